This is an optimization exercise on Yosys and OpenROAD, whose aim is small area, not a production implementation. Where RTL was checked, it was by simulation tests only, not by an equivalence proof against the original. The runs stand in the order in which they began. Some may have run side by side, so a run need not build on the results above it, and the first need not be the original design. Not every run is shown, and edits may drop behaviour that the tests do not exercise. Only the layout flow was run in runs 4 to 7, 23 and 24; the RTL was not checked for function there. Power and IR drop assume default switching activity.

--- flow/design.v ---
module DPA (clk,reset,IM_A, IM_Q,IM_D,IM_WEN,CR_A,CR_Q);
input clk;
input reset;
output [19:0] IM_A;
input [23:0] IM_Q;
output [23:0] IM_D;
output IM_WEN;
output [8:0] CR_A;
input [12:0] CR_Q;
wire clk_200ms,clk_odd,clk_even,clk_19;
reg [19:0]IM_A;
reg [23:0]IM_D;
reg IM_WEN;
wire [19:0]IM_A_pic,IM_A_CR;
wire [23:0]init_time;
wire [19:0]FB_addr;
wire [2:0]pic_size;
wire [23:0]IM_D_CR,IM_D_256,IM_D_Scaling;
wire IM_WEN_PIC,IM_WEN_CR;
wire CR_Done,Pixel_Done;
wire [1:0]control_cs;
wire [1:0]control_ns;
wire [2:0]i_mode_start;
wire process_mode;
reg transition_mode,transition_mode_ns;
Control_v3 Control_v3(
    .clk(clk),
    .reset(reset),
    .PIC_Write_Done(Pixel_Done),
    .clk_200ms(clk_200ms),
    .clk_even(clk_even),
    .PIC_size(pic_size),
    .Control_CS(control_cs),
    .i_mode_start(i_mode_start)
);
fdiv fdiv(
    .clk(clk),  
    .reset_p(reset),
    .clk_odd_sec(clk_odd),
    .clk_even_sec(clk_even),
    .clk_even_02sec(clk_200ms),
    .clk_19(clk_19) 
    );
IM_A_module IM_A_module(
	.clk(clk),
	.Reset(reset),
	.Clk_Even02(clk_200ms),
	.Clk_Even(clk_even),
	.Clk_19(clk_19),
	.Transition_Mode(transition_mode),
	.IM_Q(IM_Q),	
	.IM_WEN(IM_WEN_PIC),
	.IM_A(IM_A_pic),
	.Init_Time(init_time),
	.FB_Addr(FB_addr),
	.pic_size(pic_size),
	.Pixel_Done(Pixel_Done)
);
assign IM_D_256=IM_Q;
Clock CR(
	.clk(clk),
	.reset(reset),
	.Pixel_Done(Pixel_Done),
	.clk_odd(clk_odd),
	.clk_even(clk_even),
	.Init_time(init_time),
	.FB_Addr(FB_addr),
	.CR_Q(CR_Q),
	.CR_A(CR_A),
	.IM_A(IM_A_CR),
	.IM_WEN(IM_WEN_CR),
	.IM_D(IM_D_CR)
);
assign process_mode=(i_mode_start[0])?1'b0:
                    (i_mode_start[2])?1'b1:1'b0;
always @(posedge clk or posedge reset) begin
    if(reset)begin
        transition_mode<=1'b0;
    end
    else begin
        transition_mode<=transition_mode_ns;
    end
end
always @(*) begin
    if(clk_200ms)begin
            transition_mode_ns=1'b1;
        end
    else if(clk_even) begin
            transition_mode_ns=1'b0;
        end
    else begin
            transition_mode_ns=transition_mode;
        end
end
scaling scaling(
    .pixel_in(IM_Q),
    .clk(clk), 
    .trantion_mode(transition_mode),  
    .process_mode(process_mode),   
    .enable(|i_mode_start),         
    .pixel_out(IM_D_Scaling),
    .clk_200ms(clk_200ms)
);
always @(*) begin
    case (control_cs)
        2'd1:IM_WEN=IM_WEN_PIC;
        2'd2:IM_WEN=IM_WEN_CR; 
        default: IM_WEN=1'd1;
    endcase
end
always @(*) begin
    case (control_cs)
        2'd1:IM_A=IM_A_pic;
        2'd2:IM_A=IM_A_CR; 
        default: IM_A=20'd0;
    endcase    
end
always @(*) begin
    case (control_cs)
        2'd1:IM_D=(pic_size==3'd2)?IM_D_256:IM_D_Scaling;
        2'd2:IM_D=IM_D_CR;
        default: IM_D=24'd0;
    endcase
end
endmodule
module Control_v3(
    clk,
    reset,
    PIC_Write_Done,
    clk_200ms,
    clk_even,
    PIC_size,
    Control_CS,
    i_mode_start
);
input clk;
input reset;
input PIC_Write_Done;
input clk_200ms;
input clk_even;
input [2:0]PIC_size;
output [2-1:0]Control_CS;
output [2:0]i_mode_start;
localparam INITIAL = 2'd0;
localparam PIC_DRAW = 2'd1;
localparam CR_DRAW = 2'd2;
reg [2-1:0]Control_CS,Control_NS;
reg [2:0]i_mode_start;
always @(posedge clk or posedge reset) begin
    if(reset)begin
        Control_CS<=INITIAL;
    end
    else begin
        Control_CS<=Control_NS;
    end
end
always @(*) begin
    case(Control_CS)
    INITIAL:begin
        Control_NS=PIC_DRAW;
    end
    PIC_DRAW:begin
        Control_NS=(PIC_Write_Done)?CR_DRAW:Control_CS;
    end
    CR_DRAW:begin
        Control_NS=(clk_even|clk_200ms)?PIC_DRAW:Control_CS;
    end
    default:begin
        Control_NS=INITIAL;
    end
    endcase
end
always @(posedge clk or posedge reset) begin
    if(reset)begin
        i_mode_start<=3'd0;
    end
    else begin
        if(Control_CS==PIC_DRAW && |PIC_size==1)begin
            i_mode_start<=PIC_size;
        end
        else begin
            i_mode_start<=3'd0;
        end
    end
end
endmodule
module IM_A_module(
	clk,
	Reset,
	Clk_Even02,
	Clk_Even,
	Clk_19,
	Transition_Mode,
	IM_Q,	
	IM_WEN,
	IM_A,
	Init_Time,
	FB_Addr,
	pic_size,
	Pixel_Done
);
parameter DATASIZE = 24;
parameter ADDRSIZE = 20;
parameter STATE = 5;
parameter COORDINATE = 10;
input clk;
input Reset;
input [DATASIZE - 1 : 0] IM_Q;
input Clk_Even02;
input Clk_Even;
input Clk_19;
input Transition_Mode;
output [ADDRSIZE - 1 : 0] IM_A;
output [DATASIZE - 1 : 0] Init_Time;
output [ADDRSIZE - 1 : 0] FB_Addr;
output [2:0] pic_size;
output IM_WEN;
output Pixel_Done;
wire [DATASIZE - 1 : 0] _Init_Time;
wire [ADDRSIZE - 1 : 0] _FB_Addr;
wire [2:0] _Photo_Num;
wire [2:0] _pic_size;
wire [ADDRSIZE - 1 : 0] _pic_addr;
wire [1:0] _Photo_Num_Cnt;
reg [ADDRSIZE - 1 : 0] FB_Addr;
reg [DATASIZE - 1 : 0] Init_Time;
reg [2:0] Photo_Num;
reg [2:0] pic_size;
reg [ADDRSIZE - 1 : 0] pic_addr;
reg [1:0] Photo_Num_Cnt;
reg IM_WEN;
reg [ADDRSIZE - 1 : 0] IM_A, _IM_A;
reg [STATE - 1 : 0] cs, ns;
reg Read_En;
reg [ADDRSIZE - 1 : 0] IM_A_Base;
wire [COORDINATE - 1 : 0] pixel_PosX, pixel_PosY;
wire Pixel_Done;					 
reg Loop_Rst;
reg _Loop_Rst;
reg [ADDRSIZE - 1 : 0] pixel_IM_A;
reg [2:0] loopi_add;
reg [2:0] loopj_add;
reg [COORDINATE - 1 : 0] pixel_UB;
reg [1:0] LBj;
reg [1:0] _LBj;
reg [9:0] UBi;
reg [9:0] UBj;
reg Write_En;
reg _Write_En;
reg Write_Set;
reg [1:0] Write_LBj;
reg [1:0] _Write_LBj;
reg [2:0] Readi_add;
wire [ADDRSIZE - 1 : 0] Write_IM_A;
wire [ADDRSIZE - 1 : 0] Read_Base;
wire [COORDINATE - 1 : 0] write_PosX, write_PosY;
assign Pixel_Done = (pic_size == 3'b001)? ((Loop_Rst == 1'd1 && cs == 5'd15)? 1'd1 : 1'd0) :
					(pic_size == 3'b010)? ((Loop_Rst == 1'd1 && cs == 5'd14)? 1'd1 : 1'd0) : 
					(pic_size == 3'b100)? ((Loop_Rst == 1'd1 && cs == 5'd14)? 1'd1 : 1'd0) : 
					1'd0;										  
assign _Photo_Num = (cs == 5'd2)? IM_Q : Photo_Num;
assign _Init_Time = (cs == 5'd4)? IM_Q : Init_Time;
assign _FB_Addr = (cs == 5'd5 && Loop_Rst == 1'd0)? IM_Q : FB_Addr;
assign _pic_size = (cs == 5'd6)? IM_Q[9:7] : ((Clk_19 == 1'd1)? 3'd0 : pic_size);
assign _pic_addr = (cs == 5'd7 && Transition_Mode == 1'd0)? IM_Q : pic_addr;
assign _Photo_Num_Cnt = (cs == 5'd3)? Photo_Num - 3'd1 : 
						((cs == 5'd6)? ((Photo_Num_Cnt == 2'd0)? Photo_Num - 3'd1 : Photo_Num_Cnt - 2'd1) : 
						Photo_Num_Cnt);
always @(posedge clk or posedge Reset)
	if(Reset == 1'd1) begin
		IM_A      <= 20'd2;
		cs        <= 5'd0;
		Init_Time <= 24'd0;
		FB_Addr   <= 20'd0;
		Photo_Num <= 3'd0;
		pic_addr  <= 20'd0;
		pic_size  <= 3'd0;
		Photo_Num_Cnt <= 2'd0;
		LBj       <= 2'd0;
		Loop_Rst  <= 1'd0;
		Write_LBj <= 2'd1;
	end
	else begin
		IM_A      <= _IM_A;
		cs        <= ns;
		Init_Time <= _Init_Time;
		FB_Addr   <= _FB_Addr;
		Photo_Num <= _Photo_Num;
		pic_addr  <= _pic_addr;
		pic_size  <= _pic_size;
		Photo_Num_Cnt <= _Photo_Num_Cnt;
		LBj       <= _LBj;
		Loop_Rst  <= _Loop_Rst;
		Write_LBj <= _Write_LBj;		
	end	
always @(*)
	case(cs)
		5'd0   : ns = 5'd1;
		5'd1    : ns =   5'd2;
		5'd2   : ns =   5'd3;
		5'd3     : ns =   5'd4;
		5'd4   : ns =   5'd5;
		5'd5    : ns =   5'd6;
		5'd6    : ns =   5'd7;
		5'd7   : ns =   5'd8;
		5'd8   : ns =   5'd9;
		5'd9  : ns =   (pic_size == 3'b010)? 5'd14 : 5'd10;
		5'd10  : ns =   5'd11;
		5'd11  : ns =   5'd12;
		5'd12  : ns =   5'd13;
		5'd13  : ns =   5'd14;
		5'd14 : ns =   (Pixel_Done == 1'd1)? 5'd16 : ((pic_size == 3'b001)?  5'd15 : 5'd9);
		5'd15 : ns =   (Pixel_Done == 1'd1)? 5'd16 : 5'd9;
		5'd16   : ns =   (Clk_Even == 1'd1)? 5'd5 : ((Clk_Even02 == 1'd1)? 5'd7 : 5'd16);
		default :ns = 5'd1;
	endcase
always @(*)
	case(cs)
		5'd1    : IM_WEN = 1'd1;
		5'd8   : IM_WEN = 1'd1;
		5'd9  : IM_WEN = 1'd1;
		5'd10  : IM_WEN = 1'd1;
		5'd11  : IM_WEN = 1'd1;
		5'd12  : IM_WEN = 1'd1;
		5'd13  : IM_WEN = 1'd1;
		5'd14 : IM_WEN = 1'd0;  
		5'd15 : IM_WEN = 1'd0;  
		default     : IM_WEN = 1'd1;
	endcase
always @(*)
	case(cs)
		5'd0	: _IM_A = IM_A;
		5'd1    : _IM_A = 20'd2;
		5'd2   : _IM_A = IM_A - 20'd2;
		5'd3   : _IM_A = IM_A + 20'd1;
		5'd4   	: _IM_A = ((Photo_Num - Photo_Num_Cnt) << 1) + 20'd2;
		5'd5    : _IM_A = IM_A - 20'd1;
		5'd6    : _IM_A = 20'd0;
		5'd8   : _IM_A = pixel_IM_A;
		5'd9  : _IM_A = (pic_size == 3'b010)? Write_IM_A : pixel_IM_A;
		5'd10  : _IM_A = pixel_IM_A;
		5'd11  : _IM_A = pixel_IM_A;
		5'd12  : _IM_A = pixel_IM_A;
		5'd13  : _IM_A = (pic_size == 3'b100 || pic_size == 3'b001)? Write_IM_A : pixel_IM_A; 
		5'd14 : _IM_A = (pic_size == 3'b001)? ((Transition_Mode == 1'd0)? Write_IM_A + 20'd255 : Write_IM_A + 20'd257) : pixel_IM_A;			 
		5'd15 : _IM_A = pixel_IM_A;
		5'd16 	: _IM_A = (Clk_Even == 1'd1)? ((Photo_Num - Photo_Num_Cnt) << 1) + 20'd2 : 20'd0;
		default     : _IM_A = IM_A;
	endcase
always @(*)
	case(pic_size)
		3'b001 : IM_A_Base = {6'b000000, pixel_PosY[6:0], pixel_PosX[6:0]};
		3'b010 : IM_A_Base = {4'b0000, pixel_PosY[7:0], pixel_PosX[7:0]};
		3'b100 : IM_A_Base = {2'b00, pixel_PosY[8:0], pixel_PosX[8:0]};
		default : IM_A_Base = 20'd0;
	endcase
always @(*)
	case(cs)
		5'd8   : pixel_IM_A = IM_A_Base + pic_addr;
		5'd9  : pixel_IM_A = (pic_size == 3'b001)? (pixel_PosY == 10'd127)?
														 IM_A_Base + pic_addr :
														 IM_A_Base + pic_addr + 20'd128 :
								   (pic_size == 3'b010)? IM_A_Base + pic_addr :
								   (pic_size == 3'b100)? IM_A_Base + pic_addr + 20'd1 :
								   20'd0;	
		5'd10  : pixel_IM_A = (pic_size == 3'b001)? (pixel_PosX == 10'd127)?
														 IM_A_Base + pic_addr:
														 IM_A_Base + pic_addr + 20'd1:
								   (pic_size == 3'b100)? IM_A_Base + pic_addr + 20'd512 : 
								   20'd0;
		5'd11  : pixel_IM_A = (pic_size == 3'b001)? (pixel_PosY == 10'd127)?
														 IM_A_Base + pic_addr + 20'd1 :
														 (pixel_PosX == 10'd127)?
														 IM_A_Base + pic_addr + 20'd128 :
														 IM_A_Base + pic_addr + 20'd129 : 
								   (pic_size == 3'b100)? IM_A_Base + pic_addr + 20'd513 : 
								   20'd0;	
		5'd14 : pixel_IM_A = (pic_size != 3'b001)? IM_A_Base + pic_addr : 20'd0;
		5'd15 : pixel_IM_A = IM_A_Base + pic_addr;		
		default     : pixel_IM_A = 20'd0;
	endcase
always @(*)
	case(pic_size)
		3'b001 : Read_En = (cs == 5'd14)? 1'd1 : 1'd0;
		3'b010 : Read_En = (cs == 5'd9)? 1'd1 : 1'd0;
		3'b100 : Read_En = (cs == 5'd13)? 1'd1 : 1'd0;
		default  : Read_En = 1'd0;
	endcase
always @(*)
	case(cs)
		5'd7   : _Loop_Rst = 1'd1;    
		5'd9  : _Loop_Rst = (pic_size == 3'b010)? (((pixel_PosX == 10'd254 && pixel_PosY == 10'd255) || (pixel_PosX == 10'd255 && pixel_PosY == 10'd255))? 1'd1 : 1'd0) : 1'd0;		
		5'd13  : _Loop_Rst = (pic_size == 3'b100)? (((pixel_PosX == 10'd510 && pixel_PosY == 10'd510) || (pixel_PosX == 10'd508 && pixel_PosY == 10'd510))? 1'd1 : 1'd0) : 1'd0;							 				 
		5'd14 : _Loop_Rst = (pic_size == 3'b001)? ((pixel_PosX == 10'd127 && pixel_PosY == 10'd127)? 1'd1 : 1'd0) : 1'd0;		
		5'd16   : _Loop_Rst = 1'd1;
		default     : _Loop_Rst = 1'd0;
	endcase
always @(*)
	case(pic_size)
		3'b001 : loopi_add = 3'd1;
		3'b010 : loopi_add = 3'd1;
		3'b100 : loopi_add = 3'd2;
		default : loopi_add = 3'd2;
	endcase
always @(*)
	case(pic_size)
		3'b001 : loopj_add = 3'd1;
		3'b010 : loopj_add = 3'd2;
		3'b100 : loopj_add = 3'd4;
		default : loopj_add = 3'd1;
	endcase		
always @(*)
	case(cs)
		5'd7   : _LBj = (Transition_Mode == 1'd0)? 
							 (pic_size == 3'b001)? 2'd0 : 
							 (pic_size == 3'b010)? 2'd1 :
							 (pic_size == 3'b100)? 2'd2 : LBj : 2'd0;						
		5'd14 : _LBj = (pic_size == 3'b010)? ((pixel_PosX[0])? 2'd0 : 2'd1) : LBj;		
		5'd13  : _LBj = (pic_size == 3'b100)? ((pixel_PosX[0] ^ pixel_PosX[1])? 2'd0 : 2'd2) : 2'd0;		
		5'd16   : _LBj = (pic_size == 3'b100)? ((Clk_Even02)? 2'd0 : LBj) : LBj;
		default     :  _LBj = LBj;
	endcase
always @(*)
	case(pic_size)
		3'b001 : UBi = 10'd127;
		3'b010 : UBi = 10'd255;
		3'b100 : UBi = 10'd510;
		default : UBi = 10'd0;
	endcase
always @(*)
	case(pic_size)
		3'b001 : UBj = 10'd127;
		3'b010 : UBj = 10'd254;
		3'b100 : UBj = 10'd508;
		default : UBj = 10'd0;
	endcase
Loop_ij Pixel(
	.clk(clk),
	.rst(Reset),
	.Reset(_Loop_Rst),
	.En(Read_En),
	.Loopi_Add(loopi_add),
	.Loopj_Add(loopj_add),
	.LBi(1'd0),
	.LBj(_LBj),
	.UBi(UBi),
	.UBj(UBj),
	.i(pixel_PosY),
	.j(pixel_PosX)
);
assign Read_Base = {4'b0000, write_PosY[7:0], write_PosX[7:0]};
assign Write_IM_A = Read_Base + FB_Addr;
always @(*)
	case(pic_size)
		3'b001 : Write_En = (cs == 5'd14)? 1'd1 : 1'd0;
		3'b010 : Write_En = (cs == 5'd14)? 1'd1 : 1'd0;
		3'b100 : Write_En = (cs == 5'd14)? 1'd1 : 1'd0;
		default  : Write_En = 1'd0;
	endcase
always @(*)
	case(cs)
		5'd7   : Write_Set = 1'd1;    
		5'd9  : Write_Set = (pic_size == 3'b010)? (((pixel_PosX == 10'd254 && pixel_PosY == 10'd255) || (pixel_PosX == 10'd255 && pixel_PosY == 10'd255))? 1'd1 : 1'd0) : 1'd0;		
		5'd13  : Write_Set = (pic_size == 3'b100)? (((pixel_PosX == 10'd510 && pixel_PosY == 10'd510) || (pixel_PosX == 10'd508 && pixel_PosY == 10'd510))? 1'd1 : 1'd0) : 1'd0;							 				 
		5'd14 : Write_Set = (pic_size == 3'b001)? ((pixel_PosX == 10'd127 && pixel_PosY == 10'd127)? 1'd1 : 1'd0) : 1'd0;		
		5'd16   : Write_Set = 1'd1;
		default     : Write_Set = 1'd0;
	endcase
always @(*)
	case(pic_size)
		3'b001 : Readi_add = 3'd2;
		default : Readi_add = 3'd1;
	endcase	
always @(*)
	case(cs)		
		5'd14 : _Write_LBj = (write_PosX[0])? 2'd0 : 2'd1;
		5'd13  : _Write_LBj = (pic_size == 3'b001)? ((Transition_Mode == 1'd0)? 2'd1 : 2'd0) : ((pic_size == 3'b100)? ((write_PosX[0])? 2'd0 : 2'd1) : Write_LBj); 
		default     :  _Write_LBj = Write_LBj;
	endcase
Loop_ij Write(
	.clk(clk),
	.rst(Reset), 
	.Reset(Write_Set),
	.En(Write_En),
	.Loopi_Add(Readi_add),
	.Loopj_Add(3'd2),
	.LBi(1'd0),
	.LBj(Write_LBj),
	.UBi(10'd255),
	.UBj(10'd254),
	.i(write_PosY),
	.j(write_PosX)
);
endmodule
module Loop_ij(
	clk, 
	rst,
	Reset,
	En,
	Loopi_Add,
	Loopj_Add,
	LBi, 
	LBj, 
	UBi, 
	UBj,
	i, 
	j 
);
input clk; 
input rst;
input Reset;
input En;
input LBi;
input [1:0] LBj;
input [9:0] UBi;
input [9:0] UBj;
input [2:0] Loopi_Add;
input [2:0] Loopj_Add;
output reg [9:0] i, j;
wire [9:0] ni, nj;
always@(posedge clk or posedge rst )
	begin
		if(rst)begin
			i <= 'd0;
			j <= 'd0;
		end
		else begin
			i <= ni;
			j <= nj;
		end
	end
assign ni = (Reset)?{9'b000000000, LBi}:(En == 1'd0)? i : ((i >= UBi)? i : (j >= UBj)? i + {7'b0000000, Loopi_Add} : i);
assign nj = (Reset)?{8'b00000000, LBj}:(En == 1'd0)? j : ((j >= UBj)? ((i >= UBi)? j : {8'b00000000, LBj}) : j + {7'b0000000, Loopj_Add});
endmodule
module Clock(
	clk,
	reset,
	Pixel_Done,
	clk_odd,
	clk_even,
	Init_time,
	FB_Addr,
	CR_Q,
	CR_A,
	IM_A,
	IM_WEN,
	IM_D
);
parameter DATASIZE = 24;
parameter ADDRSIZE = 20;
parameter CR_ADDRSIZE = 9;
parameter CR_DATASIZE = 13;
parameter TIMESIZE = 8;
parameter BCDSIZE = 4;
parameter STATE = 3;
parameter COUNT = 6;
input clk;
input reset;
input [CR_DATASIZE - 1:0] CR_Q;
input Pixel_Done;
input clk_odd;
input clk_even;
input [DATASIZE - 1 : 0] Init_time;
input [ADDRSIZE - 1 : 0] FB_Addr;
output [ADDRSIZE - 1:0] IM_A;
output IM_WEN;
output [CR_ADDRSIZE - 1:0] CR_A;
output [DATASIZE - 1:0] IM_D;
reg Complete;
reg [ADDRSIZE - 1:0] IM_A;
reg IM_WEN;
reg [CR_ADDRSIZE - 1:0] CR_A, nx_CR_A;
reg [DATASIZE - 1:0] IM_D, nx_CR_Q_Out;
reg [COUNT - 1:0] CR_Q_count, nx_IM_D;									
reg [TIMESIZE - 1:0] hours, nx_hours;				  
reg [TIMESIZE - 1:0] minutes, nx_minutes;			
reg [TIMESIZE - 1:0] seconds, nx_seconds;													
reg [COUNT - 1:0] count_num, nx_count_num;       	
reg [COUNT - 1:0] count_data, nx_count_data;    		
reg [STATE - 1:0] cs, ns;
reg [BCDSIZE - 1:0] write_num;							
reg [CR_ADDRSIZE - 1:0] Init_CR_A;	
reg [ADDRSIZE - 1:0] _IM_A;
wire [BCDSIZE - 1:0] BCD_Sec[0:1], BCD_Min[0:1], BCD_Hor[0:1]; 	  	
wire nx_Complete;
wire start;
wire CR_Done;
reg Loop_En;
wire [4:0] Row;
wire [4:0] Column;
wire [4:0] Number; 
wire [6:0] Shift;
wire [ADDRSIZE - 1 : 0] FB_Base;
wire [ADDRSIZE - 1 : 0] FB_Base_test;
wire enj;
wire eni;
always @(posedge clk or posedge reset)
	if(reset == 1'd1) begin
		CR_A <= 8'b0;
		cs <= 3'd0;
		IM_D <= 24'b0;
		hours <= 8'b0;
		minutes <= 8'b0;
		seconds <= 8'b0;
		IM_A <= 20'd0;
	end
	else begin 
		CR_A <= nx_CR_A;
		cs <= ns;
		IM_D <= nx_CR_Q_Out;
		hours <= nx_hours;
		minutes <= nx_minutes;
		seconds <= nx_seconds;
		IM_A <= _IM_A;
	end
assign CR_Done = (Number == 5'd7 && Column == 5'd23 && Row == 5'd13)? 1'd1 : 1'd0;
assign start = Pixel_Done | clk_odd;
always @(*)												
	case(cs)				
		3'd0 : ns = (start)? 3'd2 : cs;			 
		3'd1 : ns = (start)? 3'd2 : cs;		 
		3'd2 : ns = 3'd3;
		3'd3 : ns = 3'd4;
		3'd4 : ns = 3'd5;
		3'd5 : ns = (CR_Done == 1'd1)? 3'd1 : 	
						((Row == 5'd13)?  
						3'd3 : 
						cs);								
		default ns = cs;
	endcase
assign Shift = {Number,3'd0}+{Number,2'd0}+Number;   
assign FB_Base = 20'd59544 + {7'b0, Column, 3'b0, Row} + Shift;
always @(*)
	case(Row)
		5'd13 : _IM_A = IM_A;
		default : _IM_A = FB_Base + FB_Addr;
	endcase
always @(*)
	case(cs)
		3'd5 : IM_WEN = 1'd0;
		default : IM_WEN = 1'd1;
	endcase
always @(*)									
	case(cs)
		3'd2 : nx_CR_A = Init_CR_A;
		3'd3 : nx_CR_A = (Row == 5'd0 && Column == 5'd0)? Init_CR_A : CR_A + 9'd1; 
		default nx_CR_A = CR_A;
	endcase
always @(*)
	case(cs)
		3'd4 : nx_CR_Q_Out = (CR_Q[5'd12 - Row] == 1'd1)?  24'hffffff : 24'h000000; 
		3'd5 : nx_CR_Q_Out = (CR_Q[5'd12 - Row] == 1'd1)? 24'hffffff : 24'h000000; 
		default nx_CR_Q_Out = IM_D;
	endcase
always @(*)
	case(cs)
		3'd3 : Loop_En = 1'd0;
		3'd0 : Loop_En = 1'd0;
		3'd1 : Loop_En = 1'd0;
		3'd2 : Loop_En = 1'd0;
		default : Loop_En = 1'd1;
	endcase
Loop_1 loopRow(
	.clk(clk),
	.rst(reset),
	.UB(5'd13),
	.LB(5'd0),
	.en(Loop_En),
	.en_n(enj),
	.loop_out(Row)
);
Loop_1 loopCol(
	.clk(clk),
	.rst(reset),
	.UB(5'd23),
	.LB(5'd0),
	.en(enj),
	.en_n(eni),
	.loop_out(Column)
);
Loop_1 loopNum(
	.clk(clk),
	.rst(reset),
	.UB(5'd7),
	.LB(5'd0),
	.en(eni),
	.en_n(),
	.loop_out(Number)
);
always @(*)								
	case(Number)
		5'd0 : write_num = BCD_Hor[1];
		5'd1 : write_num = BCD_Hor[0];
		5'd2 : write_num = 4'd10;		 
		5'd3 : write_num = BCD_Min[1];
		5'd4 : write_num = BCD_Min[0];
		5'd5 : write_num = 4'd10;		 
		5'd6 : write_num = BCD_Sec[1];
		5'd7 : write_num = BCD_Sec[0];
		default write_num = 4'd0;
	endcase
always @(*)
	case(write_num)						
		4'd0 : Init_CR_A = 13'd0;
		4'd1 : Init_CR_A = 13'd24;
		4'd2 : Init_CR_A = 13'd48;
		4'd3 : Init_CR_A = 13'd72;
		4'd4 : Init_CR_A = 13'd96;
		4'd5 : Init_CR_A = 13'd120;
		4'd6 : Init_CR_A = 13'd144;
		4'd7 : Init_CR_A = 13'd168;
		4'd8 : Init_CR_A = 13'd192;
		4'd9 : Init_CR_A = 13'd216;
		4'd10 : Init_CR_A = 13'd240;
		default Init_CR_A = 13'd0;
	endcase	
always @(*)
	case(cs)
		3'd0 : nx_hours = Init_time[23:16];
		3'd1 : nx_hours = (clk_even || clk_odd)? ((seconds == 8'd59)? 
								((minutes == 8'd59)? 
								((hours == 8'd23)? 8'd0 
								: hours + 8'd1) : 
								hours) : hours) : 
								hours;
		default nx_hours = hours;
	endcase
always @(*)
	case(cs)
		3'd0 : nx_minutes = Init_time[15:8];
		3'd1 : nx_minutes = (clk_even || clk_odd)? ((seconds == 8'd59)? 
									((minutes == 8'd59)? 8'd0 : 
									minutes + 8'd1) : 
									minutes) : 
									minutes;
		default nx_minutes = minutes;
	endcase
always @(*)
	case(cs)
		3'd0 : nx_seconds = Init_time[7:0];
		3'd1 : nx_seconds = (clk_even || clk_odd)? ((seconds == 8'd59)? 
									8'd0 : 
									seconds + 8'd1) : 
									seconds;
		default nx_seconds = seconds;
	endcase
BtoBCD_6bit BCD1(
    .raw_num(seconds),
    .bcd_ten(BCD_Sec[1]),
    .bcd_one(BCD_Sec[0])
);
BtoBCD_6bit BCD2(
    .raw_num(minutes),
    .bcd_ten(BCD_Min[1]),
    .bcd_one(BCD_Min[0])
);
BtoBCD_6bit_hour BCD3(
    .raw_num(hours),
    .bcd_ten(BCD_Hor[1]),
    .bcd_one(BCD_Hor[0])
);
endmodule
module BtoBCD_6bit (
    input [7:0] raw_num,
    output [3:0] bcd_ten,
    output [3:0] bcd_one
);
    assign bcd_ten = (raw_num < 8'd10) ? 4'd0 :
                     (raw_num < 8'd20) ? 4'd1 :
                     (raw_num < 8'd30) ? 4'd2 :
                     (raw_num < 8'd40) ? 4'd3 :
                     (raw_num < 8'd50) ? 4'd4 :
                     (raw_num < 8'd60) ? 4'd5 : 4'd0;
    assign  bcd_one = raw_num - bcd_ten * 10 ;
endmodule
module BtoBCD_6bit_hour (
    input [7:0] raw_num,
    output [3:0] bcd_ten,
    output [3:0] bcd_one
);
    assign bcd_ten = (raw_num < 8'd10) ? 4'd0 :
                     (raw_num < 8'd20) ? 4'd1 :
                     (raw_num < 8'd30) ? 4'd2 : 4'd0;
    assign  bcd_one = raw_num - bcd_ten * 10 ;
endmodule
module Loop_1(
	clk,
	rst,
	UB,
	LB,
	en,
	en_n,
	loop_out
);
input clk, rst, en;
input [4:0] UB, LB;
output reg [4:0] loop_out;
output en_n;
reg [4:0] _loop_out;
wire cmpUB;
always @(posedge clk or posedge rst)
	if(rst)
		loop_out <= 5'd0;
	else
		loop_out <= _loop_out; 
always @(*)
	if(en_n)
		_loop_out <= LB;
	else if(en)
		_loop_out <= loop_out + 5'd1;
	else	
		_loop_out <= loop_out;
assign cmpUB = (loop_out >= UB)? 1'b1 : 1'b0;
assign en_n = cmpUB & en;
endmodule
module scaling 
(
    input [23:0] pixel_in,
    input clk, 
    input trantion_mode,  
    input process_mode,   
    input enable,
    input clk_200ms,
    output reg [23:0] pixel_out
);
    localparam INIT = 4'd0;
    localparam RECEIVE_A = 4'd1;
    localparam RECEIVE_B = 4'd2;
    localparam RECEIVE_C = 4'd3;
    localparam RECEIVE_D = 4'd4;
    localparam WB1 = 4'd5;
    localparam WB2 = 4'd6;
    localparam NOP = 4'd7;
    localparam BEFORE02SEC = 1'b0;
    localparam AFTER02SEC = 1'b1;
    localparam EXPAND = 1'b0;
    localparam COMPRESS = 1'b1;
    reg [3:0] scaling_cs, scaling_ns;
    reg  [8:0] next_pixel_sum_r, next_pixel_sum_g, next_pixel_sum_b;
    reg  [9:0] next_pixel_sum_r1, next_pixel_sum_g1, next_pixel_sum_b1;
    reg  [8:0] pixel_sum_r, pixel_sum_g, pixel_sum_b;
    reg  [9:0] pixel_sum_r1, pixel_sum_g1, pixel_sum_b1;
    reg  [9:0] pixel_addition_r, pixel_addition_g, pixel_addition_b;
    wire [9:0] pixel_addition_sum_r, pixel_addition_sum_g, pixel_addition_sum_b;
    always @(posedge clk ) begin
        if (enable == 0) begin 
            scaling_cs <= NOP;
        end
        else if(clk_200ms)begin
            scaling_cs <= WB1;
        end
        else begin 
            scaling_cs <= scaling_ns;
        end
    end
    always @(*) begin
        case (scaling_cs)
            NOP:begin
                scaling_ns = INIT;
            end
            INIT : begin 
                scaling_ns = RECEIVE_A ;
            end
            RECEIVE_A: begin 
                scaling_ns = RECEIVE_B ;
            end
            RECEIVE_B: begin 
                scaling_ns = RECEIVE_C ;
            end
            RECEIVE_C : begin 
                scaling_ns = RECEIVE_D ; 
            end
            RECEIVE_D :begin 
                scaling_ns = (process_mode == COMPRESS)?  WB2 : WB1 ;
            end
            WB1 :begin  
                scaling_ns =  WB2 ; 
            end
            WB2 : begin 
                scaling_ns = INIT ;  
            end
            default : begin 
                scaling_ns = INIT;
            end
        endcase 
    end
    always @(posedge clk) begin
        case (scaling_cs)
            INIT, NOP : begin 
                pixel_sum_r <= 9'd0;
                pixel_sum_g <= 9'd0;
                pixel_sum_b <= 9'd0;
                pixel_sum_r1 <= 10'd0;
                pixel_sum_g1 <= 10'd0;
                pixel_sum_b1 <= 10'd0;
            end
            RECEIVE_A, RECEIVE_B, RECEIVE_C, RECEIVE_D : begin  
                pixel_sum_r <= next_pixel_sum_r;
                pixel_sum_g <= next_pixel_sum_g;
                pixel_sum_b <= next_pixel_sum_b;
                pixel_sum_r1 <= next_pixel_sum_r1;
                pixel_sum_g1 <= next_pixel_sum_g1;
                pixel_sum_b1 <= next_pixel_sum_b1;
            end 
        endcase
    end
    assign pixel_addition_sum_r = pixel_addition_r + pixel_in[23:16];
    assign pixel_addition_sum_g = pixel_addition_g + pixel_in[15:8];
    assign pixel_addition_sum_b = pixel_addition_b + pixel_in[7:0];
    always @(*) begin 
        case (scaling_cs)
            RECEIVE_B : begin  
                pixel_addition_r = pixel_sum_r1;
                pixel_addition_g = pixel_sum_g1;
                pixel_addition_b = pixel_sum_b1;
            end
            RECEIVE_C : begin  
                if (process_mode == EXPAND && trantion_mode == BEFORE02SEC) begin 
                    pixel_addition_r = {1'b0,pixel_sum_r};
                    pixel_addition_g = {1'b0,pixel_sum_g};
                    pixel_addition_b = {1'b0,pixel_sum_b};
                end else begin 
                    pixel_addition_r = pixel_sum_r1;
                    pixel_addition_g = pixel_sum_g1;
                    pixel_addition_b = pixel_sum_b1;
                end
            end
            RECEIVE_D : begin 
                    pixel_addition_r = pixel_sum_r1;
                    pixel_addition_g = pixel_sum_g1;
                    pixel_addition_b = pixel_sum_b1;
            end 
            default : begin 
                pixel_addition_r = 10'd0;
                pixel_addition_g = 10'd0;
                pixel_addition_b = 10'd0;
            end
        endcase
    end
    always @(*) begin
        case(scaling_cs)
            RECEIVE_A : begin    
                    next_pixel_sum_r = pixel_in[23:16];
                    next_pixel_sum_g = pixel_in[15:8]; 
                    next_pixel_sum_b = pixel_in[7:0];
                    next_pixel_sum_r1 = pixel_in[23:16];
                    next_pixel_sum_g1 = pixel_in[15:8];
                    next_pixel_sum_b1 = pixel_in[7:0];
            end
            RECEIVE_B : begin
                        next_pixel_sum_r = pixel_sum_r;
                        next_pixel_sum_g = pixel_sum_g; 
                        next_pixel_sum_b = pixel_sum_b;
                        next_pixel_sum_r1 = pixel_addition_sum_r;
                        next_pixel_sum_g1 = pixel_addition_sum_g;
                        next_pixel_sum_b1 = pixel_addition_sum_b;
            end
            RECEIVE_C : begin
                    if (trantion_mode == BEFORE02SEC && process_mode == EXPAND)begin 
                        next_pixel_sum_r = pixel_addition_sum_r [8:0];
                        next_pixel_sum_g = pixel_addition_sum_g [8:0];
                        next_pixel_sum_b = pixel_addition_sum_b [8:0];
                        next_pixel_sum_r1 = pixel_sum_r1;
                        next_pixel_sum_g1 = pixel_sum_g1;
                        next_pixel_sum_b1 = pixel_sum_b1;
                    end else begin 
                        next_pixel_sum_r = pixel_sum_r;
                        next_pixel_sum_g = pixel_sum_g; 
                        next_pixel_sum_b = pixel_sum_b;
                        next_pixel_sum_r1 =  pixel_addition_sum_r;
                        next_pixel_sum_g1 =  pixel_addition_sum_g;
                        next_pixel_sum_b1 =  pixel_addition_sum_b;
                    end
            end
            RECEIVE_D : begin                    
                    if (trantion_mode == BEFORE02SEC && process_mode == EXPAND)begin 
                        next_pixel_sum_r = pixel_sum_r;
                        next_pixel_sum_g = pixel_sum_g; 
                        next_pixel_sum_b = pixel_sum_b;
                        next_pixel_sum_r1 = pixel_sum_r1;
                        next_pixel_sum_g1 = pixel_sum_g1;
                        next_pixel_sum_b1 = pixel_sum_b1;
                    end else begin 
                        next_pixel_sum_r = pixel_sum_r;
                        next_pixel_sum_g = pixel_sum_g; 
                        next_pixel_sum_b = pixel_sum_b;
                        next_pixel_sum_r1 =  pixel_addition_sum_r;
                        next_pixel_sum_g1 =  pixel_addition_sum_g;
                        next_pixel_sum_b1 =  pixel_addition_sum_b;
                    end
            end
            default : begin 
                next_pixel_sum_r1 = 10'd0;
                next_pixel_sum_g1 = 10'd0;
                next_pixel_sum_b1 = 10'd0;
                next_pixel_sum_r = 9'd0;
                next_pixel_sum_g = 9'd0;
                next_pixel_sum_b = 9'd0;
            end 
        endcase
    end
always @ (*) begin 
    case (scaling_cs) 
        WB1 : begin
            if(trantion_mode == BEFORE02SEC) begin  
                pixel_out = {pixel_sum_r[8:1], pixel_sum_g[8:1], pixel_sum_b[8:1]};  
            end else begin 
                pixel_out = {pixel_sum_r[7:0], pixel_sum_g[7:0], pixel_sum_b[7:0]};  
            end
        end
        WB2 : begin 
            if (trantion_mode == BEFORE02SEC && process_mode == EXPAND) begin 
                pixel_out = {pixel_sum_r1[8:1], pixel_sum_g1[8:1], pixel_sum_b1[8:1]};  
            end else begin 
                pixel_out = {pixel_sum_r1[9:2], pixel_sum_g1[9:2], pixel_sum_b1[9:2]};  
            end
        end
        default: begin 
            pixel_out = 24'd0;
        end
    endcase
end
endmodule
module fdiv (
    input clk,  
    input reset_p,
    output reg clk_odd_sec,
    output reg clk_even_sec,
    output reg clk_even_02sec,
    output reg clk_19
     );
    reg [21:0] cs; 
    wire [21:0] ns;
    always @(posedge clk or posedge reset_p ) begin
        if(reset_p == 1) begin
            cs <= 22'd0;
        end
        else begin
            cs <= ns ;
        end
    end
    assign ns = (cs >= 22'd2_200_000) ? 200_001 : cs + 1; 
    always @(posedge clk) begin
        case (cs)
            22'd 200_000 : begin  
                clk_odd_sec <= 1'b0;
                clk_even_sec <= 1'b0;
                clk_even_02sec <= 1'b1;
                clk_19 <= 1'b0;
            end
            22'd 1_000_000 :begin  
                clk_odd_sec <= 1'b1;
                clk_even_sec <= 1'b0;
                clk_even_02sec <= 1'b0;
                clk_19 <= 1'b0;
            end 
            22'd 1_999_999 : begin  
                clk_odd_sec <= 1'b0;
                clk_even_sec <= 1'b1;
                clk_even_02sec <= 1'b0;
                clk_19 <= 1'b0;
            end
            22'd 1_900_000 : begin  
                clk_odd_sec <= 1'b0;
                clk_even_sec <= 1'b0;
                clk_even_02sec <= 1'b0;
                clk_19 <= 1'b1;
            end
            22'd 2_200_000 : begin  
                clk_odd_sec <= 1'b0;
                clk_even_sec <= 1'b0;
                clk_even_02sec <= 1'b1;
                clk_19 <= 1'b0;
            end
            default : begin 
                clk_odd_sec <= 1'b0;
                clk_even_sec <= 1'b0;
                clk_even_02sec <= 1'b0;
                clk_19 <= 1'b0;
            end
        endcase    
    end
endmodule
--- flow/constraint.sdc ---
create_clock -name core_clock -period 10.0 [get_ports {clk}]
set_input_delay 2.0000 -clock core_clock [delete_from_list [all_inputs] [get_ports {clk}]]
set_output_delay 2.0000 -clock core_clock [all_outputs]
set_load 0.01 [all_outputs]
--- flow/config.mk ---
export PLATFORM = sky130hd
export DESIGN_NAME = DPA
export DESIGN_NICKNAME = DPA
export VERILOG_FILES = /design/flow/design.v
export SDC_FILE = /design/flow/constraint.sdc
export NUM_CORES = 4
export LEC_CHECK = 0
export CAP_MARGIN = 20
export CORE_MARGIN = 2
export CORE_UTILIZATION = 40
export SLEW_MARGIN = 20
--- flow/run.sh ---
#!/bin/bash
# synth_recipe.tcl (not shown) runs the flow's synth.tcl, then flattens the netlist and writes it again
# the make line also repeats each setting of config.mk as NAME=value (left out here)
make -C /OpenROAD-flow-scripts/flow DESIGN_CONFIG=/design/flow/config.mk WORK_HOME=/design/flow/orfs CLKGATE_MAP_FILE= SYNTH_SCRIPT=/design/flow/synth_recipe.tcl finish
==> flow_summary.ini, run 1 <==
[run_status]
status = finished clean

[timing]
rsz0062_at_grt = false
fin_crit_sh_pct = 63.9
slew_viol_final = 0
fmax_mhz = 156
setup_violations = 0
setup_tns_ns = 0
relSlewSlack_pct = 21.8
skew_ns = 0.0198
hold_viol = 0
tightest_slew_ns = 1.17
fin_crit_ns = 6.39
setup_slack_ns = 3.61

[job]
max_cap_violations = 0

[pwr]
leakage_uw = 0.0122
power.total_uw = 5640
peakVddDrop_uv = 140
power.density_mw_per_mm2 = 192

[clocking]
clock_latency_ns = 0.57
cts.repair.resized = 0
cts_buffers = 38
hold_buffers = 0
clk_pin_slew_ns = 0.06
cts_setup_buffers = 0
cts_sinks = 305
cts.htree.levels = 2
cts_root_buf = clkbuf_16
clockBufferDepth = 3
cts_tree = done

[global_route]
grt_overflow = 0
first_global_vias = 23300
grt_pass1_wl_mm = 136
antenna_found_initial = 2
grt_usage_pct = 25.4
grt_max_degree = 85

[routing]
num_vias = 24600
vias_per_cell = 6.20
initialDrtViolationCount = 2321
drt_wl_total_mm = 88.0
antenna_left = 0
drc = 0
wl_per_cell_um = 22.2
drtPass1Iterations = 6

[synthesis]
synth_edf_count = 57
async_flop_share_pct = 79.0
syn_area_mm2 = 0.0263
syn_nets = 3311
netlist_top_cells_count = nand2_1, dfrtp_1, nor2_1, o21ai_0, a21oi_1
synth_top_cell_area_share_pct = 22.7
yosysSeqAreaShare_pct = 30.0
yosysMostFrequentCell = nand2_1
syn_avg_cell_area_um2 = 8.63
yosysUniqueCellTypes = 104
synth.area.top_cells = dfrtp_1, ha_1, edfxtp_1
ys_seq_elements = 305
yosys_most_used_dff = dfrtp_1
yosys_warnings = 8
synth_top_cell_by_area = dfrtp_1
syn_inst = 3052

[setup_path]
end_kind = flip-flop
critical_path_arrival_ns = 6.83
startpoint = IM_A_module.pic_size[2]
critical_path_class = flip-flop to flip-flop
critPathRequiredTime_ns = 10.43
path_max_fanout = 17
worstReg2RegStart = IM_A_module.pic_size[2]
start_kind = flip-flop

[layout]
syn2layout_area_growth_pct = 11.4
diodes = 0
fin_area_mm2 = 0.0293
instances_no_fill = 3959
final_layout_size_suffix_gt1_share_pct = 7.63
nets = 3325

[placement]
gp_routability_congestion = 0.948
post_dp_cell_area_mm2 = 0.0281
placed_cells = 3890
place_hpwl_mm = 64.5
dp_slack_ns = 3.50
io_buffers = 92

[floorplanning]
dieArea_mm2 = 0.0679
num_io_pins = 93
design.core.area_mm2 = 0.0655
die_x_um = 261
rows = 94
start_util_pct = 40.2
die_h_um = 261

[worst_hold_path]
hp-start = fdiv.cs[0]
min_path_type = flip-flop to flip-flop
-- final cells by class --
cell class | instances | area (um2)
Clock inverter | 12 | 125
Clock buffer | 57 | 1120
Inverter | 114 | 435
Fill cell | 6298 | 36200
Timing Repair Buffer | 128 | 1210
Tap cell | 864 | 1080
Sequential cell | 305 | 7890
Multi-Input combinational cell | 2479 | 17500
-- power by group --
| part | switching (uW) | internal [uW] |
|---|---|---|
| Clock | 587 | 811 |
| Combinational | 1400 | 959 |
| Sequential | 309 | 1570 |
| Total | 2300 | 3340 |
-- cell usage in the layout (no fill, tap or decap), drive strengths merged, types with 37 or more instances in the layout --
cell type,netlist,routed
nand2,246,246
dfrtp,239,239
o21ai,239,239
nor2,235,235
a21oi,228,228
ha,196,196
inv,113,115
xnor2,99,99
nand3,98,98
clkdlybuf4s50,0,92
a22o,75,75
xor2,72,72
mux2i,70,70
mux2,68,68
nor3,67,67
nor2b,66,66
edfxtp,57,57
clkbuf,131,57
a21o,49,49
a22oi,42,42
a21boi,40,40
o211ai,38,38
o221ai,37,37
-- state kept, by name (all words and copies together) (netlist names), 10 cells and up --
register / count
IM_A_module.Write.j: 10
IM_A_module.Init_Time: 24
IM_A_module.Write.i: 10
IM_A_module.Pixel.j: 10
IM_A_module.FB_Addr: 20
CR.IM_A: 20
scaling.pixel_sum_b1: 10
scaling.pixel_sum_g1: 10
IM_A_module.IM_A: 20
IM_A_module.pic_addr: 20
IM_A_module.Pixel.i: 10
fdiv.cs: 22
scaling.pixel_sum_r1: 10
-- critical path, cell delays in order, from the launching register on --
cell and delay (ns):
dfrtp_1 0.42, nor2b_1 0.24, nor2b_1 0.16, buf_4 0.22, clkinv_1 0.15, buf_4 0.28
nand2_1 0.33, nand2_1 0.17, nand2_1 0.11, fa_1 0.49, a211oi_4 0.33, o21ai_2 0.14
a2111oi_4 0.51, nor2_1 0.14, xor2_2 0.58, ha_1 0.67, nand3_1 0.36, a2111oi_2 0.43
a21oi_1 0.11, a211oi_1 0.28, nand3_1 0.13
-- path summary, 6_finish.rpt --
path                       slack (ns)                   endpoint  cells after the start
setup / recovery                 3.61       IM_A_module.IM_A[15]                     20
hold / removal                   0.48                 fdiv.cs[0]                      1
setup reg to reg                 3.61       IM_A_module.IM_A[15]                     20
hold reg to reg                  0.48                 fdiv.cs[0]                      1
max in group asynchronous        6.82                CR.IM_A[18]                      3
min in group asynchronous        1.94  IM_A_module.Init_Time[20]                      2
-- cells by family (layout without fill, tap and decap cells) --
family	Yosys count	count (layout)	synth area share, %
mux	141	141	5.83
compound gates	1006	1006	25.6
flops	305	305	30.0
simple gates	941	941	17.8
buf+inv	268	311	3.90
xor+xnor	171	171	5.75
fa+ha+maj	220	220	11.1
-- routing by layer --
metal	track usage [%]	share of wire (%)	vias up
met5	0	0.015	-
met4	9.27	3.5	2
met3	3.53	7.2	163
met2	40.0	45	999
met1	35.3	44	12000
li1	-	-	11400
-- metrics by stage --
step | util [%] | hold WS (ns)
after floorplan | - | 0.455
after global placement | 42.8 | 0.480
after detailed placement | 42.8 | 0.479
after CTS | 44.7 | 0.487
after global routing | 44.8 | 0.510
final | 44.8 | 0.478
==> run 2, diff against run 1 <==
==> flow/design.v (replaced) <==
module DPA (clk,reset,IM_A, IM_Q,IM_D,IM_WEN,CR_A,CR_Q);
input clk;
input reset;
output [19:0] IM_A;
input [23:0] IM_Q;
output [23:0] IM_D;
output IM_WEN;
output [8:0] CR_A;
input [12:0] CR_Q;
reg [2:0] ph;
reg [18:0] hi;
reg [1:0] pno;
reg [19:0] fb, pa;
reg sz128, sz256;
reg [5:0] sec, min;
reg [4:0] hour;
reg [9:0] acc_r, acc_g, acc_b;
reg pb;
wire ph4 = (ph == 3'd4);
wire [19:0] hi_inc = {1'b0, hi} + 20'd1;
wire wrap = hi_inc[19];
wire init = (hi[18:16] == 3'd0);
wire hdr  = (hi[18:12] == 7'd30);
wire clk1 = (hi[18:12] == 7'd31);
wire clk2 = (hi[18:12] == 7'd80);
wire clkd = clk1 | clk2;
wire pass = (hi[18:15] == 4'd4) | (hi[18:15] == 4'd6);
wire first = ~hi[16];
always @(posedge clk or posedge reset)
	if (reset) begin
		ph <= 3'd0;
		hi <= 19'd0;
	end else begin
		ph <= ph4 ? 3'd0 : ph + 3'd1;
		if (ph4) hi <= (wrap | init) ? 19'd124288 : hi_inc[18:0];
	end
wire [2:0] pnext = {1'b0, pno} + 3'd1;
always @(posedge clk or posedge reset)
	if (reset) pno <= 2'd0;
	else if (wrap & ph4) pno <= (pnext == IM_Q[2:0]) ? 2'd0 : pnext[1:0];
always @(posedge clk) begin
	if (init & (ph == 3'd3)) fb <= IM_Q[19:0];
	if (hdr & (ph == 3'd2)) pa <= IM_Q[19:0];
	if (hdr & (ph == 3'd3)) begin
		sz128 <= IM_Q[7];
		sz256 <= IM_Q[8];
	end
end
wire tinc = (wrap & ph4) | (clk2 & (hi[11:0] == 12'd0) & (ph == 3'd0));
wire s59 = (sec == 6'd59);
wire m59 = (min == 6'd59);
wire h23 = (hour == 5'd23);
always @(posedge clk) begin
	if (init & (ph == 3'd2)) begin
		sec <= IM_Q[5:0];
		min <= IM_Q[13:8];
		hour <= IM_Q[20:16];
	end else if (tinc) begin
		sec <= s59 ? 6'd0 : sec + 6'd1;
		if (s59) begin
			min <= m59 ? 6'd0 : min + 6'd1;
			if (m59) hour <= h23 ? 5'd0 : hour + 5'd1;
		end
	end
end
wire [2:0] ci = hi[11:9];
wire [4:0] cr = hi[8:4];
wire [3:0] cc = hi[3:0];
reg [5:0] dv;
always @(*)
	case (ci)
		3'd0, 3'd1: dv = {1'b0, hour};
		3'd3, 3'd4: dv = min;
		default: dv = sec;
	endcase
wire [2:0] tens = (dv >= 6'd50) ? 3'd5 : (dv >= 6'd40) ? 3'd4 : (dv >= 6'd30) ? 3'd3 :
                  (dv >= 6'd20) ? 3'd2 : (dv >= 6'd10) ? 3'd1 : 3'd0;
wire [3:0] ones = dv - tens * 4'd10;
wire colon = (ci == 3'd2) | (ci == 3'd5);
wire tsel = (ci == 3'd0) | (ci == 3'd3) | (ci == 3'd6);
wire [3:0] dig = colon ? 4'd10 : tsel ? {1'b0, tens} : ones;
assign CR_A = dig * 9'd24 + cr;
wire cvalid = ~(cc[3] & cc[2] & (cc[1] | cc[0])) & ~(cr[4] & cr[3]);
wire bit12 = ((ci == 3'd0) & (cr == 5'd0)) ? CR_Q[12] : pb;
wire cbit = (cc == 4'd0) ? bit12 : CR_Q[4'd12 - cc];
always @(posedge clk)
	if (clkd & cvalid & (cc != 4'd0)) pb <= CR_Q[12];
reg [7:0] kx;
always @(*)
	case (ci)
		3'd0: kx = 8'd152;
		3'd1: kx = 8'd165;
		3'd2: kx = 8'd178;
		3'd3: kx = 8'd191;
		3'd4: kx = 8'd204;
		3'd5: kx = 8'd217;
		3'd6: kx = 8'd230;
		default: kx = 8'd243;
	endcase
wire [7:0] py = hi[14:7];
wire [6:0] pxh = hi[6:0];
wire px0 = py[0] ^ first;
wire dx = ph[0];
wire dy = ph[1];
wire inclk = (py[7] & py[6] & py[5] & (py[4] | py[3])) & (pxh[6] & (pxh[5] | pxh[4] | (pxh[3] & pxh[2])));
wire dx1 = dx & px0 & ~(pxh == 7'd127);
wire dy1 = dy & py[0] & ~(py[7:1] == 7'd127);
reg [19:0] base, off;
always @(*) begin
	base = 20'd0;
	off = 20'd0;
	if (clkd) begin
		base = fb;
		off = {4'd0, 3'b111, cr + 5'd8, kx} + cc;
	end else if (pass) begin
		if (ph4) begin
			base = fb;
			off = {4'd0, py, pxh, px0};
		end else begin
			base = pa;
			if (sz256) off = {4'd0, py, pxh, px0};
			else if (sz128) off = {6'd0, py[7:1] + dy1, pxh + dx1};
			else off = {2'd0, py, dy, pxh, px0, dx};
		end
	end else if (hdr) begin
		off = {17'd0, pno, 1'b0} + {17'd0, ph} + 20'd2;
	end else begin
		off = {17'd0, ph} - 20'd1;
	end
end
assign IM_A = base + off;
wire clr = (ph == 3'd1);
wire [9:0] s_r = (clr ? 10'd0 : acc_r) + IM_Q[23:16];
wire [9:0] s_g = (clr ? 10'd0 : acc_g) + IM_Q[15:8];
wire [9:0] s_b = (clr ? 10'd0 : acc_b) + IM_Q[7:0];
always @(posedge clk) begin
	acc_r <= s_r;
	acc_g <= s_g;
	acc_b <= s_b;
end
wire we = ph4 & ((pass & ~inclk) | (clkd & cvalid));
assign IM_WEN = ~we;
assign IM_D = clkd ? {24{cbit}} : {s_r[9:2], s_g[9:2], s_b[9:2]};
endmodule
--- a/flow/config.mk
+++ b/flow/config.mk
@@ -5,6 +5,7 @@
 export SDC_FILE = /design/flow/constraint.sdc
 export NUM_CORES = 4
 export LEC_CHECK = 0
+export ABC_AREA = 1
 export CAP_MARGIN = 20
 export CORE_MARGIN = 2
 export CORE_UTILIZATION = 40
==> run 2 against run 1 <==
Still clean. Sequential power fell by about 70%. Worst setup slack got worse by 1.0 ns. Critical path depth rose by 4. Power fell by 67%. Die area fell by 65%. Register-to-register slack improved by 2.4 ns.
==> flow_summary.ini, run 2 <==
[setup_path]
crit_slowest_cell = dfrtp_1
crit_chain = inv_2 > nor2_1 > a21oi_1 > ha_1 > inv_1 > nor2_1 > o21ai_0 > nand2_1 > o21ai_0 > o21ai_0 > nand2_1 > o21ai_0 > ha_1 > nand2_1 > nor2_1 > and3_1 > nor2_1 > o21ai_0 > nand3_1 > nand2_1 > nand3_1 > nand2_1 > xor2_1 > clkdlybuf4s50_1
worstReg2RegStart = ph[1]
critPathRequiredTime_ns = 8.00
critical_path_arrival_ns = 5.42
critical_path_class = flip-flop to primary output
end_kind = primary output
start_kind = flip-flop
cp_slowest_stage_delay_ns = 0.73
path_max_fanout = 15
startpoint = hi[9]

[timing]
skew_ns = 0.0102
fin_crit_ns = 7.42
setup_violations = 0
hold_viol = 0
setup_tns_ns = 0
tightest_slew_ns = 0.938
relSlewSlack_pct = 37.3
fmax_mhz = 135
setup_slack_ns = 2.58
hold_ws_ns = 0.505
rsz0062_at_grt = false
slew_viol_final = 0
fin_crit_sh_pct = 74.2

[placement]
io_buffers = 92
gp_routability_congestion = 0.928
post_dp_cell_area_mm2 = 0.0103
place_hpwl_mm = 20.6
dp_slack_ns = 2.72

[clocking]
cts_tree = done
cts_setup_buffers = 0
cts_sinks = 114
clockBufferDepth = 2
clock_latency_ns = 0.42
cts_root_buf = clkbuf_16
hold_buffers = 0
cts_buffers = 17
cts.repair.resized = 0
clk_pin_slew_ns = 0.06
cts.htree.levels = 4

[synthesis]
yosysSeqAreaShare_pct = 32.9
syn_inst = 1233
syn_area_mm2 = 0.00914
synth_top_cell_area_share_pct = 19.7
syn_avg_cell_area_um2 = 7.41
synth_edf_count = 60
yosysMostFrequentCell = nand2_1
yosysUniqueCellTypes = 51
syn_nets = 1357
yosys_warnings = 1
netlist_top_cells_count = nand2_1, inv_1, nor2_1, o21ai_0, ha_1
synth.area.top_cells = edfxtp_1, ha_1, nand2_1
async_flop_share_pct = 21.1
synth_top_cell_by_area = edfxtp_1
ys_seq_elements = 114
yosys_most_used_dff = edfxtp_1

[pwr]
sequentialPowerShare_pct = 30.2
p_comb_share_pct = 38.3
leakage_uw = 0.00503
p_sw_uw = 619
switching_share_pct = 33.3
power.density_mw_per_mm2 = 171
peakVddDrop_uv = 200
p_clk_share_pct = 31.5
p_int_uw = 1240

[routing]
drtPass1Iterations = 8
wl_met2_mm = 12.1
initialDrtViolationCount = 645
maxUsedRoutingLayer = met4
drt_wl_total_mm = 26.6
vias_per_cell = 5.28
wl_per_cell_um = 16.5
num_vias = 8518
drc = 0
wl_met3_mm = 1.44
antenna_left = 0
wl_met1_mm = 12.4

[floorplanning]
num_io_pins = 93
design.core.area_mm2 = 0.0225
die_x_um = 155
rows = 55
start_util_pct = 40.6
die_h_um = 155
dieArea_mm2 = 0.0241

[global_route]
antenna_found_initial = 0
grt_pass1_wl_mm = 42.4
grt_max_degree = 26
grt_usage_pct = 22.3
first_global_vias = 8281
grt_overflow = 0

[layout]
post-route-util_pct = 48.3
nets = 1439
final_layout_size_suffix_gt1_share_pct = 5.35
diodes = 0
final_cell_mix = nand2_1, inv_1, nor2_1
top_regs = fb: 20 flops, pa: 20 flops, hi: 19 flops
fin_area_mm2 = 0.0109
syn2layout_area_growth_pct = 18.8
final_common_cell = nand2_1

[run_status]
status = finished clean

[worst_hold_path]
min_path_type = flip-flop to flip-flop
hp-start = acc_b[9]

[job]
max_cap_violations = 0
==> run 2: changes by cell type after synthesis, sizes merged, moves of 79 or more <==
cell,before,now
a21oi,228,70
ha,196,76
xnor2,99,20
clkbuf,131,18
dfrtp,239,24
o21ai,239,101
==> run 2: cells by family after synthesis <==
logic type	share of synthesized area, %
adder cells (fa/ha/maj)	12.4
buffers and inverters	9.04
flip-flops	32.9
AO/OA/AOI/OAI	14.5
multiplexers	0.110
XOR/XNOR	6.71
AND/OR/NAND/NOR	24.4
==> run 2: worst max-delay path, delay by kind of cell, from the launching register on <==
| kind | cells | cell delay, ns |
|---|---|---|
| AOI/OAI and AO/OA | 6 | 1.01 |
| buffers and inverters | 3 | 0.93 |
| DFF | 1 | 0.73 |
| and+or+nand+nor | 12 | 1.47 |
| adders and majority gates | 2 | 0.71 |
| xor gates and xnor gates | 1 | 0.14 |
==> run 2: power groups by stage <==
| stage | Combinational, uW | Sequential (uW) | Clock (uW) |
|---|---|---|---|
| finish | 713 | 562 | 585 |
| global route | 798 | 567 | 612 |
| CTS | 716 | 562 | 590 |
| detailed placement | 705 | 571 | 0 |
| global placement | 707 | 570 | 0 |
| floorplan | 426 | 568 | 0 |
==> run 2: layout make-up <==
type                    instances  area, um2
fillers                      2224      11600
clock buffers                  18        429
multi-input cells             911       5320
flip-flops and latches        114       3000
well taps                     285        357
repair buffers                 99        981
inverters                     172        646
clock inverters                14        130
==> run 2: worst paths after layout <==
| kind | cells past startpoint | slack [ns] | endpoint |
|---|---|---|---|
| max | 24 | 2.58 | IM_A[16] |
| min | 2 | 0.51 | acc_b[9] |
| max reg2reg | 15 | 6.00 | acc_r[8] |
| min reg2reg | 2 | 0.51 | acc_b[9] |
| max in group asynchronous | 3 | 7.80 | pno[1] |
| min in group asynchronous | 2 | 1.79 | hi[6] |
==> run 2: stage by stage <==
step	instances	power (uW)
6_report	1613	1860
4_1_cts	1612	1870
2_1_floorplan	1233	993
3_3_place_gp	1580	1280
5_1_grt	1613	1980
3_5_place_dp	1580	1280
==> run 2: metal layers <==
layer	GRT usage, %	vias to the layer above
met5	0	-
li1	-	4247
met2	37.0	292
met1	29.7	3944
met3	3.79	35
met4	7.32	0
==> run 3, diff against run 2 <==
--- a/flow/config.mk
+++ b/flow/config.mk
@@ -5,7 +5,6 @@
 export SDC_FILE = /design/flow/constraint.sdc
 export NUM_CORES = 4
 export LEC_CHECK = 0
-export ABC_AREA = 1
 export CAP_MARGIN = 20
 export CORE_MARGIN = 2
 export CORE_UTILIZATION = 40
==> run 3 against run 2 <==
Still clean. Power shrank 3.0%. Synthesized area decreased by 1.1%. Critical path depth decreased by 5. Synthesized cell count fell by 14%. Cell area down 1.9%. Core utilization is 0.11 points higher. Combinational power fell by 4.2%. Count of clock-buffer cells in the layout did not move. Sequential power is essentially flat. Cell count fell by 12%. Critical endpoint is now CR_A[8]. Largest power group unchanged. Highest routed layer unchanged.
==> flow_summary.ini, run 3 <==
[run_status]
status = finished clean

[routing]
vias_per_cell = 5.59
antenna_left = 0
initialDrtViolationCount = 562
drt_wl_total_mm = 25.5
drtPass1Iterations = 5
drc = 0
num_vias = 7905
wl_per_cell_um = 18.0

[synthesis]
async_flop_share_pct = 21.1
yosysSeqAreaShare_pct = 33.2
yosysUniqueCellTypes = 75
syn_avg_cell_area_um2 = 8.49
synth.area.top_cells = edfxtp_1, ha_1, nand2_1
syn_inst = 1064
syn_nets = 1188
synth_edf_count = 60
synth_top_cell_area_share_pct = 19.9
netlist_top_cells_count = nand2_1, a21oi_1, ha_1, nor2_1, o21ai_0
yosysMostFrequentCell = nand2_1
yosys_warnings = 1
ys_seq_elements = 114
syn_area_mm2 = 0.00903
synth_top_cell_by_area = edfxtp_1
yosys_most_used_dff = edfxtp_1

[setup_path]
crit_cells = 19
critical_path_arrival_ns = 6.37
r2r_setup_slack_ns = 6.53
start_kind = flip-flop
critPathRequiredTime_ns = 8.00
critical_path_class = flip-flop to primary output
critPathTopFamily = compound AO/OA/AOI/OAI gates
end_kind = primary output
crit_chain = clkinv_1 > a211oi_1 > a211oi_4 > inv_2 > o21ai_0 > a221oi_1 > nor2_1 > ha_1 > fa_1 > or3_1 > a31oi_1 > and2_1 > inv_2 > ha_1 > nor4b_1 > nand2b_1 > a21oi_1 > a221o_1 > clkdlybuf4s50_1
worst-path-buf-inv = 4
crit_slowest_cell = dfrtp_1
worstReg2RegStart = hi[1]
path_max_fanout = 24
rr_worst_depth = 7
cp_slowest_stage_delay_ns = 0.84
startpoint = hi[11]

[timing]
hold_ws_ns = 0.508
hold_viol = 0
relSlewSlack_pct = 30.6
skew_ns = 0.0112
slew_viol_final = 0
rsz0062_at_grt = false
setup_tns_ns = 0
fin_crit_sh_pct = 83.7
fin_crit_ns = 8.37
tightest_slew_ns = 1.04
fmax_mhz = 120
setup_violations = 0

[worst_hold_path]
hold-path-cell-count = 2
min_path_type = flip-flop to flip-flop
hp-start = acc_g[8]

[pwr]
p_clk_share_pct = 31.0
sequentialPowerShare_pct = 31.1
switching_share_pct = 29.8
p_comb_share_pct = 37.9
p_int_uw = 1270
p_sw_uw = 538
peakVddDrop_uv = 187
power.density_mw_per_mm2 = 169
leakage_uw = 0.00442

[global_route]
first_global_vias = 7478
grt_max_degree = 50
grt_overflow = 0
grt_pass1_wl_mm = 40.8
grt_usage_pct = 21.6
antenna_found_initial = 0

[floorplanning]
die_h_um = 154
dieArea_mm2 = 0.0238
num_io_pins = 93
start_util_pct = 41.0
die_x_um = 154
rows = 54
design.core.area_mm2 = 0.0220

[clocking]
hold_buffers = 0
cts_tree = done
cts.repair.resized = 0
cts_setup_buffers = 0
cts.htree.levels = 4
clock_latency_ns = 0.42
clockBufferDepth = 2
cts_buffers = 17
cts_root_buf = clkbuf_16
clk_pin_slew_ns = 0.05
cts_sinks = 114

[layout]
fillers = 2112
top_regs = fb: 20 flops, pa: 20 flops, hi: 19 flops
final_common_cell = nand2_1
diodes = 0
instances_no_fill = 1414
nets = 1245
syn2layout_area_growth_pct = 17.9
final_cell_mix = nand2_1, clkdlybuf4s50_1, a21oi_1
final_layout_size_suffix_gt1_share_pct = 5.38

[placement]
place_hpwl_mm = 18.9
io_buffers = 92
placed_cells = 1382
gp_routability_congestion = 0.912

[job]
max_cap_violations = 0
run 3: worst min-delay path, delay by kind of cell (launching register included):
kind | cells | cell delay (ns)
DFF | 1 | 0.30
xor gates and xnor gates | 1 | 0.08
and+or+nand+nor | 1 | 0.06
run 3: path summary, 6_finish.rpt:
kind / to
max reg2reg: min[2]
min: acc_g[8]
max in group asynchronous: hi[10]
max: CR_A[8]
min reg2reg: acc_g[8]
min in group asynchronous: hi[6]
run 3: cells by family after synthesis:
family / Yosys count / synth area share (%)
XOR/XNOR: 85 / 8.24
multiplexers: 9 / 1.55
buffers and inverters: 111 / 4.97
flip-flops: 114 / 33.2
AO/OA/AOI/OAI: 290 / 20.6
adder cells (fa/ha/maj): 87 / 12.7
AND/OR/NAND/NOR: 368 / 18.7
run 3: metrics by stage:
stage                     instance area, um2  total power (uW)  worst slack (ns)  utilization [%]
after global routing                   10700              1900              1.14             48.4
after global placement                 10100              1250              2.24             45.9
after detailed placement               10100              1250              2.05             45.9
final                                  10700              1800              1.63             48.4
after CTS                              10600              1820              1.63             48.3
after floorplan                         9030               984              3.63                -
run 3: layout make-up:
class                   count  area [um2]  area share, %
well taps                 280         350           3.29
multi-input cells         839        5600           52.5
repair buffers             99         973           9.14
clock buffers              18         429           4.03
inverters                  50         188           1.76
clock inverters            14         115           1.08
flip-flops and latches    114        3000           28.2
run 3: layer usage:
| metal | part of all wire, % | global-route usage [%] |
|---|---|---|
| met1 | 48 | 31.7 |
| met2 | 44 | 33.0 |
| met3 | 6.2 | 3.73 |
| met4 | 1.8 | 5.82 |
| met5 | 0 | 0 |
run 3: power by group through the flow:
stage               registers (uW)  logic [uW]  clock network (uW)
CTS                            561         689                 567
global placement               569         679                   0
floorplan                      565         418                   0
detailed placement             570         679                   0
global route                   567         750                 587
finish                         561         683                 560
==> run 4, diff against run 3 <==
==> flow/design.v (replaced) <==
module DPA (clk,reset,IM_A, IM_Q,IM_D,IM_WEN,CR_A,CR_Q);
input clk;
input reset;
output [19:0] IM_A;
input [23:0] IM_Q;
output [23:0] IM_D;
output IM_WEN;
output [8:0] CR_A;
input [12:0] CR_Q;
genvar k;
reg [2:0] ph;
reg [18:0] hi;
reg [1:0] pno;
reg [19:0] fb, pa;
reg sz128, sz256;
reg [5:0] sec, min;
reg [4:0] hour;
reg [29:0] acc;
reg pb;
wire ph0 = (ph == 3'd0);
wire ph1 = (ph == 3'd1);
wire ph2 = (ph == 3'd2);
wire ph3 = (ph == 3'd3);
wire ph4 = ph[2];
wire [19:0] hc;
wire [18:0] hn;
assign hc[0] = 1'b1;
generate for (k = 0; k < 19; k = k + 1) begin : hinc
	assign hn[k] = hi[k] ^ hc[k];
	assign hc[k+1] = hi[k] & hc[k];
end endgenerate
wire wrap = hc[19];
wire init = ~(hi[18] | hi[17] | hi[16]);
wire hdr  = (hi[18:12] == 7'd30);
wire clk1 = (hi[18:12] == 7'd31);
wire clk2 = (hi[18:12] == 7'd80);
wire clkd = clk1 | clk2;
wire pass = ~hi[18] & hi[17] & ~hi[15];
wire first = ~hi[16];
wire rl = wrap | init;
wire [18:0] hload = {hn[18:17], hn[16:13] | {4{rl}}, hn[12:11], hn[10] | rl, hn[9], hn[8:7] | {2{rl}}, hn[6:0]};
always @(posedge clk or posedge reset)
	if (reset) begin
		ph <= 3'd0;
		hi <= 19'd0;
	end else begin
		ph <= {ph3, ph2 | (ph1), ph0 | ph2};
		if (ph4) hi <= hload;
	end
wire [1:0] pnext = {pno[1] ^ pno[0], ~pno[0]};
wire plast = ({pno == 2'd3, pnext} == IM_Q[2:0]);
always @(posedge clk or posedge reset)
	if (reset) pno <= 2'd0;
	else if (wrap & ph4) pno <= plast ? 2'd0 : pnext;
always @(posedge clk) begin
	if (init & ph3) fb <= IM_Q[19:0];
	if (hdr & ph2) pa <= IM_Q[19:0];
	if (hdr & ph3) begin
		sz128 <= IM_Q[7];
		sz256 <= IM_Q[8];
	end
end
wire tinc = (wrap & ph4) | (clk2 & (hi[11:0] == 12'd0) & ph0);
wire [6:0] sc, mc;
wire [5:0] sn, mn;
wire [5:0] hrc;
wire [4:0] hn5;
assign sc[0] = 1'b1;
assign mc[0] = 1'b1;
assign hrc[0] = 1'b1;
generate for (k = 0; k < 6; k = k + 1) begin : tinc6
	assign sn[k] = sec[k] ^ sc[k];
	assign sc[k+1] = sec[k] & sc[k];
	assign mn[k] = min[k] ^ mc[k];
	assign mc[k+1] = min[k] & mc[k];
end endgenerate
generate for (k = 0; k < 5; k = k + 1) begin : tinc5
	assign hn5[k] = hour[k] ^ hrc[k];
	assign hrc[k+1] = hour[k] & hrc[k];
end endgenerate
wire s59 = sec[5] & sec[4] & sec[3] & sec[1] & sec[0];
wire m59 = min[5] & min[4] & min[3] & min[1] & min[0];
wire h23 = hour[4] & hour[2] & hour[1] & hour[0];
always @(posedge clk) begin
	if (init & ph2) begin
		sec <= IM_Q[5:0];
		min <= IM_Q[13:8];
		hour <= IM_Q[20:16];
	end else if (tinc) begin
		sec <= s59 ? 6'd0 : sn;
		if (s59) begin
			min <= m59 ? 6'd0 : mn;
			if (m59) hour <= h23 ? 5'd0 : hn5;
		end
	end
end
wire [2:0] ci = hi[11:9];
wire [4:0] cr = hi[8:4];
wire [3:0] cc = hi[3:0];
reg [5:0] dv;
always @(*)
	case (ci)
		3'd0, 3'd1: dv = {1'b0, hour};
		3'd3, 3'd4: dv = min;
		default: dv = sec;
	endcase
wire [2:0] tens = (dv >= 6'd50) ? 3'd5 : (dv >= 6'd40) ? 3'd4 : (dv >= 6'd30) ? 3'd3 :
                  (dv >= 6'd20) ? 3'd2 : (dv >= 6'd10) ? 3'd1 : 3'd0;
wire [5:0] ones6 = dv - tens * 4'd10;
wire [3:0] ones = ones6[3:0];
wire colon = (ci == 3'd2) | (ci == 3'd5);
wire tsel = (ci == 3'd0) | (ci == 3'd3) | (ci == 3'd6);
wire [3:0] dig = colon ? 4'd10 : tsel ? {1'b0, tens} : ones;
wire [1:0] rh = cr[4:3] - 2'd1;
assign CR_A = {{1'b0, dig, 1'b0} + {2'b0, dig} + {4'b0, rh}, cr[2:0]};
wire cvalid = ~(cc[3] & cc[2] & (cc[1] | cc[0])) & (cr[4] | cr[3]);
wire bit12 = ((ci == 3'd0) & (cr == 5'd8)) ? CR_Q[12] : pb;
wire cbit = (cc == 4'd0) ? bit12 : CR_Q[4'd12 - cc];
always @(posedge clk)
	if (clkd & cvalid & (cc != 4'd0)) pb <= CR_Q[12];
reg [7:0] kx;
always @(*)
	case (ci)
		3'd0: kx = 8'd152;
		3'd1: kx = 8'd165;
		3'd2: kx = 8'd178;
		3'd3: kx = 8'd191;
		3'd4: kx = 8'd204;
		3'd5: kx = 8'd217;
		3'd6: kx = 8'd230;
		default: kx = 8'd243;
	endcase
wire [8:0] xc;
wire [7:0] cx;
wire [7:0] cc8 = {4'd0, cc};
assign xc[0] = 1'b0;
generate for (k = 0; k < 8; k = k + 1) begin : cxadd
	wire b = cc8[k];
	assign cx[k] = kx[k] ^ b ^ xc[k];
	assign xc[k+1] = (kx[k] & b) | (xc[k] & (kx[k] ^ b));
end endgenerate
wire [7:0] py = hi[14:7];
wire [6:0] pxh = hi[6:0];
wire px0 = py[0] ^ first;
wire dx = ph[0];
wire dy = ph[1];
wire inclk = (py[7] & py[6] & py[5] & (py[4] | py[3])) & (pxh[6] & (pxh[5] | pxh[4] | (pxh[3] & pxh[2])));
wire dx1 = dx & px0 & ~(&pxh);
wire dy1 = dy & py[0] & ~(&py[7:1]);
wire [7:0] yc;
wire [6:0] Y1;
assign yc[0] = dy1;
generate for (k = 0; k < 7; k = k + 1) begin : yinc
	assign Y1[k] = py[k+1] ^ yc[k];
	assign yc[k+1] = py[k+1] & yc[k];
end endgenerate
wire sW = clkd | (pass & ph4);
wire sP = pass & ~ph4;
wire sA = pass & (ph4 | sz256);
wire sE = pass & ~ph4 & ~sz256 & sz128;
wire sF = pass & ~ph4 & ~sz256 & ~sz128;
wire sH = ~clkd & ~pass;
reg [3:0] hs;
always @(*)
	if (hdr) hs = {1'b0, pno, 1'b1} + 4'd2 + {3'd0, ph[1]};
	else hs = {1'b0, ph} - 4'd1;
wire [19:0] base = ({20{sW}} & fb) | ({20{sP}} & pa);
wire [19:0] off = ({20{clkd}} & {4'd0, 3'b111, cr, cx}) |
                  ({20{sA}} & {4'd0, py, pxh, px0}) |
                  ({20{sE}} & {6'd0, Y1, pxh}) |
                  ({20{sF}} & {2'd0, py, dy, pxh, px0, dx}) |
                  ({20{sH}} & {16'd0, hs});
wire [20:0] ac;
assign ac[0] = sE & dx1;
generate for (k = 0; k < 20; k = k + 1) begin : aadd
	assign IM_A[k] = base[k] ^ off[k] ^ ac[k];
	assign ac[k+1] = (base[k] & off[k]) | (ac[k] & (base[k] ^ off[k]));
end endgenerate
wire [29:0] s;
generate for (k = 0; k < 3; k = k + 1) begin : ch
	wire [10:0] c;
	wire [9:0] q10 = {2'b00, IM_Q[k*8+7:k*8]};
	assign c[0] = 1'b0;
	genvar j;
	for (j = 0; j < 10; j = j + 1) begin : b
		wire a = acc[k*10+j] & ~ph1;
		wire q = q10[j];
		assign s[k*10+j] = a ^ q ^ c[j];
		assign c[j+1] = (a & q) | (c[j] & (a ^ q));
	end
	assign IM_D[k*8+7:k*8] = clkd ? {8{cbit}} : s[k*10+9:k*10+2];
end endgenerate
always @(posedge clk) acc <= s;
wire we = ph4 & ((pass & ~inclk) | (clkd & cvalid));
assign IM_WEN = ~we;
endmodule
--- a/flow/config.mk
+++ b/flow/config.mk
@@ -8,4 +8,6 @@
 export CAP_MARGIN = 20
 export CORE_MARGIN = 2
 export CORE_UTILIZATION = 40
+export CTS_BUF_LIST = sky130_fd_sc_hd__clkbuf_4
+export CTS_CLUSTER_SIZE = 20
 export SLEW_MARGIN = 20
==> run 4 against run 3 <==
Now fails the layout checks on setup timing. Largest power group is now sequential cells. Sequential power shrank 2%. Cell area is 12% lower. Critical path depth rose by 11. Clock power is 34% lower. Synthesized cell count down 37%. Core utilization up 2.1 points. Cell count shrank 27%. Die area down 16%. Non-clock buffer count is 46 higher. Register-to-register slack worse by 1.8 ns. Worst hold slack lost 0.014 ns. Sequential cell count unchanged.
==> flow_summary.ini, run 4 <==
[run_status]
status = failed layout checks
failed_layout_checks = setup timing

[floorplanning]
rows = 50
num_io_pins = 93
die_h_um = 141
start_util_pct = 40.6
design.core.area_mm2 = 0.0186
die_x_um = 141
dieArea_mm2 = 0.0200

[layout]
top_register = acc
top_regs = acc: 30 flops, fb: 20 flops, pa: 20 flops
final_layout_size_suffix_gt1_share_pct = 19.2
syn2layout_area_growth_pct = 24.3
largest_reg_flops = 30
final_common_cell = clkdlybuf4s50_1
final_cell_mix = clkdlybuf4s50_1, ha_1, edfxtp_1
nets = 940

[setup_path]
worst-path-buf-inv = 4
start_kind = flip-flop
path_max_fanout = 4
critical_path_arrival_ns = 8.38
critical_path_class = flip-flop to primary output
end_kind = primary output
worst_path_most_repeated_cell = fa_2
cp_slowest_stage_delay_ns = 0.45
critPathTopFamily = adder cells
crit_slowest_cell = dfrtp_1
critPathRequiredTime_ns = 8.00

[global_route]
antenna_found_initial = 1
grt_max_degree = 36
grt_overflow = 0
first_global_vias = 5784
grt_usage_pct = 20.0
grt_pass1_wl_mm = 30.6

[timing]
skew_ns = 0.0232
slew_viol_final = 0
fmax_mhz = 96.3
hold_viol = 0
fin_crit_sh_pct = 104
rsz0062_at_grt = true
setup_slack_ns = -0.383
setup_tns_ns = -1.14
setup_violations = 4
fin_crit_ns = 10.38
relSlewSlack_pct = 32.6
tightest_slew_ns = 1.01
hold_ws_ns = 0.495

[routing]
drtPass1Iterations = 6
num_vias = 5620
wl_per_cell_um = 18.8
drc = 0
initialDrtViolationCount = 383
vias_per_cell = 5.41
drt_wl_total_mm = 19.5
antenna_left = 0

[synthesis]
netlist_top_cells_count = ha_1, edfxtp_1, nand2_1, fa_1, inv_1
syn_inst = 668
synth_edf_count = 60
yosysUniqueCellTypes = 72
synth_top_cell_area_share_pct = 23.9
yosys_warnings = 1
synth_top_cell_by_area = edfxtp_1
syn_area_mm2 = 0.00754
async_flop_share_pct = 21.1
syn_nets = 818
yosys_most_used_dff = edfxtp_1
yosysSeqAreaShare_pct = 39.8
synth.area.top_cells = edfxtp_1, fa_1, ha_1
syn_avg_cell_area_um2 = 11.3
yosysMostFrequentCell = ha_1
ys_seq_elements = 114

[job]
max_cap_violations = 0

[clocking]
clk_pin_slew_ns = 0.12
cts_setup_buffers = 0
cts_root_buf = clkbuf_4
cts.htree.levels = 4
clockBufferDepth = 2
hold_buffers = 0
cts_buffers = 17
clock_latency_ns = 0.53
cts_tree = done
cts_sinks = 114

[pwr]
p_clk_share_pct = 25.9
leakage_uw = 0.00386
power.density_mw_per_mm2 = 152
sequentialPowerShare_pct = 38.7
p_sw_uw = 405
switching_share_pct = 28.4
p_int_uw = 1020
p_comb_share_pct = 35.4
peakVddDrop_uv = 159

[placement]
io_buffers = 92
gp_routability_congestion = 0.880
place_hpwl_mm = 14.8

[worst_hold_path]
min_path_type = flip-flop to flip-flop
-- run 4: metal layers --
| layer | GRT usage (%) | share of wire (%) | routed length (um) | vias up |
|---|---|---|---|---|
| li1 | - | - | - | 2667 |
| met4 | 4.47 | 1.0 | 195 | 0 |
| met1 | 26.6 | 44 | 8650 | 2785 |
| met5 | 0 | 0 | 0 | - |
| met3 | 4.59 | 5.3 | 1030 | 14 |
| met2 | 33.7 | 49 | 9650 | 154 |
-- run 4: path summary, 6_finish.rpt --
check / startpoint / to / slack [ns] / cells after the start
worst max-delay path: hi[18] / IM_A[19] / -0.38 / 30
worst min-delay path: acc[19] / acc[19] / 0.49 / 2
worst max register to register: hi[1] / hour[1] / 4.70 / 24
worst min register to register: acc[19] / acc[19] / 0.49 / 2
max in group asynchronous: reset / hi[14] / 7.77 / 2
min in group asynchronous: reset / hi[5] / 1.84 / 2
-- run 4: layout make-up --
cell class,instances,area [um2]
inverters,44,165
well taps,234,293
repair buffers,145,1330
multi-input cells,468,4280
clock buffers,19,143
clock inverters,13,159
fillers,1653,9210
flip-flops and latches,114,3000
diodes,1,2.50
-- run 4: power groups by stage --
stage	Clock (uW)	Sequential [uW]	Combinational [uW]
global placement	0	562	498
detailed placement	0	563	503
finish	370	552	504
global route	399	557	555
CTS	381	552	513
floorplan	0	560	266
-- run 4: cells by family (layout without fill, tap and decap cells) --
| group | after synthesis | in the layout | synth area share, % |
|---|---|---|---|
| simple gates | 156 | 156 | 10.4 |
| flops | 114 | 114 | 39.8 |
| mux | 18 | 18 | 2.76 |
| other cells | 0 | 1 | 0 |
| buf+inv | 86 | 221 | 4.76 |
| compound gates | 161 | 161 | 16.7 |
| fa+ha+maj | 112 | 112 | 23.1 |
| xor+xnor | 21 | 21 | 2.44 |
-- run 4: timing repair --
item / 4_1_cts / 5_1_grt
resized for setup: 41 / 7
setup endpoints to repair: 6 / 6
pin swaps: 3 / 1
-- run 4: through the flow --
stage | total power [uW] | std cells | area [um2] | util [%] | worst slack, ns
after global routing | 1510 | 1038 | 9370 | 50.4 | -0.707
after CTS | 1450 | 1036 | 9340 | 50.3 | -0.379
after global placement | 1060 | 1004 | 8990 | 48.4 | -0.527
final | 1430 | 1038 | 9370 | 50.4 | -0.383
after floorplan | 826 | 668 | 7580 | - | 0.0227
after detailed placement | 1070 | 1004 | 8990 | 48.4 | -0.612
-- run 4: worst register-to-register path, delay by kind of cell (launching register included) --
family / cells / cell delay (ns)
compound gates: 2 / 0.26
fa+ha+maj: 18 / 3.47
buf+inv: 2 / 0.31
flops: 1 / 0.47
simple gates: 2 / 0.52
==> run 5, diff against run 4 <==
--- a/flow/design.v
+++ b/flow/design.v
@@ -170,12 +170,24 @@
                   ({20{sE}} & {6'd0, Y1, pxh}) |
                   ({20{sF}} & {2'd0, py, dy, pxh, px0, dx}) |
                   ({20{sH}} & {16'd0, hs});
-wire [20:0] ac;
+wire [16:0] ac;
 assign ac[0] = sE & dx1;
-generate for (k = 0; k < 20; k = k + 1) begin : aadd
+generate for (k = 0; k < 16; k = k + 1) begin : aadd
 	assign IM_A[k] = base[k] ^ off[k] ^ ac[k];
 	assign ac[k+1] = (base[k] & off[k]) | (ac[k] & (base[k] ^ off[k]));
 end endgenerate
+wire [4:0] c0, c1;
+wire [3:0] t0, t1;
+wire [3:0] ot = {2'b00, off[17:16]};
+assign c0[0] = 1'b0;
+assign c1[0] = 1'b1;
+generate for (k = 0; k < 4; k = k + 1) begin : asel
+	assign t0[k] = base[16+k] ^ ot[k] ^ c0[k];
+	assign c0[k+1] = (base[16+k] & ot[k]) | (c0[k] & (base[16+k] ^ ot[k]));
+	assign t1[k] = base[16+k] ^ ot[k] ^ c1[k];
+	assign c1[k+1] = (base[16+k] & ot[k]) | (c1[k] & (base[16+k] ^ ot[k]));
+end endgenerate
+assign IM_A[19:16] = ac[16] ? t1 : t0;
 wire [29:0] s;
 generate for (k = 0; k < 3; k = k + 1) begin : ch
 	wire [10:0] c;
==> run 5 against run 4 <==
Still fails the layout checks on setup timing. Synthesized area rose by 0.17%. Register-to-register slack got worse by 0.04 ns. Via count increased by 1.6%. Worst hold slack worse by 0.013 ns. Global-route usage increased by 0.23 points. Largest cell class unchanged. Power is 1.0% lower. Critical path type unchanged. Cell area down 0.65%.
==> flow_summary.ini, run 5 <==
[placement]
dp_slack_ns = -0.670
gp_routability_congestion = 0.844
post_dp_cell_area_mm2 = 0.00894
place_hpwl_mm = 14.8
io_buffers = 92

[clocking]
clk_pin_slew_ns = 0.11
clock_latency_ns = 0.53
cts_root_buf = clkbuf_4
cts_setup_buffers = 0
cts_sinks = 114
cts_tree = done
hold_buffers = 0
cts.htree.levels = 4
cts_buffers = 17
clockBufferDepth = 2

[setup_path]
start_kind = flip-flop
cp_slowest_stage_delay_ns = 0.44
critical_path_arrival_ns = 8.17
end_kind = primary output
critPathRequiredTime_ns = 8.00
critical_path_class = flip-flop to primary output
worst_path_most_repeated_cell = fa_2
path_max_fanout = 4
crit_slowest_cell = dfrtp_1

[routing]
wl_per_cell_um = 18.4
initialDrtViolationCount = 414
drtPass1Iterations = 6
drt_wl_total_mm = 19.3
antenna_left = 0
vias_per_cell = 5.44
drc = 0
num_vias = 5710

[pwr]
leakage_uw = 0.00402
power.density_mw_per_mm2 = 152
peakVddDrop_uv = 181

[synthesis]
synth_top_cell_by_area = edfxtp_1
syn_area_mm2 = 0.00755
synth.area.top_cells = edfxtp_1, fa_1, ha_1
async_flop_share_pct = 21.1
ys_seq_elements = 114
synth_top_cell_area_share_pct = 23.9
netlist_top_cells_count = ha_1, nand2_1, edfxtp_1, inv_1, fa_1
yosys_warnings = 1
syn_inst = 687
yosysUniqueCellTypes = 61
syn_nets = 837
yosysMostFrequentCell = ha_1
yosysSeqAreaShare_pct = 39.8
yosys_most_used_dff = edfxtp_1
synth_edf_count = 60
syn_avg_cell_area_um2 = 11.0

[floorplanning]
die_x_um = 141
dieArea_mm2 = 0.0200
num_io_pins = 93
rows = 50
die_h_um = 141
design.core.area_mm2 = 0.0186
start_util_pct = 40.5

[layout]
top_register = acc
final_common_cell = clkdlybuf4s50_1
fin_area_mm2 = 0.00931
final_cell_mix = clkdlybuf4s50_1, ha_1, nand2_1
nets = 952
largest_reg_flops = 30
final_layout_size_suffix_gt1_share_pct = 15.5
syn2layout_area_growth_pct = 23.3
top_regs = acc: 30 flops, fb: 20 flops, pa: 20 flops
fillers = 1707

[timing]
rsz0062_at_grt = true
setup_violations = 3
fin_crit_sh_pct = 102
hold_viol = 0
relSlewSlack_pct = 35.0
fin_crit_ns = 10.17
setup_tns_ns = -0.366
tightest_slew_ns = 0.960
fmax_mhz = 98.4
setup_slack_ns = -0.168
hold_ws_ns = 0.481
skew_ns = 0.0243
slew_viol_final = 0

[global_route]
grt_pass1_wl_mm = 31.3
grt_max_degree = 35
first_global_vias = 5878
antenna_found_initial = 1
grt_overflow = 0
grt_usage_pct = 20.3

[run_status]
failed_layout_checks = setup timing
status = failed layout checks

[worst_hold_path]
min_path_type = flip-flop to flip-flop

[job]
max_cap_violations = 0
[run 5: cell type report]
class,count,area [um2],area share (%)
Multi-Input combinational cell,482,4270,45.9
Sequential cell,114,3000,32.3
Timing Repair Buffer,139,1270,13.6
Tap cell,234,293,3.15
Inverter,48,180,1.94
Clock buffer,20,150,1.61
Clock inverter,12,141,1.52
Antenna cell,1,2.50,0.0269
[run 5: cell families after synthesis]
logic type	Yosys count	synth area share (%)
AO/OA/AOI/OAI	151	15.2
XOR/XNOR	23	2.77
adder cells (fa/ha/maj)	111	22.8
buffers and inverters	91	5.19
flip-flops	114	39.8
multiplexers	15	2.62
AND/OR/NAND/NOR	182	11.7
[run 5: power breakdown]
| group | leakage (uW) | switching (uW) | internal (uW) |
|---|---|---|---|
| clock network | 0.000158 | 182 | 179 |
| logic | 0.00279 | 207 | 291 |
| registers | 0.00107 | 8.88 | 544 |
[run 5: final timing paths]
kind,start,endpoint,slack (ns),depth (start not counted)
worst max-delay path,hi[17],IM_A[19],-0.17,30
worst min-delay path,acc[9],acc[9],0.48,2
worst max register to register,hi[0],hour[0],4.66,23
worst min register to register,acc[9],acc[9],0.48,2
max in group asynchronous,reset,pno[0],7.70,2
min in group asynchronous,reset,hi[2],1.87,2
[run 5: timing repair]
item,CTS,global route
setup endpoints to repair,6,6
pin swaps,6,5
resized for setup,37,10
[run 5: critical path: cells and delay by family (launching register included)]
kind	cells	cell delay, ns
buffers and inverters	5	0.36
AO/OA/AOI/OAI	1	0.34
adder cells (fa/ha/maj)	18	5.56
AND/OR/NAND/NOR	4	0.60
multiplexers	1	0.22
XOR/XNOR	1	0.11
flip-flops	1	0.44
[run 5: routing by layer]
| metal | track usage [%] | wire, um | up-vias |
|---|---|---|---|
| li1 | - | - | 2693 |
| met1 | 27.5 | 8560 | 2806 |
| met2 | 32.7 | 9180 | 192 |
| met3 | 4.69 | 1200 | 19 |
| met4 | 6.00 | 346 | 0 |
| met5 | 0 | 0 | - |
[run 5: stage by stage]
| step | utilization [%] | instances | total power (uW) |
|---|---|---|---|
| after floorplan | - | 687 | 821 |
| after global placement | 48.0 | 1017 | 1050 |
| after detailed placement | 48.0 | 1017 | 1060 |
| after CTS | 49.8 | 1049 | 1430 |
| after global routing | 49.9 | 1050 | 1500 |
| final | 49.9 | 1050 | 1410 |
==> run 6, diff against run 5 <==
==> flow/flow/run.sh (new file) <==
#!/bin/bash
set -euo pipefail
export BUFFER_PORTS_ARGS="-buffer_cell sky130_fd_sc_hd__buf_1"
export CTS_ARGS="-sink_clustering_enable -repair_clock_nets -buf_list sky130_fd_sc_hd__clkbuf_4 -sink_clustering_size 20 -dont_use_dummy_load"
bash standard.sh > standard_flow.log 2>&1
==> flow/standard.sh (new file) <==
#!/bin/bash
# synth_recipe.tcl (not shown) runs the flow's synth.tcl, then flattens the netlist and writes it again
# the make line also repeats each setting of config.mk as NAME=value (left out here)
make -C /OpenROAD-flow-scripts/flow DESIGN_CONFIG=/design/flow/config.mk WORK_HOME=/design/flow/orfs CLKGATE_MAP_FILE= SYNTH_SCRIPT=/design/flow/synth_recipe.tcl "${@:-finish}"
removed: flow/run.sh
==> run 6 against run 5 <==
Still fails the layout checks on setup timing. Fmax up 0.69%. Count of clock-buffer cells in the layout down 3. Global-route usage is 0.22 points lower. Sequential share of layout area increased by 2.7 points. Largest cell class unchanged. Critical path type unchanged.
==> flow_summary.ini, run 6 <==
[run_status]
status = failed layout checks
failed_layout_checks = setup timing

[clocking]
hold_buffers = 0
cts_setup_buffers = 0
cts_buffers = 17
clock_latency_ns = 0.50
clockBufferDepth = 2
cts_tree = done
clk_pin_slew_ns = 0.09
cts.htree.levels = 4
cts_sinks = 114
cts_root_buf = clkbuf_4

[setup_path]
worst_path_most_repeated_cell = fa_2
crit_cells = 32
cp_slowest_stage_delay_ns = 0.40
worst-path-buf-inv = 5
end_kind = primary output
critPathTopFamily = adder cells
rr_worst_depth = 23
critPathRequiredTime_ns = 8.00
r2r-end = hour[3]
crit_slowest_cell = dfrtp_1
worstReg2RegStart = hi[0]
critical_path_class = flip-flop to primary output
crit_path_end = IM_A[19]
start_kind = flip-flop
startpoint = hi[17]
path_max_fanout = 3
critical_path_arrival_ns = 8.10
r2r_setup_slack_ns = 4.56

[pwr]
power.total_uw = 1160
sequentialPowerShare_pct = 47.7
power.density_mw_per_mm2 = 135
p_clk_share_pct = 19.4
p_sw_uw = 364
peakVddDrop_uv = 145
p_comb_share_pct = 32.9
leakage_uw = 0.00367
switching_share_pct = 31.3
p_int_uw = 798

[layout]
largest_reg_flops = 30
top_regs = acc: 30 flops, fb: 20 flops, pa: 20 flops
final_common_cell = buf_1
final_layout_size_suffix_gt1_share_pct = 14.4
final_cell_mix = buf_1, ha_1, nand2_1
fillers = 1797
syn2layout_area_growth_pct = 13.9
top_register = acc
nets = 949

[global_route]
grt_usage_pct = 20.1
grt_pass1_wl_mm = 30.8
antenna_found_initial = 1
grt_overflow = 0
first_global_vias = 5754
grt_max_degree = 35

[synthesis]
synth_top_cell_by_area = edfxtp_1
syn_inst = 687
syn_area_mm2 = 0.00755
synth_top_cell_area_share_pct = 23.9
synth_edf_count = 60
syn_nets = 837
yosysUniqueCellTypes = 61
yosys_warnings = 1
syn_avg_cell_area_um2 = 11.0
yosysSeqAreaShare_pct = 39.8
yosys_most_used_dff = edfxtp_1
netlist_top_cells_count = ha_1, nand2_1, edfxtp_1, inv_1, fa_1
ys_seq_elements = 114
yosysMostFrequentCell = ha_1
synth.area.top_cells = edfxtp_1, fa_1, ha_1
async_flop_share_pct = 21.1

[floorplanning]
num_io_pins = 93
start_util_pct = 40.5
die_x_um = 141
design.core.area_mm2 = 0.0186
rows = 50
dieArea_mm2 = 0.0200
die_h_um = 141

[routing]
drt_wl_total_mm = 19.1
vias_per_cell = 5.48
wl_per_cell_um = 18.5
drc = 0
antenna_left = 0
drtPass1Iterations = 5
num_vias = 5654
initialDrtViolationCount = 413

[job]
max_cap_violations = 0

[timing]
fin_crit_sh_pct = 101
fmax_mhz = 99.0
rsz0062_at_grt = true
relSlewSlack_pct = 34.1
slew_viol_final = 0
setup_tns_ns = -0.171
setup_slack_ns = -0.0978
setup_violations = 3
hold_viol = 0
fin_crit_ns = 10.10
hold_ws_ns = 0.485
skew_ns = 0.0232
tightest_slew_ns = 0.982

[placement]
dp_slack_ns = -0.246
gp_routability_congestion = 0.891
io_buffers = 92
place_hpwl_mm = 14.9

[worst_hold_path]
min_path_type = flip-flop to flip-flop
## run 6: per-layer routing
| layer | global-route usage, % | vias to the layer above | share of wire, % |
|---|---|---|---|
| met5 | 0 | - | 0 |
| met4 | 6.11 | 0 | 1.7 |
| met3 | 4.29 | 19 | 5.4 |
| met2 | 31.9 | 182 | 47 |
| met1 | 27.7 | 2766 | 46 |
| li1 | - | 2687 | - |
## run 6: cell type report
class | count | area, um2 | area share (%)
Multi-Input combinational cell | 482 | 4290 | 49.9
Inverter | 48 | 180 | 2.10
Antenna cell | 1 | 2.50 | 0.0291
Sequential cell | 114 | 3010 | 35.0
Tap cell | 234 | 293 | 3.41
Timing Repair Buffer | 136 | 696 | 8.09
Clock buffer | 17 | 128 | 1.48
## run 6: per-stage QoR
stage               area [um2]  util [%]  instances
floorplan                 7580         -        687
global placement          8350      44.8       1014
detailed placement        8350      44.8       1014
CTS                       8550      45.9       1031
global route              8600      46.1       1032
finish                    8600      46.1       1032
## run 6: worst reg2reg max path, cell delays in order, from the launching register on
cell	delay (ns)
dfrtp_1	0.43
ha_1	0.24
ha_1	0.19
ha_1	0.18
ha_1	0.18
ha_1	0.18
ha_1	0.20
ha_1	0.19
ha_1	0.18
ha_1	0.18
ha_1	0.18
ha_1	0.20
ha_1	0.19
ha_1	0.19
ha_1	0.18
ha_1	0.19
ha_1	0.19
ha_1	0.19
ha_1	0.19
nand2_1	0.20
o311ai_0	0.29
buf_4	0.29
nor2b_1	0.23
nor2b_1	0.27
## run 6: worst min path at each step
stage | from | endpoint | cells after the start
final | acc[19] | acc[19] | 2
after floorplan | acc[19] | acc[19] | 2
after global placement | acc[19] | acc[19] | 2
after global routing | acc[19] | acc[19] | 2
after CTS | acc[19] | acc[19] | 2
after detailed placement | acc[19] | acc[19] | 2
## run 6: power by group through the flow
stage	Combinational, uW	Sequential [uW]	Clock, uW
4_1_cts	389	555	237
5_1_grt	432	558	255
2_1_floorplan	261	560	0
3_5_place_dp	380	565	0
3_3_place_gp	366	562	0
6_report	383	554	225
## run 6: logic make-up (layout without fill, tap and decap cells)
kind of cell	after synthesis	after routing	synth area share, %
fa+ha+maj	111	111	22.8
flops	114	114	39.8
compound gates	151	151	15.2
simple gates	182	182	11.7
other cells	0	1	0
xor+xnor	23	23	2.77
mux	15	15	2.62
buf+inv	91	201	5.19
## run 6: timing repair
action,in CTS,in global routing
pin swaps,8,8
endpoints found under the setup margin,5,3
resized for setup,28,8
==> run 7, diff against run 6 <==
--- a/flow/design.v
+++ b/flow/design.v
@@ -170,24 +170,15 @@
                   ({20{sE}} & {6'd0, Y1, pxh}) |
                   ({20{sF}} & {2'd0, py, dy, pxh, px0, dx}) |
                   ({20{sH}} & {16'd0, hs});
-wire [16:0] ac;
+wire [20:0] ac;
+wire [7:0] sp = (base[15:8] | off[15:8]) & ~(base[15:8] & off[15:8]);
+wire skip = &sp;
 assign ac[0] = sE & dx1;
-generate for (k = 0; k < 16; k = k + 1) begin : aadd
-	assign IM_A[k] = base[k] ^ off[k] ^ ac[k];
-	assign ac[k+1] = (base[k] & off[k]) | (ac[k] & (base[k] ^ off[k]));
+generate for (k = 0; k < 20; k = k + 1) begin : aadd
+	wire ci = (k == 16) ? (skip ? ac[8] : ac[16]) : ac[k];
+	assign IM_A[k] = base[k] ^ off[k] ^ ci;
+	assign ac[k+1] = (base[k] & off[k]) | (ci & (base[k] ^ off[k]));
 end endgenerate
-wire [4:0] c0, c1;
-wire [3:0] t0, t1;
-wire [3:0] ot = {2'b00, off[17:16]};
-assign c0[0] = 1'b0;
-assign c1[0] = 1'b1;
-generate for (k = 0; k < 4; k = k + 1) begin : asel
-	assign t0[k] = base[16+k] ^ ot[k] ^ c0[k];
-	assign c0[k+1] = (base[16+k] & ot[k]) | (c0[k] & (base[16+k] ^ ot[k]));
-	assign t1[k] = base[16+k] ^ ot[k] ^ c1[k];
-	assign c1[k+1] = (base[16+k] & ot[k]) | (c1[k] & (base[16+k] ^ ot[k]));
-end endgenerate
-assign IM_A[19:16] = ac[16] ? t1 : t0;
 wire [29:0] s;
 generate for (k = 0; k < 3; k = k + 1) begin : ch
 	wire [10:0] c;
==> run 7 against run 6 <==
The layout still fails its checks (setup timing). Routed wire length fell by 2.8%. Global-route usage fell by 0.82 points. Clock skew rose by 0.0049 ns. Cell count fell by 0.39%. Sequential power barely moved. Synthesized cell count fell by 1.2%. Fmax fell by 4.4%. Synthesized area rose by 1.6%.
==> flow_summary.ini, run 7 <==
[routing]
initialDrtViolationCount = 420
num_vias = 5577
drt_wl_total_mm = 18.6
vias_per_cell = 5.43
drtPass1Iterations = 5
drc = 0
antenna_left = 0
wl_per_cell_um = 18.1

[synthesis]
synth_edf_count = 60
synth_top_cell_by_area = edfxtp_1
syn_nets = 837
syn_avg_cell_area_um2 = 11.3
syn_inst = 679
yosys_most_used_dff = edfxtp_1
netlist_top_cells_count = ha_1, edfxtp_1, nand2_1, fa_1, inv_1
synth.area.top_cells = edfxtp_1, ha_1, fa_1
ys_seq_elements = 114
yosysUniqueCellTypes = 69
yosys_warnings = 1
async_flop_share_pct = 21.1
yosysSeqAreaShare_pct = 39.1
synth_top_cell_area_share_pct = 23.5
yosysMostFrequentCell = ha_1
syn_area_mm2 = 0.00767

[layout]
final_cell_mix = buf_1, ha_1, nand2_1, edfxtp_1, buf_4
final_layout_size_suffix_gt1_share_pct = 15.7
syn2layout_area_growth_pct = 13.5
diodes = 0
top_regs = acc: 30 flops, fb: 20 flops, pa: 20 flops
fin_area_mm2 = 0.00871
top_register = acc
final_common_cell = buf_1
largest_reg_flops = 30
nets = 954

[setup_path]
path_max_fanout = 3
crit_slowest_cell = dfrtp_1
cp_slowest_stage_delay_ns = 0.37
critical_path_class = flip-flop to primary output
end_kind = primary output
start_kind = flip-flop
r2r_setup_slack_ns = 4.84
critical_path_arrival_ns = 8.57
critPathRequiredTime_ns = 8.00
worst_path_most_repeated_cell = fa_2

[global_route]
grt_overflow = 0
antenna_found_initial = 0
grt_pass1_wl_mm = 30.1
grt_usage_pct = 19.2
grt_max_degree = 31
first_global_vias = 5680

[pwr]
power.density_mw_per_mm2 = 133
peakVddDrop_uv = 171
leakage_uw = 0.00371

[timing]
rsz0062_at_grt = true
fin_crit_sh_pct = 106
tightest_slew_ns = 1.02
setup_slack_ns = -0.567
setup_tns_ns = -1.90
setup_violations = 4
fin_crit_ns = 10.57
skew_ns = 0.0280
fmax_mhz = 94.6
slew_viol_final = 0
relSlewSlack_pct = 32.1
hold_viol = 0

[clocking]
cts.htree.levels = 4
cts_tree = done
clock_latency_ns = 0.52
cts_sinks = 114
cts_root_buf = clkbuf_4
clockBufferDepth = 2
clk_pin_slew_ns = 0.10
cts_buffers = 17

[floorplanning]
num_io_pins = 93
die_x_um = 142
dieArea_mm2 = 0.0203
start_util_pct = 40.9
design.core.area_mm2 = 0.0188
rows = 50
die_h_um = 142

[run_status]
failed_layout_checks = setup timing
status = failed layout checks

[placement]
io_buffers = 92
gp_routability_congestion = 0.910
post_dp_cell_area_mm2 = 0.00851
place_hpwl_mm = 14.7

[worst_hold_path]
min_path_type = flip-flop to flip-flop

[job]
max_cap_violations = 0
-- run 7: changes by cell type after synthesis, sizes merged, moves of 4 or more --
cell	previous run	this run
ha	67	74
nand3	16	7
o21ai	20	24
nand3b	5	1
clkbuf	23	29
a21oi	16	12
nand2	64	60
buf	20	12
inv	47	42
-- run 7: final timing paths --
path                            cells past startpoint       end    start
worst max-delay path                               32  IM_A[19]   hi[18]
worst min-delay path                                2   acc[29]  acc[29]
worst max register to register                     23   hour[3]    hi[1]
worst min register to register                      2   acc[29]  acc[29]
max in group asynchronous                           2    hi[11]    reset
min in group asynchronous                           2     hi[2]    reset
-- run 7: layer usage --
| metal | vias to the layer above | share of wire [%] | global-route usage (%) |
|---|---|---|---|
| li1 | 2674 | - | - |
| met4 | 0 | 1.5 | 5.42 |
| met1 | 2726 | 46 | 26.2 |
| met3 | 23 | 5.7 | 4.44 |
| met5 | - | 0 | 0 |
| met2 | 154 | 47 | 30.9 |
-- run 7: logic make-up (layout without fill, tap and decap cells) --
family	Yosys count	in the layout	share of synthesized area, %
mux	19	19	3.15
flops	114	114	39.1
xor+xnor	21	21	2.50
simple gates	169	169	10.9
compound gates	153	153	15.8
fa+ha+maj	120	120	24.0
buf+inv	83	198	4.52
-- run 7: repair_timing --
item	in CTS	in global routing
gates resized for setup	8	13
buffers inserted	0	1
pin swaps	1	3
endpoints found under the setup margin	5	5
hold buffers	0	0
-- run 7: power breakdown --
part | switching, uW | leakage [uW] | total [uW] | internal (uW)
sequential | 10.1 | 0.00107 | 554 | 544
clock | 148 | 0.0000782 | 226 | 77.5
combinational | 203 | 0.00257 | 378 | 175
-- run 7: worst max-delay path: cells and delay by family (launching register included) --
kind	cells	cell delay (ns)
AOI/OAI and AO/OA	2	0.49
xor gates and xnor gates	1	0.11
adders and majority gates	19	5.97
buffers and inverters	5	0.49
DFF	1	0.37
muxes	1	0.13
and+or+nand+nor	4	0.47
-- run 7: final cells by class --
class	count	area [um2]
clock buffers	17	128
flip-flops and latches	114	3000
multi-input cells	482	4400
repair buffers	139	729
well taps	234	293
inverters	42	158
fillers	1779	10100
-- run 7: per-stage QoR --
stage / std cells / utilization (%) / worst slack, ns / hold WS [ns] / power [uW]
after global placement: 1010 / 45.4 / -0.128 / 0.466 / 928
final: 1028 / 46.4 / -0.567 / 0.489 / 1160
after CTS: 1027 / 46.1 / -0.623 / 0.489 / 1170
after detailed placement: 1010 / 45.4 / -0.232 / 0.473 / 941
after global routing: 1028 / 46.4 / -0.933 / 0.500 / 1240
after floorplan: 679 / - / 0.0288 / 0.455 / 822
==> run 8, diff against run 7 <==
--- a/flow/design.v
+++ b/flow/design.v
@@ -170,15 +170,13 @@
                   ({20{sE}} & {6'd0, Y1, pxh}) |
                   ({20{sF}} & {2'd0, py, dy, pxh, px0, dx}) |
                   ({20{sH}} & {16'd0, hs});
-wire [20:0] ac;
-wire [7:0] sp = (base[15:8] | off[15:8]) & ~(base[15:8] & off[15:8]);
-wire skip = &sp;
+wire [12:0] ac;
 assign ac[0] = sE & dx1;
-generate for (k = 0; k < 20; k = k + 1) begin : aadd
-	wire ci = (k == 16) ? (skip ? ac[8] : ac[16]) : ac[k];
-	assign IM_A[k] = base[k] ^ off[k] ^ ci;
-	assign ac[k+1] = (base[k] & off[k]) | (ci & (base[k] ^ off[k]));
+generate for (k = 0; k < 12; k = k + 1) begin : aadd
+	assign IM_A[k] = base[k] ^ off[k] ^ ac[k];
+	assign ac[k+1] = (base[k] & off[k]) | (ac[k] & (base[k] ^ off[k]));
 end endgenerate
+assign IM_A[19:12] = base[19:12] + {2'b00, off[17:12]} + {7'd0, ac[12]};
 wire [29:0] s;
 generate for (k = 0; k < 3; k = k + 1) begin : ch
 	wire [10:0] c;
==> flow/run.sh (new file) <==
#!/bin/bash
# synth_recipe.tcl (not shown) runs the flow's synth.tcl, then flattens the netlist and writes it again
# the make line also repeats each setting of config.mk as NAME=value (left out here)
make -C /OpenROAD-flow-scripts/flow DESIGN_CONFIG=/design/flow/config.mk WORK_HOME=/design/flow/orfs CLKGATE_MAP_FILE= SYNTH_SCRIPT=/design/flow/synth_recipe.tcl finish
--- a/flow/config.mk
+++ b/flow/config.mk
@@ -9,5 +9,5 @@
 export CORE_MARGIN = 2
 export CORE_UTILIZATION = 40
 export CTS_BUF_LIST = sky130_fd_sc_hd__clkbuf_4
-export CTS_CLUSTER_SIZE = 20
+export CTS_CLUSTER_SIZE = 14
 export SLEW_MARGIN = 20
removed: flow/flow/run.sh
removed: flow/standard.sh
==> run 8 against run 7 <==
Now clean on timing, DRC and antenna. Register-to-register slack lost 0.10 ns. Synthesized cell count is 5.4% higher. Power rose by 22%. Cell area grew 7.4%. Non-clock buffer count decreased by 8. Sequential share of layout area is 2.4 points lower.
==> flow_summary.ini, run 8 <==
[timing]
slew_viol_final = 0
rsz0062_at_grt = true
setup_tns_ns = 0
fmax_mhz = 103
fin_crit_ns = 9.73
fin_crit_sh_pct = 97.3
relSlewSlack_pct = 37.1
setup_violations = 0
skew_ns = 0.0198
hold_viol = 0
tightest_slew_ns = 0.938

[synthesis]
synth_edf_count = 60
syn_avg_cell_area_um2 = 10.7
yosysUniqueCellTypes = 76
synth_top_cell_area_share_pct = 23.4
synth.area.top_cells = edfxtp_1, ha_1, fa_1
synth_top_cell_by_area = edfxtp_1
yosysMostFrequentCell = nand2_1
yosysSeqAreaShare_pct = 39.0
yosys_most_used_dff = edfxtp_1
yosys_warnings = 1
syn_area_mm2 = 0.00770
ys_seq_elements = 114
syn_nets = 866
syn_inst = 716
async_flop_share_pct = 21.1
netlist_top_cells_count = nand2_1, ha_1, edfxtp_1, inv_1, fa_1

[clocking]
clock_latency_ns = 0.55
cts.htree.levels = 4
clockBufferDepth = 2
cts_root_buf = clkbuf_4
cts_buffers = 17
cts_sinks = 114
cts_tree = done
clk_pin_slew_ns = 0.12

[routing]
num_vias = 5832
drtPass1Iterations = 6
initialDrtViolationCount = 462
drc = 0
drt_wl_total_mm = 19.7
antenna_left = 0
wl_per_cell_um = 18.3
vias_per_cell = 5.43

[pwr]
p_clk_share_pct = 25.0
leakage_uw = 0.00402
p_sw_uw = 439
p_comb_share_pct = 35.8
p_int_uw = 972
switching_share_pct = 31.1
power.total_uw = 1410
sequentialPowerShare_pct = 39.2
power.density_mw_per_mm2 = 151
peakVddDrop_uv = 210

[layout]
regArea_mm2 = 0.00300
nets = 977
top_register = acc
instances_no_fill = 1074
syn2layout_area_growth_pct = 21.5
fillers = 1697
final_common_cell = nand2_1
multi_input_area_mm2 = 0.00438
diodes = 0
final_cell_mix = nand2_1, clkdlybuf4s50_1, ha_1
largest_reg_flops = 30
final_layout_size_suffix_gt1_share_pct = 15.7
top_regs = acc: 30 flops, fb: 20 flops, pa: 20 flops
post-route-util_pct = 49.8

[floorplanning]
num_io_pins = 93
die_h_um = 143
design.core.area_mm2 = 0.0188
rows = 50
start_util_pct = 41.0
die_x_um = 143
dieArea_mm2 = 0.0204

[setup_path]
start_kind = flip-flop
path_max_fanout = 3
critical_path_class = flip-flop to primary output
worst_path_most_repeated_cell = fa_2
critical_path_arrival_ns = 7.73
worst-path-buf-inv = 5
end_kind = primary output
crit_slowest_cell = or3b_4
critPathTopFamily = adder cells
critPathRequiredTime_ns = 8.00
cp_slowest_stage_delay_ns = 0.43

[worst_hold_path]
min_path_type = flip-flop to flip-flop

[job]
max_cap_violations = 0

[global_route]
antenna_found_initial = 0
grt_max_degree = 28
grt_pass1_wl_mm = 31.5
grt_usage_pct = 20.2
grt_overflow = 0
first_global_vias = 6019

[placement]
placed_cells = 1040
io_buffers = 92
place_hpwl_mm = 15.3
gp_routability_congestion = 0.884

[run_status]
status = finished clean
[run 8: cell types whose count changed in the layout (fill, tap and decap cells not counted), moves of 6 or more]
cell             previous run  this run
clkdlybuf4s50_1             0        88
buf_1                      87         0
nand2_1                    60        99
a21o_1                     26         5
buf_4                      47        39
fa_2                       18        11
inv_1                      36        43
o21a_1                      3         9
[run 8: per-stage QoR]
| step | hold WS, ns | instance area (um2) | setup WS (ns) |
|---|---|---|---|
| 3_5_place_dp | 0.489 | 8980 | -0.188 |
| 2_1_floorplan | 0.456 | 7700 | 0.413 |
| 6_report | 0.508 | 9350 | 0.274 |
| 5_1_grt | 0.516 | 9350 | -0.0559 |
| 3_3_place_gp | 0.468 | 8980 | 0.0317 |
| 4_1_cts | 0.506 | 9320 | 0.00667 |
[run 8: per-layer routing]
layer	vias up	wire length (um)	track usage, %
li1	2782	-	-
met1	2836	8750	27.4
met2	200	9290	33.2
met3	14	1450	4.63
met5	-	0	0
met4	0	177	4.38
[run 8: logic make-up after synthesis]
logic type | after synthesis | synth area share (%)
flops | 114 | 39.0
simple gates | 213 | 13.1
compound gates | 147 | 15.0
buf+inv | 87 | 5.10
fa+ha+maj | 111 | 22.0
xor+xnor | 25 | 2.85
mux | 19 | 2.89
[run 8: worst reg2reg max path: cells and delay by family, from the launching register on]
| family | cells | cell delay (ns) |
|---|---|---|
| and+or+nand+nor | 2 | 0.53 |
| DFF | 1 | 0.49 |
| adders and majority gates | 18 | 3.50 |
| buffers and inverters | 1 | 0.18 |
| AOI/OAI and AO/OA | 2 | 0.29 |
[run 8: timing repair]
action | in CTS | in global routing
hold buffers | 0 | 0
hold endpoints to repair | 0 | 0
gates resized for setup | 17 | 14
endpoints found under the setup margin | 7 | 5
setup buffers | 2 | 0
pin swaps | 6 | 3
[run 8: path summary, 6_finish.rpt]
path                            cells after the start  slack (ns)       end     from
worst max-delay path                               31        0.27  IM_A[19]   hi[17]
worst min-delay path                                2        0.51   acc[19]  acc[19]
worst max register to register                     23        4.74   hour[4]    hi[0]
worst min register to register                      2        0.51   acc[19]  acc[19]
max in group asynchronous                           2        7.70    hi[12]    reset
min in group asynchronous                           2        1.85     ph[0]    reset
[run 8: layout make-up]
| class | count | area share (%) |
|---|---|---|
| Clock inverter | 14 | 1.62 |
| Sequential cell | 114 | 32.1 |
| Multi-Input combinational cell | 515 | 46.9 |
| Timing Repair Buffer | 131 | 12.9 |
| Inverter | 48 | 1.93 |
| Tap cell | 234 | 3.13 |
| Clock buffer | 18 | 1.45 |
[run 8: power by group through the flow]
stage               combinational, uW  clock (uW)  sequential [uW]
finish                            505         353              553
global route                      566         381              558
floorplan                         255           0              560
CTS                               516         359              553
global placement                  501           0              562
detailed placement                505           0              564
==> run 9, diff against run 8 <==
==> flow/flow/run.sh (new file) <==
#!/bin/bash
set -euo pipefail
export BUFFER_PORTS_ARGS="-buffer_cell sky130_fd_sc_hd__buf_1"
export CTS_ARGS="-sink_clustering_enable -repair_clock_nets -buf_list sky130_fd_sc_hd__clkbuf_4 -sink_clustering_size 20 -dont_use_dummy_load"
bash standard.sh > standard_flow.log 2>&1
==> flow/standard.sh (new file) <==
#!/bin/bash
# synth_recipe.tcl (not shown) runs the flow's synth.tcl, then flattens the netlist and writes it again
# the make line also repeats each setting of config.mk as NAME=value (left out here)
make -C /OpenROAD-flow-scripts/flow DESIGN_CONFIG=/design/flow/config.mk WORK_HOME=/design/flow/orfs CLKGATE_MAP_FILE= SYNTH_SCRIPT=/design/flow/synth_recipe.tcl "${@:-finish}"
--- a/flow/config.mk
+++ b/flow/config.mk
@@ -9,5 +9,5 @@
 export CORE_MARGIN = 2
 export CORE_UTILIZATION = 40
 export CTS_BUF_LIST = sky130_fd_sc_hd__clkbuf_4
-export CTS_CLUSTER_SIZE = 14
+export CTS_CLUSTER_SIZE = 20
 export SLEW_MARGIN = 20
removed: flow/run.sh
==> run 9 against run 8 <==
Global-route usage shrank 0.74 points. Critical path type unchanged. Sequential share of layout area grew 2.7 points. Critical endpoint unchanged. Core utilization shrank 3.8 points. Cell count shrank 1.9%. Cell area shrank 7.7%.
==> flow_summary.ini, run 9 <==
[floorplanning]
start_util_pct = 41.0
die_h_um = 143
design.core.area_mm2 = 0.0188
rows = 50
dieArea_mm2 = 0.0204
die_x_um = 143
num_io_pins = 93

[synthesis]
yosysSeqAreaShare_pct = 39.0
ys_seq_elements = 114
yosysMostFrequentCell = nand2_1
synth_top_cell_area_share_pct = 23.4
syn_area_mm2 = 0.00770
synth_top_cell_by_area = edfxtp_1
synth.area.top_cells = edfxtp_1, ha_1, fa_1
yosys_most_used_dff = edfxtp_1
async_flop_share_pct = 21.1
syn_avg_cell_area_um2 = 10.7
synth_edf_count = 60
syn_inst = 716
yosys_warnings = 1
syn_nets = 866
yosysUniqueCellTypes = 76
netlist_top_cells_count = nand2_1, ha_1, edfxtp_1, inv_1, fa_1

[layout]
syn2layout_area_growth_pct = 12.1
final_common_cell = nand2_1
fin_area_mm2 = 0.00863
top_regs = acc: 30 flops, fb: 20 flops, pa: 20 flops
diodes = 0
largest_reg_flops = 30
nets = 972
final_layout_size_suffix_gt1_share_pct = 14.4
final_cell_mix = nand2_1, buf_1, ha_1
top_register = acc
post-route-util_pct = 46.0

[setup_path]
critPathTopFamily = adder cells
r2r_setup_slack_ns = 4.74
crit_cells = 32
worst_path_most_repeated_cell = fa_2
critical_path_arrival_ns = 7.81
start_kind = flip-flop
r2r-end = hour[1]
rr_worst_depth = 23
worst-path-buf-inv = 6
crit_path_end = IM_A[19]
startpoint = hi[18]
worstReg2RegStart = hi[0]
end_kind = primary output
critical_path_class = flip-flop to primary output
path_max_fanout = 3
cp_slowest_stage_delay_ns = 0.42
crit_slowest_cell = dfrtp_1
critPathRequiredTime_ns = 8.00

[placement]
io_buffers = 92
dp_slack_ns = 0.172
post_dp_cell_area_mm2 = 0.00831
place_hpwl_mm = 14.5
gp_routability_congestion = 0.896

[pwr]
leakage_uw = 0.00368
power.density_mw_per_mm2 = 135
power.total_uw = 1160
peakVddDrop_uv = 188

[clocking]
cts_buffers = 17
clock_latency_ns = 0.54
clk_pin_slew_ns = 0.10
cts_tree = done
cts_root_buf = clkbuf_4
cts_sinks = 114
clockBufferDepth = 2
cts.htree.levels = 4
hold_buffers = 0

[global_route]
antenna_found_initial = 0
grt_overflow = 0
grt_pass1_wl_mm = 30.0
grt_usage_pct = 19.4
first_global_vias = 5514
grt_max_degree = 31

[timing]
fin_crit_sh_pct = 98.1
rsz0062_at_grt = true
relSlewSlack_pct = 27.8
hold_ws_ns = 0.487
fmax_mhz = 102
slew_viol_final = 0
skew_ns = 0.0360
hold_viol = 0
setup_violations = 0
fin_crit_ns = 9.81
tightest_slew_ns = 1.08
setup_slack_ns = 0.186

[job]
max_cap_violations = 0

[routing]
wl_per_cell_um = 18.3
drt_wl_total_mm = 19.3
num_vias = 5760
drc = 0
initialDrtViolationCount = 388
drtPass1Iterations = 5
antenna_left = 0
vias_per_cell = 5.46

[run_status]
status = finished clean

[worst_hold_path]
min_path_type = flip-flop to flip-flop
run 9: worst min path at each step:
stage,startpoint,to,slack [ns],cells after the start
floorplan,acc[19],acc[19],0.46,2
global placement,acc[19],acc[19],0.47,2
detailed placement,acc[9],acc[9],0.48,2
CTS,acc[9],acc[9],0.49,2
global route,acc[19],acc[19],0.54,2
finish,acc[19],acc[19],0.49,2
run 9: metrics by stage:
stage,setup TNS [ns],std cells
5_1_grt,-0.0584,1054
2_1_floorplan,0,716
6_report,0,1054
3_5_place_dp,0,1027
4_1_cts,0,1048
3_3_place_gp,0,1027
run 9: what timing repair did:
action | in CTS | in global routing
cloned | 0 | 0
gates resized for setup | 13 | 24
setup buffers | 4 | 5
setup endpoints to repair | 4 | 4
pin swaps | 6 | 6
run 9: metal layers:
metal  wire [um]  global-route usage (%)  vias to the layer above
li1            -                       -                     2754
met1        9090                    27.6                     2788
met2        8500                    28.9                      188
met3        1330                    4.90                       30
met4         353                    6.88                        0
met5           0                       0                        -
run 9: logic make-up after synthesis:
logic type / count (synthesis) / synth area share [%]
buffers and inverters: 87 / 5.10
AO/OA/AOI/OAI: 147 / 15.0
flip-flops: 114 / 39.0
XOR/XNOR: 25 / 2.85
AND/OR/NAND/NOR: 213 / 13.1
multiplexers: 19 / 2.89
adder cells (fa/ha/maj): 111 / 22.0
run 9: tightest hold or removal path, delay by kind of cell, from the launching register on:
family | cells | cell delay [ns]
DFF | 1 | 0.31
xor gates and xnor gates | 1 | 0.07
and+or+nand+nor | 1 | 0.06
run 9: final cells by class:
type / instances / area, um2
clock buffers: 17 / 128
well taps: 234 / 293
fillers: 1800 / 10100
repair buffers: 126 / 631
flip-flops and latches: 114 / 3010
multi-input cells: 515 / 4390
inverters: 48 / 180
run 9: report_power, final:
part / switching (uW) / internal, uW
Sequential: 8.20 / 544
Combinational: 221 / 158
Clock: 153 / 77.3
==> run 10, diff against run 9 <==
==> flow/flow/run.sh (replaced) <==
#!/bin/bash
# The standard layout with three changes:
#  - the combinational part of the standard synthesis is re-mapped with a
#    stronger ABC area script (flow/remap.sh; registers untouched),
#  - ports are buffered with buf_1 instead of the default buffer,
#  - clock tree with clkbuf_4 and no dummy loads.
set -euo pipefail
W=$(pwd)
export BUFFER_PORTS_ARGS="-buffer_cell sky130_fd_sc_hd__buf_1"
export CTS_ARGS="-sink_clustering_enable -repair_clock_nets -buf_list sky130_fd_sc_hd__clkbuf_4 -sink_clustering_size 20 -dont_use_dummy_load"
bash standard.sh synth > "$W/flow_synth.log" 2>&1
R=$W/orfs/results/sky130hd/DPA/base
LIB=$FLOW_HOME/platforms/sky130hd/lib/sky130_fd_sc_hd__tt_025C_1v80.lib
if [[ -x $FLOW_HOME/../tools/install/yosys/bin/yosys ]]; then
  export YOSYS=$FLOW_HOME/../tools/install/yosys/bin/yosys
fi
cp "$R/1_2_yosys.v" "$W/synth_standard.v"
mkdir -p "$W/remap"
bash "$W/flow/remap.sh" "$W/synth_standard.v" "$W/remap/remapped.v" "$LIB" "$W/remap" > "$W/flow_remap.log" 2>&1
cp "$W/remap/remapped.v" "$R/1_2_yosys.v"
rm -f "$R/1_synth.odb" "$R/1_synth.sdc"
bash standard.sh > "$W/flow_layout.log" 2>&1
==> flow/flow/remap.sh (new file) <==
#!/bin/bash
# Re-map the combinational logic of the standard synthesis netlist with a
# stronger ABC area script.  Flip-flops, full/half adders and tie cells are
# kept as they are (same instances, same names).
# usage: remap.sh IN.v OUT.v LIB WORKDIR
set -euo pipefail
IN=$1; OUT=$2; LIB=$3; WD=$4
YOSYS=${YOSYS:-$(command -v yosys || echo /OpenROAD-flow-scripts/tools/install/yosys/bin/yosys)}
DONT="sky130_fd_sc_hd__lpflow_bleeder_1 sky130_fd_sc_hd__lpflow_clkbufkapwr_1 sky130_fd_sc_hd__lpflow_clkbufkapwr_16 sky130_fd_sc_hd__lpflow_clkbufkapwr_2 sky130_fd_sc_hd__lpflow_clkbufkapwr_4 sky130_fd_sc_hd__lpflow_clkbufkapwr_8 sky130_fd_sc_hd__lpflow_clkinvkapwr_1 sky130_fd_sc_hd__lpflow_clkinvkapwr_16 sky130_fd_sc_hd__lpflow_clkinvkapwr_2 sky130_fd_sc_hd__lpflow_clkinvkapwr_4 sky130_fd_sc_hd__lpflow_clkinvkapwr_8 sky130_fd_sc_hd__lpflow_decapkapwr_12 sky130_fd_sc_hd__lpflow_decapkapwr_3 sky130_fd_sc_hd__lpflow_decapkapwr_4 sky130_fd_sc_hd__lpflow_decapkapwr_6 sky130_fd_sc_hd__lpflow_decapkapwr_8 sky130_fd_sc_hd__lpflow_inputiso0n_1 sky130_fd_sc_hd__lpflow_inputiso0p_1 sky130_fd_sc_hd__lpflow_inputiso1n_1 sky130_fd_sc_hd__lpflow_inputiso1p_1 sky130_fd_sc_hd__lpflow_inputisolatch_1 sky130_fd_sc_hd__lpflow_isobufsrc_1 sky130_fd_sc_hd__lpflow_isobufsrc_16 sky130_fd_sc_hd__lpflow_isobufsrc_2 sky130_fd_sc_hd__lpflow_isobufsrc_4 sky130_fd_sc_hd__lpflow_isobufsrc_8 sky130_fd_sc_hd__lpflow_isobufsrckapwr_16 sky130_fd_sc_hd__lpflow_lsbuf_lh_hl_isowell_tap_1 sky130_fd_sc_hd__lpflow_lsbuf_lh_hl_isowell_tap_2 sky130_fd_sc_hd__lpflow_lsbuf_lh_hl_isowell_tap_4 sky130_fd_sc_hd__lpflow_lsbuf_lh_isowell_4 sky130_fd_sc_hd__lpflow_lsbuf_lh_isowell_tap_1 sky130_fd_sc_hd__lpflow_lsbuf_lh_isowell_tap_2 sky130_fd_sc_hd__lpflow_lsbuf_lh_isowell_tap_4 sky130_fd_sc_hd__probe_p_8 sky130_fd_sc_hd__probec_p_8 "
cells=$(grep -o "sky130_fd_sc_hd__[a-z0-9_]*" "$IN" | sort -u)
keep=""
for c in $cells; do
  case $c in
    *__df*|*__edf*|*__sdf*|*__fa_*|*__ha_*|*__conb_*) keep="$keep $c";;
  esac
done
cat > "$WD/remap.abc" <<'EOA'
strash
&get -n
&deepsyn -T 60
&dch -f
&nf -R 1000
&put
EOA
{
  echo "read_liberty -ignore_miss_func $LIB"
  for c in $keep; do echo "setattr -mod -set blackbox 1 $c"; done
  echo "read_verilog $IN"
  echo "hierarchy -top DPA"
  echo "flatten"
  echo "opt_clean -purge"
  echo "tee -o $WD/remap_before.txt stat -liberty $LIB"
  dargs=""
  for d in $DONT; do dargs="$dargs -dont_use $d"; done
  echo "abc -liberty $LIB -script $WD/remap.abc $dargs"
  echo "hilomap -singleton -hicell sky130_fd_sc_hd__conb_1 HI -locell sky130_fd_sc_hd__conb_1 LO"
  echo "opt_clean -purge"
  echo "insbuf -buf sky130_fd_sc_hd__buf_4 A X"
  echo "rename -enumerate"
  echo "tee -o $WD/remap_after.txt stat -liberty $LIB"
  echo "write_verilog -noattr -noexpr -nohex -nodec $OUT"
} > "$WD/remap.ys"
"$YOSYS" -s "$WD/remap.ys"
==> run 10 against run 9 <==
Still clean. Largest cell class unchanged. Worst hold slack better by 0.0019 ns. Routed wire length down 6.4%. Cell area down 4.9%. Cell count down 6.0%. Sequential power about the same. Critical endpoint is now IM_A[18]. Sequential cell count unchanged. Synthesized area down 7.3%. Worst setup slack better by 0.13 ns. Combinational power down 3%. Synthesized cell count down 12%. Core utilization up 1.3 points. Highest routed layer unchanged. Clock power down 2%.
==> flow_summary.ini, run 10 <==
[pwr]
leakage_uw = 0.00337
power.density_mw_per_mm2 = 140
peakVddDrop_uv = 180
power.total_uw = 1150

[timing]
fmax_mhz = 103
rsz0062_at_grt = false
slew_viol_final = 0
skew_ns = 0.0538
hold_ws_ns = 0.488
fin_crit_sh_pct = 96.8
setup_slack_ns = 0.315
tightest_slew_ns = 0.770
setup_tns_ns = 0
setup_violations = 0
fin_crit_ns = 9.68
hold_viol = 0
relSlewSlack_pct = 48.1

[synthesis]
syn_nets = 781
syn_inst = 631
syn_area_mm2 = 0.00714
yosys_warnings = 1
syn_avg_cell_area_um2 = 11.3

[setup_path]
rr_worst_depth = 21
r2r_setup_slack_ns = 4.96
end_kind = primary output
crit_cells = 30
worstReg2RegStart = hi[0]
r2r-end = sec[5]
worst-path-buf-inv = 6
critPathRequiredTime_ns = 8.00
cp_slowest_stage_delay_ns = 0.43
critical_path_arrival_ns = 7.68
path_max_fanout = 7
critical_path_class = flip-flop to primary output
worst_path_most_repeated_cell = fa_2
crit_path_end = IM_A[18]
crit_slowest_cell = or4_4
critPathTopFamily = adder cells
startpoint = hi[18]
start_kind = flip-flop

[global_route]
grt_usage_pct = 20.3
first_global_vias = 5450
antenna_found_initial = 0
grt_overflow = 0
grt_pass1_wl_mm = 28.8
grt_max_degree = 32

[clocking]
cts_tree = done
clk_pin_slew_ns = 0.09
clock_latency_ns = 0.51
cts_root_buf = clkbuf_4
clockBufferDepth = 2
cts_sinks = 114
hold_buffers = 0
cts.htree.levels = 4
cts_buffers = 17

[placement]
io_buffers = 92
place_hpwl_mm = 13.8
post_dp_cell_area_mm2 = 0.00795
dp_slack_ns = 0.00101
gp_routability_congestion = 0.903

[layout]
final_layout_size_suffix_gt1_share_pct = 9.79
final_common_cell = buf_1
fin_area_mm2 = 0.00820
largest_reg_flops = 30
top_register = acc
nets = 918
syn2layout_area_growth_pct = 14.9
top_regs = acc: 30 flops, fb: 20 flops, pa: 20 flops
diodes = 0
final_cell_mix = buf_1, ha_1, edfxtp_1

[routing]
drt_wl_total_mm = 18.1
initialDrtViolationCount = 431
drc = 0
drtPass1Iterations = 5
num_vias = 5386
vias_per_cell = 5.43
antenna_left = 0
wl_per_cell_um = 18.2

[floorplanning]
rows = 48
num_io_pins = 93
die_h_um = 138
die_x_um = 138
dieArea_mm2 = 0.0189
start_util_pct = 41.1
design.core.area_mm2 = 0.0174

[run_status]
status = finished clean

[worst_hold_path]
min_path_type = flip-flop to flip-flop

[job]
max_cap_violations = 0
## run 10: where the power goes
group	internal [uW]	switching [uW]
logic	172	197
registers	544	9.40
clock network	77.5	149
total	793	356
## run 10: cell type report
class | count | area [um2]
fillers | 1651 | 9160
multi-input cells | 458 | 3990
flip-flops and latches | 114 | 3000
repair buffers | 121 | 589
well taps | 225 | 282
inverters | 56 | 210
clock buffers | 17 | 128
## run 10: worst min path at each step
stage | startpoint | endpoint | slack [ns] | cells past startpoint
floorplan | acc[19] | acc[19] | 0.46 | 2
global route | acc[29] | acc[29] | 0.53 | 2
detailed placement | acc[19] | acc[19] | 0.47 | 2
CTS | acc[19] | acc[19] | 0.49 | 2
finish | acc[19] | acc[19] | 0.49 | 2
global placement | acc[19] | acc[19] | 0.47 | 2
## run 10: worst min-delay path: stages (launching register included)
cell and delay, ns:
dfxtp_1 0.30, nand2_1 0.06, xnor2_1 0.07
## run 10: per-stage QoR
stage	utilization, %	cells
floorplan	-	631
global placement	45.8	970
finish	47.3	991
detailed placement	45.8	970
global route	47.3	991
CTS	46.7	987
## run 10: repair_timing
action | 4_1_cts | 5_1_grt
resized for setup | 13 | 16
pin swaps | 5 | 5
setup endpoints to repair | 5 | 4
setup buffers | 0 | 3
## run 10: metal layers
metal / routed length [um] / track usage (%)
met5: 0 / 0
met4: 231 / 4.75
met3: 951 / 4.56
met2: 8510 / 32.4
met1: 8360 / 28.0
==> run 11, diff against run 10 <==
--- a/flow/config.mk
+++ b/flow/config.mk
@@ -7,7 +7,8 @@
 export LEC_CHECK = 0
 export CAP_MARGIN = 20
 export CORE_MARGIN = 2
-export CORE_UTILIZATION = 40
+export CORE_UTILIZATION = 55
 export CTS_BUF_LIST = sky130_fd_sc_hd__clkbuf_4
 export CTS_CLUSTER_SIZE = 20
+export GPL_TIMING_DRIVEN = 0
 export SLEW_MARGIN = 20
==> run 11 against run 10 <==
The layout now fails its checks (setup timing). Non-clock buffer count down 8. Sequential cell count unchanged. Synthesized cell count unchanged. Sequential share of layout area up 0.36 points. Largest cell class unchanged. Power about the same.
==> flow_summary.ini, run 11 <==
[setup_path]
rr_worst_depth = 15
critical_path_arrival_ns = 8.12
critical_path_class = flip-flop to primary output
path_max_fanout = 4
r2r-end = acc[19]
worstReg2RegStart = ph[2]
cp_slowest_stage_delay_ns = 0.47
start_kind = flip-flop
worst-path-buf-inv = 5
worst_path_most_repeated_cell = fa_2
r2r_setup_slack_ns = 4.84
end_kind = primary output
crit_slowest_cell = or4_4
critPathTopFamily = adder cells
critPathRequiredTime_ns = 8.00

[timing]
setup_tns_ns = -0.124
hold_ws_ns = 0.487
relSlewSlack_pct = 35.7
setup_slack_ns = -0.124
skew_ns = 0.0300
fmax_mhz = 98.8
slew_viol_final = 0
tightest_slew_ns = 0.959
rsz0062_at_grt = true
setup_violations = 1
fin_crit_sh_pct = 101
hold_viol = 0
fin_crit_ns = 10.12

[worst_hold_path]
holdPathEnd = acc[9]
min_path_type = flip-flop to flip-flop
hold-path-cell-count = 2
hp-start = acc[9]

[placement]
place_hpwl_mm = 13.1
gp_routability_congestion = 0.900
dp_slack_ns = -1.15
io_buffers = 92
post_dp_cell_area_mm2 = 0.00778

[routing]
drc = 0
num_vias = 5442
vias_per_cell = 5.84
drt_wl_total_mm = 18.5
antenna_left = 0
wl_per_cell_um = 19.9
drtPass1Iterations = 5
initialDrtViolationCount = 393

[run_status]
failed_layout_checks = setup timing
status = failed layout checks

[global_route]
grt_usage_pct = 27.9
first_global_vias = 5504
grt_pass1_wl_mm = 29.5
grt_max_degree = 33
antenna_found_initial = 0
grt_overflow = 0

[synthesis]
syn_avg_cell_area_um2 = 11.3
syn_inst = 631
syn_area_mm2 = 0.00714
syn_nets = 781
yosys_warnings = 1

[layout]
diodes = 0
fin_area_mm2 = 0.00814
final_common_cell = buf_1
final_layout_size_suffix_gt1_share_pct = 11.1
top_register = acc
top_regs = acc: 30 flops, fb: 20 flops, pa: 20 flops
fillers = 1065
nets = 912
syn2layout_area_growth_pct = 14.1
largest_reg_flops = 30
post-route-util_pct = 64.5
final_cell_mix = buf_1, ha_1, edfxtp_1

[pwr]
peakVddDrop_uv = 158
leakage_uw = 0.00335
power.density_mw_per_mm2 = 141

[clocking]
cts_root_buf = clkbuf_4
hold_buffers = 0
cts_tree = done
cts_sinks = 114
clock_latency_ns = 0.53
cts.htree.levels = 4
cts_buffers = 17
clockBufferDepth = 2
clk_pin_slew_ns = 0.08

[floorplanning]
die_h_um = 118
design.core.area_mm2 = 0.0126
rows = 41
die_x_um = 118
start_util_pct = 56.5
num_io_pins = 93
dieArea_mm2 = 0.0139

[job]
max_cap_violations = 0
## run 11: worst max-delay path by stage
stage                     to  depth (start not counted)  slack, ns   start
finish              IM_A[18]                         29      -0.12  hi[18]
detailed placement  IM_A[18]                         29      -1.15  hi[18]
global placement    IM_A[18]                         29       -1.0  hi[18]
CTS                 IM_A[18]                         29      -0.15  hi[18]
floorplan           IM_A[18]                         28       0.08  hi[18]
global route        IM_A[18]                         29      -0.39  hi[18]
## run 11: metrics by stage
| stage | instances | total power, uW |
|---|---|---|
| after floorplan | 631 | 819 |
| after global placement | 895 | 912 |
| after detailed placement | 898 | 934 |
| after CTS | 929 | 1160 |
| after global routing | 932 | 1230 |
| final | 932 | 1150 |
## run 11: what timing repair did
| item | CTS | global route |
|---|---|---|
| cloned | 2 | 0 |
| pin swaps | 12 | 10 |
| setup buffers | 12 | 3 |
| setup endpoints to repair | 9 | 6 |
| gates resized for setup | 33 | 8 |
## run 11: final cells by class
cell class | count | area (um2) | share of cell area, %
buffer | 3 | 22.5 | 0.277
tap | 172 | 215 | 2.64
inverter | 56 | 216 | 2.66
clock buffer | 17 | 128 | 1.57
sequential | 114 | 3010 | 37.0
timing repair buffer | 110 | 498 | 6.12
multi-input combinational | 460 | 4050 | 49.7
## run 11: worst min-delay path: stages, from the launching register on
cell and delay, ns:
dfxtp_1 0.31, nand2_1 0.06, xnor2_1 0.07
## run 11: per-layer routing
layer	routed length (um)	part of all wire (%)	global-route usage (%)	vias to the layer above
met1	8140	44	37.1	2667
li1	-	-	-	2556
met4	420	2.3	9.49	0
met2	8830	48	44.7	189
met5	0	0	0	-
met3	1120	6.1	7.03	30
## run 11: power breakdown
| part | internal, uW | total, uW | leakage, uW | switching (uW) |
|---|---|---|---|---|
| sequential | 544 | 554 | 0.00107 | 9.77 |
| combinational | 173 | 368 | 0.00220 | 195 |
| clock | 77.4 | 228 | 0.0000782 | 150 |
| total | 794 | 1150 | 0.00335 | 355 |
==> run 12, diff against run 11 <==
--- a/flow/flow/run.sh
+++ b/flow/flow/run.sh
@@ -7,7 +7,7 @@
 set -euo pipefail
 W=$(pwd)
 export BUFFER_PORTS_ARGS="-buffer_cell sky130_fd_sc_hd__buf_1"
-export CTS_ARGS="-sink_clustering_enable -repair_clock_nets -buf_list sky130_fd_sc_hd__clkbuf_4 -sink_clustering_size 20 -dont_use_dummy_load"
+export CTS_ARGS="-sink_clustering_enable -repair_clock_nets -buf_list sky130_fd_sc_hd__clkbuf_8 -sink_clustering_size 40 -dont_use_dummy_load"
 bash standard.sh synth > "$W/flow_synth.log" 2>&1
 R=$W/orfs/results/sky130hd/DPA/base
 LIB=$FLOW_HOME/platforms/sky130hd/lib/sky130_fd_sc_hd__tt_025C_1v80.lib
--- a/flow/config.mk
+++ b/flow/config.mk
@@ -7,8 +7,7 @@
 export LEC_CHECK = 0
 export CAP_MARGIN = 20
 export CORE_MARGIN = 2
-export CORE_UTILIZATION = 55
+export CORE_UTILIZATION = 40
 export CTS_BUF_LIST = sky130_fd_sc_hd__clkbuf_4
 export CTS_CLUSTER_SIZE = 20
-export GPL_TIMING_DRIVEN = 0
 export SLEW_MARGIN = 20
==> run 12 against run 11 <==
The run now finishes clean. Power grew 7.4%. Die area grew 36%. Critical path depth grew 1. Synthesized area is the same. Largest power group unchanged.
==> flow_summary.ini, run 12 <==
[run_status]
status = finished clean

[layout]
multi_input_area_mm2 = 0.00399
top_register = acc
fillers = 1641
final_layout_size_suffix_gt1_share_pct = 9.92
regArea_mm2 = 0.00300
syn2layout_area_growth_pct = 16.4
nets = 918
diodes = 0
final_cell_mix = buf_1, ha_1, edfxtp_1
largest_reg_flops = 30
top_regs = acc: 30 flops, fb: 20 flops, pa: 20 flops
final_common_cell = buf_1

[clocking]
clk_pin_slew_ns = 0.06
cts_sinks = 114
cts_buffers = 17
clock_latency_ns = 0.43
cts.htree.levels = 4
cts_tree = done
hold_buffers = 0
cts_root_buf = clkbuf_8
clockBufferDepth = 2

[setup_path]
cp_slowest_stage_delay_ns = 0.49
critical_path_arrival_ns = 7.73
critical_path_class = flip-flop to primary output
rr_worst_depth = 21
start_kind = flip-flop
end_kind = primary output
worst_path_most_repeated_cell = fa_2
crit_slowest_cell = or4_4
path_max_fanout = 5
critPathRequiredTime_ns = 8.00

[timing]
relSlewSlack_pct = 47.9
tightest_slew_ns = 0.774
hold_viol = 0
rsz0062_at_grt = false
fin_crit_ns = 9.73
setup_slack_ns = 0.273
setup_violations = 0
slew_viol_final = 0
fmax_mhz = 103
setup_tns_ns = 0
fin_crit_sh_pct = 97.3
skew_ns = 0.0344

[pwr]
peakVddDrop_uv = 182
leakage_uw = 0.00342
power.density_mw_per_mm2 = 149

[synthesis]
syn_nets = 781
syn_inst = 631
syn_avg_cell_area_um2 = 11.3
yosys_warnings = 1
syn_area_mm2 = 0.00714

[floorplanning]
start_util_pct = 41.1
design.core.area_mm2 = 0.0174
rows = 48
num_io_pins = 93
dieArea_mm2 = 0.0189
die_h_um = 138
die_x_um = 138

[placement]
io_buffers = 92
dp_slack_ns = 0.00101
place_hpwl_mm = 13.8
gp_routability_congestion = 0.903

[global_route]
antenna_found_initial = 0
grt_max_degree = 32
first_global_vias = 5442
grt_usage_pct = 20.3
grt_overflow = 0
grt_pass1_wl_mm = 28.9

[worst_hold_path]
hold-path-cell-count = 2
min_path_type = flip-flop to flip-flop

[routing]
wl_per_cell_um = 18.3
drc = 0
drt_wl_total_mm = 18.2
antenna_left = 0
num_vias = 5427
drtPass1Iterations = 5
vias_per_cell = 5.48
initialDrtViolationCount = 475

[job]
max_cap_violations = 0
==> run 12: cell count changes in the layout (fill, tap and decap cells not counted), moves of 4 or more <==
cell and change:
buf_4 +9, clkbuf_4 -17, clkbuf_8 +17, dfrtp_1 +4, nor2_1 +5
==> run 12: critical path: cells and delay by family (launching register included) <==
kind / cells / cell delay [ns]
compound gates: 6 / 0.89
xor+xnor: 1 / 0.13
buf+inv: 6 / 0.50
flops: 1 / 0.37
fa+ha+maj: 14 / 4.63
simple gates: 3 / 0.79
==> run 12: per-layer routing <==
metal  track usage (%)  part of all wire, %  up-vias
met5                 0                    0        -
met1              28.1                   46     2676
met4              5.04                  1.2        0
met2              32.4                   47      175
li1                  -                    -     2560
met3              4.45                  5.5       16
==> run 12: final cells by class <==
type / count / share of cell area, %
clock buffer: 17 / 2.82
multi-input combinational: 458 / 48.0
timing repair buffer: 121 / 7.09
tap: 225 / 3.39
sequential: 114 / 36.2
inverter: 56 / 2.53
==> run 12: metrics by stage <==
stage | cell area [um2] | utilization [%] | instances | hold WS [ns] | total power (uW)
detailed placement | 7950 | 45.8 | 970 | 0.475 | 937
CTS | 8220 | 47.3 | 987 | 0.486 | 1250
finish | 8310 | 47.9 | 991 | 0.485 | 1230
global route | 8310 | 47.9 | 991 | 0.520 | 1310
floorplan | 7150 | - | 631 | 0.455 | 819
global placement | 7950 | 45.8 | 970 | 0.468 | 919
==> run 12: what timing repair did <==
item,in CTS,in global routing
endpoints found under the setup margin,4,4
buffers inserted,0,3
pin swaps,2,10
gates resized for setup,13,17
==> run 12: final timing paths <==
| kind | endpoint | startpoint | slack (ns) |
|---|---|---|---|
| hold / removal | acc[19] | acc[19] | 0.48 |
| max in group asynchronous | hi[9] | reset | 8.09 |
| min in group asynchronous | hi[0] | reset | 1.49 |
| hold reg to reg | acc[19] | acc[19] | 0.48 |
| setup reg to reg | sec[5] | hi[0] | 4.96 |
| setup / recovery | IM_A[18] | hi[18] | 0.27 |
==> run 12: where the power goes <==
part           total [uW]  internal [uW]  switching, uW
sequential            554            545           9.55
combinational         369            172            197
clock                 311            149            162
==> run 13, diff against run 12 <==
--- a/flow/flow/run.sh
+++ b/flow/flow/run.sh
@@ -7,7 +7,7 @@
 set -euo pipefail
 W=$(pwd)
 export BUFFER_PORTS_ARGS="-buffer_cell sky130_fd_sc_hd__buf_1"
-export CTS_ARGS="-sink_clustering_enable -repair_clock_nets -buf_list sky130_fd_sc_hd__clkbuf_8 -sink_clustering_size 40 -dont_use_dummy_load"
+export CTS_ARGS="-sink_clustering_enable -repair_clock_nets -buf_list sky130_fd_sc_hd__clkbuf_4 -sink_clustering_size 20 -dont_use_dummy_load"
 bash standard.sh synth > "$W/flow_synth.log" 2>&1
 R=$W/orfs/results/sky130hd/DPA/base
 LIB=$FLOW_HOME/platforms/sky130hd/lib/sky130_fd_sc_hd__tt_025C_1v80.lib
==> flow/config.mk (replaced) <==
export PLATFORM = sky130hd
export DESIGN_NAME = DPA
export DESIGN_NICKNAME = DPA
export VERILOG_FILES = /design/flow/design.v
export SDC_FILE = /design/flow/constraint.sdc
export NUM_CORES = 4
export LEC_CHECK = 0
export CAP_MARGIN = 10
export CORE_MARGIN = 2
export CORE_UTILIZATION = 50
export CTS_BUF_LIST = sky130_fd_sc_hd__clkbuf_4
export CTS_CLUSTER_SIZE = 20
export SLEW_MARGIN = 10
==> run 13 against run 12 <==
Global-route usage grew 4.8 points. Highest routed layer unchanged. Cell count shrank 4.0%. First-iteration DRC count shrank 15%. Sequential power is essentially flat. Fmax shrank 0.42%. Die area shrank 19%. Synthesized area is the same. Sequential share of layout area grew 0.64 points. Via count shrank 0.41%. Register-to-register slack gained 0.04 ns.
==> flow_summary.ini, run 13 <==
[routing]
drt_wl_total_mm = 17.9
drc = 0
initialDrtViolationCount = 405
drtPass1Iterations = 5
vias_per_cell = 5.68
wl_per_cell_um = 18.8
num_vias = 5405
antenna_left = 0

[layout]
top_register = acc
final_common_cell = buf_1
final_cell_mix = buf_1, ha_1, edfxtp_1
instances_no_fill = 951
largest_reg_flops = 30
final_layout_size_suffix_gt1_share_pct = 10.6
top_regs = acc: 30 flops, fb: 20 flops, pa: 20 flops
nets = 922
syn2layout_area_growth_pct = 14.4

[timing]
fin_crit_ns = 9.77
hold_ws_ns = 0.488
fmax_mhz = 102
fin_crit_sh_pct = 97.7
slew_viol_final = 0
hold_viol = 0
skew_ns = 0.0460
setup_violations = 0
relSlewSlack_pct = 24.6
rsz0062_at_grt = true
tightest_slew_ns = 1.13

[floorplanning]
num_io_pins = 93
start_util_pct = 51.2
die_h_um = 123
die_x_um = 123
design.core.area_mm2 = 0.0139
rows = 43
dieArea_mm2 = 0.0152

[setup_path]
worst_path_most_repeated_cell = fa_2
start_kind = flip-flop
r2r-end = sec[1]
critical_path_arrival_ns = 7.77
cp_slowest_stage_delay_ns = 0.44
crit_slowest_cell = or4_4
end_kind = primary output
worst-path-buf-inv = 5
critPathTopFamily = adder cells
r2r_setup_slack_ns = 5.00
critPathRequiredTime_ns = 8.00
rr_worst_depth = 21
worstReg2RegStart = hi[0]
path_max_fanout = 2
critical_path_class = flip-flop to primary output

[placement]
place_hpwl_mm = 13.5
placed_cells = 925
gp_routability_congestion = 0.897
io_buffers = 92

[clocking]
clk_pin_slew_ns = 0.10
cts_tree = done
clockBufferDepth = 2
cts_root_buf = clkbuf_4
cts_buffers = 17
cts.htree.levels = 4
clock_latency_ns = 0.53
hold_buffers = 0
cts_sinks = 114

[synthesis]
syn_nets = 781
yosys_warnings = 1
syn_area_mm2 = 0.00714
syn_inst = 631
syn_avg_cell_area_um2 = 11.3

[global_route]
first_global_vias = 5318
grt_pass1_wl_mm = 28.1
grt_usage_pct = 25.0
grt_max_degree = 32
grt_overflow = 0
antenna_found_initial = 1

[pwr]
power.density_mw_per_mm2 = 140
peakVddDrop_uv = 136
leakage_uw = 0.00338

[job]
max_cap_violations = 0

[worst_hold_path]
hp-start = acc[29]
holdPathEnd = acc[29]
hold-path-cell-count = 2
min_path_type = flip-flop to flip-flop

[run_status]
status = finished clean
-- run 13: worst min-delay path, cell delays in order, from the launching register on --
cell and delay [ns]:
dfxtp_1 0.31, nand2_1 0.06, xnor2_1 0.07
-- run 13: per-stage QoR --
stage / cell area, um2 / util (%) / worst slack (ns) / total power [uW] / TNS [ns]
floorplan: 7150 / - / 0.0786 / 819 / 0
global placement: 7900 / 56.7 / 0.121 / 917 / 0
CTS: 8090 / 58.0 / 0.0194 / 1160 / 0
global route: 8170 / 58.6 / -0.0697 / 1220 / -0.114
detailed placement: 7900 / 56.7 / -0.000759 / 928 / -0.000759
finish: 8170 / 58.6 / 0.231 / 1140 / 0
-- run 13: worst max-delay path by stage --
stage	cells past startpoint	end	startpoint	slack, ns
after global routing	32	IM_A[18]	hi[17]	-0.07
after detailed placement	29	IM_A[18]	hi[18]	-0.0008
after global placement	29	IM_A[18]	hi[18]	0.12
after CTS	29	IM_A[18]	hi[18]	0.02
after floorplan	28	IM_A[18]	hi[18]	0.08
final	29	IM_A[18]	hi[18]	0.23
-- run 13: routing by layer --
layer	vias to the layer above	global-route usage [%]	share of wire, %
li1	2568	-	-
met1	2635	33.4	43
met2	174	40.0	49
met3	28	5.90	5.3
met4	0	9.02	2.1
met5	-	0	0
-- run 13: area by class of cell --
type / count / area (um2)
Timing Repair Buffer: 125 / 599
Multi-Input combinational cell: 458 / 4000
Clock buffer: 17 / 128
Inverter: 56 / 210
Sequential cell: 114 / 3000
Tap cell: 180 / 225
Antenna cell: 1 / 2.50
Fill cell: 1256 / 5770
-- run 13: repair_timing --
item	in CTS	in global routing
buffers inserted	1	7
resized for setup	18	13
hold endpoints to repair	0	0
setup endpoints to repair	5	5
pin swaps	7	9
-- run 13: report_power, final --
part / internal [uW] / switching (uW) / total [uW]
registers: 544 / 9.62 / 553
logic: 170 / 191 / 361
clock network: 77.6 / 153 / 231
==> run 14, diff against run 13 <==
==> flow/config.mk (replaced) <==
export PLATFORM = sky130hd
export DESIGN_NAME = DPA
export DESIGN_NICKNAME = DPA
export VERILOG_FILES = /design/flow/design.v
export SDC_FILE = /design/flow/constraint.sdc
export NUM_CORES = 4
export LEC_CHECK = 0
export CAP_MARGIN = 0
export CORE_MARGIN = 2
export CORE_UTILIZATION = 40
export CTS_BUF_LIST = sky130_fd_sc_hd__clkbuf_4
export CTS_CLUSTER_SIZE = 20
export SLEW_MARGIN = 0
==> run 14 against run 13 <==
Worst setup slack improved by 0.076 ns. Sequential power is essentially flat. Worst hold slack barely moved. Die area increased by 24%. Largest cell class unchanged. Power grew 0.17%. First-iteration DRC count is 2.2% higher. Cell count is 4.1% higher. Clock skew increased by 0.0076 ns. Clock power fell by 2%.
==> flow_summary.ini, run 14 <==
[run_status]
status = finished clean

[placement]
io_buffers = 92
gp_routability_congestion = 0.903
place_hpwl_mm = 13.8

[timing]
hold_ws_ns = 0.488
setup_violations = 0
fmax_mhz = 103
slew_viol_final = 0
rsz0062_at_grt = false
setup_tns_ns = 0
hold_viol = 0
tightest_slew_ns = 0.947
fin_crit_sh_pct = 96.9
relSlewSlack_pct = 36.5
skew_ns = 0.0536
fin_crit_ns = 9.69

[pwr]
switching_share_pct = 31.0
p_comb_share_pct = 32.0
leakage_uw = 0.00335
sequentialPowerShare_pct = 48.2
p_sw_uw = 355
p_clk_share_pct = 19.7
power.total_uw = 1150
p_int_uw = 792
power.density_mw_per_mm2 = 140
peakVddDrop_uv = 179

[clocking]
cts_root_buf = clkbuf_4
cts_sinks = 114
cts.htree.levels = 4
clockBufferDepth = 2
clock_latency_ns = 0.52
cts_tree = done
cts_buffers = 17
hold_buffers = 0
clk_pin_slew_ns = 0.08

[floorplanning]
die_h_um = 138
num_io_pins = 93
start_util_pct = 41.1
die_x_um = 138
dieArea_mm2 = 0.0189
design.core.area_mm2 = 0.0174
rows = 48

[setup_path]
worst-path-buf-inv = 6
cp_slowest_stage_delay_ns = 0.43
critPathTopFamily = adder cells
start_kind = flip-flop
crit_slowest_cell = or4_4
worstReg2RegStart = hi[0]
crit_path_end = IM_A[18]
crit_cells = 30
r2r_setup_slack_ns = 4.98
startpoint = hi[18]
end_kind = primary output
r2r-end = sec[5]
worst_path_most_repeated_cell = fa_2
path_max_fanout = 7
critPathRequiredTime_ns = 8.00
critical_path_arrival_ns = 7.69
critical_path_class = flip-flop to primary output
rr_worst_depth = 21

[global_route]
grt_overflow = 0
first_global_vias = 5450
grt_max_degree = 32
grt_pass1_wl_mm = 28.8
antenna_found_initial = 0
grt_usage_pct = 20.3
grt.busiest_layer = met2
grt_use_met1_pct = 28.0
met3_usage_pct = 4.56
grt_util_met2_pct = 32.4

[routing]
antenna_left = 0
initialDrtViolationCount = 414
wl_per_cell_um = 18.2
drt_wl_total_mm = 18.1
num_vias = 5405
drc = 0
drtPass1Iterations = 5
vias_per_cell = 5.46

[synthesis]
syn_area_mm2 = 0.00714
syn_nets = 781
yosys_warnings = 1
syn_avg_cell_area_um2 = 11.3
syn_inst = 631

[job]
max_cap_violations = 0

[layout]
fillers = 1652
syn2layout_area_growth_pct = 14.6
final_cell_mix = buf_1, ha_1, edfxtp_1
largest_reg_flops = 30
top_register = acc
final_layout_size_suffix_gt1_share_pct = 9.67
final_common_cell = buf_1
diodes = 0
top_regs = acc: 30 flops, fb: 20 flops, pa: 20 flops
nets = 917

[worst_hold_path]
hold-path-cell-count = 2
min_path_type = flip-flop to flip-flop
## run 14: per-stage QoR
| stage | utilization, % | std cells | instance area (um2) | setup WS [ns] |
|---|---|---|---|---|
| global route | 47.1 | 990 | 8170 | 0.00739 |
| finish | 47.1 | 990 | 8170 | 0.307 |
| floorplan | - | 631 | 7150 | 0.0786 |
| detailed placement | 45.8 | 970 | 7950 | 0.00101 |
| global placement | 45.8 | 970 | 7950 | 0.108 |
| CTS | 46.7 | 987 | 8110 | 0.0419 |
## run 14: power groups by stage
stage	clock, uW	sequential (uW)	combinational, uW
after floorplan	0	560	258
after global placement	0	563	356
after detailed placement	0	564	373
after CTS	235	554	377
after global routing	252	558	417
final	226	553	367
## run 14: area by class of cell
cell class	count	area [um2]	share of cell area, %
multi-input combinational	458	3990	48.8
sequential	114	3000	36.8
timing repair buffer	120	562	6.87
tap	225	282	3.44
inverter	56	210	2.57
clock buffer	17	128	1.56
## run 14: tightest hold or removal path, stage by stage, from the launching register on
cell	delay, ns
dfxtp_1	0.30
nand2_1	0.06
xnor2_1	0.07
## run 14: routing by layer
layer / routed length [um] / share of wire [%]
met5: 0 / 0
met4: 235 / 1.3
met3: 940 / 5.2
met2: 8510 / 47
met1: 8370 / 46
## run 14: what timing repair did
item	in CTS	in global routing
pin swaps	5	5
buffers inserted	0	3
endpoints found under the hold margin	0	0
setup endpoints to repair	5	4
gates resized for setup	13	16
## run 14: worst min path at each step
stage / start / to / slack (ns)
after global routing: acc[29] / acc[29] / 0.53
after detailed placement: acc[19] / acc[19] / 0.47
after CTS: acc[19] / acc[19] / 0.49
after floorplan: acc[19] / acc[19] / 0.46
final: acc[19] / acc[19] / 0.49
after global placement: acc[19] / acc[19] / 0.47
==> run 15, diff against run 14 <==
--- a/flow/flow/run.sh
+++ b/flow/flow/run.sh
@@ -7,7 +7,7 @@
 set -euo pipefail
 W=$(pwd)
 export BUFFER_PORTS_ARGS="-buffer_cell sky130_fd_sc_hd__buf_1"
-export CTS_ARGS="-sink_clustering_enable -repair_clock_nets -buf_list sky130_fd_sc_hd__clkbuf_4 -sink_clustering_size 20 -dont_use_dummy_load"
+export CTS_ARGS="-sink_clustering_enable -repair_clock_nets -buf_list sky130_fd_sc_hd__clkbuf_8 -sink_clustering_size 30 -sink_clustering_max_diameter 60 -dont_use_dummy_load"
 bash standard.sh synth > "$W/flow_synth.log" 2>&1
 R=$W/orfs/results/sky130hd/DPA/base
 LIB=$FLOW_HOME/platforms/sky130hd/lib/sky130_fd_sc_hd__tt_025C_1v80.lib
--- a/flow/config.mk
+++ b/flow/config.mk
@@ -5,9 +5,9 @@
 export SDC_FILE = /design/flow/constraint.sdc
 export NUM_CORES = 4
 export LEC_CHECK = 0
-export CAP_MARGIN = 0
+export CAP_MARGIN = 20
 export CORE_MARGIN = 2
 export CORE_UTILIZATION = 40
 export CTS_BUF_LIST = sky130_fd_sc_hd__clkbuf_4
 export CTS_CLUSTER_SIZE = 20
-export SLEW_MARGIN = 0
+export SLEW_MARGIN = 20
==> run 15 against run 14 <==
Sequential power about the same. Count of clock-buffer cells in the layout unchanged. Clock skew down 0.019 ns. First-iteration DRC count up 15%. Critical endpoint unchanged. Critical path depth unchanged. Global-route usage about the same. Combinational power about the same. Cell count up 0.10%. Fmax down 0.35%. Die area unchanged. Routed wire length up 0.57%. Non-clock buffer count up 1.
==> flow_summary.ini, run 15 <==
[setup_path]
crit_slowest_cell = or4_4
start_kind = flip-flop
worst_path_most_repeated_cell = fa_2
critical_path_class = flip-flop to primary output
worstReg2RegStart = hi[0]
path_max_fanout = 5
critical_path_arrival_ns = 7.73
cp_slowest_stage_delay_ns = 0.49
startpoint = hi[18]
end_kind = primary output
critPathRequiredTime_ns = 8.00

[layout]
nets = 918
top_register = acc
diodes = 0
final_layout_size_suffix_gt1_share_pct = 9.92
final_common_cell = buf_1
final_cell_mix = buf_1, ha_1, edfxtp_1
top_regs = acc: 30 flops, fb: 20 flops, pa: 20 flops
syn2layout_area_growth_pct = 16.4
largest_reg_flops = 30

[placement]
gp_routability_congestion = 0.903
place_hpwl_mm = 13.8
io_buffers = 92

[clocking]
clock_latency_ns = 0.43
cts_sinks = 114
cts_root_buf = clkbuf_8
clockBufferDepth = 2
cts.htree.levels = 4
cts_tree = done
clk_pin_slew_ns = 0.06
cts_buffers = 17
hold_buffers = 0

[floorplanning]
die_x_um = 138
design.core.area_mm2 = 0.0174
start_util_pct = 41.1
num_io_pins = 93
rows = 48
dieArea_mm2 = 0.0189
die_h_um = 138

[routing]
antenna_left = 0
vias_per_cell = 5.48
num_vias = 5427
drtPass1Iterations = 5
initialDrtViolationCount = 475
drc = 0
drt_wl_total_mm = 18.2
wl_per_cell_um = 18.3

[timing]
rsz0062_at_grt = false
setup_tns_ns = 0
fin_crit_sh_pct = 97.3
hold_viol = 0
slew_viol_final = 0
setup_violations = 0
hold_ws_ns = 0.485
skew_ns = 0.0344
fmax_mhz = 103
fin_crit_ns = 9.73
tightest_slew_ns = 0.774
relSlewSlack_pct = 47.9

[synthesis]
syn_area_mm2 = 0.00714
syn_inst = 631
syn_nets = 781
syn_avg_cell_area_um2 = 11.3
yosys_warnings = 1

[global_route]
first_global_vias = 5442
grt_usage_pct = 20.3
grt_pass1_wl_mm = 28.9
antenna_found_initial = 0
grt_max_degree = 32
grt_overflow = 0

[pwr]
power.density_mw_per_mm2 = 149
power.total_uw = 1230
peakVddDrop_uv = 182
leakage_uw = 0.00342

[worst_hold_path]
hp-start = acc[19]
min_path_type = flip-flop to flip-flop

[run_status]
status = finished clean

[job]
max_cap_violations = 0
[run 15: area by class of cell]
type,instances,area (um2)
clock buffers,17,234
flip-flops and latches,114,3000
inverters,56,210
well taps,225,282
repair buffers,121,589
multi-input cells,458,3990
fillers,1641,9050
[run 15: report_power, final]
| part | switching, uW | internal (uW) | total (uW) |
|---|---|---|---|
| logic | 197 | 172 | 369 |
| registers | 9.55 | 545 | 554 |
| clock network | 162 | 149 | 311 |
| total | 369 | 865 | 1230 |
[run 15: per-stage QoR]
stage               instance area (um2)  std cells  utilization (%)  setup WS [ns]
floorplan                          7150        631                -         0.0786
global placement                   7950        970             45.8          0.108
detailed placement                 7950        970             45.8        0.00101
CTS                                8220        987             47.3         0.0287
global route                       8310        991             47.9         0.0293
finish                             8310        991             47.9          0.273
[run 15: path summary, 6_finish.rpt]
kind | end | slack (ns) | depth (start not counted)
min | acc[19] | 0.48 | 2
min reg2reg | acc[19] | 0.48 | 2
max in group asynchronous | hi[9] | 8.09 | 3
min in group asynchronous | hi[0] | 1.49 | 2
max reg2reg | sec[5] | 4.96 | 21
max | IM_A[18] | 0.27 | 30
[run 15: worst max-delay path: cells and delay by family (launching register included)]
| family | cells | cell delay, ns |
|---|---|---|
| buf+inv | 6 | 0.50 |
| fa+ha+maj | 14 | 4.63 |
| flops | 1 | 0.37 |
| compound gates | 6 | 0.89 |
| xor+xnor | 1 | 0.13 |
| simple gates | 3 | 0.79 |
[run 15: timing repair]
action / in CTS / in global routing
cloned: 0 / 0
gates resized for setup: 13 / 17
pin swaps: 2 / 10
setup endpoints to repair: 4 / 4
endpoints found under the hold margin: 0 / 0
buffers inserted: 0 / 3
[run 15: layer usage]
metal / wire length, um / global-route usage [%] / part of all wire, % / vias to the layer above
met5: 0 / 0 / 0 / -
met4: 227 / 5.04 / 1.2 / 0
met3: 1010 / 4.45 / 5.5 / 16
met2: 8570 / 32.4 / 47 / 175
met1: 8360 / 28.1 / 46 / 2676
li1: - / - / - / 2560
==> run 16, diff against run 15 <==
--- a/flow/flow/run.sh
+++ b/flow/flow/run.sh
@@ -7,7 +7,7 @@
 set -euo pipefail
 W=$(pwd)
 export BUFFER_PORTS_ARGS="-buffer_cell sky130_fd_sc_hd__buf_1"
-export CTS_ARGS="-sink_clustering_enable -repair_clock_nets -buf_list sky130_fd_sc_hd__clkbuf_8 -sink_clustering_size 30 -sink_clustering_max_diameter 60 -dont_use_dummy_load"
+export CTS_ARGS="-sink_clustering_enable -repair_clock_nets -buf_list sky130_fd_sc_hd__clkbuf_16 -sink_clustering_size 60 -dont_use_dummy_load"
 bash standard.sh synth > "$W/flow_synth.log" 2>&1
 R=$W/orfs/results/sky130hd/DPA/base
 LIB=$FLOW_HOME/platforms/sky130hd/lib/sky130_fd_sc_hd__tt_025C_1v80.lib
==> run 16 against run 15 <==
Still clean on timing, DRC and antenna. Cell area increased by 2.2%. Synthesized area is the same. Die area did not move. Worst hold slack got worse by 0.0010 ns. Critical path depth did not move.
==> flow_summary.ini, run 16 <==
[run_status]
status = finished clean

[worst_hold_path]
min_path_type = flip-flop to flip-flop

[setup_path]
critical_path_arrival_ns = 7.76
start_kind = flip-flop
r2r_setup_slack_ns = 4.98
end_kind = primary output
worstReg2RegStart = hi[0]
crit_slowest_cell = or4_4
critPathRequiredTime_ns = 8.00
path_max_fanout = 7
crit_path_end = IM_A[18]
worst_path_most_repeated_cell = fa_2
rr_worst_depth = 21
r2r-end = sec[5]
critical_path_class = flip-flop to primary output
cp_slowest_stage_delay_ns = 0.49
startpoint = hi[18]

[clocking]
cts_tree = done
clock_latency_ns = 0.42
cts_buffers = 17
cts.htree.levels = 4
clk_pin_slew_ns = 0.05
cts_root_buf = clkbuf_16
hold_buffers = 0
cts_sinks = 114
clockBufferDepth = 2

[job]
max_cap_violations = 0

[placement]
placed_cells = 970
post_dp_cell_area_mm2 = 0.00795
gp_routability_congestion = 0.903
io_buffers = 92
place_hpwl_mm = 13.8

[routing]
drc = 0
initialDrtViolationCount = 405
vias_per_cell = 5.48
num_vias = 5427
wl_per_cell_um = 18.5
drt_wl_total_mm = 18.4
drtPass1Iterations = 5
antenna_left = 0

[floorplanning]
dieArea_mm2 = 0.0189
design.core.area_mm2 = 0.0174
rows = 48
die_h_um = 138
num_io_pins = 93
start_util_pct = 41.1
die_x_um = 138

[pwr]
p_comb_share_pct = 26.3
leakage_uw = 0.00349
power.total_uw = 1400
p_int_uw = 1010
switching_share_pct = 28.0
power.density_mw_per_mm2 = 165
peakVddDrop_uv = 195
sequentialPowerShare_pct = 39.6
p_sw_uw = 392
p_clk_share_pct = 34.1

[global_route]
grt_usage_pct = 20.5
first_global_vias = 5512
grt_pass1_wl_mm = 29.2
grt_overflow = 0
antenna_found_initial = 0
grt_max_degree = 32

[synthesis]
yosys_warnings = 1
syn_avg_cell_area_um2 = 11.3
syn_nets = 781
syn_inst = 631
syn_area_mm2 = 0.00714

[timing]
tightest_slew_ns = 0.817
skew_ns = 0.0330
setup_tns_ns = 0
hold_viol = 0
fin_crit_ns = 9.76
fmax_mhz = 102
fin_crit_sh_pct = 97.6
setup_violations = 0
relSlewSlack_pct = 45.0
slew_viol_final = 0

[layout]
largest_reg_flops = 30
syn2layout_area_growth_pct = 19.0
top_regs = acc: 30 flops, fb: 20 flops, pa: 20 flops
instances_no_fill = 990
diodes = 0
nets = 917
top_register = acc
final_cell_mix = buf_1, ha_1, edfxtp_1
final_layout_size_suffix_gt1_share_pct = 9.54
final_common_cell = buf_1
post-route-util_pct = 48.9
fin_area_mm2 = 0.00849
[run 16: cell type report]
type / instances / area [um2]
multi-input combinational: 458 / 3990
tap: 225 / 282
timing repair buffer: 120 / 582
sequential: 114 / 3000
fill: 1624 / 8870
inverter: 56 / 210
clock buffer: 17 / 425
[run 16: repair_timing]
action | 4_1_cts | 5_1_grt
resized for setup | 12 | 16
setup buffers | 0 | 2
pin swaps | 2 | 11
endpoints found under the setup margin | 4 | 4
[run 16: worst max-delay path: cells and delay by family (launching register included)]
| family | cells | cell delay (ns) |
|---|---|---|
| XOR/XNOR | 1 | 0.13 |
| AO/OA/AOI/OAI | 6 | 0.88 |
| buffers and inverters | 6 | 0.54 |
| adder cells (fa/ha/maj) | 14 | 4.61 |
| flip-flops | 1 | 0.37 |
| AND/OR/NAND/NOR | 3 | 0.79 |
[run 16: power by group through the flow]
| stage | logic, uW | clock network, uW | registers (uW) |
|---|---|---|---|
| 2_1_floorplan | 258 | 0 | 560 |
| 3_3_place_gp | 356 | 0 | 563 |
| 3_5_place_dp | 373 | 0 | 564 |
| 4_1_cts | 377 | 484 | 556 |
| 5_1_grt | 418 | 500 | 559 |
| 6_report | 369 | 478 | 555 |
[run 16: per-stage QoR]
step	setup WS, ns	hold slack [ns]
after CTS	0.00632	0.485
after global routing	-0.0168	0.517
after global placement	0.108	0.468
after floorplan	0.0786	0.455
final	0.241	0.484
after detailed placement	0.00101	0.475
[run 16: layer usage]
metal / track usage, % / share of wire [%] / vias to the layer above
li1: - / - / 2558
met5: 0 / 0 / -
met1: 27.8 / 45 / 2650
met2: 32.9 / 47 / 193
met4: 6.13 / 1.7 / 0
met3: 4.71 / 6.4 / 26
[run 16: how the worst min path moves through the flow]
| stage | startpoint | end | slack (ns) | depth (start not counted) |
|---|---|---|---|---|
| after floorplan | acc[19] | acc[19] | 0.46 | 2 |
| after global placement | acc[19] | acc[19] | 0.47 | 2 |
| after detailed placement | acc[19] | acc[19] | 0.47 | 2 |
| after CTS | acc[19] | acc[19] | 0.48 | 2 |
| after global routing | acc[29] | acc[29] | 0.52 | 2 |
| final | acc[19] | acc[19] | 0.48 | 2 |
==> run 17, diff against run 16 <==
--- a/flow/design.v
+++ b/flow/design.v
@@ -60,7 +60,7 @@
 		sz256 <= IM_Q[8];
 	end
 end
-wire tinc = (wrap & ph4) | (clk2 & (hi[11:0] == 12'd0) & ph0);
+wire tinc = (wrap | ((hi[18:12] == 7'd79) & hc[12])) & ph4;
 wire [6:0] sc, mc;
 wire [5:0] sn, mn;
 wire [5:0] hrc;
@@ -176,7 +176,15 @@
 	assign IM_A[k] = base[k] ^ off[k] ^ ac[k];
 	assign ac[k+1] = (base[k] & off[k]) | (ac[k] & (base[k] ^ off[k]));
 end endgenerate
-assign IM_A[19:12] = base[19:12] + {2'b00, off[17:12]} + {7'd0, ac[12]};
+wire [7:0] u0 = base[19:12] + {2'b00, off[17:12]};
+wire [8:0] uc;
+wire [7:0] u1;
+assign uc[0] = 1'b1;
+generate for (k = 0; k < 8; k = k + 1) begin : uinc
+	assign u1[k] = u0[k] ^ uc[k];
+	assign uc[k+1] = u0[k] & uc[k];
+end endgenerate
+assign IM_A[19:12] = ac[12] ? u1 : u0;
 wire [29:0] s;
 generate for (k = 0; k < 3; k = k + 1) begin : ch
 	wire [10:0] c;
--- a/flow/flow/run.sh
+++ b/flow/flow/run.sh
@@ -7,7 +7,7 @@
 set -euo pipefail
 W=$(pwd)
 export BUFFER_PORTS_ARGS="-buffer_cell sky130_fd_sc_hd__buf_1"
-export CTS_ARGS="-sink_clustering_enable -repair_clock_nets -buf_list sky130_fd_sc_hd__clkbuf_16 -sink_clustering_size 60 -dont_use_dummy_load"
+export CTS_ARGS="-sink_clustering_enable -repair_clock_nets -buf_list sky130_fd_sc_hd__clkbuf_4 -sink_clustering_size 20 -dont_use_dummy_load"
 bash standard.sh synth > "$W/flow_synth.log" 2>&1
 R=$W/orfs/results/sky130hd/DPA/base
 LIB=$FLOW_HOME/platforms/sky130hd/lib/sky130_fd_sc_hd__tt_025C_1v80.lib
--- a/flow/config.mk
+++ b/flow/config.mk
@@ -5,9 +5,9 @@
 export SDC_FILE = /design/flow/constraint.sdc
 export NUM_CORES = 4
 export LEC_CHECK = 0
-export CAP_MARGIN = 20
+export CAP_MARGIN = 0
 export CORE_MARGIN = 2
 export CORE_UTILIZATION = 40
 export CTS_BUF_LIST = sky130_fd_sc_hd__clkbuf_4
 export CTS_CLUSTER_SIZE = 20
-export SLEW_MARGIN = 20
+export SLEW_MARGIN = 0
==> run 17 against run 16 <==
Largest cell class unchanged. Die area increased by 2.3%. Combinational power decreased by 1%. Largest power group unchanged. Worst hold slack improved by 0.0033 ns. Critical path type unchanged. Highest routed layer unchanged.
==> flow_summary.ini, run 17 <==
[timing]
hold_viol = 0
setup_violations = 0
fin_crit_sh_pct = 92.2
relSlewSlack_pct = 22.8
tightest_slew_ns = 1.15
skew_ns = 0.0450
fin_crit_ns = 9.22
fmax_mhz = 108
slew_viol_final = 0
rsz0062_at_grt = false
setup_tns_ns = 0

[synthesis]
yosys_warnings = 1
syn_inst = 638
syn_avg_cell_area_um2 = 11.5
syn_nets = 794
syn_area_mm2 = 0.00731

[setup_path]
worstReg2RegStart = hi[0]
end_kind = primary output
critical_path_class = flip-flop to primary output
rr_worst_depth = 21
r2r_setup_slack_ns = 4.85
critPathRequiredTime_ns = 8.00
r2r-end = sec[3]
start_kind = flip-flop
critical_path_arrival_ns = 7.22
path_max_fanout = 15

[placement]
place_hpwl_mm = 13.3
io_buffers = 92
gp_routability_congestion = 0.893

[routing]
initialDrtViolationCount = 619
vias_per_cell = 5.50
drc = 0
antenna_left = 0
drtPass1Iterations = 5
wl_per_cell_um = 17.6
num_vias = 5423
drt_wl_total_mm = 17.3

[worst_hold_path]
hold-path-cell-count = 2
hp-start = acc[9]
min_path_type = flip-flop to flip-flop
holdPathEnd = acc[9]

[global_route]
grt_max_degree = 39
grt_overflow = 0
first_global_vias = 5536
grt_pass1_wl_mm = 28.7
grt_usage_pct = 18.9
antenna_found_initial = 1

[pwr]
power.total_uw = 1140
leakage_uw = 0.00339
power.density_mw_per_mm2 = 140
peakVddDrop_uv = 156

[layout]
nets = 914
syn2layout_area_growth_pct = 11.6
final_layout_size_suffix_gt1_share_pct = 4.10
top_register = acc
largest_reg_flops = 30
final_cell_mix = buf_1, ha_1, edfxtp_1
fillers = 1695
final_common_cell = buf_1
top_regs = acc: 30 flops, fb: 20 flops, pa: 20 flops

[clocking]
cts.repair.resized = 0
cts_tree = done
hold_buffers = 0
clockBufferDepth = 2
clock_latency_ns = 0.52
cts_setup_buffers = 0
cts_buffers = 17
cts_root_buf = clkbuf_4
cts.htree.levels = 4
cts_sinks = 114
clk_pin_slew_ns = 0.09

[floorplanning]
die_h_um = 139
design.core.area_mm2 = 0.0180
dieArea_mm2 = 0.0194
rows = 49
die_x_um = 139
num_io_pins = 93
start_util_pct = 40.7

[job]
max_cap_violations = 0

[run_status]
status = finished clean
-- run 17: metal layers --
metal	wire length, um	GRT usage (%)
met5	0	0
met3	945	4.87
met4	222	5.32
met2	8450	31.2
met1	7730	24.6
-- run 17: worst max-delay path by stage --
stage            from  endpoint
2_1_floorplan  hi[14]  IM_A[19]
3_3_place_gp   hi[18]  IM_A[19]
3_5_place_dp   hi[18]  IM_A[19]
4_1_cts        hi[15]  IM_A[19]
5_1_grt        hi[15]  IM_A[19]
6_report       hi[15]  IM_A[19]
-- run 17: area by class of cell --
cell class / count / area [um2] / share of cell area (%)
diodes: 1 / 2.50 / 0.0307
clock buffers: 17 / 128 / 1.56
inverters: 56 / 210 / 2.58
multi-input cells: 465 / 4090 / 50.2
flip-flops and latches: 114 / 3000 / 36.8
well taps: 229 / 287 / 3.51
repair buffers: 104 / 435 / 5.34
-- run 17: where the power goes --
group          total, uW  internal, uW  switching [uW]
clock                224          77.3             147
sequential           553           544            9.46
combinational        365           170             195
total               1140           791             351
-- run 17: stage by stage --
| stage | util (%) | hold WS (ns) | worst slack [ns] | instance area (um2) | cells |
|---|---|---|---|---|---|
| after global placement | 44.7 | 0.468 | 1.47 | 8030 | 968 |
| after CTS | 45.4 | 0.488 | 0.753 | 8150 | 985 |
| after global routing | 45.4 | 0.534 | 0.266 | 8160 | 986 |
| after detailed placement | 44.7 | 0.474 | 1.33 | 8030 | 968 |
| after floorplan | - | 0.455 | 1.15 | 7310 | 638 |
| final | 45.4 | 0.487 | 0.778 | 8160 | 986 |
-- run 17: critical path, stage by stage (launching register included) --
cell	delay, ns
dfrtp_1	0.45
or3b_1	0.52
nor3_1	0.23
and2_0	0.63
a222oi_1	0.14
o211a_1	0.18
fa_1	0.41
fa_1	0.40
fa_1	0.39
fa_1	0.37
clkinv_1	0.06
fa_1	0.17
fa_1	0.18
fa_1	0.17
clkinv_1	0.09
fa_1	0.37
clkinv_1	0.07
fa_1	0.16
clkinv_1	0.07
fa_1	0.36
clkinv_1	0.07
fa_1	0.20
fa_1	0.40
nand2_1	0.11
xnor2_1	0.18
xnor2_1	0.13
buf_1	0.16
==> run 18, diff against run 17 <==
--- a/flow/flow/run.sh
+++ b/flow/flow/run.sh
@@ -7,7 +7,7 @@
 set -euo pipefail
 W=$(pwd)
 export BUFFER_PORTS_ARGS="-buffer_cell sky130_fd_sc_hd__buf_1"
-export CTS_ARGS="-sink_clustering_enable -repair_clock_nets -buf_list sky130_fd_sc_hd__clkbuf_4 -sink_clustering_size 20 -dont_use_dummy_load"
+export CTS_ARGS="-sink_clustering_enable -repair_clock_nets -buf_list sky130_fd_sc_hd__clkbuf_4 -sink_clustering_size 16 -dont_use_dummy_load"
 bash standard.sh synth > "$W/flow_synth.log" 2>&1
 R=$W/orfs/results/sky130hd/DPA/base
 LIB=$FLOW_HOME/platforms/sky130hd/lib/sky130_fd_sc_hd__tt_025C_1v80.lib
--- a/flow/config.mk
+++ b/flow/config.mk
@@ -9,5 +9,5 @@
 export CORE_MARGIN = 2
 export CORE_UTILIZATION = 40
 export CTS_BUF_LIST = sky130_fd_sc_hd__clkbuf_4
-export CTS_CLUSTER_SIZE = 20
+export CTS_CLUSTER_SIZE = 16
 export SLEW_MARGIN = 0
==> run 18 against run 17 <==
Sequential cell count unchanged. Count of clock-buffer cells in the layout unchanged. Register-to-register slack hardly changed. Core utilization is the same. Global-route usage stayed put. Sequential share of layout area unchanged. Critical path type unchanged. Largest power group unchanged.
==> flow_summary.ini, run 18 <==
[setup_path]
cp_slowest_stage_delay_ns = 0.63
crit_slowest_cell = and2_0
end_kind = primary output
path_max_fanout = 15
start_kind = flip-flop
critical_path_class = flip-flop to primary output
worst_path_most_repeated_cell = fa_1
critPathRequiredTime_ns = 8.00
critical_path_arrival_ns = 7.22

[floorplanning]
start_util_pct = 40.7
num_io_pins = 93
die_x_um = 139
dieArea_mm2 = 0.0194
design.core.area_mm2 = 0.0180
rows = 49
die_h_um = 139

[synthesis]
syn_inst = 638
syn_nets = 794
syn_area_mm2 = 0.00731
syn_avg_cell_area_um2 = 11.5
yosys_warnings = 1

[worst_hold_path]
min_path_type = flip-flop to flip-flop

[timing]
hold_viol = 0
rsz0062_at_grt = false
hold_ws_ns = 0.487
slew_viol_final = 0
setup_violations = 0
fin_crit_ns = 9.22
fin_crit_sh_pct = 92.2
tightest_slew_ns = 1.15
setup_tns_ns = 0
relSlewSlack_pct = 22.8
skew_ns = 0.0450
fmax_mhz = 108

[clocking]
cts_root_buf = clkbuf_4
cts.repair.resized = 0
cts_sinks = 114
cts.htree.levels = 4
hold_buffers = 0
clock_latency_ns = 0.52
clk_pin_slew_ns = 0.09
cts_tree = done
cts_setup_buffers = 0
clockBufferDepth = 2
cts_buffers = 17

[routing]
antenna_left = 0
vias_per_cell = 5.50
num_vias = 5423
drt_wl_total_mm = 17.3
wl_per_cell_um = 17.6
initialDrtViolationCount = 619
drtPass1Iterations = 5
drc = 0

[global_route]
antenna_found_initial = 1
grt_pass1_wl_mm = 28.7
first_global_vias = 5536
grt_usage_pct = 18.9
grt_overflow = 0
grt_max_degree = 39

[pwr]
leakage_uw = 0.00339
power.density_mw_per_mm2 = 140
peakVddDrop_uv = 156
power.total_uw = 1140

[run_status]
status = finished clean

[layout]
nets = 914
largest_reg_flops = 30
final_layout_size_suffix_gt1_share_pct = 4.10
syn2layout_area_growth_pct = 11.6
fillers = 1695
final_cell_mix = buf_1, ha_1, edfxtp_1
final_common_cell = buf_1
top_regs = acc: 30 flops, fb: 20 flops, pa: 20 flops
top_register = acc

[job]
max_cap_violations = 0

[placement]
io_buffers = 92
place_hpwl_mm = 13.3
gp_routability_congestion = 0.893
[run 18: per-stage QoR]
step	instances	area (um2)	utilization, %	setup slack, ns
global route	986	8160	45.4	0.266
global placement	968	8030	44.7	1.47
finish	986	8160	45.4	0.778
CTS	985	8150	45.4	0.753
detailed placement	968	8030	44.7	1.33
floorplan	638	7310	-	1.15
[run 18: layout make-up]
cell class | instances | area [um2] | share of cell area, %
multi-input cells | 465 | 4090 | 50.2
flip-flops and latches | 114 | 3000 | 36.8
repair buffers | 104 | 435 | 5.34
well taps | 229 | 287 | 3.51
inverters | 56 | 210 | 2.58
clock buffers | 17 | 128 | 1.56
diodes | 1 | 2.50 | 0.0307
[run 18: worst max-delay path, delay by kind of cell, from the launching register on]
family          cells  cell delay (ns)
compound gates      2             0.32
xor+xnor            2             0.31
fa+ha+maj          12             3.58
buf+inv             6             0.52
simple gates        4             1.49
flops               1             0.45
[run 18: path summary, 6_finish.rpt]
path                             start       end  slack [ns]  depth (start not counted)
max in group asynchronous        reset     hi[1]        7.95                          2
worst max-delay path            hi[15]  IM_A[19]        0.78                         26
worst min register to register  acc[9]    acc[9]        0.49                          2
worst min-delay path            acc[9]    acc[9]        0.49                          2
min in group asynchronous        reset    hi[14]        1.56                          2
worst max register to register   hi[0]    sec[3]        4.85                         21
[run 18: report_power, final]
part	leakage (uW)	internal [uW]	total (uW)	switching [uW]
clock	0.0000782	77.3	224	147
sequential	0.00107	544	553	9.46
combinational	0.00224	170	365	195
[run 18: layer usage]
metal  track usage (%)  part of all wire [%]
met2              31.2                    49
met3              4.87                   5.4
met1              24.6                    45
met5                 0                     0
met4              5.32                   1.3
==> run 19, diff against run 18 <==
--- a/flow/config.mk
+++ b/flow/config.mk
@@ -10,4 +10,5 @@
 export CORE_UTILIZATION = 40
 export CTS_BUF_LIST = sky130_fd_sc_hd__clkbuf_4
 export CTS_CLUSTER_SIZE = 16
+export GPL_TIMING_DRIVEN = 0
 export SLEW_MARGIN = 0
==> run 19 against run 18 <==
Critical path type unchanged. Cell area increased by 1.2%. Global-route usage decreased by 0.073 points. Die area unchanged. Register-to-register slack got worse by 0.05 ns. Highest routed layer unchanged. Synthesized area unchanged. Count of clock-buffer cells in the layout unchanged.
==> flow_summary.ini, run 19 <==
[run_status]
status = finished clean

[setup_path]
crit_slowest_cell = nor2_1
critPathRequiredTime_ns = 8.00
worst-path-buf-inv = 6
cp_slowest_stage_delay_ns = 0.87
critPathTopFamily = adder cells
end_kind = primary output
worst_path_most_repeated_cell = fa_1
path_max_fanout = 16
critical_path_class = flip-flop to primary output
critical_path_arrival_ns = 7.44
start_kind = flip-flop

[timing]
setup_tns_ns = 0
setup_violations = 0
setup_slack_ns = 0.555
relSlewSlack_pct = 25.5
hold_ws_ns = 0.485
tightest_slew_ns = 1.12
fin_crit_ns = 9.44
skew_ns = 0.0458
slew_viol_final = 0
rsz0062_at_grt = false
fmax_mhz = 106
hold_viol = 0
fin_crit_sh_pct = 94.4

[clocking]
cts.htree.levels = 4
clock_latency_ns = 0.53
clockBufferDepth = 2
cts_setup_buffers = 0
cts_buffers = 17
cts_root_buf = clkbuf_4
cts_sinks = 114
clk_pin_slew_ns = 0.09
cts_tree = done

[global_route]
grt_max_degree = 40
grt.busiest_layer = met2
grt_usage_pct = 18.8
antenna_found_initial = 0
grt_util_met2_pct = 32.5
grt_pass1_wl_mm = 28.9
first_global_vias = 5669
met3_usage_pct = 4.35
grt_use_met1_pct = 23.2
grt_overflow = 0

[placement]
placed_cells = 967
dp_slack_ns = 0.731
gp_routability_congestion = 0.866
place_hpwl_mm = 13.5
io_buffers = 92

[synthesis]
yosys_warnings = 1
syn_inst = 638
syn_avg_cell_area_um2 = 11.5
syn_nets = 794
syn_area_mm2 = 0.00731

[routing]
vias_per_cell = 5.50
wl_per_cell_um = 17.9
drtPass1Iterations = 5
initialDrtViolationCount = 456
antenna_left = 0
drc = 0
drt_wl_total_mm = 17.6
num_vias = 5408

[layout]
final_layout_size_suffix_gt1_share_pct = 4.77
syn2layout_area_growth_pct = 12.9
diodes = 0
final_common_cell = buf_1
final_cell_mix = buf_1, ha_1, edfxtp_1
instances_no_fill = 984
nets = 913
regArea_mm2 = 0.00300
largest_reg_flops = 30
fillers = 1684
multi_input_area_mm2 = 0.00411
top_regs = acc: 30 flops, fb: 20 flops, pa: 20 flops
top_register = acc

[job]
max_cap_violations = 0

[pwr]
power.density_mw_per_mm2 = 139
peakVddDrop_uv = 138
power.total_uw = 1150
leakage_uw = 0.00341

[floorplanning]
die_h_um = 139
dieArea_mm2 = 0.0194
num_io_pins = 93
die_x_um = 139
start_util_pct = 40.7
design.core.area_mm2 = 0.0180
rows = 49

[worst_hold_path]
min_path_type = flip-flop to flip-flop
## run 19: stage by stage
step / area [um2] / utilization (%)
after CTS: 8240 / 45.9
after floorplan: 7310 / -
final: 8250 / 45.9
after detailed placement: 8110 / 45.2
after global routing: 8250 / 45.9
after global placement: 7940 / 44.2
## run 19: power by group
group          internal (uW)  switching (uW)  leakage, uW
combinational            171             195      0.00226
clock                   77.4             149    0.0000782
sequential               544            10.1      0.00107
total                    792             354      0.00341
## run 19: metal layers
layer  wire length, um  vias to the layer above  share of wire, %
li1                  -                     2571                 -
met1              7480                     2635                43
met2              8800                      179                50
met3              1020                       23               5.8
met4               269                        0               1.5
met5                 0                        -                 0
## run 19: final cells by class
cell class | count | share of cell area (%)
Tap cell | 229 | 3.47
Clock buffer | 17 | 1.55
Timing Repair Buffer | 100 | 5.91
Buffer | 3 | 0.273
Multi-Input combinational cell | 465 | 49.8
Sequential cell | 114 | 36.4
Inverter | 56 | 2.55
## run 19: worst reg2reg max path: stages (launching register included)
cell      delay [ns]
dfrtp_2         0.69
nand2b_1        0.80
and2_0          0.43
ha_1            0.19
clkinv_1        0.05
fa_1            0.15
clkinv_1        0.07
fa_1            0.37
fa_1            0.39
fa_1            0.39
fa_1            0.41
fa_1            0.40
fa_1            0.38
ha_1            0.20
xnor2_1         0.21
## run 19: what timing repair did
item	4_1_cts	5_1_grt
hold buffers	0	0
setup endpoints to repair	0	1
gates resized for setup	0	1
## run 19: path summary, 6_finish.rpt
path / startpoint / end / slack, ns / depth (start not counted)
setup / recovery: hi[18] / IM_A[19] / 0.56 / 25
hold reg to reg: acc[19] / acc[19] / 0.49 / 2
setup reg to reg: ph[2] / acc[9] / 4.80 / 14
max in group asynchronous: reset / ph[2] / 7.95 / 2
hold / removal: acc[19] / acc[19] / 0.49 / 2
min in group asynchronous: reset / hi[10] / 1.53 / 2
==> run 20, diff against run 19 <==
--- a/flow/flow/remap.sh
+++ b/flow/flow/remap.sh
@@ -1,7 +1,8 @@
 #!/bin/bash
 # Re-map the combinational logic of the standard synthesis netlist with a
-# stronger ABC area script.  Flip-flops, full/half adders and tie cells are
-# kept as they are (same instances, same names).
+# stronger ABC area script.  Flip-flops, full adders and tie cells are kept
+# as they are (same instances, same names); half adders are re-mapped with
+# the rest of the logic.
 # usage: remap.sh IN.v OUT.v LIB WORKDIR
 set -euo pipefail
 IN=$1; OUT=$2; LIB=$3; WD=$4
@@ -11,7 +12,7 @@
 keep=""
 for c in $cells; do
   case $c in
-    *__df*|*__edf*|*__sdf*|*__fa_*|*__ha_*|*__conb_*) keep="$keep $c";;
+    *__df*|*__edf*|*__sdf*|*__fa_*|*__conb_*) keep="$keep $c";;
   esac
 done
 cat > "$WD/remap.abc" <<'EOA'
--- a/flow/config.mk
+++ b/flow/config.mk
@@ -10,5 +10,4 @@
 export CORE_UTILIZATION = 40
 export CTS_BUF_LIST = sky130_fd_sc_hd__clkbuf_4
 export CTS_CLUSTER_SIZE = 16
-export GPL_TIMING_DRIVEN = 0
 export SLEW_MARGIN = 0
==> run 20 against run 19 <==
Core utilization rose by 0.49 points. Via count rose by 2.2%. Clock skew rose by 0.0022 ns. Count of clock-buffer cells in the layout did not move. Critical path depth rose by 6. Critical path type unchanged. Largest cell class unchanged. Register-to-register slack improved by 0.10 ns. Global-route usage rose by 2.9 points. Sequential share of layout area rose by 2.8 points. Clock power barely moved. Still clean. Sequential cell count did not move.
==> flow_summary.ini, run 20 <==
[pwr]
peakVddDrop_uv = 160
power.density_mw_per_mm2 = 150
leakage_uw = 0.00281
power.total_uw = 1150

[timing]
tightest_slew_ns = 1.18
hold_viol = 0
slew_viol_final = 0
fin_crit_ns = 9.53
setup_tns_ns = 0
relSlewSlack_pct = 21.3
setup_violations = 0
fmax_mhz = 105
skew_ns = 0.0479
hold_ws_ns = 0.487
fin_crit_sh_pct = 95.3

[clocking]
clk_pin_slew_ns = 0.10
cts_root_buf = clkbuf_4
cts.htree.levels = 4
hold_buffers = 0
clock_latency_ns = 0.52
cts_sinks = 114
cts_tree = done
clockBufferDepth = 2
cts_buffers = 17

[layout]
fin_area_mm2 = 0.00767
nets = 852
syn2layout_area_growth_pct = 13.9
fillers = 1598
final_layout_size_suffix_gt1_share_pct = 7.00
diodes = 0
post-route-util_pct = 46.4
final_common_cell = buf_1
top_register = acc
top_regs = acc: 30 flops, fb: 20 flops, pa: 20 flops
final_cell_mix = buf_1, nand2_1, edfxtp_1
largest_reg_flops = 30

[synthesis]
yosys_warnings = 1
syn_avg_cell_area_um2 = 10.4
syn_area_mm2 = 0.00673
syn_nets = 725
syn_inst = 646

[routing]
num_vias = 5528
initialDrtViolationCount = 337
wl_per_cell_um = 18.7
antenna_left = 0
vias_per_cell = 5.58
drc = 0
drt_wl_total_mm = 18.5
drtPass1Iterations = 5

[run_status]
status = finished clean

[global_route]
antenna_found_initial = 0
grt_pass1_wl_mm = 30.0
grt_max_degree = 31
first_global_vias = 5550
grt_overflow = 0
grt_usage_pct = 21.7

[floorplanning]
start_util_pct = 40.8
dieArea_mm2 = 0.0179
rows = 47
die_h_um = 134
die_x_um = 134
num_io_pins = 93
design.core.area_mm2 = 0.0165

[setup_path]
critical_path_arrival_ns = 7.53
worstReg2RegStart = ph[1]
rr_worst_depth = 14
crit_slowest_cell = o41a_1
r2r_setup_slack_ns = 4.90
worst_path_most_repeated_cell = fa_1
end_kind = primary output
start_kind = flip-flop
r2r-end = acc[29]
cp_slowest_stage_delay_ns = 0.48
critPathRequiredTime_ns = 8.00
path_max_fanout = 6
critical_path_class = flip-flop to primary output

[placement]
gp_routability_congestion = 0.862
io_buffers = 92
post_dp_cell_area_mm2 = 0.00742
place_hpwl_mm = 13.9

[worst_hold_path]
hp-start = acc[0]
hold-path-cell-count = 2
holdPathEnd = acc[0]
min_path_type = flip-flop to flip-flop

[job]
max_cap_violations = 0
run 20: area by class of cell:
cell class,instances,area (um2),share of cell area [%]
tap,220,275,3.59
multi-input combinational,493,3630,47.4
sequential,114,3010,39.2
inverter,36,135,1.76
timing repair buffer,111,488,6.36
clock buffer,17,128,1.66
run 20: what timing repair did:
| action | in CTS | in global routing |
|---|---|---|
| buffers inserted | 0 | 8 |
| gates resized for setup | 1 | 21 |
| pin swaps | 0 | 2 |
| setup endpoints to repair | 1 | 4 |
run 20: metal layers:
metal | GRT usage, % | share of wire, % | vias up | routed length, um
li1 | - | - | 2613 | -
met3 | 4.83 | 5.6 | 13 | 1040
met1 | 28.9 | 44 | 2718 | 8180
met2 | 36.4 | 49 | 184 | 9130
met5 | 0 | 0 | - | 0
met4 | 4.67 | 1.0 | 0 | 188
run 20: how the worst max path moves through the flow:
stage | from | endpoint | cells after the start
after detailed placement | hi[17] | IM_A[19] | 31
after floorplan | hi[18] | IM_A[19] | 30
after global placement | hi[17] | IM_A[19] | 31
after CTS | hi[17] | IM_A[19] | 31
final | hi[15] | IM_A[19] | 31
after global routing | hi[15] | IM_A[19] | 31
run 20: where the power goes:
group          total, uW  switching [uW]  internal, uW
Combinational        368             198           170
Sequential           556            12.8           544
Clock                224             147          77.5
Total               1150             358           791
run 20: worst max-delay path: cells and delay by family (launching register included):
family,cells,cell delay (ns)
adders and majority gates,12,3.38
and+or+nand+nor,6,1.14
AOI/OAI and AO/OA,4,1.07
buffers and inverters,8,0.81
DFF,1,0.43
xor gates and xnor gates,1,0.17
run 20: stage by stage:
stage | cells | setup slack (ns)
final | 991 | 0.473
after global routing | 991 | -0.0305
after CTS | 983 | 0.0146
after detailed placement | 966 | 0.475
after global placement | 966 | 0.643
after floorplan | 646 | 0.215
==> run 21, diff against run 20 <==
--- a/flow/design.v
+++ b/flow/design.v
@@ -24,7 +24,7 @@
 wire ph4 = ph[2];
 wire [19:0] hc;
 wire [18:0] hn;
-assign hc[0] = 1'b1;
+assign hc[0] = ph4;
 generate for (k = 0; k < 19; k = k + 1) begin : hinc
 	assign hn[k] = hi[k] ^ hc[k];
 	assign hc[k+1] = hi[k] & hc[k];
@@ -37,7 +37,7 @@
 wire clkd = clk1 | clk2;
 wire pass = ~hi[18] & hi[17] & ~hi[15];
 wire first = ~hi[16];
-wire rl = wrap | init;
+wire rl = wrap | (init & ph4);
 wire [18:0] hload = {hn[18:17], hn[16:13] | {4{rl}}, hn[12:11], hn[10] | rl, hn[9], hn[8:7] | {2{rl}}, hn[6:0]};
 always @(posedge clk or posedge reset)
 	if (reset) begin
@@ -45,13 +45,13 @@
 		hi <= 19'd0;
 	end else begin
 		ph <= {ph3, ph2 | (ph1), ph0 | ph2};
-		if (ph4) hi <= hload;
+		hi <= hload;
 	end
 wire [1:0] pnext = {pno[1] ^ pno[0], ~pno[0]};
 wire plast = ({pno == 2'd3, pnext} == IM_Q[2:0]);
 always @(posedge clk or posedge reset)
 	if (reset) pno <= 2'd0;
-	else if (wrap & ph4) pno <= plast ? 2'd0 : pnext;
+	else if (wrap) pno <= plast ? 2'd0 : pnext;
 always @(posedge clk) begin
 	if (init & ph3) fb <= IM_Q[19:0];
 	if (hdr & ph2) pa <= IM_Q[19:0];
@@ -60,14 +60,19 @@
 		sz256 <= IM_Q[8];
 	end
 end
-wire tinc = (wrap | ((hi[18:12] == 7'd79) & hc[12])) & ph4;
+wire tinc = wrap | ((hi[18:12] == 7'd79) & hc[12]);
+wire s59 = sec[5] & sec[4] & sec[3] & sec[1] & sec[0];
+wire m59 = min[5] & min[4] & min[3] & min[1] & min[0];
+wire h23 = hour[4] & hour[2] & hour[1] & hour[0];
+wire minc = tinc & s59;
+wire hrinc = minc & m59;
 wire [6:0] sc, mc;
 wire [5:0] sn, mn;
 wire [5:0] hrc;
 wire [4:0] hn5;
-assign sc[0] = 1'b1;
-assign mc[0] = 1'b1;
-assign hrc[0] = 1'b1;
+assign sc[0] = tinc;
+assign mc[0] = minc;
+assign hrc[0] = hrinc;
 generate for (k = 0; k < 6; k = k + 1) begin : tinc6
 	assign sn[k] = sec[k] ^ sc[k];
 	assign sc[k+1] = sec[k] & sc[k];
@@ -78,21 +83,11 @@
 	assign hn5[k] = hour[k] ^ hrc[k];
 	assign hrc[k+1] = hour[k] & hrc[k];
 end endgenerate
-wire s59 = sec[5] & sec[4] & sec[3] & sec[1] & sec[0];
-wire m59 = min[5] & min[4] & min[3] & min[1] & min[0];
-wire h23 = hour[4] & hour[2] & hour[1] & hour[0];
+wire tload = init & ph2;
 always @(posedge clk) begin
-	if (init & ph2) begin
-		sec <= IM_Q[5:0];
-		min <= IM_Q[13:8];
-		hour <= IM_Q[20:16];
-	end else if (tinc) begin
-		sec <= s59 ? 6'd0 : sn;
-		if (s59) begin
-			min <= m59 ? 6'd0 : mn;
-			if (m59) hour <= h23 ? 5'd0 : hn5;
-		end
-	end
+	sec <= tload ? IM_Q[5:0] : (minc ? 6'd0 : sn);
+	min <= tload ? IM_Q[13:8] : (hrinc ? 6'd0 : mn);
+	hour <= tload ? IM_Q[20:16] : ((hrinc & h23) ? 5'd0 : hn5);
 end
 wire [2:0] ci = hi[11:9];
 wire [4:0] cr = hi[8:4];
==> run 21 against run 20 <==
Sequential cell count did not move. Cell area fell by 1.3%. Still clean. Sequential power barely moved. Via count rose by 2.7%. Sequential share of layout area fell by 1.7 points.
==> flow_summary.ini, run 21 <==
[timing]
hold_viol = 0
slew_viol_final = 0
relSlewSlack_pct = 35.3
skew_ns = 0.0503
fin_crit_sh_pct = 95.7
fin_crit_ns = 9.57
fmax_mhz = 104
tightest_slew_ns = 0.965
setup_violations = 0

[job]
max_cap_violations = 0

[clocking]
clock_latency_ns = 0.52
hold_buffers = 0
cts_sinks = 114
cts_buffers = 17
cts_tree = done
clk_pin_slew_ns = 0.07
cts_root_buf = clkbuf_4
cts.htree.levels = 4
clockBufferDepth = 2

[layout]
nets = 876
final_layout_size_suffix_gt1_share_pct = 7.67
post-route-util_pct = 47.3
diodes = 0
largest_reg_flops = 30
final_cell_mix = buf_1, nand2_1, nor2_1
final_common_cell = buf_1
top_register = acc
top_regs = acc: 30 flops, fb: 20 flops, pa: 20 flops
syn2layout_area_growth_pct = 14.7
fillers = 1584

[setup_path]
r2r_setup_slack_ns = 4.83
cp_slowest_stage_delay_ns = 0.54
worstReg2RegStart = ph[1]
rr_worst_depth = 14
r2r-end = acc[9]
critPathRequiredTime_ns = 8.00
crit_slowest_cell = dfrtp_2
critical_path_arrival_ns = 7.57
worst_path_most_repeated_cell = fa_1
end_kind = primary output
start_kind = flip-flop
path_max_fanout = 16
startpoint = hi[0]
critical_path_class = flip-flop to primary output

[global_route]
antenna_found_initial = 0
grt_pass1_wl_mm = 29.8
first_global_vias = 5451
grt_overflow = 0
grt_max_degree = 31
grt_usage_pct = 21.8

[routing]
num_vias = 5680
antenna_left = 0
drc = 0
drt_wl_total_mm = 18.5
wl_per_cell_um = 18.3
vias_per_cell = 5.62
drtPass1Iterations = 6
initialDrtViolationCount = 576

[pwr]
peakVddDrop_uv = 146
power.density_mw_per_mm2 = 153
power.total_uw = 1160
leakage_uw = 0.00293

[synthesis]
syn_area_mm2 = 0.00660
syn_avg_cell_area_um2 = 9.97
yosys_warnings = 1
syn_nets = 741
syn_inst = 662

[floorplanning]
start_util_pct = 41.2
die_h_um = 132
design.core.area_mm2 = 0.0160
die_x_um = 132
rows = 46
num_io_pins = 93
dieArea_mm2 = 0.0175

[placement]
place_hpwl_mm = 13.9
io_buffers = 92
gp_routability_congestion = 0.921

[run_status]
status = finished clean

[worst_hold_path]
hp-start = acc[20]
hold-path-cell-count = 2
holdPathEnd = acc[20]
min_path_type = flip-flop to flip-flop
[run 21: changes by cell type in the layout (fill, tap and decap cells not counted), moves of 5 or more]
cell	before	now
nor2_1	40	51
edfxtp_1	60	43
nand2b_1	2	7
dfxtp_1	30	47
buf_4	19	26
nand3_1	14	22
and2_0	28	23
nand2_1	73	79
[run 21: power by group]
part / internal, uW / switching [uW] / total, uW
combinational: 175 / 203 / 378
sequential: 538 / 17.0 / 555
clock: 77.5 / 148 / 226
[run 21: how the worst max path moves through the flow]
stage | to | slack, ns | cells past startpoint
finish | IM_A[19] | 0.43 | 30
global route | IM_A[19] | -0.02 | 33
CTS | IM_A[19] | 0.04 | 30
detailed placement | IM_A[19] | 0.53 | 33
global placement | IM_A[19] | 0.62 | 33
floorplan | IM_A[19] | 0.25 | 31
[run 21: per-layer routing]
metal  up-vias  GRT usage (%)  wire (um)
li1       2678              -          -
met1      2777           29.7       8390
met2       188           34.2       8540
met3        37           3.64        859
met4         0           9.92        701
met5         -              0          0
[run 21: through the flow]
stage                     setup slack, ns  cells  hold WS (ns)  area [um2]  setup TNS, ns
after detailed placement            0.527    984         0.475        7330              0
after floorplan                     0.251    662         0.445        6600              0
after global placement              0.624    984         0.461        7330              0
final                               0.428   1011         0.483        7570              0
after global routing              -0.0158   1011         0.524        7570        -0.0165
after CTS                          0.0357   1001         0.488        7460              0
[run 21: worst max-delay path, delay by kind of cell (launching register included)]
kind / cells / cell delay (ns)
buf+inv: 6 / 0.46
flops: 1 / 0.54
xor+xnor: 1 / 0.14
fa+ha+maj: 12 / 4.28
compound gates: 4 / 0.83
simple gates: 7 / 0.81
[run 21: area by class of cell]
type | count | area (um2) | share of cell area (%)
clock buffers | 17 | 128 | 1.69
inverters | 32 | 120 | 1.59
multi-input cells | 513 | 3660 | 48.4
flip-flops and latches | 114 | 2840 | 37.5
well taps | 216 | 270 | 3.57
repair buffers | 119 | 547 | 7.22
[run 21: timing repair]
item	in CTS	in global routing
setup endpoints to repair	1	2
setup buffers	0	10
resized for setup	1	18
pin swaps	0	1
==> run 22, diff against run 21 <==
--- a/flow/config.mk
+++ b/flow/config.mk
@@ -10,4 +10,5 @@
 export CORE_UTILIZATION = 40
 export CTS_BUF_LIST = sky130_fd_sc_hd__clkbuf_4
 export CTS_CLUSTER_SIZE = 16
+export PLACE_DENSITY = 0.8
 export SLEW_MARGIN = 0
==> run 22 against run 21 <==
Synthesized area unchanged. Cell area is 0.33% higher. Fmax down 0.12%. First-iteration DRC count fell by 11%. Still clean. Worst hold slack better by 0.0053 ns.
==> flow_summary.ini, run 22 <==
[run_status]
status = finished clean

[pwr]
peakVddDrop_uv = 182
power.density_mw_per_mm2 = 152
leakage_uw = 0.00294

[setup_path]
worst_path_most_repeated_cell = fa_1
worst-path-buf-inv = 6
r2r_setup_slack_ns = 4.71
critPathTopFamily = adder cells
start_kind = flip-flop
critPathRequiredTime_ns = 8.00
critical_path_arrival_ns = 7.58
end_kind = primary output
path_max_fanout = 15
cp_slowest_stage_delay_ns = 0.66
critical_path_class = flip-flop to primary output
crit_slowest_cell = dfrtp_1

[routing]
wl_met1_mm = 7.79
num_vias = 5755
initialDrtViolationCount = 512
wl_met2_mm = 7.77
wl_met3_mm = 1.68
antenna_left = 0
drtPass1Iterations = 6
vias_per_cell = 5.68
drt_wl_total_mm = 17.5
drc = 0
maxUsedRoutingLayer = met4
wl_per_cell_um = 17.3

[global_route]
first_global_vias = 5205
grt_overflow = 0
grt_pass1_wl_mm = 27.5
grt_usage_pct = 20.1
grt_max_degree = 31
antenna_found_initial = 1

[timing]
setup_tns_ns = 0
relSlewSlack_pct = 37.0
tightest_slew_ns = 0.946
skew_ns = 0.0391
fin_crit_sh_pct = 95.8
fin_crit_ns = 9.58
setup_slack_ns = 0.416
hold_ws_ns = 0.489
slew_viol_final = 0
hold_viol = 0
fmax_mhz = 104
setup_violations = 0

[layout]
instances_no_fill = 1014
final_common_cell = buf_1
fin_area_mm2 = 0.00759
final_layout_size_suffix_gt1_share_pct = 8.16
final_cell_mix = buf_1, nand2_1, nor2_1
top_regs = acc: 30 flops, fb: 20 flops, pa: 20 flops
syn2layout_area_growth_pct = 15.1
fillers = 1542
top_register = acc
nets = 878
largest_reg_flops = 30

[synthesis]
syn_inst = 662
syn_nets = 741
yosys_warnings = 1
syn_avg_cell_area_um2 = 9.97
syn_area_mm2 = 0.00660

[clocking]
cts_root_buf = clkbuf_4
clockBufferDepth = 2
clock_latency_ns = 0.52
cts_sinks = 114
cts_tree = done
clk_pin_slew_ns = 0.09
cts.htree.levels = 4
cts_buffers = 17

[placement]
placed_cells = 987
post_dp_cell_area_mm2 = 0.00735
dp_slack_ns = 0.522
io_buffers = 92
gp_routability_congestion = 0.937
place_hpwl_mm = 13.2

[job]
max_cap_violations = 0

[floorplanning]
start_util_pct = 41.2
design.core.area_mm2 = 0.0160
rows = 46
num_io_pins = 93
die_x_um = 132
die_h_um = 132
dieArea_mm2 = 0.0175

[worst_hold_path]
min_path_type = flip-flop to flip-flop
run 22: area by class of cell:
class                   count  area (um2)  area share [%]
repair buffers            121         562            7.40
multi-input cells         513        3670            48.4
diodes                      1        2.50          0.0329
flip-flops and latches    114        2840            37.4
well taps                 216         270            3.56
clock buffers              17         128            1.68
inverters                  32         120            1.58
run 22: what timing repair did:
| item | CTS | global route |
|---|---|---|
| pin swaps | 0 | 1 |
| hold buffers | 0 | 0 |
| endpoints found under the setup margin | 1 | 2 |
| resized for setup | 4 | 16 |
| buffers inserted | 0 | 9 |
run 22: per-layer routing:
| metal | GRT usage [%] | vias to the layer above |
|---|---|---|
| li1 | - | 2690 |
| met1 | 28.2 | 2744 |
| met2 | 29.8 | 292 |
| met3 | 6.86 | 29 |
| met4 | 5.38 | 0 |
| met5 | 0 | - |
run 22: where the power goes:
group | internal [uW] | switching (uW)
clock | 77.5 | 143
sequential | 538 | 16.4
combinational | 177 | 204
run 22: path summary, 6_finish.rpt:
path	from	end	cells past startpoint
min	acc[20]	acc[20]	2
max reg2reg	ph[1]	acc[19]	14
max	hi[1]	IM_A[19]	30
min reg2reg	acc[20]	acc[20]	2
max in group asynchronous	reset	hi[18]	2
min in group asynchronous	reset	hi[14]	2
run 22: worst register-to-register path, cell delays in order, from the launching register on:
cell and delay [ns]:
dfrtp_1 0.71, xnor2_1 0.23, nor2_1 0.21, nand2_1 0.56, nand2_1 0.33, fa_1 0.21, clkinv_1 0.07, fa_1 0.39
fa_1 0.41, fa_1 0.41, fa_1 0.41, fa_1 0.39, fa_1 0.44, and3_1 0.18, nor3_1 0.24
run 22: metrics by stage:
step / util [%] / total power (uW)
after floorplan: - / 829
after global placement: 46.0 / 930
after detailed placement: 46.0 / 943
after CTS: 46.8 / 1160
after global routing: 47.5 / 1230
final: 47.5 / 1160
==> run 23, diff against run 22 <==
--- a/flow/design.v
+++ b/flow/design.v
@@ -31,21 +31,23 @@
 end endgenerate
 wire wrap = hc[19];
 wire init = ~(hi[18] | hi[17] | hi[16]);
-wire hdr  = (hi[18:12] == 7'd30);
-wire clk1 = (hi[18:12] == 7'd31);
-wire clk2 = (hi[18:12] == 7'd80);
-wire clkd = clk1 | clk2;
-wire pass = ~hi[18] & hi[17] & ~hi[15];
 wire first = ~hi[16];
+reg hdr, clkd, pass;
 wire rl = wrap | (init & ph4);
 wire [18:0] hload = {hn[18:17], hn[16:13] | {4{rl}}, hn[12:11], hn[10] | rl, hn[9], hn[8:7] | {2{rl}}, hn[6:0]};
 always @(posedge clk or posedge reset)
 	if (reset) begin
 		ph <= 3'd0;
 		hi <= 19'd0;
+		hdr <= 1'b0;
+		clkd <= 1'b0;
+		pass <= 1'b0;
 	end else begin
 		ph <= {ph3, ph2 | (ph1), ph0 | ph2};
 		hi <= hload;
+		hdr <= (hload[18:12] == 7'd30);
+		clkd <= (hload[18:12] == 7'd31) | (hload[18:12] == 7'd80);
+		pass <= ~hload[18] & hload[17] & ~hload[15];
 	end
 wire [1:0] pnext = {pno[1] ^ pno[0], ~pno[0]};
 wire plast = ({pno == 2'd3, pnext} == IM_Q[2:0]);
@@ -108,11 +110,12 @@
 wire [3:0] dig = colon ? 4'd10 : tsel ? {1'b0, tens} : ones;
 wire [1:0] rh = cr[4:3] - 2'd1;
 assign CR_A = {{1'b0, dig, 1'b0} + {2'b0, dig} + {4'b0, rh}, cr[2:0]};
+wire we;
 wire cvalid = ~(cc[3] & cc[2] & (cc[1] | cc[0])) & (cr[4] | cr[3]);
 wire bit12 = ((ci == 3'd0) & (cr == 5'd8)) ? CR_Q[12] : pb;
 wire cbit = (cc == 4'd0) ? bit12 : CR_Q[4'd12 - cc];
 always @(posedge clk)
-	if (clkd & cvalid & (cc != 4'd0)) pb <= CR_Q[12];
+	if (we) pb <= CR_Q[12];
 reg [7:0] kx;
 always @(*)
 	case (ci)
@@ -195,6 +198,6 @@
 	assign IM_D[k*8+7:k*8] = clkd ? {8{cbit}} : s[k*10+9:k*10+2];
 end endgenerate
 always @(posedge clk) acc <= s;
-wire we = ph4 & ((pass & ~inclk) | (clkd & cvalid));
+assign we = ph4 & ((pass & ~inclk) | (clkd & cvalid));
 assign IM_WEN = ~we;
 endmodule
--- a/flow/flow/run.sh
+++ b/flow/flow/run.sh
@@ -7,7 +7,7 @@
 set -euo pipefail
 W=$(pwd)
 export BUFFER_PORTS_ARGS="-buffer_cell sky130_fd_sc_hd__buf_1"
-export CTS_ARGS="-sink_clustering_enable -repair_clock_nets -buf_list sky130_fd_sc_hd__clkbuf_4 -sink_clustering_size 16 -dont_use_dummy_load"
+export CTS_ARGS="-sink_clustering_enable -repair_clock_nets -buf_list sky130_fd_sc_hd__clkbuf_4 -root_buf sky130_fd_sc_hd__clkbuf_8 -sink_clustering_size 10 -dont_use_dummy_load"
 bash standard.sh synth > "$W/flow_synth.log" 2>&1
 R=$W/orfs/results/sky130hd/DPA/base
 LIB=$FLOW_HOME/platforms/sky130hd/lib/sky130_fd_sc_hd__tt_025C_1v80.lib
--- a/flow/config.mk
+++ b/flow/config.mk
@@ -10,5 +10,4 @@
 export CORE_UTILIZATION = 40
 export CTS_BUF_LIST = sky130_fd_sc_hd__clkbuf_4
 export CTS_CLUSTER_SIZE = 16
-export PLACE_DENSITY = 0.8
 export SLEW_MARGIN = 0
==> run 23 against run 22 <==
Register-to-register slack got worse by 0.07 ns. Non-clock buffer count fell by 15. Critical path type unchanged. Critical path depth fell by 2. Still clean on timing, DRC and antenna. Synthesized area rose by 3.1%. Power rose by 2.1%. Critical endpoint unchanged. Core utilization fell by 1.3 points. Fmax fell by 0.17%. Highest routed layer unchanged.
==> flow_summary.ini, run 23 <==
[run_status]
status = finished clean

[global_route]
grt_overflow = 0
antenna_found_initial = 0
first_global_vias = 5297
grt_usage_pct = 20.1
grt_max_degree = 35
grt_pass1_wl_mm = 28.0

[routing]
vias_per_cell = 5.41
num_vias = 5686
initialDrtViolationCount = 423
drtPass1Iterations = 6
drt_wl_total_mm = 17.5
antenna_left = 0
drc = 0
wl_per_cell_um = 16.7

[timing]
fin_crit_sh_pct = 96.0
hold_viol = 0
rsz0062_at_grt = false
slew_viol_final = 0
skew_ns = 0.0443
tightest_slew_ns = 1.03
setup_violations = 0
setup_tns_ns = 0
relSlewSlack_pct = 30.7
fmax_mhz = 104
setup_slack_ns = 0.399
fin_crit_ns = 9.60

[floorplanning]
num_io_pins = 93
die_h_um = 134
start_util_pct = 41.0
die_x_um = 134
rows = 47
design.core.area_mm2 = 0.0166
dieArea_mm2 = 0.0181

[pwr]
peakVddDrop_uv = 156
power.density_mw_per_mm2 = 154
leakage_uw = 0.00279

[placement]
placed_cells = 1033
place_hpwl_mm = 13.0
gp_routability_congestion = 0.883
io_buffers = 92
dp_slack_ns = 0.681
post_dp_cell_area_mm2 = 0.00751

[layout]
instances_no_fill = 1051
final_cell_mix = buf_1, nand2_1, clkinv_1
fin_area_mm2 = 0.00766
final_layout_size_suffix_gt1_share_pct = 4.33
final_common_cell = buf_1
nets = 912
fillers = 1695
top_regs = acc: 30 flops, fb: 20 flops, pa: 20 flops
diodes = 0
largest_reg_flops = 30
top_register = acc
syn2layout_area_growth_pct = 12.5

[clocking]
clockBufferDepth = 2
hold_buffers = 0
clk_pin_slew_ns = 0.09
cts_tree = done
cts_root_buf = clkbuf_8
cts.htree.levels = 4
clock_latency_ns = 0.43
cts_sinks = 117
cts_buffers = 17

[setup_path]
cp_slowest_stage_delay_ns = 0.47
end_kind = primary output
critical_path_class = flip-flop to primary output
worst_path_most_repeated_cell = fa_1
path_max_fanout = 16
critical_path_arrival_ns = 7.60
start_kind = flip-flop
critPathRequiredTime_ns = 8.00
rr_worst_depth = 18
crit_slowest_cell = dfrtp_2

[synthesis]
yosys_warnings = 1
syn_area_mm2 = 0.00681
syn_nets = 790
syn_avg_cell_area_um2 = 9.57
syn_inst = 711

[worst_hold_path]
hold-path-cell-count = 2
min_path_type = flip-flop to flip-flop

[job]
max_cap_violations = 0
==> run 23: metrics by stage <==
step	power, uW	util, %	hold slack [ns]
4_1_cts	1190	46.1	0.482
3_5_place_dp	954	45.3	0.467
2_1_floorplan	841	-	0.451
5_1_grt	1270	46.2	0.505
3_3_place_gp	953	45.3	0.461
6_report	1180	46.2	0.480
==> run 23: where the power goes <==
part / leakage, uW / switching, uW / total [uW] / internal (uW)
Combinational: 0.00162 / 221 / 378 / 158
Sequential: 0.00109 / 15.8 / 566 / 550
Clock: 0.0000808 / 153 / 236 / 83.1
Total: 0.00279 / 389 / 1180 / 791
==> run 23: metal layers <==
| metal | share of wire (%) | wire length [um] | GRT usage [%] | vias to the layer above |
|---|---|---|---|---|
| met2 | 46 | 8110 | 32.1 | 200 |
| met1 | 46 | 8050 | 27.8 | 2716 |
| met4 | 1.4 | 248 | 4.91 | 0 |
| li1 | - | - | - | 2744 |
| met3 | 6.5 | 1140 | 4.65 | 26 |
| met5 | 0 | 0 | 0 | - |
==> run 23: final cells by class <==
class | instances | area (um2) | share of cell area [%]
sequential | 117 | 2910 | 38.0
tap | 220 | 275 | 3.60
inverter | 62 | 233 | 3.04
multi-input combinational | 529 | 3650 | 47.7
clock buffer | 17 | 134 | 1.75
timing repair buffer | 106 | 455 | 5.95
==> run 23: worst paths after layout <==
path	start	end	slack, ns
max in group asynchronous	reset	hi[9]	7.80
worst min-delay path	acc[20]	acc[20]	0.48
worst max register to register	hi[0]	hour[4]	4.64
min in group asynchronous	reset	hi[4]	1.68
worst max-delay path	ph[2]	IM_A[19]	0.40
worst min register to register	acc[20]	acc[20]	0.48
==> run 23: critical path, delay by kind of cell, from the launching register on <==
kind                     cells  cell delay, ns
adder cells (fa/ha/maj)     13            4.63
AND/OR/NAND/NOR              6            0.82
buffers and inverters        6            0.62
AO/OA/AOI/OAI                2            0.49
flip-flops                   1            0.47
XOR/XNOR                     1            0.14
==> run 23: timing repair <==
item | CTS | global route
gates resized for setup | 0 | 5
setup endpoints to repair | 0 | 1
buffers inserted | 0 | 1
==> run 24, diff against run 23 <==
--- a/flow/flow/run.sh
+++ b/flow/flow/run.sh
@@ -7,7 +7,7 @@
 set -euo pipefail
 W=$(pwd)
 export BUFFER_PORTS_ARGS="-buffer_cell sky130_fd_sc_hd__buf_1"
-export CTS_ARGS="-sink_clustering_enable -repair_clock_nets -buf_list sky130_fd_sc_hd__clkbuf_4 -root_buf sky130_fd_sc_hd__clkbuf_8 -sink_clustering_size 10 -dont_use_dummy_load"
+export CTS_ARGS="-sink_clustering_enable -repair_clock_nets -buf_list sky130_fd_sc_hd__clkbuf_4 -sink_clustering_size 16 -dont_use_dummy_load"
 bash standard.sh synth > "$W/flow_synth.log" 2>&1
 R=$W/orfs/results/sky130hd/DPA/base
 LIB=$FLOW_HOME/platforms/sky130hd/lib/sky130_fd_sc_hd__tt_025C_1v80.lib
==> run 24 against run 23 <==
Worst setup slack lost 0.0035 ns. Synthesized cell count is the same. Via count is essentially flat. Cell area grew 0.18%. Worst hold slack lost 0.0013 ns. Clock skew shrank 0.0025 ns. Die area is the same. Count of clock-buffer cells in the layout is the same. Largest cell class unchanged.
==> flow_summary.ini, run 24 <==
[worst_hold_path]
holdPathEnd = acc[20]
hold-path-cell-count = 2
hp-start = acc[20]
min_path_type = flip-flop to flip-flop

[setup_path]
r2r_setup_slack_ns = 4.66
critical_path_class = flip-flop to primary output
worst_path_most_repeated_cell = fa_1
start_kind = flip-flop
worstReg2RegStart = hi[0]
crit_slowest_cell = fa_1
path_max_fanout = 22
end_kind = primary output
critPathRequiredTime_ns = 8.00
r2r-end = hour[4]
critical_path_arrival_ns = 7.60
cp_slowest_stage_delay_ns = 0.43
rr_worst_depth = 18

[pwr]
leakage_uw = 0.00279
peakVddDrop_uv = 155
power.density_mw_per_mm2 = 153

[layout]
regArea_mm2 = 0.00291
top_regs = acc: 30 flops, fb: 20 flops, pa: 20 flops
fillers = 1691
final_layout_size_suffix_gt1_share_pct = 4.80
diodes = 0
final_cell_mix = buf_1, nand2_1, clkinv_1
largest_reg_flops = 30
final_common_cell = buf_1
top_register = acc
fin_area_mm2 = 0.00767
multi_input_area_mm2 = 0.00365
nets = 914
syn2layout_area_growth_pct = 12.7

[clocking]
cts_sinks = 117
cts_tree = done
clockBufferDepth = 2
cts_buffers = 17
clock_latency_ns = 0.53
clk_pin_slew_ns = 0.09
cts_root_buf = clkbuf_4
cts.htree.levels = 4

[timing]
relSlewSlack_pct = 30.1
fin_crit_ns = 9.60
skew_ns = 0.0418
fmax_mhz = 104
slew_viol_final = 0
fin_crit_sh_pct = 96.0
rsz0062_at_grt = false
tightest_slew_ns = 1.04
setup_tns_ns = 0
hold_viol = 0
setup_violations = 0

[synthesis]
syn_avg_cell_area_um2 = 9.57
syn_inst = 711
syn_nets = 790
yosys_warnings = 1
syn_area_mm2 = 0.00681

[global_route]
antenna_found_initial = 0
grt_usage_pct = 20.1
grt_max_degree = 35
first_global_vias = 5303
grt_pass1_wl_mm = 28.0
grt_overflow = 0

[floorplanning]
dieArea_mm2 = 0.0181
design.core.area_mm2 = 0.0166
start_util_pct = 41.0
rows = 47
die_h_um = 134
num_io_pins = 93
die_x_um = 134

[placement]
post_dp_cell_area_mm2 = 0.00751
gp_routability_congestion = 0.883
io_buffers = 92
place_hpwl_mm = 13.0

[job]
max_cap_violations = 0

[routing]
wl_per_cell_um = 16.7
drt_wl_total_mm = 17.6
num_vias = 5683
antenna_left = 0
initialDrtViolationCount = 431
drtPass1Iterations = 7
vias_per_cell = 5.40
drc = 0

[run_status]
status = finished clean
## run 24: cell count changes in the layout (fill, tap and decap cells not counted), sizes merged
cell  change
buf       +2
## run 24: power by group
group	switching, uW	internal, uW
combinational	221	157
sequential	15.8	550
clock	151	77.5
total	387	785
## run 24: layout make-up
| type | instances | share of cell area (%) |
|---|---|---|
| Clock buffer | 17 | 1.66 |
| Inverter | 62 | 3.03 |
| Multi-Input combinational cell | 529 | 47.6 |
| Sequential cell | 117 | 37.9 |
| Tap cell | 220 | 3.59 |
| Timing Repair Buffer | 108 | 6.13 |
## run 24: how the worst max path moves through the flow
stage	start	end	slack, ns	depth (start not counted)
2_1_floorplan	ph[2]	IM_A[19]	0.79	27
5_1_grt	pass	IM_A[19]	0.02	29
4_1_cts	ph[2]	IM_A[19]	0.08	28
6_report	pass	IM_A[19]	0.40	29
3_5_place_dp	ph[2]	IM_A[19]	0.68	28
3_3_place_gp	ph[2]	IM_A[19]	0.77	28
## run 24: worst max-delay path, delay by kind of cell, from the launching register on
family	cells	cell delay [ns]
xor gates and xnor gates	1	0.14
buffers and inverters	6	0.60
DFF	1	0.42
adders and majority gates	13	4.56
and+or+nand+nor	8	1.15
AOI/OAI and AO/OA	1	0.21
## run 24: per-layer routing
metal,up-vias,share of wire [%],track usage (%)
li1,2747,-,-
met1,2716,46,27.7
met2,193,46,32.2
met3,27,5.9,4.76
met4,0,1.3,4.91
met5,-,0,0
## run 24: stage by stage
| step | instances | total power, uW | util (%) | setup WS [ns] | hold slack [ns] |
|---|---|---|---|---|---|
| floorplan | 711 | 841 | - | 0.787 | 0.451 |
| global placement | 1033 | 953 | 45.3 | 0.766 | 0.461 |
| detailed placement | 1033 | 954 | 45.3 | 0.681 | 0.467 |
| CTS | 1050 | 1190 | 46.0 | 0.0788 | 0.482 |
| global route | 1053 | 1260 | 46.3 | 0.0185 | 0.505 |
| finish | 1053 | 1170 | 46.3 | 0.396 | 0.479 |
## run 24: what timing repair did
action | 4_1_cts | 5_1_grt
endpoints found under the setup margin | 0 | 2
gates resized for setup | 0 | 7
buffers inserted | 0 | 3
endpoints found under the hold margin | 0 | 0
hold buffers | 0 | 0

[afterwards: timing with drivers on the ports]
The results above use ideal ports. As a check the final layouts listed here were re-extracted and re-timed, cells and wires unchanged. Step 1 assumes that a clkbuf_16 drives the clock port and a buf_2 every other input. Step 2 adds t to the input delays and takes it off the output delays; t is the mean of the earliest and latest rising clock arrival at the registers after step 1. Input paths then give back, and output paths get back, about the clock's delay inside the block. Three values: no drivers, after step 1, after step 2; two values: the first two.
run	t, ns	setup slack, ns	slew at the worst register clock pin (ns)	worst data-port slew with drivers (ns)
run 1	0.631	3.605 / 3.605 / 3.605	0.07 / 0.07	0.06
run 2	0.459	2.581 / 2.535 / 2.630	0.06 / 0.06	0.06
run 3	0.457	1.632 / 1.586 / 2.043	0.06 / 0.06	0.05
run 4	0.556	-0.383 / -0.420 / 0.136	0.12 / 0.12	0.04
run 5	0.555	-0.168 / -0.208 / 0.348	0.12 / 0.12	0.05
run 6	0.532	-0.098 / -0.136 / 0.396	0.10 / 0.10	0.04
run 7	0.546	-0.567 / -0.604 / -0.059	0.11 / 0.11	0.05
run 8	0.573	0.274 / 0.238 / 0.812	0.12 / 0.12	0.04
run 9	0.563	0.186 / 0.150 / 0.713	0.10 / 0.10	0.04
run 10	0.523	0.315 / 0.281 / 0.804	0.12 / 0.12	0.04
run 11	0.551	-0.124 / -0.160 / 0.392	0.10 / 0.10	0.04
run 12	0.449	0.273 / 0.238 / 0.687	0.08 / 0.08	0.04
run 13	0.541	0.231 / 0.194 / 0.735	0.12 / 0.12	0.04
run 14	0.527	0.307 / 0.273 / 0.800	0.12 / 0.12	0.04
run 15	0.449	0.273 / 0.238 / 0.687	0.08 / 0.08	0.04
run 16	0.444	0.241 / 0.202 / 0.646	0.06 / 0.06	0.04
run 17	0.535	0.778 / 0.742 / 1.277	0.10 / 0.10	0.04
run 18	0.535	0.778 / 0.742 / 1.277	0.10 / 0.10	0.04
run 19	0.541	0.555 / 0.522 / 1.063	0.11 / 0.11	0.04
run 20	0.535	0.473 / 0.438 / 0.973	0.11 / 0.11	0.04
run 21	0.534	0.428 / 0.392 / 0.926	0.11 / 0.11	0.04
run 22	0.541	0.416 / 0.376 / 0.917	0.12 / 0.12	0.05
run 23	0.444	0.399 / 0.364 / 0.808	0.11 / 0.11	0.04
run 24	0.545	0.396 / 0.362 / 0.908	0.11 / 0.11	0.04
